Background: an optimization exercise with open tools, aiming at small area and a short achievable clock period. Do not read the settings as production practice.
At most, simulation tests tie the RTL to the original design; equivalence was not proved.
Runs are listed by start time; runs that overlapped did not see each other's results, and the first one shown may already differ from the original design.
The series may have gaps, and a smaller design here may also do less where the tests do not look.
Function not checked in runs 3 to 8, 10 to 13 and 20: the RTL went through the layout flow alone.
Power figures rest on the tool's default switching activity, not on a simulated workload.

==> design/flow/design.v <==
module alu(input [31:0] aluIn1, input [31:0] aluIn2, input [4:0] func, input aluOp, input iCarry, output reg [31:0] aluOut, output reg carry, output reg overflow, output reg zero, output reg neg);
always@(*)
	begin
		aluOut = 32'b0;
		zero = 1'b0;
		overflow=1'b0;
		carry=1'b0;
		case(aluOp) 
			1'b0:
			begin 
			aluOut = aluIn1 + aluIn2;
			if(aluIn1[31]==0 && aluIn2[31]==0 && aluOut[31]==1)
				overflow=1'b1;
			else if(aluIn1[31]==1 && aluIn2[31]==1 && aluOut[31]==0)
				overflow=1'b1;
			end
			1'b1:
			begin
				case(func)
				5'b00101: begin
			          aluOut = aluIn2 - aluIn1 - iCarry;
			          if(aluIn1[31]==0 && aluIn2[31]==1 && aluOut[31]==1)
				          overflow=1'b1;
			          else if(aluIn1[31]==1 && aluIn2[31]==0 && aluOut[31]==0)
			           	overflow=1'b1;
			           end
				5'b01001: begin
			          aluOut = aluIn2 >> aluIn1;
			          end
				5'b00110: begin
			          aluOut = ~aluIn2; 
			          end
				endcase 			
			end		 
		endcase
		if(aluIn1[31]==0 && aluIn2[31]==1 && aluOut[31]==0)
			carry=1'b1;
		else if(aluIn1[31]==1 && aluIn2[31]==0 && aluOut[31]==0)
			carry=1'b1;
		else if(aluIn1[31]==1 && aluIn2[31]==1)
			carry=1'b1;
		if (aluOut == 0)
			zero = 1'b1;
		neg = aluOut[31];
	end
endmodule
module adder(input [31:0] in1, input [31:0] in2, output reg [31:0] adder_out, output reg overflow);
	always@(*)
	begin
		overflow = 1'b0;
		adder_out = in1 +in2;
		if(in1[31]==0 && in2[31]==0 && adder_out[31]==1)
			overflow=1'b1;
		else if(in1[31]==1 && in2[31]==1 && adder_out[31]==0)
			overflow=1'b1;
		end
endmodule
module simple_adder(input [31:0] in1, input [31:0] in2, output reg [31:0] adder_out);
	always@(*)
	begin
		adder_out = in1 + in2;
	end
endmodule
module control_S (input [4:0] R_opcode, input [4:0] S_opcode,  output reg  ALU_Op,
output reg R_RegWrite, output reg S_RegWrite, output reg Mem_Write, output reg Mem_Read, output reg Branch,
output reg Jump, output reg PC_Write, output reg exception, output reg aluSrcA, output reg aluSrcB);
reg Exception1, Exception2;
always@(*)
begin
aluSrcA = 0;
aluSrcB = 0;
PC_Write = 1;
  case(S_opcode)
    5'b01010: begin  
              Exception1 = 0;
              Branch = 0;
              Jump = 0;
              S_RegWrite = 1;
              Mem_Read = 1;
              Mem_Write = 0;
              end
     5'b01011: begin  
              Exception1 = 0;
              Branch = 0;
              Jump = 0;
              S_RegWrite = 0;
              Mem_Read = 0;
              Mem_Write = 1;
              end
      5'b11100: begin  
              Exception1 = 0;
              Branch = 0;
              Jump = 1;
              S_RegWrite = 0;
              Mem_Read = 0;
              Mem_Write = 0;
              end
      5'b11010: begin  
              Exception1 = 0;
              Branch = 1;
              Jump = 0;
              S_RegWrite = 0;
              Mem_Read = 0;
              Mem_Write = 0;
              end
      default: begin
              Exception1 = 1;
              Branch = 0;
              Jump = 0;
              S_RegWrite = 0;
              Mem_Read = 0;
              Mem_Write = 0;
            end
    endcase
    case(R_opcode)
    5'b00011: begin  
              ALU_Op = 1'b0;
              Exception2= 0;
              aluSrcA = 0 ; 
              aluSrcB = 0 ; 
              R_RegWrite = 1;
              end
      5'b01000: begin  
              Exception2= 0;
              aluSrcA = 1 ; 
              aluSrcB = 1 ; 
              ALU_Op = 1'b1;
              R_RegWrite = 1;
            end
      default: begin
              Exception2= 1;
              ALU_Op = 1'b0;
              R_RegWrite = 0;
              end
   endcase
   exception = Exception1 | Exception2;
  end
endmodule
module ForwardingUnit(input [2:0] ID_EXRm,input [2:0] ID_EXRn, input [2:0] ID_EXSm, input [2:0] ID_EXSn, input [2:0] ID_EXSd, input [2:0]  EX_MEMRd, input [2:0]  EX_MEMSd, input [2:0] MEM_WBRd, input [2:0] MEM_WBSd, input ID_EXMW, input EX_MEMMW, input MEM_WBMR, input EX_MEMRRegWrite,input MEM_WBRRegWrite,input MEM_WBSRegWrite,output reg [1:0]  ForwardA, output reg [1:0] ForwardB , output reg [1:0] ForwardC,output reg [1:0] ForwardD, output reg ForwardAS, output reg ForwardLS);
 always@(*)
 begin
 if((EX_MEMRRegWrite)&&(EX_MEMRd != 0)&&(EX_MEMRd == ID_EXRm)) 
	ForwardA = 2'b01;
 else if((MEM_WBRRegWrite)&&(MEM_WBRd != 0)&&(MEM_WBRd == ID_EXRm) && !((EX_MEMRRegWrite)&&(EX_MEMRd != 0)&&(EX_MEMRd == ID_EXRm))) 
	ForwardA = 2'b10;
 else if ((MEM_WBSRegWrite) && (MEM_WBSd !=0) && (MEM_WBSd == ID_EXRm)) 
	ForwardA = 2'b11;
 else
	ForwardA=2'b00;
 end
 always@(*)
 begin
 if((EX_MEMRRegWrite)&&(EX_MEMRd != 0)&&(EX_MEMRd == ID_EXRn)) 
	ForwardB = 2'b01;
 else if((MEM_WBRRegWrite)&&(MEM_WBRd != 0)&&(MEM_WBRd == ID_EXRn) && !((EX_MEMRRegWrite)&&(EX_MEMRd != 0)&&(EX_MEMRd == ID_EXRn))) 
	ForwardB = 2'b10;
 else if ((MEM_WBSRegWrite) && (MEM_WBSd !=0) && (MEM_WBSd == ID_EXRn)) 
	ForwardB = 2'b11;
 else
	ForwardB=2'b00;
 end
 always@(*)
 begin
 if((EX_MEMRRegWrite)&&(EX_MEMRd != 0)&&(EX_MEMRd == ID_EXSm)) 
	ForwardC = 2'b01;
 else if((MEM_WBRRegWrite)&&(MEM_WBRd != 0)&&(MEM_WBRd == ID_EXSm) && !((EX_MEMRRegWrite)&&(EX_MEMRd != 0)&&(EX_MEMRd == ID_EXSm))) 
	ForwardC = 2'b10;
 else if ((MEM_WBSRegWrite) && (MEM_WBSd !=0) && (MEM_WBSd == ID_EXSm)) 
	ForwardC = 2'b11;
 else
	ForwardC=2'b00;
 end
 always@(*)
 begin
 if((EX_MEMRRegWrite)&&(EX_MEMRd != 0)&&(EX_MEMRd == ID_EXSn)) 
	ForwardD = 2'b01;
 else if((MEM_WBRRegWrite)&&(MEM_WBRd != 0)&&(MEM_WBRd == ID_EXSn) && !((EX_MEMRRegWrite)&&(EX_MEMRd != 0)&&(EX_MEMRd == ID_EXSn))) 
	ForwardD = 2'b10;
 else if ((MEM_WBSRegWrite) && (MEM_WBSd !=0) && (MEM_WBSd == ID_EXSn)) 
	ForwardD = 2'b11;
 else
	ForwardD=2'b00;
end
always@(*)
begin
	if(ID_EXMW && EX_MEMRRegWrite && (EX_MEMRd == ID_EXSd) && (EX_MEMRd != 0))
		ForwardAS = 1;
	else
		ForwardAS = 0;
end
always@(*)
	begin
  if((MEM_WBMR == EX_MEMMW) && (MEM_WBSd == EX_MEMSd) && (MEM_WBSd != 0))
		ForwardLS = 1;
	else
		ForwardLS = 0;
 end
 endmodule
module HazardDetection(input ID_EXMemRead,input [2:0] IF_IDRm, input [2:0] IF_IDRd,input [2:0] IF_IDSm,input [2:0] IF_IDSn,input [2:0] IF_IDSd, input [2:0] ID_EXSd, input Branch, output reg ControlMux,output reg PCWrite, output reg IF_IDWrite);
 always@(*)
 begin
    ControlMux=1'b1;
    PCWrite=1'b1;
    IF_IDWrite = 1'b1;
 if(Branch || ((ID_EXMemRead) && ((ID_EXSd == IF_IDRm) || (ID_EXSd == IF_IDRd) ||(ID_EXSd == IF_IDSm) || (ID_EXSd == IF_IDSn))))
  begin
    ControlMux=1'b0;
    PCWrite=1'b0;
    IF_IDWrite = 1'b0;
  end
	end
 endmodule
module D_ff_Mem (input clk, input reset, input regWrite, input decOut1b,input init, input d, output reg q);
	always @ (posedge clk)
	begin
	if(reset==1)
		q<=init;
	else
		if(regWrite == 1 && decOut1b==1) begin q<=d; end
	end
endmodule
module register1bit(input clk,input reset,input regWrite,input decOut1b,input init, input d_in, output q_out);
	D_ff_Mem dMem0 (clk,reset,regWrite,decOut1b,init,d_in,q_out);
endmodule
module register2bit(input clk,input reset,input regWrite,input decOut1b,input [1:0]init, input [1:0] d_in, output [1:0] q_out);
	D_ff_Mem dMem0 (clk,reset,regWrite,decOut1b,init[0],d_in[0],q_out[0]);
	D_ff_Mem dMem1 (clk,reset,regWrite,decOut1b,init[1],d_in[1],q_out[1]);
endmodule
module register_Mem(input clk,input reset,input regWrite,input decOut1b,input [7:0]init, input [7:0] d_in, output [7:0] q_out);
	D_ff_Mem dMem0 (clk,reset,regWrite,decOut1b,init[0],d_in[0],q_out[0]);
	D_ff_Mem dMem1 (clk,reset,regWrite,decOut1b,init[1],d_in[1],q_out[1]);
	D_ff_Mem dMem2 (clk,reset,regWrite,decOut1b,init[2],d_in[2],q_out[2]);
	D_ff_Mem dMem3 (clk,reset,regWrite,decOut1b,init[3],d_in[3],q_out[3]);
	D_ff_Mem dMem4 (clk,reset,regWrite,decOut1b,init[4],d_in[4],q_out[4]);
	D_ff_Mem dMem5 (clk,reset,regWrite,decOut1b,init[5],d_in[5],q_out[5]);
	D_ff_Mem dMem6 (clk,reset,regWrite,decOut1b,init[6],d_in[6],q_out[6]);
	D_ff_Mem dMem7 (clk,reset,regWrite,decOut1b,init[7],d_in[7],q_out[7]);
endmodule
module mux16to1( input [7:0] outR0,outR1,outR2,outR3,outR4,outR5,outR6,outR7,outR8,outR9,outR10,outR11,outR12,outR13,outR14,outR15, input [3:0] Sel, output reg [7:0] outBus );
	always@(outR0 or outR1 or outR2 or outR3 or outR4 or outR5 or outR6 or outR7 or outR8 or outR9 or outR10 or outR11 or outR12 or outR13 or outR14 or outR15 or Sel)
	case (Sel)
				4'b0000: outBus=outR0;
				4'b0001: outBus=outR1;
				4'b0010: outBus=outR2;
				4'b0011: outBus=outR3;
				4'b0100: outBus=outR4;
				4'b0101: outBus=outR5;
				4'b0110: outBus=outR6;
				4'b0111: outBus=outR7;
				4'b1000: outBus=outR8;
				4'b1001: outBus=outR9;
				4'b1010: outBus=outR10;
				4'b1011: outBus=outR11;
				4'b1100: outBus=outR12;
				4'b1101: outBus=outR13;
				4'b1110: outBus=outR14;
				4'b1111: outBus=outR15;
	endcase
endmodule
module Mem(input clk, input reset,input memWrite,input memRead, input [31:0] pc, input [7:0] dataIn,output [7:0] IR );
	wire [7:0] Qout0, Qout1, Qout2, Qout3, Qout4, Qout5, Qout6, Qout7,
					Qout8, Qout9, Qout10, Qout11, Qout12, Qout13, Qout14, Qout15;
	wire [15:0] decOut;
	decoder4to16 dec0( pc[4:1], decOut);
	register_Mem r0(clk,reset,memWrite,decOut[0],8'b0000_1111,dataIn,Qout0);  
	register_Mem r1(clk,reset,memWrite,decOut[1],8'b1010_0101,dataIn,Qout1);  
	register_Mem r2(clk,reset,memWrite,decOut[2],8'b0100_0010,dataIn,Qout2);  
	register_Mem r3(clk,reset,memWrite,decOut[3],8'b0000_0000,dataIn,Qout3);  
	register_Mem r4(clk,reset,memWrite,decOut[4],8'b0000_0000,dataIn,Qout4);  
	register_Mem r5(clk,reset,memWrite,decOut[5],8'b0000_1001,dataIn,Qout5);  
	register_Mem r6(clk,reset,memWrite,decOut[6],8'b1010_1010,dataIn,Qout6);  
	register_Mem r7(clk,reset,memWrite,decOut[7],8'b1000_0100,dataIn,Qout7);   
	register_Mem r8(clk,reset,memWrite,decOut[8],8'b1010_0000,dataIn,Qout8);  
	register_Mem r9(clk,reset,memWrite,decOut[9],8'b0100_0000,dataIn,Qout9);  
	register_Mem r10(clk,reset,memWrite,decOut[10],8'b0000_0001,dataIn,Qout10);  
	register_Mem r11(clk,reset,memWrite,decOut[11],8'b0000_0111,dataIn,Qout11);  
	register_Mem r12(clk,reset,memWrite,decOut[12],8'b0000_0000,dataIn,Qout12);	 
	register_Mem r13(clk,reset,memWrite,decOut[13],8'b1100_0000,dataIn,Qout13);  
	register_Mem r14(clk,reset,memWrite,decOut[14],8'b0010_0101,dataIn,Qout14);  
	register_Mem r15(clk,reset,memWrite,decOut[15],8'b0010_0011,dataIn,Qout15);  
	mux16to1 mMem (Qout0,Qout1,Qout2,Qout3,Qout4,Qout5,Qout6,Qout7,Qout8,Qout9,Qout10,Qout11,Qout12,Qout13,Qout14,Qout15,pc[4:1],IR);
endmodule
module D_ff (input clk, input reset, input regWrite1,input regWrite2, input decOut1b,input decOut2b, input d1,input d2, output reg q);
	always @(posedge clk)
	begin
	if(reset==1'b1)
		q<=1'b0;
	else
		if(regWrite1 == 1'b1 && decOut1b==1'b1) begin q<=d1; end
		else
		  if(regWrite2 == 1'b1 && decOut2b==1'b1) begin q<=d2; end
	end
endmodule
module register32bit( input clk, input reset, input regWrite1,input regWrite2, input decOut1b,input decOut2b, input [31:0] writeData1,input [31:0] writeData2, output  [31:0] outR );
	D_ff d0(clk, reset, regWrite1,regWrite2, decOut1b,decOut2b, writeData1[0], writeData2[0], outR[0]);
	D_ff d1(clk, reset, regWrite1,regWrite2, decOut1b,decOut2b, writeData1[1], writeData2[1], outR[1]);
	D_ff d2(clk, reset, regWrite1,regWrite2, decOut1b,decOut2b, writeData1[2], writeData2[2], outR[2]);
	D_ff d3(clk, reset, regWrite1,regWrite2, decOut1b,decOut2b, writeData1[3], writeData2[3], outR[3]);
	D_ff d4(clk, reset, regWrite1,regWrite2, decOut1b,decOut2b, writeData1[4], writeData2[4], outR[4]);
	D_ff d5(clk, reset, regWrite1,regWrite2, decOut1b,decOut2b, writeData1[5], writeData2[5], outR[5]);
	D_ff d6(clk, reset, regWrite1,regWrite2, decOut1b,decOut2b, writeData1[6], writeData2[6], outR[6]);
	D_ff d7(clk, reset, regWrite1,regWrite2, decOut1b,decOut2b, writeData1[7], writeData2[7], outR[7]);
	D_ff d8(clk, reset, regWrite1,regWrite2, decOut1b,decOut2b, writeData1[8], writeData2[8], outR[8]);
	D_ff d9(clk, reset, regWrite1,regWrite2, decOut1b,decOut2b, writeData1[9], writeData2[9], outR[9]);
	D_ff d10(clk, reset,regWrite1,regWrite2, decOut1b,decOut2b, writeData1[10],writeData2[10], outR[10]);
	D_ff d11(clk, reset,regWrite1,regWrite2, decOut1b,decOut2b, writeData1[11],writeData2[11], outR[11]);
	D_ff d12(clk, reset,regWrite1,regWrite2, decOut1b,decOut2b, writeData1[12],writeData2[12], outR[12]);
	D_ff d13(clk, reset,regWrite1,regWrite2, decOut1b,decOut2b, writeData1[13],writeData2[13], outR[13]);
	D_ff d14(clk, reset,regWrite1,regWrite2, decOut1b,decOut2b, writeData1[14],writeData2[14], outR[14]);
	D_ff d15(clk, reset,regWrite1,regWrite2, decOut1b,decOut2b, writeData1[15],writeData2[15], outR[15]);
  D_ff d16(clk, reset, regWrite1,regWrite2, decOut1b,decOut2b, writeData1[16], writeData2[16], outR[16]);
	D_ff d17(clk, reset, regWrite1,regWrite2, decOut1b,decOut2b, writeData1[17], writeData2[17], outR[17]);
	D_ff d18(clk, reset, regWrite1,regWrite2, decOut1b,decOut2b, writeData1[18], writeData2[18], outR[18]);
	D_ff d19(clk, reset, regWrite1,regWrite2, decOut1b,decOut2b, writeData1[19], writeData2[19], outR[19]);
	D_ff d20(clk, reset, regWrite1,regWrite2, decOut1b,decOut2b, writeData1[20], writeData2[20], outR[20]);
	D_ff d21(clk, reset, regWrite1,regWrite2, decOut1b,decOut2b, writeData1[21], writeData2[21], outR[21]);
	D_ff d22(clk, reset, regWrite1,regWrite2, decOut1b,decOut2b, writeData1[22], writeData2[22], outR[22]);
	D_ff d23(clk, reset, regWrite1,regWrite2, decOut1b,decOut2b, writeData1[23], writeData2[23], outR[23]);
	D_ff d24(clk, reset, regWrite1,regWrite2, decOut1b,decOut2b, writeData1[24], writeData2[24], outR[24]);
	D_ff d25(clk, reset, regWrite1,regWrite2, decOut1b,decOut2b, writeData1[25],writeData2[25], outR[25]);
	D_ff d26(clk, reset, regWrite1,regWrite2, decOut1b,decOut2b, writeData1[26],writeData2[26], outR[26]);
	D_ff d27(clk, reset, regWrite1,regWrite2, decOut1b,decOut2b, writeData1[27],writeData2[27], outR[27]);
	D_ff d28(clk, reset, regWrite1,regWrite2, decOut1b,decOut2b, writeData1[28],writeData2[28], outR[28]);
	D_ff d29(clk, reset, regWrite1,regWrite2, decOut1b,decOut2b, writeData1[29],writeData2[29], outR[29]);
	D_ff d30(clk, reset, regWrite1,regWrite2, decOut1b,decOut2b, writeData1[30],writeData2[30], outR[30]);
	D_ff d31(clk, reset, regWrite1,regWrite2, decOut1b,decOut2b, writeData1[31],writeData2[31], outR[31]);
endmodule
module registerSet( input clk, input reset, input regWrite1,input regWrite2 ,input [7:0] decOut1,
  input [7:0] decOut2, input [31:0] writeData1, input [31:0] writeData2, output [31:0] outR0,
  output [31:0] outR1,output [31:0] outR2,output [31:0] outR3,output [31:0] outR4,output [31:0] outR5,
  output [31:0] outR6,output [31:0] outR7 );
		register32bit r0 (clk, reset, 1'b0     ,1'b0     , decOut1[0] , decOut2[0] , writeData1 ,writeData2, outR0 );
		register32bit r1 (clk, reset, regWrite1,regWrite2, decOut1[1] , decOut2[1] , writeData1 ,writeData2, outR1 );
		register32bit r2 (clk, reset, regWrite1,regWrite2, decOut1[2] , decOut2[2] , writeData1 ,writeData2, outR2 );
		register32bit r3 (clk, reset, regWrite1,regWrite2, decOut1[3] , decOut2[3] , writeData1 ,writeData2, outR3 );
		register32bit r4 (clk, reset, regWrite1,regWrite2, decOut1[4] , decOut2[4] , writeData1 ,writeData2, outR4 );
		register32bit r5 (clk, reset, regWrite1,regWrite2, decOut1[5] , decOut2[5] , writeData1 ,writeData2, outR5 );
		register32bit r6 (clk, reset, regWrite1,regWrite2, decOut1[6] , decOut2[6] , writeData1 ,writeData2, outR6 );
		register32bit r7 (clk, reset, regWrite1,regWrite2, decOut1[7] , decOut2[7] , writeData1 ,writeData2, outR7 );
	endmodule
module decoder4to16(input [3:0] sel, output [15:0] decOut);
	assign decOut = 16'b1 << sel;
endmodule
module decoder3to8(input [2:0] destReg, output reg [7:0] decOut);
	always@(*)
	case(destReg)
			3'b000: decOut=8'b00000001;
			3'b001: decOut=8'b00000010;
			3'b010: decOut=8'b00000100;
			3'b011: decOut=8'b00001000;
			3'b100: decOut=8'b00010000;
			3'b101: decOut=8'b00100000;
			3'b110: decOut=8'b01000000;
			3'b111: decOut=8'b10000000;
	endcase
endmodule
module mux8to1( input [31:0] outR0,outR1,outR2,outR3,outR4,outR5,outR6,outR7, input [2:0] Sel, output reg [31:0] outBus );
	always@(outR0 or outR1 or outR2 or outR3 or outR4 or outR5 or outR6 or outR7 or Sel)
	case (Sel)
				3'b000: outBus=outR0;
				3'b001: outBus=outR1;
				3'b010: outBus=outR2;
				3'b011: outBus=outR3;
				3'b100: outBus=outR4;
				3'b101: outBus=outR5;
				3'b110: outBus=outR6;
				3'b111: outBus=outR7;
	endcase
endmodule
module registerFile(input clk, input reset, input RregWrite,input SregWrite,input [2:0] Rm, input [2:0] Rn,
		input [2:0] Rd, input [2:0] RwAddr, input [31:0] RwriteData,input [2:0] Sm, input [2:0] Sn, input [2:0] Sd, input [2:0] SwAddr,
		input [31:0] SwriteData, output [31:0] RmoutBus, output [31:0] RnoutBus, output [31:0] RdoutBus, output [31:0] SmoutBus,
		output [31:0] SnoutBus,output [31:0] SdoutBus );
	wire [7:0] RdecOut;
	wire [7:0] SdecOut;
	wire [31:0] outR0,outR1,outR2,outR3,outR4,outR5,outR6,outR7;
	decoder3to8 dec0 (RwAddr,RdecOut);
	decoder3to8 dec1 (SwAddr,SdecOut);
	registerSet RegSet(clk,reset,RregWrite,SregWrite, RdecOut,SdecOut,RwriteData,SwriteData,outR0,outR1,outR2,outR3,outR4,outR5,outR6,outR7 );
	mux8to1 m1(outR0,outR1,outR2,outR3,outR4,outR5,outR6,outR7,Rm,RmoutBus);
	mux8to1 m2(outR0,outR1,outR2,outR3,outR4,outR5,outR6,outR7,Rd,RdoutBus);
	mux8to1 m6(outR0,outR1,outR2,outR3,outR4,outR5,outR6,outR7,Rn,RnoutBus);
	mux8to1 m3(outR0,outR1,outR2,outR3,outR4,outR5,outR6,outR7,Sm,SmoutBus);
	mux8to1 m4(outR0,outR1,outR2,outR3,outR4,outR5,outR6,outR7,Sn,SnoutBus);
	mux8to1 m5(outR0,outR1,outR2,outR3,outR4,outR5,outR6,outR7,Sd,SdoutBus);
endmodule
module mux4to1_32bits(input [31:0] in1, input [31:0] in2, input [31:0] in3,input [31:0] in4, input [1:0] sel, output reg [31:0] muxout);
always @ (*)
  begin
    case(sel)
      2'b00: muxout = in1;
      2'b01: muxout = in2;
      2'b10: muxout = in3;
      2'b11: muxout = in4;
    endcase
end
endmodule
module mux2to1_32bits(input [31:0] in1, input [31:0] in2, input sel, output reg [31:0] muxout);
always@(*)
  begin
    case(sel)
      0: muxout = in1;
      1: muxout = in2;
  endcase
end
endmodule
module mux2to1_2bits(input selector, output reg [1:0] muxout);
always @(*)
begin
  case (selector)
    0: muxout = 2'b10;
    1: muxout = 2'b01;
  endcase
end
endmodule
module D_ff_reg (input clk, input reset, input regWrite , input decOut1b, input d, output reg q);
	always @ (posedge clk)
	begin
	if(reset==1'b1)
		q<=1'b0;
	else
		if(regWrite == 1'b1 && decOut1b==1'b1) begin q<=d; end
		end
endmodule
module register1bit_pipe( input clk, input reset, input regWrite, input decOut1b, input writeData, output outBus);
  D_ff_reg d0(clk, reset, regWrite, decOut1b, writeData, outBus);
endmodule
module register2bit_pipe( input clk, input reset, input regWrite, input decOut1b, input [1:0] writeData, output  [1:0] outBus);
  D_ff_reg d0(clk, reset, regWrite, decOut1b, writeData[0], outBus[0]);
	D_ff_reg d1(clk, reset, regWrite, decOut1b, writeData[1], outBus[1]);
endmodule
module register3bit_pipe( input clk, input reset, input regWrite, input decOut1b, input [2:0] writeData, output  [2:0] outBus);
  D_ff_reg d0(clk, reset, regWrite, decOut1b, writeData[0], outBus[0]);
	D_ff_reg d1(clk, reset, regWrite, decOut1b, writeData[1], outBus[1]);
  D_ff_reg d2(clk, reset, regWrite, decOut1b, writeData[2], outBus[2]);
endmodule
module register7bit_pipe( input clk, input reset, input regWrite, input decOut1b, input [6:0] writeData, output  [6:0] outBus);
  D_ff_reg d0(clk, reset, regWrite, decOut1b, writeData[0], outBus[0]);
	D_ff_reg d1(clk, reset, regWrite, decOut1b, writeData[1], outBus[1]);
  D_ff_reg d2(clk, reset, regWrite, decOut1b, writeData[2], outBus[2]);
  D_ff_reg d3(clk, reset, regWrite, decOut1b, writeData[3], outBus[3]);
	D_ff_reg d4(clk, reset, regWrite, decOut1b, writeData[4], outBus[4]);
  D_ff_reg d5(clk, reset, regWrite, decOut1b, writeData[5], outBus[5]);
  D_ff_reg d6(clk, reset, regWrite, decOut1b, writeData[6], outBus[6]);
endmodule
module register5bit_pipe( input clk, input reset, input regWrite, input decOut1b, input [4:0] writeData, output  [4:0] outBus);
  D_ff_reg d0(clk, reset, regWrite, decOut1b, writeData[0], outBus[0]);
	D_ff_reg d1(clk, reset, regWrite, decOut1b, writeData[1], outBus[1]);
  D_ff_reg d2(clk, reset, regWrite, decOut1b, writeData[2], outBus[2]);
  D_ff_reg d3(clk, reset, regWrite, decOut1b, writeData[3], outBus[3]);
	D_ff_reg d4(clk, reset, regWrite, decOut1b, writeData[4], outBus[4]);
endmodule
module register8bit_pipe( input clk, input reset, input regWrite, input decOut1b, input [7:0] writeData, output  [7:0] outBus);
  D_ff_reg d0(clk, reset, regWrite, decOut1b, writeData[0], outBus[0]);
	D_ff_reg d1(clk, reset, regWrite, decOut1b, writeData[1], outBus[1]);
  D_ff_reg d2(clk, reset, regWrite, decOut1b, writeData[2], outBus[2]);
	D_ff_reg d3(clk, reset, regWrite, decOut1b, writeData[3], outBus[3]);
  D_ff_reg d4(clk, reset, regWrite, decOut1b, writeData[4], outBus[4]);
	D_ff_reg d5(clk, reset, regWrite, decOut1b, writeData[5], outBus[5]);
  D_ff_reg d6(clk, reset, regWrite, decOut1b, writeData[6], outBus[6]);
	D_ff_reg d7(clk, reset, regWrite, decOut1b, writeData[7], outBus[7]);
endmodule
module register32bit_pipe(input clk, input reset, input regWrite, input decOut1b, input [31:0] writeData, output  [31:0] outBus);
  D_ff_reg d0(clk, reset, regWrite, decOut1b, writeData[0], outBus[0]);
	D_ff_reg d1(clk, reset, regWrite, decOut1b, writeData[1], outBus[1]);
  D_ff_reg d2(clk, reset, regWrite, decOut1b, writeData[2], outBus[2]);
	D_ff_reg d3(clk, reset, regWrite, decOut1b, writeData[3], outBus[3]);
  D_ff_reg d4(clk, reset, regWrite, decOut1b, writeData[4], outBus[4]);
	D_ff_reg d5(clk, reset, regWrite, decOut1b, writeData[5], outBus[5]);
  D_ff_reg d6(clk, reset, regWrite, decOut1b, writeData[6], outBus[6]);
	D_ff_reg d7(clk, reset, regWrite, decOut1b, writeData[7], outBus[7]);
  D_ff_reg d8(clk, reset, regWrite, decOut1b, writeData[8], outBus[8]);
	D_ff_reg d9(clk, reset, regWrite, decOut1b, writeData[9], outBus[9]);
  D_ff_reg d10(clk, reset, regWrite, decOut1b, writeData[10], outBus[10]);
	D_ff_reg d11(clk, reset, regWrite, decOut1b, writeData[11], outBus[11]);
  D_ff_reg d12(clk, reset, regWrite, decOut1b, writeData[12], outBus[12]);
	D_ff_reg d13(clk, reset, regWrite, decOut1b, writeData[13], outBus[13]);
  D_ff_reg d14(clk, reset, regWrite, decOut1b, writeData[14], outBus[14]);
	D_ff_reg d15(clk, reset, regWrite, decOut1b, writeData[15], outBus[15]);
  D_ff_reg d16(clk, reset, regWrite, decOut1b, writeData[16], outBus[16]);
	D_ff_reg d17(clk, reset, regWrite, decOut1b, writeData[17], outBus[17]);
  D_ff_reg d18(clk, reset, regWrite, decOut1b, writeData[18], outBus[18]);
	D_ff_reg d19(clk, reset, regWrite, decOut1b, writeData[19], outBus[19]);
  D_ff_reg d20(clk, reset, regWrite, decOut1b, writeData[20], outBus[20]);
	D_ff_reg d21(clk, reset, regWrite, decOut1b, writeData[21], outBus[21]);
  D_ff_reg d22(clk, reset, regWrite, decOut1b, writeData[22], outBus[22]);
	D_ff_reg d23(clk, reset, regWrite, decOut1b, writeData[23], outBus[23]);
  D_ff_reg d24(clk, reset, regWrite, decOut1b, writeData[24], outBus[24]);
	D_ff_reg d25(clk, reset, regWrite, decOut1b, writeData[25], outBus[25]);
  D_ff_reg d26(clk, reset, regWrite, decOut1b, writeData[26], outBus[26]);
	D_ff_reg d27(clk, reset, regWrite, decOut1b, writeData[27], outBus[27]);
  D_ff_reg d28(clk, reset, regWrite, decOut1b, writeData[28], outBus[28]);
	D_ff_reg d29(clk, reset, regWrite, decOut1b, writeData[29], outBus[29]);
  D_ff_reg d30(clk, reset, regWrite, decOut1b, writeData[30], outBus[30]);
	D_ff_reg d31(clk, reset, regWrite, decOut1b, writeData[31], outBus[31]);
endmodule
module pipeline0(input clk, input reset,input regWrite, input decOut1b, input pipelineFlush, input [31:0] pcOut, instr, output [31:0] p0_pcOut, p0_instr);
  register32bit_pipe PCValue(clk, reset || pipelineFlush, regWrite, decOut1b, instr, p0_instr);
  register32bit_pipe pc(clk, reset || pipelineFlush, regWrite, decOut1b, pcOut, p0_pcOut);
endmodule
module pipeline1(input clk, input reset, input regWritePipe, input memRead, input decOut1b, memWrite, R_regWrite, S_regWrite,
 aluSrcA, aluSrcB, branch,  PCWrite, input [31:0] p0_pcOut, RmoutBus, RnoutBus, RdoutBus, SmoutBus, SnoutBus, SdoutBus, input aluOp,
 input [2:0] Rm, Rn, Rd, Sm, Sn, Sd, Imm, input [4:0] func, output [31:0] p1_pcOut, p1_RmoutBus, p1_RnoutBus, p1_RdoutBus, p1_SmoutBus, p1_SnoutBus, p1_SdoutBus,
 output p1_aluOp, output [2:0] p1_Rm,  p1_Rn, p1_Rd, p1_Sm, p1_Sn, p1_Sd, p1_Imm, output p1_memWrite, p1_memRead,
  p1_S_regWrite, p1_R_regWrite, p1_branch, p1_jump, p1_aluSrcA, p1_aluSrcB, output [4:0] p1_func, output p1_PCWrite );
  register32bit_pipe pc(clk, reset, regWritePipe, decOut1b, p0_pcOut, p1_pcOut);
  register32bit_pipe regRm(clk, reset, regWritePipe, decOut1b, RmoutBus, p1_RmoutBus);
  register32bit_pipe regRd(clk, reset, regWritePipe, decOut1b, RdoutBus, p1_RdoutBus);
  register32bit_pipe regSm(clk, reset, regWritePipe, decOut1b, SmoutBus, p1_SmoutBus);
  register32bit_pipe regSn(clk, reset, regWritePipe, decOut1b, SnoutBus, p1_SnoutBus);
  register32bit_pipe regSd(clk, reset, regWritePipe, decOut1b, SdoutBus, p1_SdoutBus);
  register32bit_pipe regRn(clk, reset, regWritePipe, decOut1b, RnoutBus, p1_RnoutBus);
  register5bit_pipe funcfield (clk, reset, regWritePipe, decOut1b, func, p1_func);
  register3bit_pipe decode_Rm(clk, reset, regWritePipe, decOut1b, Rm, p1_Rm);
  register3bit_pipe decode_Rn(clk, reset, regWritePipe, decOut1b, Rn, p1_Rn);
  register3bit_pipe decode_Rd(clk, reset, regWritePipe, decOut1b, Rd, p1_Rd);
  register3bit_pipe decode_Sm(clk, reset, regWritePipe, decOut1b, Sm, p1_Sm);
  register3bit_pipe decode_Sn(clk, reset, regWritePipe, decOut1b, Sn, p1_Sn);
  register3bit_pipe decode_Sd(clk, reset, regWritePipe, decOut1b, Sd, p1_Sd);
  register3bit_pipe decode_Imm(clk, reset, regWritePipe, decOut1b, Imm, p1_Imm);
  register1bit_pipe sig_ALUOP(clk, reset, regWritePipe, decOut1b, aluOp, p1_aluOp);
  register1bit_pipe sig_memWrite(clk, reset, regWritePipe, decOut1b, memWrite, p1_memWrite);
  register1bit_pipe sig_memRead(clk, reset, regWritePipe, decOut1b, memRead, p1_memRead);
  register1bit_pipe sig_RregWrite(clk, reset, regWritePipe, decOut1b, R_regWrite, p1_R_regWrite);
  register1bit_pipe sig_SregWrite(clk, reset, regWritePipe, decOut1b, S_regWrite, p1_S_regWrite);
  register1bit_pipe sig_PCWrite(clk, reset, regWritePipe, decOut1b, PCWrite, p1_PCWrite);
  register1bit_pipe sig_ALUSRCA(clk, reset, regWritePipe, decOut1b, aluSrcA, p1_aluSrcA);
  register1bit_pipe sig_ALUSRCb(clk, reset, regWritePipe, decOut1b, aluSrcB, p1_aluSrcB);
  register1bit_pipe sig_branch(clk, reset, regWritePipe, decOut1b, branch, p1_branch);
  assign p1_jump = 1'b0;
endmodule
module pipeline2(input clk, input reset,input regWritePipe, input decOut1b, input [31:0] aluOut, p1_SdoutBus, input [7:0] flag , input carry,
input p1_memRead, p1_PCWrite, p1_branch,  input p1_memWrite,input p1_S_regWrite, p1_R_regWrite , input [2:0] p1_Rd, p1_Sd,
input [31:0] adderOut, output p2_memRead, output p2_memWrite,
	output p2_S_regWrite, p2_R_regWrite, output [31:0] p2_aluOut, output [7:0] p2_flag, output p2_carry, output [2:0] p2_Rd, p2_Sd, output p2_PCWrite, p2_branch, output [31:0] p2_adderOut, p2_SdoutBus);
  register3bit_pipe decode2_Rd(clk, reset, regWritePipe, decOut1b, p1_Rd, p2_Rd);
  register3bit_pipe decode2_Sd(clk, reset, regWritePipe, decOut1b, p1_Sd, p2_Sd);
  register8bit_pipe flagRegister(clk, reset, regWritePipe, decOut1b, flag, p2_flag);
  register32bit_pipe regOfSd(clk, reset, regWritePipe, decOut1b, p1_SdoutBus, p2_SdoutBus);
  register32bit_pipe aluoutreg(clk, reset, regWritePipe, decOut1b, aluOut, p2_aluOut);
  register32bit_pipe adderoutreg(clk, reset, regWritePipe, decOut1b, adderOut, p2_adderOut);
  register1bit_pipe sig2_R_regWrite(clk, reset, regWritePipe, decOut1b, p1_R_regWrite, p2_R_regWrite);
  register1bit_pipe sig2_S_regWrite(clk, reset, regWritePipe, decOut1b, p1_S_regWrite, p2_S_regWrite);
  register1bit_pipe sig2_readMem(clk, reset, regWritePipe, decOut1b, p1_memRead, p2_memRead);
  register1bit_pipe sig2_writeMem(clk, reset, regWritePipe, decOut1b, p1_memWrite, p2_memWrite);
  register1bit_pipe sig2_PCWrite(clk, reset, regWritePipe, decOut1b, p1_PCWrite, p2_PCWrite);
  register1bit_pipe sig2_branch(clk, reset, regWritePipe, decOut1b, p1_branch, p2_branch);
  register1bit_pipe sig2_carry(clk, reset, regWritePipe, decOut1b, carry, p2_carry);
endmodule
module pipeline3(input clk, input reset,input regWritePipe, input decOut1b, p2_MR, input [2:0] p2_Rd, p2_Sd, input [31:0] p2_aluOut, input [31:0] memOut,input p2_S_regWrite,p2_R_regWrite, output p3_MR, p3_R_regWrite, p3_S_regWrite, output [2:0] p3_Sd, p3_Rd,output [31:0] p3_aluOut, p3_memOut);
	register32bit_pipe ALUOUT(clk, reset, regWritePipe, decOut1b, p2_aluOut, p3_aluOut );
	register32bit_pipe MEMORY(clk, reset, regWritePipe, decOut1b, memOut, p3_memOut);
	register3bit_pipe decode_Rd(clk, reset, regWritePipe, decOut1b, p2_Rd, p3_Rd);
	register3bit_pipe decode_Sd(clk, reset, regWritePipe, decOut1b, p2_Sd, p3_Sd);
	  register1bit_pipe MR(clk, reset, regWritePipe, decOut1b, p2_MR, p3_MR);
	register1bit_pipe sig3_R_regWrite( clk, reset, regWritePipe, decOut1b, p2_R_regWrite, p3_R_regWrite );
  register1bit_pipe sig3_S_regWrite( clk, reset, regWritePipe, decOut1b, p2_S_regWrite, p3_S_regWrite );
endmodule
module signExt8to32( input [7:0] offset, output reg [31:0] signExtOffset);
	always@(*)
	begin
			signExtOffset={{24{offset[7]}},offset[7:0]};
	end
endmodule
module signExt11to32( input [10:0] offset, output reg [31:0] signExtOffset);
	always@(*)
	begin
			signExtOffset={{21{offset[7]}},offset[7:0]};
	end
endmodule
module zeroExt8to32( input [7:0] offset, output reg [31:0] zeroExtOffset);
	always@(*)
	begin
			zeroExtOffset = {24'b0, offset};
	end
endmodule
module topmodule (input clk, input reset,
	output [31:0] imem_addr, input [31:0] imem_data,
	output rf_r_we, output [2:0] rf_r_addr, output [31:0] rf_r_data,
	output rf_s_we, output [2:0] rf_s_addr, output [31:0] rf_s_data,
	output dm_we, output [3:0] dm_addr, output [7:0] dm_wdata,
	output [31:0] epc, output [1:0] cause);
	wire [31:0] muxout8, muxout9, PCadder_out, PC_out,  Jump_add, Branch_add, Exception_add, muxout1, muxout2, muxout3, muxout4, muxout5, muxout6, muxout7, instr, p0_instr, p0_pcOut, p1_pcOut;
	wire [31:0] RwriteData, SwriteData,RmoutBus, RdoutBus, SmoutBus, RnoutBus,SnoutBus,SdoutBus, p1_RmoutBus, p1_RnoutBus,
 p1_RdoutBus, p1_SmoutBus, p1_SnoutBus, p1_SdoutBus, p2_SdoutBus;
	wire [31:0] p3_memOut;
	wire [31:0] branch_signExtOffset,jump_signExtOffset, S_type_out, aluOut, p2_aluOut, p2_S_type_out, p3_aluOut, zero_Memout;
	wire p1_PCWrite, ALU_Op, R_RegWrite, S_RegWrite, Mem_Write, Mem_Read, branch, jump, PC_Write, exception, aluSrcA, aluSrcB, p1_aluOp, p1_memWrite, p1_memRead, p1_S_regWrite, p1_R_regWrite, p1_branch, p1_jump, p1_aluSrcA, p1_aluSrcB, p2_memRead,  p2_memWrite, p2_S_regWrite, p2_R_regWrite, p2_PCWrite, p2_branch, p3_memRead, p3_R_regWrite, p3_S_regWrite;
	wire [2:0] p1_Rm,  p1_Rn, p1_Rd, p1_Sm, p1_Sn, p1_Sd, p1_Imm, p2_Rd, p2_Sd, p3_Rd, p3_Sd;
	wire S_carry,S_overflow, carry, overflow, zero, neg, p2_carry;
	wire carryOut = 1'b0;
	wire [1:0] ForwardA, ForwardB , ForwardC,ForwardD;
	wire [7:0] flag, p2_flag, Memout;
	assign flag = 8'b0;
	wire [4:0] p1_func;
	wire ControlMux, hduPCWrite, IF_IDWrite, ForwardAS, ForwardLS;
	wire [1:0] causeWrite;
	wire [1:0] cause_out;
	wire [31:0] EPC_out;
	register32bit_pipe PC(clk, reset, PC_Write && hduPCWrite, 1'b1, muxout3, PC_out);
	simple_adder A_PC(PC_out, 32'b00000000000000000000000000000100, PCadder_out);
	simple_adder A_jump(jump_signExtOffset<<1, PC_out, Jump_add);
	simple_adder A_branch(branch_signExtOffset<<1, PC_out, Branch_add);
	mux2to1_32bits M1(PCadder_out, Jump_add, jump, muxout1);
	mux2to1_32bits M2(muxout1, Branch_add, branch && p2_carry, muxout2);
	mux2to1_32bits M3(muxout2, 32'b1111_1111_1111_1100, exception || overflow, muxout3);
	assign imem_addr = PC_out;
	assign instr = imem_data;
	pipeline0 p0 (clk,  reset,1'b1,1'b1, branch && p2_carry,PC_out, instr, p0_pcOut, p0_instr);
	registerFile R1(clk, reset,  p3_R_regWrite, p3_S_regWrite,p0_instr[8:6], p0_instr[5:3], p0_instr[2:0], p3_Rd, p3_aluOut , p0_instr[24:22], p0_instr[21:19], p0_instr[18:16], p3_Sd, p3_memOut, RmoutBus, RdoutBus, RnoutBus, SmoutBus, SnoutBus,SdoutBus);
	signExt8to32 sExt_branch(p0_instr[23:16], branch_signExtOffset);
	signExt11to32 sExt_jump (p0_instr[26:16] , jump_signExtOffset);
	control_S control (p0_instr[15:11], p0_instr[31:27],  ALU_Op, R_RegWrite, S_RegWrite, Mem_Write, Mem_Read, branch, jump, PC_Write, exception, aluSrcA, aluSrcB);
	pipeline1 p1(clk, reset,1'b1, Mem_Read, 1'b1, Mem_Write, R_RegWrite, S_RegWrite, aluSrcA, aluSrcB, branch,	 PC_Write && hduPCWrite, p0_pcOut, RmoutBus, RnoutBus, RdoutBus, SmoutBus, SnoutBus, SdoutBus, ALU_Op, p0_instr[8:6], p0_instr[5:3], p0_instr[2:0], p0_instr[24:22], p0_instr[21:19], p0_instr[18:16], p0_instr[8:6], p0_instr[10:6], p1_pcOut, p1_RmoutBus, p1_RnoutBus, p1_RdoutBus, p1_SmoutBus, p1_SnoutBus, p1_SdoutBus, p1_aluOp, p1_Rm,  p1_Rn, p1_Rd, p1_Sm, p1_Sn, p1_Sd, p1_Imm, p1_memWrite, p1_memRead,
  p1_S_regWrite, p1_R_regWrite, p1_branch, p1_jump, p1_aluSrcA, p1_aluSrcB, p1_func, p1_PCWrite);
	ForwardingUnit FU(p1_Rm, p1_Rn, p1_Sm, p1_Sn, p1_Sd, p2_Rd, p2_Sd, p3_Rd, p3_Sd, p1_memWrite, p2_memWrite, p3_memRead, p2_R_regWrite, p3_R_regWrite, p3_S_regWrite, ForwardA, ForwardB , ForwardC, ForwardD, ForwardAS, ForwardLS);
	HazardDetection hdu(p1_memRead, p0_instr[5:3], p0_instr[2:0], p0_instr[24:22], p0_instr[21:19], p0_instr[18:16], p1_Sd, branch || jump, ControlMux, hduPCWrite, IF_IDWrite);
	mux4to1_32bits M4 (p1_RmoutBus, p2_aluOut, p3_aluOut, p3_memOut, ForwardA, muxout4);
	mux4to1_32bits M5 (p1_RnoutBus, p2_aluOut, p3_aluOut, p3_memOut, ForwardB, muxout5);
	mux4to1_32bits M6 (p1_SmoutBus, p2_aluOut, p3_aluOut, p3_memOut, ForwardC, muxout6);
	mux4to1_32bits M7 (p1_SnoutBus, p2_aluOut, p3_aluOut, p3_memOut, ForwardD, muxout7);
	adder S_type(muxout6, muxout7, S_type_out, S_overflow);
	mux2to1_32bits M8(muxout4, p1_Imm, p1_aluSrcA, muxout8);
	mux2to1_32bits M9(muxout5, p1_RdoutBus, p1_aluSrcB, muxout9);
	alu A1(muxout8, muxout9, p1_func, p1_aluOp, carryOut, aluOut, carry, overflow, zero, neg);
	mux2to1_2bits causemux(exception, causeWrite);
	register32bit_pipe EPC(clk, reset, exception || overflow, 1'b1, p1_pcOut, EPC_out);
	register2bit CauseReg(clk,reset,exception || overflow,1'b1,2'b00, causeWrite, cause_out);  
	pipeline2 p2(clk, reset,1'b1, 1'b1, aluOut, p1_SdoutBus, flag , carry, p1_memRead, p1_PCWrite, p1_branch,  p1_memWrite, p1_S_regWrite, p1_R_regWrite, p1_Rd, p1_Sd, S_type_out,	 p2_memRead, p2_memWrite, p2_S_regWrite, p2_R_regWrite,  p2_aluOut, p2_flag, p2_carry, p2_Rd, p2_Sd, p2_PCWrite, p2_branch, p2_S_type_out, p2_SdoutBus);
	Mem DM(clk, reset,p2_memWrite,p2_memRead, p2_S_type_out, p2_SdoutBus [7:0],Memout);
	zeroExt8to32 zExt(Memout, zero_Memout);
	pipeline3 p3(clk, reset,1'b1,1'b1, p2_memRead, p2_Rd, p2_Sd, p2_aluOut, zero_Memout,p2_S_regWrite,p2_R_regWrite, p3_memRead, p3_R_regWrite, p3_S_regWrite, p3_Sd, p3_Rd,p3_aluOut, p3_memOut);
	assign rf_r_we = p3_R_regWrite;
	assign rf_r_addr = p3_Rd;
	assign rf_r_data = p3_aluOut;
	assign rf_s_we = p3_S_regWrite;
	assign rf_s_addr = p3_Sd;
	assign rf_s_data = p3_memOut;
	assign dm_we = p2_memWrite;
	assign dm_addr = p2_S_type_out[4:1];
	assign dm_wdata = p2_SdoutBus[7:0];
	assign epc = EPC_out;
	assign cause = cause_out;
endmodule
==> design/flow/run.sh <==
#!/bin/bash
# synth_recipe.tcl (not shown) runs the flow's synth.tcl, then flattens the netlist and writes it again
# the make line also repeats each setting of config.mk as NAME=value (left out here)
make -C /OpenROAD-flow-scripts/flow DESIGN_CONFIG=/design/flow/config.mk WORK_HOME=/design/flow/orfs CLKGATE_MAP_FILE= SYNTH_SCRIPT=/design/flow/synth_recipe.tcl finish
==> design/flow/config.mk <==
export PLATFORM = sky130hd
export DESIGN_NAME = topmodule
export DESIGN_NICKNAME = topmodule
export VERILOG_FILES = /design/flow/design.v
export SDC_FILE = /design/flow/constraint.sdc
export NUM_CORES = 4
export LEC_CHECK = 0
export CAP_MARGIN = 20
export CORE_MARGIN = 2
export CORE_UTILIZATION = 40
export SLEW_MARGIN = 20
==> design/flow/constraint.sdc <==
create_clock -name core_clock -period 6.5 [get_ports {clk}]
set_input_delay 1.3000 -clock core_clock [delete_from_list [all_inputs] [get_ports {clk}]]
set_output_delay 1.3000 -clock core_clock [all_outputs]
set_load 0.01 [all_outputs]
==> impl_metrics.ini, run 1 <==
[sta]
min_period_over_period = 0.952
setup_viol = 0
max_slew_margin = 0.218
finalCriticalPeriod_ns = 6.19
finalClockSkew_ns = 0.0429
rsz0062_at_grt = false
hold_slack_ns = 0.421
fmax_mhz = 162
maxSlewViolCount = 0
finalHoldViolCount = 0
worst_slew_pin_slew_ns = 1.17

[setup_path]
slowest_delay_ns = 0.78
end_kind = register
path_max_fanout = 16
arrival_ns = 6.74
cp.required_ns = 7.05
critical_path.cell_chain = o31ai_2, or4_1, and3_2, nand2_1, a2bb2oi_1, ha_1, buf_4, nand4b_1, a211oi_1, a21o_1, o221ai_1, mux2_2, or4_4, a21boi_1, buf_4, nor2_1, buf_4, o311ai_0
reg2reg_slack_ns = 0.31
path_delay_family = compound AO/OA/AOI/OAI gates
worst-path-buf-inv = 3
critPathKind = register to register
slowest_stage = a2bb2oi_1
crit_path_start_kind = register
critPathMostFrequentCell = buf_4

[synthesis]
yosys_most_used_dff = dfxtp_1
synthArstFlopShare = 0
synth_seq_cells = 762
yosysWarningCount = 19
ys_seq_area_frac = 0.351
synthAdderAreaFrac = 0.0304
synthMuxAreaShare = 0.106
synth_top_cells_by_area = dfxtp_1 (35%), nor2_1 (5.8%), a22oi_1 (4.7%)
syn_inst = 5282
synthTopCellsByCount = dfxtp_1 (762), nor2_1 (670), nand2_1 (440), a21oi_1 (372), clkbuf_1 (343)
synth-compound-area-share = 0.217
synth_top_family_by_area = compound AO/OA/AOI/OAI gates
synth_most_common_cell = dfxtp_1
synth_area_leader_cell = dfxtp_1
synthXorXnorAreaFrac = 0.0262
synth_top_area_share = 0.351
syn_area_sq_mm = 0.0434
synthSimpleGateAreaFrac = 0.193
synth.avg_cell_area_sq_um = 8.22
synth_cell_types = 101
synth_edf_count = 0

[clock_tree]
clk_latency_ns = 0.68
h-tree-depth = 3
numCtsBuffers = 83
cts_sinks = 762
cts_tree = done
clk_pin_slew_ns = 0.06
cts_setup_buffers = 0
root_buffer = clkbuf_16
clock_path_buffers = 3

[worst_hold_path]
min_path_type = register to register

[run]
cap_violations = 0

[placement]
port_buffers = 156
dp_hpwl_microns = 113000
placed_cell_area_sq_mm = 0.0454
gp_congestion = 0.958
dp_cells = 6434

[global_routing]
grt_pass1_vias = 38129
grt_start_max_net_pins = 79
overflow = 0
grt_pass1_wl_microns = 247000
track_usage = 0.286
antenna_found_initial = 4

[power_and_ir_drop]
powerDensity_mw_per_mm2 = 221
irDropWorstVdd_uv = 212
power.leakage_nw = 18.0

[run_status]
status = finished clean

[routing]
drcViolationCount = 0
ant_nets = 0
vias = 40767
drt_first_iter_violations = 5164
viasPerCell = 6.19
drtPass1Iterations = 6
routed_wirelength_microns = 166000
wl_per_cell_microns = 25.2

[die]
start_util = 0.405
io_pins = 185
die_h_microns = 334
dieArea_sq_mm = 0.111
coreArea_sq_mm = 0.107
die_w_microns = 334
rows = 120

[finish]
synthToLayoutAreaGrowth_pct = 11.3
stdcell_count = 6586
fin_nets = 5253
drive_gt1_frac = 0.112
stdcell_area_sq_mm = 0.0483
-- per-layer routing --
metal	track usage	part of all wire
met1	0.403	0.43
met2	0.426	0.43
met5	0	0.00017
met3	0.0594	0.11
met4	0.114	0.038
-- worst reg2reg max path, cell delays in order, from the launching register on --
cell and delay, ns:
dfxtp_1 0.32, o31ai_2 0.53, or4_1 0.35, and3_2 0.45, nand2_1 0.11, a2bb2oi_1 0.78, ha_1 0.39, buf_4 0.18
nand4b_1 0.22, a211oi_1 0.33, a21o_1 0.25, o221ai_1 0.28, mux2_2 0.39, or4_4 0.57, a21boi_1 0.16, buf_4 0.16
nor2_1 0.05, buf_4 0.20, o311ai_0 0.35
-- cell type report --
cell class	count	area [sq um]
Fill cell	10481	59000
Multi-Input combinational cell	3842	25100
Sequential cell	762	15300
Timing Repair Buffer	317	2860
Clock buffer	111	2320
Tap cell	1403	1760
Clock inverter	39	554
Inverter	110	415
Antenna cell	2	5.00
-- stage by stage --
stage	power [mW]	utilization	TNS, ns	setup WS (ns)
after global routing	11.0	0.450	0	0.0248
after global placement	5.85	0.423	0	0.0811
final	10.7	0.450	0	0.310
after floorplan	5.52	-	0	0.873
after detailed placement	5.85	0.423	-0.620	-0.0792
after CTS	10.7	0.450	0	0.0193
-- cells by family after synthesis --
group	count (synthesis)
other	1
adder cells (fa/ha/maj)	103
XOR/XNOR	127
AND/OR/NAND/NOR	1824
multiplexers	374
AO/OA/AOI/OAI	1388
buffers and inverters	703
flip-flops	762
-- cell usage in the layout, fill, tap and decap left out, types with 43 or more instances in the layout --
cell type	count
a21oi_1	363
a221oi_1	65
a22oi_1	271
a311oi_1	65
and2_1	77
buf_4	154
clkbuf_16	83
clkdlybuf4s50_1	155
dfxtp_1	746
ha_1	99
inv_1	105
mux2_2	133
mux2i_1	184
mux4_2	57
nand2_1	440
nand3_1	207
nor2_1	666
nor2b_1	152
nor3_1	76
o21ai_0	174
o22ai_1	50
xnor2_1	82
xor2_1	43
-- final timing paths --
check                               start                    endpoint  cells past startpoint
min              p1.regSd.d3.q$_SDFF_PP0_  p2.regOfSd.d3.q$_SDFF_PP0_                      1
max          p3.decode_Sd.d0.q$_SDFF_PP0_       PC.d16.q$_SDFFE_PP0N_                     18
min reg2reg      p1.regSd.d3.q$_SDFF_PP0_  p2.regOfSd.d3.q$_SDFF_PP0_                      1
max reg2reg  p3.decode_Sd.d0.q$_SDFF_PP0_       PC.d16.q$_SDFFE_PP0N_                     18
-- power by group --
part	switching [mW]	internal (mW)
Sequential	0.111	4.72
Clock	2.09	2.83
Combinational	0.606	0.340
-- timing repair --
action / 4_1_cts / 5_1_grt
endpoints found under the setup margin: 17 / 62
hold buffers: 0 / 0
gates resized for setup: 1 / 11
==> run 2, diff against run 1 <==
==> design/flow/design.v (replaced) <==
module topmodule (input clk, input reset,
	output [31:0] imem_addr, input [31:0] imem_data,
	output rf_r_we, output [2:0] rf_r_addr, output [31:0] rf_r_data,
	output rf_s_we, output [2:0] rf_s_addr, output [31:0] rf_s_data,
	output dm_we, output [3:0] dm_addr, output [7:0] dm_wdata,
	output [31:0] epc, output [1:0] cause);
	reg  [31:2] pc;                  
	reg  [31:0] ir;                  
	reg  [31:2] id_pc;               
	reg  [31:2] ex_pc;
	reg  [31:0] ex_a, ex_b;          
	reg         ex_fa, ex_fb;        
	reg  [4:0]  ex_sm, ex_sn;        
	reg         ex_fc, ex_fd;
	reg  [7:0]  ex_sdat;             
	reg         ex_op1, ex_ovf1, ex_c1;
	reg  [2:0]  ex_rd, ex_sd;
	reg         ex_rwe, ex_ld, ex_st;
	reg  [31:0] mem_alu;
	reg         mem_carry;
	reg  [2:0]  mem_rd, mem_sd;
	reg         mem_rwe, mem_ld, mem_st;
	reg  [3:0]  mem_addr;
	reg  [7:0]  mem_sdat;
	reg  [31:0] wb_alu;
	reg  [7:0]  wb_mem;
	reg  [2:0]  wb_rd, wb_sd;
	reg         wb_rwe, wb_swe;
	reg  [31:2] epc_q;
	reg  [1:0]  cause_q;
	reg  [31:0] rf1, rf2, rf3, rf4, rf5, rf6, rf7;
	reg  [7:0]  dm0, dm1, dm2, dm3, dm4, dm5, dm6, dm7, dm8, dm9, dm10, dm11, dm12, dm13, dm14, dm15;
	wire [4:0] sop  = ir[31:27];
	wire [4:0] rop  = ir[15:11];
	wire [4:0] func = ir[10:6];
	wire [2:0] f_rm = ir[8:6];
	wire [2:0] f_rn = ir[5:3];
	wire [2:0] f_rd = ir[2:0];
	wire [2:0] f_sm = ir[24:22];
	wire [2:0] f_sn = ir[21:19];
	wire [2:0] f_sd = ir[18:16];
	wire is_ld  = sop == 5'b01010;
	wire is_st  = sop == 5'b01011;
	wire is_br  = sop == 5'b11010;
	wire is_jp  = sop == 5'b11100;
	wire is_add = rop == 5'b00011;
	wire is_op1 = rop == 5'b01000;
	wire exc    = ~(is_ld | is_st | is_br | is_jp) | ~(is_add | is_op1);
	wire stall = is_br | is_jp |
		(ex_ld & ((ex_sd == f_rn) | (ex_sd == f_rd) | (ex_sd == f_sm) | (ex_sd == f_sn)));
	wire flush = is_br & mem_carry;
	reg [31:0] rd_a, rd_b;
	reg [4:0]  rd_sm, rd_sn;
	reg [7:0]  rd_sd;
	wire [2:0] a_b = is_op1 ? f_rn : f_rd;
	always @(*) begin
		case (f_rm)
			3'd1: rd_a = rf1; 3'd2: rd_a = rf2; 3'd3: rd_a = rf3; 3'd4: rd_a = rf4;
			3'd5: rd_a = rf5; 3'd6: rd_a = rf6; 3'd7: rd_a = rf7; default: rd_a = 32'd0;
		endcase
		case (a_b)
			3'd1: rd_b = rf1; 3'd2: rd_b = rf2; 3'd3: rd_b = rf3; 3'd4: rd_b = rf4;
			3'd5: rd_b = rf5; 3'd6: rd_b = rf6; 3'd7: rd_b = rf7; default: rd_b = 32'd0;
		endcase
		case (f_sm)
			3'd1: rd_sm = rf1[4:0]; 3'd2: rd_sm = rf2[4:0]; 3'd3: rd_sm = rf3[4:0]; 3'd4: rd_sm = rf4[4:0];
			3'd5: rd_sm = rf5[4:0]; 3'd6: rd_sm = rf6[4:0]; 3'd7: rd_sm = rf7[4:0]; default: rd_sm = 5'd0;
		endcase
		case (f_sn)
			3'd1: rd_sn = rf1[4:0]; 3'd2: rd_sn = rf2[4:0]; 3'd3: rd_sn = rf3[4:0]; 3'd4: rd_sn = rf4[4:0];
			3'd5: rd_sn = rf5[4:0]; 3'd6: rd_sn = rf6[4:0]; 3'd7: rd_sn = rf7[4:0]; default: rd_sn = 5'd0;
		endcase
		case (f_sd)
			3'd1: rd_sd = rf1[7:0]; 3'd2: rd_sd = rf2[7:0]; 3'd3: rd_sd = rf3[7:0]; 3'd4: rd_sd = rf4[7:0];
			3'd5: rd_sd = rf5[7:0]; 3'd6: rd_sd = rf6[7:0]; 3'd7: rd_sd = rf7[7:0]; default: rd_sd = 8'd0;
		endcase
	end
	reg [7:0] memout;
	always @(*) begin
		case (mem_addr)
			4'd0: memout = dm0;   4'd1: memout = dm1;   4'd2: memout = dm2;   4'd3: memout = dm3;
			4'd4: memout = dm4;   4'd5: memout = dm5;   4'd6: memout = dm6;   4'd7: memout = dm7;
			4'd8: memout = dm8;   4'd9: memout = dm9;   4'd10: memout = dm10; 4'd11: memout = dm11;
			4'd12: memout = dm12; 4'd13: memout = dm13; 4'd14: memout = dm14; default: memout = dm15;
		endcase
	end
	wire m2_a = ex_rwe & (ex_rd != 3'd0) & (ex_rd == f_rm);
	wire m2_b = ex_rwe & (ex_rd != 3'd0) & (ex_rd == f_rn);
	wire m2_c = ex_rwe & (ex_rd != 3'd0) & (ex_rd == f_sm);
	wire m2_d = ex_rwe & (ex_rd != 3'd0) & (ex_rd == f_sn);
	wire m3r_a = mem_rwe & (mem_rd != 3'd0) & (mem_rd == f_rm);
	wire m3r_b = mem_rwe & (mem_rd != 3'd0) & (mem_rd == f_rn);
	wire m3r_c = mem_rwe & (mem_rd != 3'd0) & (mem_rd == f_sm);
	wire m3r_d = mem_rwe & (mem_rd != 3'd0) & (mem_rd == f_sn);
	wire m3s_a = mem_ld & (mem_sd != 3'd0) & (mem_sd == f_rm);
	wire m3s_b = mem_ld & (mem_sd != 3'd0) & (mem_sd == f_rn);
	wire m3s_c = mem_ld & (mem_sd != 3'd0) & (mem_sd == f_sm);
	wire m3s_d = mem_ld & (mem_sd != 3'd0) & (mem_sd == f_sn);
	wire [31:0] pre_a = m3r_a ? mem_alu : m3s_a ? {24'd0, memout} : rd_a;
	wire [31:0] pre_b = m3r_b ? mem_alu : m3s_b ? {24'd0, memout} : rd_b;
	wire [4:0]  pre_c = m3r_c ? mem_alu[4:0] : m3s_c ? memout[4:0] : rd_sm;
	wire [4:0]  pre_d = m3r_d ? mem_alu[4:0] : m3s_d ? memout[4:0] : rd_sn;
	wire [31:0] sub_r = rd_b - {29'd0, f_rm};
	wire [31:0] lsr_r = rd_b >> f_rm;
	wire f_sub = func == 5'b00101;
	wire f_lsr = func == 5'b01001;
	wire f_neg = func == 5'b00110;
	wire [31:0] op1_r = f_sub ? sub_r : f_lsr ? lsr_r : f_neg ? ~rd_b : 32'd0;
	wire op1_ovf = f_sub & rd_b[31] & sub_r[31];
	wire op1_c   = rd_b[31] & ~op1_r[31];
	wire [31:0] in1 = ex_fa ? mem_alu : ex_a;
	wire [31:0] in2 = ex_fb ? mem_alu : ex_b;
	wire [32:0] sum = {1'b0, in1} + {1'b0, in2};
	wire ovf_add = (in1[31] == in2[31]) & (sum[31] != in1[31]);
	wire ovf   = ex_op1 ? ex_ovf1 : ovf_add;
	wire carry = ex_op1 ? ex_c1 : sum[32];
	wire [4:0] s1 = ex_fc ? mem_alu[4:0] : ex_sm;
	wire [4:0] s2 = ex_fd ? mem_alu[4:0] : ex_sn;
	wire [4:0] s_sum = s1 + s2;
	wire trap = exc | ovf;
	always @(posedge clk) begin
		if (reset) pc <= 30'd0;
		else if (!stall) pc <= trap ? 30'h3fff : pc + 30'd1;
		if (reset | flush) begin
			ir <= 32'd0;
			id_pc <= 30'd0;
		end else begin
			ir <= imem_data;
			id_pc <= pc;
		end
		if (reset) begin
			ex_pc <= 30'd0; ex_a <= 32'd0; ex_b <= 32'd0; ex_fa <= 1'b0; ex_fb <= 1'b0;
			ex_sm <= 5'd0; ex_sn <= 5'd0; ex_fc <= 1'b0; ex_fd <= 1'b0; ex_sdat <= 8'd0;
			ex_op1 <= 1'b0; ex_ovf1 <= 1'b0; ex_c1 <= 1'b0; ex_rd <= 3'd0; ex_sd <= 3'd0;
			ex_rwe <= 1'b0; ex_ld <= 1'b0; ex_st <= 1'b0;
		end else begin
			ex_pc <= id_pc;
			ex_a <= is_op1 ? op1_r : pre_a;
			ex_b <= is_op1 ? 32'd0 : pre_b;
			ex_fa <= ~is_op1 & m2_a;
			ex_fb <= ~is_op1 & m2_b;
			ex_sm <= pre_c; ex_sn <= pre_d; ex_fc <= m2_c; ex_fd <= m2_d;
			ex_sdat <= rd_sd;
			ex_op1 <= is_op1; ex_ovf1 <= op1_ovf; ex_c1 <= op1_c;
			ex_rd <= f_rd; ex_sd <= f_sd;
			ex_rwe <= is_add | is_op1; ex_ld <= is_ld; ex_st <= is_st;
		end
		if (reset) begin
			mem_alu <= 32'd0; mem_carry <= 1'b0; mem_rd <= 3'd0; mem_sd <= 3'd0;
			mem_rwe <= 1'b0; mem_ld <= 1'b0; mem_st <= 1'b0; mem_addr <= 4'd0; mem_sdat <= 8'd0;
		end else begin
			mem_alu <= sum[31:0]; mem_carry <= carry; mem_rd <= ex_rd; mem_sd <= ex_sd;
			mem_rwe <= ex_rwe; mem_ld <= ex_ld; mem_st <= ex_st; mem_addr <= s_sum[4:1]; mem_sdat <= ex_sdat;
		end
		if (reset) begin
			wb_alu <= 32'd0; wb_mem <= 8'd0; wb_rd <= 3'd0; wb_sd <= 3'd0; wb_rwe <= 1'b0; wb_swe <= 1'b0;
		end else begin
			wb_alu <= mem_alu; wb_mem <= memout; wb_rd <= mem_rd; wb_sd <= mem_sd;
			wb_rwe <= mem_rwe; wb_swe <= mem_ld;
		end
		if (reset) begin
			epc_q <= 30'd0; cause_q <= 2'b00;
		end else if (trap) begin
			epc_q <= ex_pc; cause_q <= exc ? 2'b01 : 2'b10;
		end
	end
	wire [7:0] wr_r = {8{wb_rwe}} & {wb_rd == 3'd7, wb_rd == 3'd6, wb_rd == 3'd5, wb_rd == 3'd4,
		wb_rd == 3'd3, wb_rd == 3'd2, wb_rd == 3'd1, 1'b0};
	wire [7:0] wr_s = {8{wb_swe}} & {wb_sd == 3'd7, wb_sd == 3'd6, wb_sd == 3'd5, wb_sd == 3'd4,
		wb_sd == 3'd3, wb_sd == 3'd2, wb_sd == 3'd1, 1'b0};
	wire [31:0] wb_mem32 = {24'd0, wb_mem};
	always @(posedge clk) begin
		if (reset) rf1 <= 32'd0; else if (wr_r[1]) rf1 <= wb_alu; else if (wr_s[1]) rf1 <= wb_mem32;
		if (reset) rf2 <= 32'd0; else if (wr_r[2]) rf2 <= wb_alu; else if (wr_s[2]) rf2 <= wb_mem32;
		if (reset) rf3 <= 32'd0; else if (wr_r[3]) rf3 <= wb_alu; else if (wr_s[3]) rf3 <= wb_mem32;
		if (reset) rf4 <= 32'd0; else if (wr_r[4]) rf4 <= wb_alu; else if (wr_s[4]) rf4 <= wb_mem32;
		if (reset) rf5 <= 32'd0; else if (wr_r[5]) rf5 <= wb_alu; else if (wr_s[5]) rf5 <= wb_mem32;
		if (reset) rf6 <= 32'd0; else if (wr_r[6]) rf6 <= wb_alu; else if (wr_s[6]) rf6 <= wb_mem32;
		if (reset) rf7 <= 32'd0; else if (wr_r[7]) rf7 <= wb_alu; else if (wr_s[7]) rf7 <= wb_mem32;
	end
	wire [15:0] dm_sel = {15'd0, mem_st} << mem_addr;
	always @(posedge clk) begin
		if (reset) dm0  <= 8'h0f; else if (dm_sel[0])  dm0  <= mem_sdat;
		if (reset) dm1  <= 8'ha5; else if (dm_sel[1])  dm1  <= mem_sdat;
		if (reset) dm2  <= 8'h42; else if (dm_sel[2])  dm2  <= mem_sdat;
		if (reset) dm3  <= 8'h00; else if (dm_sel[3])  dm3  <= mem_sdat;
		if (reset) dm4  <= 8'h00; else if (dm_sel[4])  dm4  <= mem_sdat;
		if (reset) dm5  <= 8'h09; else if (dm_sel[5])  dm5  <= mem_sdat;
		if (reset) dm6  <= 8'haa; else if (dm_sel[6])  dm6  <= mem_sdat;
		if (reset) dm7  <= 8'h84; else if (dm_sel[7])  dm7  <= mem_sdat;
		if (reset) dm8  <= 8'ha0; else if (dm_sel[8])  dm8  <= mem_sdat;
		if (reset) dm9  <= 8'h40; else if (dm_sel[9])  dm9  <= mem_sdat;
		if (reset) dm10 <= 8'h01; else if (dm_sel[10]) dm10 <= mem_sdat;
		if (reset) dm11 <= 8'h07; else if (dm_sel[11]) dm11 <= mem_sdat;
		if (reset) dm12 <= 8'h00; else if (dm_sel[12]) dm12 <= mem_sdat;
		if (reset) dm13 <= 8'hc0; else if (dm_sel[13]) dm13 <= mem_sdat;
		if (reset) dm14 <= 8'h25; else if (dm_sel[14]) dm14 <= mem_sdat;
		if (reset) dm15 <= 8'h23; else if (dm_sel[15]) dm15 <= mem_sdat;
	end
	assign imem_addr = {pc, 2'b00};
	assign rf_r_we   = wb_rwe;
	assign rf_r_addr = wb_rd;
	assign rf_r_data = wb_alu;
	assign rf_s_we   = wb_swe;
	assign rf_s_addr = wb_sd;
	assign rf_s_data = {24'd0, wb_mem};
	assign dm_we     = mem_st;
	assign dm_addr   = mem_addr;
	assign dm_wdata  = mem_sdat;
	assign epc       = {epc_q, 2'b00};
	assign cause     = cause_q;
endmodule
==> impl_metrics.ini, run 2 <==
[finish]
multi_input_area_sq_mm = 0.0191
layout_common_cells = dfxtp_1 (698), nor2_1 (558), mux2i_1 (269)
fin_util = 0.466
regArea_sq_mm = 0.0141
fill_cells = 8279
drive_gt1_frac = 0.102
final_common_cell = dfxtp_1
fin_nets = 3976
synthToLayoutAreaGrowth_pct = 15.2
stdcell_area_sq_mm = 0.0397

[setup_path]
arrival_ns = 5.55
rr_endpoint = pc[25]$_SDFFE_PP0N_
path_max_fanout = 16
critPathKind = register to register
reg2reg_slack_ns = 1.42
crit_path_start_kind = register
r2r-start = ex_fb$_SDFF_PP0_
cp.required_ns = 6.97
end_kind = register
reg2reg_depth = 14

[global_routing]
track_usage = 0.263
antenna_found_initial = 2
grt_start_max_net_pins = 186
overflow = 0
grt_pass1_wl_microns = 182000
grt_pass1_vias = 28675

[die]
start_util = 0.404
rows = 107
io_pins = 185
dieArea_sq_mm = 0.0885
die_h_microns = 298
die_w_microns = 298
coreArea_sq_mm = 0.0853

[sta]
setup_viol = 0
fmax_mhz = 197
finalSetupTns_ns = 0
maxSlewViolCount = 0
max_slew_margin = 0.173
finalClockSkew_ns = 0.0412
min_period_over_period = 0.782
hold_slack_ns = 0.421
rsz0062_at_grt = false
finalCriticalPeriod_ns = 5.08
finalHoldViolCount = 0
worst_slew_pin_slew_ns = 1.23

[power_and_ir_drop]
irDropWorstVdd_uv = 195
power.leakage_nw = 14.7
p_clk_frac = 0.485
p_switching_mw = 2.38
powerDensity_mw_per_mm2 = 246
power_switching_share = 0.244
p_comb_frac = 0.058
p_int_mw = 7.38
share_seq_of_total_power = 0.457
power_mw = 9.75

[clock_tree]
clk_latency_ns = 0.65
clock_path_buffers = 3
clk_pin_slew_ns = 0.06
cts_tree = done
cts_setup_buffers = 0
cts_resized = 0
postCtsHoldBufs = 0
root_buffer = clkbuf_16
h-tree-depth = 3
cts_sinks = 704
numCtsBuffers = 80

[run]
cap_violations = 0

[run_status]
status = finished clean

[routing]
vias = 30626
routed_wirelength_microns = 121000
drtPass1Iterations = 11
drt_first_iter_violations = 3925
ant_nets = 0
wl_per_cell_microns = 23.7
drcViolationCount = 0
viasPerCell = 6.00

[synthesis]
synthTopCellsByCount = dfxtp_1 (704), nor2_1 (575), mux2i_1 (269), clkbuf_1 (251), nand2_1 (224)
synth_top_area_share = 0.409
ys_seq_area_frac = 0.409
syn_inst = 3886
synth_seq_cells = 704
syn_area_sq_mm = 0.0345
synth.avg_cell_area_sq_um = 8.87
yosysWarningCount = 1
synthArstFlopShare = 0
synth_most_common_cell = dfxtp_1
synth_cell_types = 93
yosys_most_used_dff = dfxtp_1
synth_edf_count = 0
synth_top_cells_by_area = dfxtp_1 (41%), mux2i_1 (7.8%), nor2_1 (6.3%)
synth_area_leader_cell = dfxtp_1

[worst_hold_path]
holdPathEnd = ex_pc[13]$_SDFF_PP0_
holdPathStages = 1
min_path_type = register to register
hold_start = id_pc[13]$_SDFF_PP0_

[placement]
dp_hpwl_microns = 79800
placed_cell_area_sq_mm = 0.0369
port_buffers = 154
gp_congestion = 0.931
## run 2: logic make-up after synthesis
kind of cell               Yosys count  share of synthesized area
and+or+nand+nor                   1284                      0.175
other                                1                   0.000109
xor gates and xnor gates           109                     0.0277
DFF                                704                      0.409
buffers and inverters              375                     0.0453
AOI/OAI and AO/OA                  966                      0.196
adders and majority gates           42                     0.0159
muxes                              405                      0.131
## run 2: how the worst max path moves through the flow
stage,slack (ns),depth (start not counted),from,endpoint
6_report,1.42,14,ex_fb$_SDFF_PP0_,pc[25]$_SDFFE_PP0N_
5_1_grt,0.90,14,ex_fb$_SDFF_PP0_,pc[25]$_SDFFE_PP0N_
4_1_cts,1.32,14,ex_fb$_SDFF_PP0_,pc[25]$_SDFFE_PP0N_
3_5_place_dp,1.39,14,ex_fb$_SDFF_PP0_,pc[17]$_SDFFE_PP0N_
3_3_place_gp,1.40,14,ex_fb$_SDFF_PP0_,pc[25]$_SDFFE_PP0N_
2_1_floorplan,2.03,16,ex_fb$_SDFF_PP0_,epc_q[26]$_SDFFE_PP0N_
## run 2: stage by stage
step	instances	setup WS, ns
floorplan	3913	2.03
global placement	4960	1.40
detailed placement	4960	1.39
CTS	5103	1.32
global route	5106	0.901
finish	5107	1.42
## run 2: per-layer routing
metal  up-vias  part of all wire  track usage  wire length (microns)
met5         -          0.000091            0                     11
li1      14051                 -            -                      -
met2      1528              0.44        0.405                  53400
met3       323             0.090       0.0532                  10900
met1     14722              0.42        0.350                  50400
met4         2             0.051        0.126                   6130
## run 2: area by class of cell
type / count / area share
clock buffer: 112 / 0.0573
clock inverter: 31 / 0.0115
timing repair buffer: 236 / 0.0551
inverter: 44 / 0.00416
sequential: 704 / 0.355
tap: 1144 / 0.0360
antenna: 2 / 0.000126
multi-input combinational: 2834 / 0.481
## run 2: worst max-delay path, stage by stage (launching register included)
cell	delay (ns)
dfxtp_1	0.56
mux2i_1	0.34
inv_1	0.08
ha_1	0.31
a211o_1	0.31
a2111oi_0	0.70
o221ai_1	0.50
and3b_1	0.32
o211ai_1	0.30
nor3_1	0.14
mux2i_1	0.43
o21ai_0	0.17
buf_4	0.21
nand2_1	0.43
nor2_1	0.12
## run 2: power groups by stage
stage	clock network, mW	registers, mW	logic (mW)
2_1_floorplan	0	4.49	0.379
3_3_place_gp	0	4.54	0.549
3_5_place_dp	0	4.54	0.551
4_1_cts	4.81	4.45	0.553
5_1_grt	4.97	4.46	0.600
6_report	4.73	4.45	0.568
==> run 3, diff against run 2 <==
==> design/flow/design.v (replaced) <==
module topmodule (input clk, input reset,
	output [31:0] imem_addr, input [31:0] imem_data,
	output rf_r_we, output [2:0] rf_r_addr, output [31:0] rf_r_data,
	output rf_s_we, output [2:0] rf_s_addr, output [31:0] rf_s_data,
	output dm_we, output [3:0] dm_addr, output [7:0] dm_wdata,
	output [31:0] epc, output [1:0] cause);
	reg  [31:2] pc;                  
	reg  [31:0] ir;                  
	reg  [31:2] id_pc;               
	reg  [31:2] ex_pc;
	reg  [31:0] ex_a, ex_b;          
	reg         ex_fa, ex_fb;        
	reg  [4:0]  ex_sm, ex_sn;        
	reg         ex_fc, ex_fd;
	reg  [7:0]  ex_sdat;             
	reg         ex_op1, ex_sub, ex_rb31;
	reg  [2:0]  ex_rd, ex_sd;
	reg         ex_rwe, ex_ld, ex_st;
	reg  [31:0] mem_alu;
	reg         mem_carry;
	reg  [2:0]  mem_rd, mem_sd;
	reg         mem_rwe, mem_ld, mem_st;
	reg  [3:0]  mem_addr;
	reg  [7:0]  mem_sdat;
	reg  [31:0] wb_alu;
	reg  [7:0]  wb_mem;
	reg  [2:0]  wb_rd, wb_sd;
	reg         wb_rwe, wb_swe;
	reg  [31:2] epc_q;
	reg  [1:0]  cause_q;
	reg  [31:0] rf1, rf2, rf3, rf4, rf5, rf6, rf7;
	reg  [7:0]  dm0, dm1, dm2, dm3, dm4, dm5, dm6, dm7, dm8, dm9, dm10, dm11, dm12, dm13, dm14, dm15;
	wire [4:0] sop  = ir[31:27];
	wire [4:0] rop  = ir[15:11];
	wire [4:0] func = ir[10:6];
	wire [2:0] f_rm = ir[8:6];
	wire [2:0] f_rn = ir[5:3];
	wire [2:0] f_rd = ir[2:0];
	wire [2:0] f_sm = ir[24:22];
	wire [2:0] f_sn = ir[21:19];
	wire [2:0] f_sd = ir[18:16];
	wire is_ld  = sop == 5'b01010;
	wire is_st  = sop == 5'b01011;
	wire is_br  = sop == 5'b11010;
	wire is_jp  = sop == 5'b11100;
	wire is_add = rop == 5'b00011;
	wire is_op1 = rop == 5'b01000;
	wire exc    = ~(is_ld | is_st | is_br | is_jp) | ~(is_add | is_op1);
	wire stall = is_br | is_jp |
		(ex_ld & ((ex_sd == f_rn) | (ex_sd == f_rd) | (ex_sd == f_sm) | (ex_sd == f_sn)));
	wire flush = is_br & mem_carry;
	wire [2:0] a_b = is_op1 ? f_rn : f_rd;
	wire [7:1] s_a, s_b, s_sm, s_sn, s_sd;
	genvar gi;
	generate for (gi = 1; gi < 8; gi = gi + 1) begin : dec
		assign s_a[gi]  = f_rm == gi;
		assign s_b[gi]  = a_b  == gi;
		assign s_sm[gi] = f_sm == gi;
		assign s_sn[gi] = f_sn == gi;
		assign s_sd[gi] = f_sd == gi;
	end endgenerate
	wire [31:0] rd_a = ({32{s_a[1]}} & rf1) | ({32{s_a[2]}} & rf2) | ({32{s_a[3]}} & rf3) |
		({32{s_a[4]}} & rf4) | ({32{s_a[5]}} & rf5) | ({32{s_a[6]}} & rf6) | ({32{s_a[7]}} & rf7);
	wire [31:0] rd_b = ({32{s_b[1]}} & rf1) | ({32{s_b[2]}} & rf2) | ({32{s_b[3]}} & rf3) |
		({32{s_b[4]}} & rf4) | ({32{s_b[5]}} & rf5) | ({32{s_b[6]}} & rf6) | ({32{s_b[7]}} & rf7);
	wire [4:0] rd_sm = ({5{s_sm[1]}} & rf1[4:0]) | ({5{s_sm[2]}} & rf2[4:0]) | ({5{s_sm[3]}} & rf3[4:0]) |
		({5{s_sm[4]}} & rf4[4:0]) | ({5{s_sm[5]}} & rf5[4:0]) | ({5{s_sm[6]}} & rf6[4:0]) | ({5{s_sm[7]}} & rf7[4:0]);
	wire [4:0] rd_sn = ({5{s_sn[1]}} & rf1[4:0]) | ({5{s_sn[2]}} & rf2[4:0]) | ({5{s_sn[3]}} & rf3[4:0]) |
		({5{s_sn[4]}} & rf4[4:0]) | ({5{s_sn[5]}} & rf5[4:0]) | ({5{s_sn[6]}} & rf6[4:0]) | ({5{s_sn[7]}} & rf7[4:0]);
	wire [7:0] rd_sd = ({8{s_sd[1]}} & rf1[7:0]) | ({8{s_sd[2]}} & rf2[7:0]) | ({8{s_sd[3]}} & rf3[7:0]) |
		({8{s_sd[4]}} & rf4[7:0]) | ({8{s_sd[5]}} & rf5[7:0]) | ({8{s_sd[6]}} & rf6[7:0]) | ({8{s_sd[7]}} & rf7[7:0]);
	wire [15:0] s_m;
	generate for (gi = 0; gi < 16; gi = gi + 1) begin : mdec
		assign s_m[gi] = mem_addr == gi;
	end endgenerate
	wire [7:0] memout =
		({8{s_m[0]}}  & dm0)  | ({8{s_m[1]}}  & dm1)  | ({8{s_m[2]}}  & dm2)  | ({8{s_m[3]}}  & dm3)  |
		({8{s_m[4]}}  & dm4)  | ({8{s_m[5]}}  & dm5)  | ({8{s_m[6]}}  & dm6)  | ({8{s_m[7]}}  & dm7)  |
		({8{s_m[8]}}  & dm8)  | ({8{s_m[9]}}  & dm9)  | ({8{s_m[10]}} & dm10) | ({8{s_m[11]}} & dm11) |
		({8{s_m[12]}} & dm12) | ({8{s_m[13]}} & dm13) | ({8{s_m[14]}} & dm14) | ({8{s_m[15]}} & dm15);
	wire m2_a = ex_rwe & (ex_rd != 3'd0) & (ex_rd == f_rm);
	wire m2_b = ex_rwe & (ex_rd != 3'd0) & (ex_rd == f_rn);
	wire m2_c = ex_rwe & (ex_rd != 3'd0) & (ex_rd == f_sm);
	wire m2_d = ex_rwe & (ex_rd != 3'd0) & (ex_rd == f_sn);
	wire m3r_a = mem_rwe & (mem_rd != 3'd0) & (mem_rd == f_rm);
	wire m3r_b = mem_rwe & (mem_rd != 3'd0) & (mem_rd == f_rn);
	wire m3r_c = mem_rwe & (mem_rd != 3'd0) & (mem_rd == f_sm);
	wire m3r_d = mem_rwe & (mem_rd != 3'd0) & (mem_rd == f_sn);
	wire m3s_a = mem_ld & (mem_sd != 3'd0) & (mem_sd == f_rm);
	wire m3s_b = mem_ld & (mem_sd != 3'd0) & (mem_sd == f_rn);
	wire m3s_c = mem_ld & (mem_sd != 3'd0) & (mem_sd == f_sm);
	wire m3s_d = mem_ld & (mem_sd != 3'd0) & (mem_sd == f_sn);
	wire [31:0] pre_a = m3r_a ? mem_alu : m3s_a ? {24'd0, memout} : rd_a;
	wire [31:0] pre_b = m3r_b ? mem_alu : m3s_b ? {24'd0, memout} : rd_b;
	wire [4:0]  pre_c = m3r_c ? mem_alu[4:0] : m3s_c ? memout[4:0] : rd_sm;
	wire [4:0]  pre_d = m3r_d ? mem_alu[4:0] : m3s_d ? memout[4:0] : rd_sn;
	wire f_sub = func == 5'b00101;
	wire f_lsr = func == 5'b01001;
	wire f_neg = func == 5'b00110;
	wire [31:0] neg_imm = {{29{f_rm != 3'd0}}, 3'd0 - f_rm};
	wire [31:0] lsr_r = rd_b >> f_rm;
	wire [31:0] op1_a = f_sub ? neg_imm : f_lsr ? lsr_r : f_neg ? ~rd_b : 32'd0;
	wire [31:0] in1 = ex_fa ? mem_alu : ex_a;
	wire [31:0] in2 = ex_fb ? mem_alu : ex_b;
	wire [32:0] sum = {1'b0, in1} + {1'b0, in2};
	wire ovf_add = (in1[31] == in2[31]) & (sum[31] != in1[31]);
	wire ovf   = ex_op1 ? (ex_sub & ex_rb31 & sum[31]) : ovf_add;
	wire carry = ex_op1 ? (ex_rb31 & ~sum[31]) : sum[32];
	wire [4:0] s1 = ex_fc ? mem_alu[4:0] : ex_sm;
	wire [4:0] s2 = ex_fd ? mem_alu[4:0] : ex_sn;
	wire [4:0] s_sum = s1 + s2;
	wire trap = exc | ovf;
	always @(posedge clk) begin
		if (reset) pc <= 30'd0;
		else if (!stall) pc <= trap ? 30'h3fff : pc + 30'd1;
		if (reset | flush) begin
			ir <= 32'd0;
			id_pc <= 30'd0;
		end else begin
			ir <= imem_data;
			id_pc <= pc;
		end
		if (reset) begin
			ex_pc <= 30'd0; ex_a <= 32'd0; ex_b <= 32'd0; ex_fa <= 1'b0; ex_fb <= 1'b0;
			ex_op1 <= 1'b0; ex_rwe <= 1'b0; ex_ld <= 1'b0; ex_st <= 1'b0;
		end else begin
			ex_pc <= id_pc;
			ex_a <= is_op1 ? op1_a : pre_a;
			ex_b <= is_op1 ? (f_sub ? rd_b : 32'd0) : pre_b;
			ex_fa <= ~is_op1 & m2_a;
			ex_fb <= ~is_op1 & m2_b;
			ex_op1 <= is_op1;
			ex_rwe <= is_add | is_op1; ex_ld <= is_ld; ex_st <= is_st;
		end
		ex_sm <= pre_c; ex_sn <= pre_d; ex_fc <= m2_c; ex_fd <= m2_d;
		ex_sdat <= rd_sd;
		ex_sub <= f_sub; ex_rb31 <= rd_b[31];
		ex_rd <= f_rd; ex_sd <= f_sd;
		if (reset) begin
			mem_rwe <= 1'b0; mem_ld <= 1'b0; mem_st <= 1'b0;
		end else begin
			mem_rwe <= ex_rwe; mem_ld <= ex_ld; mem_st <= ex_st;
		end
		mem_alu <= sum[31:0]; mem_carry <= carry; mem_rd <= ex_rd; mem_sd <= ex_sd;
		mem_addr <= s_sum[4:1]; mem_sdat <= ex_sdat;
		if (reset) begin
			wb_rwe <= 1'b0; wb_swe <= 1'b0;
		end else begin
			wb_rwe <= mem_rwe; wb_swe <= mem_ld;
		end
		wb_alu <= mem_alu; wb_mem <= memout; wb_rd <= mem_rd; wb_sd <= mem_sd;
		if (reset) begin
			epc_q <= 30'd0; cause_q <= 2'b00;
		end else if (trap) begin
			epc_q <= ex_pc; cause_q <= exc ? 2'b01 : 2'b10;
		end
	end
	wire [7:1] hit_r, hit_s, w_r, w_s, keep;
	generate for (gi = 1; gi < 8; gi = gi + 1) begin : rfc
		assign hit_r[gi] = wb_rwe & (wb_rd == gi);
		assign hit_s[gi] = wb_swe & (wb_sd == gi);
		assign w_r[gi]   = ~reset & hit_r[gi];
		assign w_s[gi]   = ~reset & ~hit_r[gi] & hit_s[gi];
		assign keep[gi]  = ~reset & ~hit_r[gi] & ~hit_s[gi];
	end endgenerate
	always @(posedge clk) begin
		rf1 <= ({32{w_r[1]}} & wb_alu) | ({32{w_s[1]}} & {24'd0, wb_mem}) | ({32{keep[1]}} & rf1);
		rf2 <= ({32{w_r[2]}} & wb_alu) | ({32{w_s[2]}} & {24'd0, wb_mem}) | ({32{keep[2]}} & rf2);
		rf3 <= ({32{w_r[3]}} & wb_alu) | ({32{w_s[3]}} & {24'd0, wb_mem}) | ({32{keep[3]}} & rf3);
		rf4 <= ({32{w_r[4]}} & wb_alu) | ({32{w_s[4]}} & {24'd0, wb_mem}) | ({32{keep[4]}} & rf4);
		rf5 <= ({32{w_r[5]}} & wb_alu) | ({32{w_s[5]}} & {24'd0, wb_mem}) | ({32{keep[5]}} & rf5);
		rf6 <= ({32{w_r[6]}} & wb_alu) | ({32{w_s[6]}} & {24'd0, wb_mem}) | ({32{keep[6]}} & rf6);
		rf7 <= ({32{w_r[7]}} & wb_alu) | ({32{w_s[7]}} & {24'd0, wb_mem}) | ({32{keep[7]}} & rf7);
	end
	wire [15:0] dw, dk;
	generate for (gi = 0; gi < 16; gi = gi + 1) begin : dmc
		assign dw[gi] = ~reset & mem_st & s_m[gi];
		assign dk[gi] = ~reset & ~(mem_st & s_m[gi]);
	end endgenerate
	always @(posedge clk) begin
		dm0  <= ({8{dw[0]}}  & mem_sdat) | ({8{dk[0]}}  & dm0)  | ({8{reset}} & 8'h0f);
		dm1  <= ({8{dw[1]}}  & mem_sdat) | ({8{dk[1]}}  & dm1)  | ({8{reset}} & 8'ha5);
		dm2  <= ({8{dw[2]}}  & mem_sdat) | ({8{dk[2]}}  & dm2)  | ({8{reset}} & 8'h42);
		dm3  <= ({8{dw[3]}}  & mem_sdat) | ({8{dk[3]}}  & dm3)  | ({8{reset}} & 8'h00);
		dm4  <= ({8{dw[4]}}  & mem_sdat) | ({8{dk[4]}}  & dm4)  | ({8{reset}} & 8'h00);
		dm5  <= ({8{dw[5]}}  & mem_sdat) | ({8{dk[5]}}  & dm5)  | ({8{reset}} & 8'h09);
		dm6  <= ({8{dw[6]}}  & mem_sdat) | ({8{dk[6]}}  & dm6)  | ({8{reset}} & 8'haa);
		dm7  <= ({8{dw[7]}}  & mem_sdat) | ({8{dk[7]}}  & dm7)  | ({8{reset}} & 8'h84);
		dm8  <= ({8{dw[8]}}  & mem_sdat) | ({8{dk[8]}}  & dm8)  | ({8{reset}} & 8'ha0);
		dm9  <= ({8{dw[9]}}  & mem_sdat) | ({8{dk[9]}}  & dm9)  | ({8{reset}} & 8'h40);
		dm10 <= ({8{dw[10]}} & mem_sdat) | ({8{dk[10]}} & dm10) | ({8{reset}} & 8'h01);
		dm11 <= ({8{dw[11]}} & mem_sdat) | ({8{dk[11]}} & dm11) | ({8{reset}} & 8'h07);
		dm12 <= ({8{dw[12]}} & mem_sdat) | ({8{dk[12]}} & dm12) | ({8{reset}} & 8'h00);
		dm13 <= ({8{dw[13]}} & mem_sdat) | ({8{dk[13]}} & dm13) | ({8{reset}} & 8'hc0);
		dm14 <= ({8{dw[14]}} & mem_sdat) | ({8{dk[14]}} & dm14) | ({8{reset}} & 8'h25);
		dm15 <= ({8{dw[15]}} & mem_sdat) | ({8{dk[15]}} & dm15) | ({8{reset}} & 8'h23);
	end
	assign imem_addr = {pc, 2'b00};
	assign rf_r_we   = wb_rwe;
	assign rf_r_addr = wb_rd;
	assign rf_r_data = wb_alu;
	assign rf_s_we   = wb_swe;
	assign rf_s_addr = wb_sd;
	assign rf_s_data = {24'd0, wb_mem};
	assign dm_we     = mem_st;
	assign dm_addr   = mem_addr;
	assign dm_wdata  = mem_sdat;
	assign epc       = {epc_q, 2'b00};
	assign cause     = cause_q;
endmodule
--- a/design/flow/config.mk
+++ b/design/flow/config.mk
@@ -8,4 +8,5 @@
 export CAP_MARGIN = 20
 export CORE_MARGIN = 2
 export CORE_UTILIZATION = 40
+export SETUP_SLACK_MARGIN = 2.5
 export SLEW_MARGIN = 20
==> impl_metrics.ini, run 3 <==
[sta]
max_slew_margin = 0.218
min_period_over_period = 0.617
setup_viol = 0
maxSlewViolCount = 0
worst_slew_pin_slew_ns = 1.17
hold_slack_ns = 0.324
fmax_mhz = 250
finalCriticalPeriod_ns = 4.01
rsz0062_at_grt = true
finalSetupTns_ns = 0
finalHoldViolCount = 0
finalClockSkew_ns = 0.0287

[finish]
fin_util = 0.473
synthToLayoutAreaGrowth_pct = 17.0
fin_nets = 3739
final_common_cell = dfxtp_1
stdcell_area_sq_mm = 0.0388
layout_common_cells = dfxtp_1 (700), nand2_1 (320), a21oi_1 (204)
drive_gt1_frac = 0.133
stdcell_count = 4797

[routing]
vias = 29440
ant_nets = 0
viasPerCell = 6.14
routed_wirelength_microns = 119000
drcViolationCount = 0
wl_per_cell_microns = 24.8
drt_first_iter_violations = 4015
drtPass1Iterations = 10

[synthesis]
synth_top_family_by_area = compound AO/OA/AOI/OAI gates
synthTopCellsByCount = dfxtp_1 (704), nand2_1 (321), clkbuf_1 (221), a21oi_1 (206), nor2_1 (204)
synth_seq_cells = 704
yosys_most_used_dff = dfxtp_1
synthArstFlopShare = 0
synthAdderAreaFrac = 0.0171
synth_area_leader_cell = dfxtp_1
synth_top_area_share = 0.426
synth_cell_types = 94
synth-compound-area-share = 0.230
synth_most_common_cell = dfxtp_1
syn_area_sq_mm = 0.0331
synth_edf_count = 0
synthMuxAreaShare = 0.108
syn_inst = 3593
yosysWarningCount = 1
ys_seq_area_frac = 0.426
synthXorXnorAreaFrac = 0.0257
synth.avg_cell_area_sq_um = 9.21
synth_top_cells_by_area = dfxtp_1 (43%), mux2_2 (5.3%), a22o_1 (4.8%)
synthSimpleGateAreaFrac = 0.140

[global_routing]
overflow = 0
track_usage = 0.269
grt_pass1_wl_microns = 177000
antenna_found_initial = 1
grt_pass1_vias = 27485
grt_start_max_net_pins = 93

[placement]
port_buffers = 154
gp_congestion = 0.923
dp_cells = 4629
placed_cell_area_sq_mm = 0.0357
dp_hpwl_microns = 79000

[setup_path]
crit_cells = 8
critPathKind = register to register
slowest_delay_ns = 0.70
end_kind = register
rr_endpoint = ex_a[7]$_SDFF_PP0_
critical_path.cell_chain = inv_1, a211oi_1, or2_1, a21oi_1, a21oi_1, nor2_1, a221o_1, a221o_1
crit_path_start_kind = register
r2r-start = ir[1]$_SDFF_PP0_
reg2reg_slack_ns = 2.49
path_max_fanout = 8
reg2reg_depth = 8
path_delay_family = compound AO/OA/AOI/OAI gates
arrival_ns = 4.53
slowest_stage = dfxtp_1
cp.required_ns = 7.02
worst-path-buf-inv = 1

[die]
io_pins = 185
die_h_microns = 292
rows = 105
dieArea_sq_mm = 0.0851
die_w_microns = 292
start_util = 0.404
coreArea_sq_mm = 0.0820

[clock_tree]
h-tree-depth = 3
clock_path_buffers = 3
cts_sinks = 704
clk_latency_ns = 0.66
clk_pin_slew_ns = 0.06
postCtsHoldBufs = 0
cts_tree = done
root_buffer = clkbuf_16
numCtsBuffers = 80

[worst_hold_path]
hold_start = ex_sdat[3]$_DFF_P_
holdPathEnd = mem_sdat[3]$_DFF_P_
holdPathStages = 0
min_path_type = register to register

[run_status]
status = finished clean

[power_and_ir_drop]
power.leakage_nw = 14.7
irDropWorstVdd_uv = 188
powerDensity_mw_per_mm2 = 258

[run]
cap_violations = 0
[run 3: cell types whose count changed in the layout (fill, tap and decap cells not counted), sizes merged, moves of 24 or more]
| cell | delta |
|---|---|
| nand2 | +96 |
| xor2 | -28 |
| inv | +76 |
| nand3 | +40 |
| nor2 | -369 |
| a22o | +165 |
| o21ai | +24 |
| a222oi | +47 |
| mux2 | +46 |
| a211oi | -42 |
| nor2b | -58 |
| buf | +32 |
| a22oi | -153 |
| mux2i | -126 |
[run 3: metal layers]
metal / GRT usage / routed length (microns)
met1: 0.351 / 48400
met2: 0.424 / 53500
met3: 0.0508 / 10800
met4: 0.137 / 6100
met5: 0 / 0
[run 3: how the worst max path moves through the flow]
| stage | end | slack, ns | start |
|---|---|---|---|
| floorplan | pc[22]$_SDFFE_PP0N_ | 2.87 | ex_fa$_SDFF_PP0_ |
| global placement | pc[7]$_SDFFE_PP0N_ | 1.68 | ex_fb$_SDFF_PP0_ |
| detailed placement | pc[11]$_SDFFE_PP0N_ | 1.63 | ex_fb$_SDFF_PP0_ |
| CTS | epc_q[5]$_SDFFE_PP0N_ | 2.52 | ex_fb$_SDFF_PP0_ |
| global route | ex_a[7]$_SDFF_PP0_ | 2.48 | ir[1]$_SDFF_PP0_ |
| finish | ex_a[7]$_SDFF_PP0_ | 2.49 | ir[1]$_SDFF_PP0_ |
[run 3: stage by stage]
| stage | worst slack (ns) | power (mW) |
|---|---|---|
| detailed placement | 1.63 | 5.38 |
| CTS | 2.52 | 10.0 |
| finish | 2.49 | 10.0 |
| floorplan | 2.87 | 5.02 |
| global route | 2.48 | 10.3 |
| global placement | 1.68 | 5.37 |
[run 3: kinds of logic after synthesis]
logic type / count (synthesis)
AO/OA/AOI/OAI: 1033
XOR/XNOR: 97
adder cells (fa/ha/maj): 44
buffers and inverters: 430
flip-flops: 704
multiplexers: 317
other: 1
AND/OR/NAND/NOR: 967
[run 3: repair_timing]
item / 4_1_cts / 5_1_grt
buffers inserted: 2 / 16
resized for setup: 8 / 8
setup endpoints to repair: 71 / 82
gates cloned: 0 / 0
pin swaps: 2 / 2
[run 3: layout make-up]
type | instances | area (sq um)
diodes | 1 | 2.50
repair buffers | 268 | 2520
flip-flops and latches | 704 | 14100
inverters | 121 | 454
clock buffers | 107 | 2290
multi-input cells | 2486 | 17600
well taps | 1070 | 1340
fillers | 7838 | 43200
clock inverters | 40 | 478
[run 3: worst reg2reg max path: cells and delay by family (launching register included)]
kind                   cells  cell delay (ns)
AO/OA/AOI/OAI              5             1.96
AND/OR/NAND/NOR            2             0.89
flip-flops                 1             0.70
buffers and inverters      1             0.32
[run 3: where the power goes]
part / internal (mW) / total, mW / leakage [nW] / switching (mW)
combinational: 0.264 / 0.780 / 7.66 / 0.515
sequential: 4.39 / 4.53 / 5.72 / 0.140
clock: 2.72 / 4.69 / 1.35 / 1.97
total: 7.38 / 10.0 / 14.7 / 2.62
==> run 4, diff against run 3 <==
--- a/design/flow/config.mk
+++ b/design/flow/config.mk
@@ -7,6 +7,6 @@
 export LEC_CHECK = 0
 export CAP_MARGIN = 20
 export CORE_MARGIN = 2
-export CORE_UTILIZATION = 40
+export CORE_UTILIZATION = 65
 export SETUP_SLACK_MARGIN = 2.5
 export SLEW_MARGIN = 20
==> impl_metrics.ini, run 4 <==
[sta]
fmax_mhz = 245
max_slew_margin = 0.188
finalHoldViolCount = 0
worst_slew_pin_slew_ns = 1.22
setup_viol = 0
finalClockSkew_ns = 0.0248
finalSetupTns_ns = 0
maxSlewViolCount = 0
rsz0062_at_grt = true
min_period_over_period = 0.627
finalCriticalPeriod_ns = 4.08

[clock_tree]
cts_tree = done
postCtsHoldBufs = 0
clock_path_buffers = 3
clk_pin_slew_ns = 0.06
cts_sinks = 704
clk_latency_ns = 0.65
root_buffer = clkbuf_16
numCtsBuffers = 73
h-tree-depth = 3

[worst_hold_path]
min_path_type = register to register
holdPathEnd = mem_sdat[7]$_DFF_P_
holdPathStages = 0
hold_start = ex_sdat[7]$_DFF_P_

[setup_path]
critical_path.cell_chain = or2_1, o21ai_4, o22ai_2, a221o_1, o22ai_1, mux2i_1, a221oi_1, a211oi_1
path_max_fanout = 17
crit_start = ir[15]$_SDFF_PP0_
reg2reg_slack_ns = 2.42
slowest_delay_ns = 0.62
end_kind = register
arrival_ns = 4.55
rr_endpoint = ex_a[26]$_SDFF_PP0_
slowest_stage = o22ai_1
critPathKind = register to register
crit_path_start_kind = register
cp.required_ns = 6.98
reg2reg_depth = 8
r2r-start = ir[15]$_SDFF_PP0_

[die]
start_util = 0.660
coreArea_sq_mm = 0.0502
dieArea_sq_mm = 0.0528
die_w_microns = 230
rows = 82
io_pins = 185
die_h_microns = 230

[synthesis]
synth_cell_types = 94
synth_most_common_cell = dfxtp_1
synth_top_area_share = 0.426
syn_area_sq_mm = 0.0331
synthTopCellsByCount = dfxtp_1 (704), nand2_1 (321), clkbuf_1 (221), a21oi_1 (206), nor2_1 (204)
yosysWarningCount = 1
synth.avg_cell_area_sq_um = 9.21
synth_area_leader_cell = dfxtp_1
yosys_most_used_dff = dfxtp_1
synthArstFlopShare = 0
ys_seq_area_frac = 0.426
synth_seq_cells = 704
synth_top_cells_by_area = dfxtp_1 (43%), mux2_2 (5.3%), a22o_1 (4.8%)
syn_inst = 3593
synth_edf_count = 0

[power_and_ir_drop]
p_switching_mw = 2.49
power.leakage_nw = 14.6
power_switching_share = 0.250
share_seq_of_total_power = 0.455
p_comb_frac = 0.077
p_clk_frac = 0.468
irDropWorstVdd_uv = 231
powerDensity_mw_per_mm2 = 263
power_mw = 9.99
p_int_mw = 7.50

[placement]
port_buffers = 154
placed_cell_area_sq_mm = 0.0350
dp_hpwl_microns = 77200
gp_congestion = 0.984

[finish]
fin_util = 0.758
fin_nets = 3713
layout_common_cells = dfxtp_1 (698), nand2_1 (319), a21oi_1 (204)
drive_gt1_frac = 0.127
fill_cells = 3525
final_common_cell = dfxtp_1
stdcell_area_sq_mm = 0.0380
synthToLayoutAreaGrowth_pct = 14.9

[routing]
vias = 30983
drcViolationCount = 0
wl_per_cell_microns = 27.6
ant_nets = 0
routed_wirelength_microns = 121000
drt_first_iter_violations = 4702
drtPass1Iterations = 11
viasPerCell = 7.10

[global_routing]
grt_pass1_vias = 29939
grt_start_max_net_pins = 105
track_usage = 0.439
antenna_found_initial = 1
grt_pass1_wl_microns = 179000
overflow = 0

[run]
cap_violations = 0

[run_status]
status = finished clean
[run 4: cell count changes in the layout (fill, tap and decap cells not counted), sizes merged]
cell,before,now
clkinv,29,17
inv,122,123
buf,115,95
clkinvlp,5,1
clkbuf,107,100
bufinv,5,14
[run 4: critical path, delay by kind of cell (launching register included)]
kind	cells	cell delay [ns]
AOI/OAI and AO/OA	6	2.83
and+or+nand+nor	1	0.49
DFF	1	0.31
muxes	1	0.27
[run 4: through the flow]
step	hold slack, ns	worst slack (ns)	std cells
after floorplan	0.310	2.87	3620
after global placement	0.311	1.65	4219
after detailed placement	0.312	1.87	4219
after CTS	0.327	2.47	4354
after global routing	0.328	2.47	4365
final	0.326	2.42	4366
[run 4: metal layers]
metal | share of wire | vias to the layer above | GRT usage
met2 | 0.45 | 2323 | 0.688
met5 | 0 | - | 0
met1 | 0.35 | 14722 | 0.516
li1 | - | 13251 | -
met4 | 0.093 | 0 | 0.358
met3 | 0.11 | 687 | 0.100
[run 4: worst max-delay path by stage]
stage / end / slack, ns / cells past startpoint
finish: ex_a[26]$_SDFF_PP0_ / 2.42 / 8
global route: ex_a[7]$_SDFF_PP0_ / 2.47 / 9
CTS: ex_a[25]$_SDFF_PP0_ / 2.47 / 9
detailed placement: pc[21]$_SDFFE_PP0N_ / 1.87 / 11
global placement: pc[15]$_SDFFE_PP0N_ / 1.65 / 12
floorplan: pc[22]$_SDFFE_PP0N_ / 2.87 / 15
[run 4: cell families (layout without fill, tap and decap cells)]
group | Yosys count | count (layout) | share of synthesized area
AO/OA/AOI/OAI | 1033 | 1033 | 0.230
AND/OR/NAND/NOR | 967 | 967 | 0.140
flip-flops | 704 | 704 | 0.426
buffers and inverters | 430 | 503 | 0.0535
multiplexers | 317 | 317 | 0.108
XOR/XNOR | 97 | 97 | 0.0257
adder cells (fa/ha/maj) | 44 | 44 | 0.0171
other | 1 | 29 | 0.000113
[run 4: area by class of cell]
type	instances	area (sq um)	share of cell area
timing repair buffer	249	2320	0.0611
tap	672	841	0.0221
inverter	121	454	0.0119
antenna	1	2.50	0.0000658
sequential	704	14100	0.371
multi-input combinational	2486	17600	0.463
clock inverter	34	583	0.0153
clock buffer	99	2110	0.0554
[run 4: power groups by stage]
stage	clock [mW]	combinational, mW	sequential [mW]
floorplan	0	0.453	4.56
global placement	0	0.701	4.63
detailed placement	0	0.713	4.63
CTS	4.67	0.721	4.54
global route	4.84	0.785	4.55
finish	4.68	0.765	4.55
[run 4: what timing repair did]
item	4_1_cts	5_1_grt
gates cloned	0	2
pin swaps	1	5
gates resized for setup	16	12
setup endpoints to repair	88	105
buffers inserted	2	8
==> run 5, diff against run 4 <==
--- a/design/flow/config.mk
+++ b/design/flow/config.mk
@@ -7,6 +7,6 @@
 export LEC_CHECK = 0
 export CAP_MARGIN = 20
 export CORE_MARGIN = 2
-export CORE_UTILIZATION = 65
-export SETUP_SLACK_MARGIN = 2.5
+export CORE_UTILIZATION = 40
+export SETUP_SLACK_MARGIN = 3.5
 export SLEW_MARGIN = 20
==> impl_metrics.ini, run 5 <==
[run_status]
status = finished clean

[setup_path]
path_max_fanout = 7
crit_start = ex_fa$_SDFF_PP0_
rr_endpoint = epc_q[18]$_SDFFE_PP0N_
path_delay_family = buffers and inverters
crit_cells = 16
end_kind = register
reg2reg_slack_ns = 2.99
critPathMostFrequentCell = buf_12
r2r-start = ex_fa$_SDFF_PP0_
critical_path.cell_chain = buf_12, buf_16, buf_6, mux2_4, ha_4, nand2_4, o221ai_4, a21oi_4, a211oi_4, nor4b_4, nor4bb_4, buf_12, buf_12, buf_16, mux2i_1, nor2_1
slowest_delay_ns = 0.42
slowest_stage = dfxtp_4
cp.required_ns = 7.01
reg2reg_depth = 16
crit_path_start_kind = register
arrival_ns = 4.02
critPathKind = register to register
worst-path-buf-inv = 6
crit_end = epc_q[18]$_SDFFE_PP0N_

[synthesis]
syn_inst = 3593
synthMuxAreaShare = 0.108
synth_top_family_by_area = compound AO/OA/AOI/OAI gates
synth_edf_count = 0
synthXorXnorAreaFrac = 0.0257
synth_seq_cells = 704
syn_area_sq_mm = 0.0331
synth_top_area_share = 0.426
synth-compound-area-share = 0.230
synth_cell_types = 94
synth_top_cells_by_area = dfxtp_1 (43%), mux2_2 (5.3%), a22o_1 (4.8%)
yosysWarningCount = 1
synth_area_leader_cell = dfxtp_1
synth_most_common_cell = dfxtp_1
synth.avg_cell_area_sq_um = 9.21
synthSimpleGateAreaFrac = 0.140
synthTopCellsByCount = dfxtp_1 (704), nand2_1 (321), clkbuf_1 (221), a21oi_1 (206), nor2_1 (204)
synthAdderAreaFrac = 0.0171
ys_seq_area_frac = 0.426
yosys_most_used_dff = dfxtp_1
synthArstFlopShare = 0

[clock_tree]
clk_latency_ns = 0.65
root_buffer = clkbuf_16
clock_path_buffers = 3
postCtsHoldBufs = 0
clk_pin_slew_ns = 0.06
numCtsBuffers = 78
h-tree-depth = 3
cts_tree = done
cts_sinks = 704

[placement]
port_buffers = 154
dp_hpwl_microns = 78000
dp_cells = 4614
post-place-ws_ns = 1.95
gp_congestion = 0.938

[sta]
maxSlewViolCount = 0
finalSetupTns_ns = 0
fmax_mhz = 285
worst_slew_pin_slew_ns = 1.09
rsz0062_at_grt = true
finalClockSkew_ns = 0.0413
fin_ws_ns = 2.99
finalCriticalPeriod_ns = 3.51
min_period_over_period = 0.539
finalHoldViolCount = 0
max_slew_margin = 0.258
setup_viol = 0

[routing]
routed_wirelength_microns = 129000
drcViolationCount = 0
vias = 31114
wl_per_cell_microns = 26.0
ant_nets = 0
drtPass1Iterations = 10
viasPerCell = 6.28
drt_first_iter_violations = 4309

[die]
io_pins = 185
dieArea_sq_mm = 0.0851
coreArea_sq_mm = 0.0820
rows = 105
start_util = 0.404
die_h_microns = 292
die_w_microns = 292

[finish]
stdcell_count = 4953
fin_nets = 3899
layout_common_cells = dfxtp_1 (636), nand2_1 (313), buf_4 (203)
fill_cells = 7428
regArea_sq_mm = 0.0143
multi_input_area_sq_mm = 0.0191
synthToLayoutAreaGrowth_pct = 28.0
drive_gt1_frac = 0.228
fin_util = 0.517
antenna_cells = 0
final_common_cell = dfxtp_1

[power_and_ir_drop]
powerDensity_mw_per_mm2 = 244
power_mw = 10.3
irDropWorstVdd_uv = 186
power.leakage_nw = 16.1

[global_routing]
track_usage = 0.289
overflow = 0
grt_pass1_vias = 29591
grt_start_max_net_pins = 100
antenna_found_initial = 2
grt_pass1_wl_microns = 189000

[worst_hold_path]
min_path_type = register to register
hold_start = ex_sdat[6]$_DFF_P_

[run]
cap_violations = 0
[run 5: cell counts after synthesis]
Identical to the previous run, type by type.
[run 5: layer usage]
metal	global-route usage	vias up	part of all wire
li1	-	13663	-
met1	0.369	14980	0.39
met2	0.445	1984	0.44
met3	0.0600	483	0.10
met4	0.180	4	0.066
met5	0	-	0.00021
[run 5: cells by family (layout without fill, tap and decap cells)]
group	count (synthesis)	after routing
AOI/OAI and AO/OA	1033	1033
xor gates and xnor gates	97	97
adders and majority gates	44	44
buffers and inverters	430	690
DFF	704	704
muxes	317	317
other	1	28
and+or+nand+nor	967	970
[run 5: where the power goes]
group	total [mW]	switching (mW)	internal [mW]
Combinational	0.959	0.581	0.378
Clock	4.82	1.92	2.91
Sequential	4.54	0.154	4.39
Total	10.3	2.65	7.67
[run 5: through the flow]
stage	hold slack [ns]	area, sq um
final	0.323	42400
after global routing	0.333	42400
after CTS	0.325	41200
after detailed placement	0.312	35900
after global placement	0.312	35900
after floorplan	0.310	33700
[run 5: worst min-delay path by stage]
| stage | slack [ns] | cells past startpoint | endpoint |
|---|---|---|---|
| after global routing | 0.33 | 0 | mem_sdat[4]$_DFF_P_ |
| after floorplan | 0.31 | 0 | mem_sdat[0]$_DFF_P_ |
| after CTS | 0.32 | 0 | mem_sdat[0]$_DFF_P_ |
| final | 0.32 | 0 | mem_sdat[6]$_DFF_P_ |
| after global placement | 0.31 | 0 | mem_sdat[3]$_DFF_P_ |
| after detailed placement | 0.31 | 0 | mem_sdat[0]$_DFF_P_ |
[run 5: final cells by class]
cell class	count	share of cell area
Clock inverter	38	0.0141
Multi-Input combinational cell	2489	0.451
Timing Repair Buffer	427	0.105
Tap cell	1070	0.0316
Inverter	121	0.0111
Clock buffer	104	0.0517
Sequential cell	704	0.336
[run 5: timing repair]
| action | CTS | global route |
|---|---|---|
| setup endpoints to repair | 216 | 181 |
| pin swaps | 58 | 60 |
| cloned | 17 | 2 |
| buffers inserted | 123 | 54 |
| resized for setup | 296 | 141 |
[run 5: worst reg2reg max path: stages, from the launching register on]
cell,delay [ns]
dfxtp_4,0.42
buf_12,0.14
buf_16,0.14
buf_6,0.11
mux2_4,0.31
ha_4,0.33
nand2_4,0.07
o221ai_4,0.24
a21oi_4,0.11
a211oi_4,0.36
nor4b_4,0.10
nor4bb_4,0.33
buf_12,0.20
buf_12,0.15
buf_16,0.13
mux2i_1,0.18
nor2_1,0.05
==> run 6, diff against run 5 <==
--- a/design/flow/config.mk
+++ b/design/flow/config.mk
@@ -8,5 +8,7 @@
 export CAP_MARGIN = 20
 export CORE_MARGIN = 2
 export CORE_UTILIZATION = 40
-export SETUP_SLACK_MARGIN = 3.5
+export CTS_CLUSTER_DIAMETER = 60
+export CTS_CLUSTER_SIZE = 30
+export SETUP_SLACK_MARGIN = 2.5
 export SLEW_MARGIN = 20
==> impl_metrics.ini, run 6 <==
[setup_path]
slowest_delay_ns = 0.77
cp.required_ns = 6.98
arrival_ns = 4.44
crit_end = ex_a[26]$_SDFF_PP0_
crit_path_start_kind = register
r2r-start = ir[12]$_SDFF_PP0_
path_max_fanout = 34
slowest_stage = nor2_4
rr_endpoint = ex_a[26]$_SDFF_PP0_
critPathKind = register to register
critical_path.cell_chain = or3b_4, nor2_4, o31ai_2, buf_4, a221o_1, o22ai_1, mux2i_1, a221oi_1, a211oi_1
crit_start = ir[12]$_SDFF_PP0_
reg2reg_slack_ns = 2.55
reg2reg_depth = 9
end_kind = register

[synthesis]
synth_edf_count = 0
synth.avg_cell_area_sq_um = 9.21
synthTopCellsByCount = dfxtp_1 (704), nand2_1 (321), clkbuf_1 (221), a21oi_1 (206), nor2_1 (204)
syn_inst = 3593
synth_top_cells_by_area = dfxtp_1 (43%), mux2_2 (5.3%), a22o_1 (4.8%)
synth_top_area_share = 0.426
ys_seq_area_frac = 0.426
synth_most_common_cell = dfxtp_1
yosys_most_used_dff = dfxtp_1
synthArstFlopShare = 0
synth_seq_cells = 704
synth_area_leader_cell = dfxtp_1
yosysWarningCount = 1
synth_cell_types = 94
syn_area_sq_mm = 0.0331

[placement]
dp_hpwl_microns = 79000
gp_congestion = 0.923
port_buffers = 154

[power_and_ir_drop]
irDropWorstVdd_uv = 208
power.leakage_nw = 14.5
power_mw = 9.66
powerDensity_mw_per_mm2 = 252

[routing]
wl_per_cell_microns = 24.9
viasPerCell = 6.14
vias = 29307
routed_wirelength_microns = 119000
drt_first_iter_violations = 3771
drcViolationCount = 0
ant_nets = 0
drtPass1Iterations = 9

[sta]
max_slew_margin = 0.244
maxSlewViolCount = 0
finalCriticalPeriod_ns = 3.95
worst_slew_pin_slew_ns = 1.13
finalHoldViolCount = 0
rsz0062_at_grt = true
setup_viol = 0
min_period_over_period = 0.608
finalSetupTns_ns = 0
finalClockSkew_ns = 0.0410
fmax_mhz = 253

[clock_tree]
clk_latency_ns = 0.66
cts_tree = done
root_buffer = clkbuf_16
clock_path_buffers = 3
cts_sinks = 704
clk_pin_slew_ns = 0.07
h-tree-depth = 3
numCtsBuffers = 68
postCtsHoldBufs = 0

[finish]
layout_common_cells = dfxtp_1 (700), nand2_1 (320), a21oi_1 (204)
synthToLayoutAreaGrowth_pct = 15.9
final_common_cell = dfxtp_1
fin_nets = 3721
drive_gt1_frac = 0.129

[global_routing]
grt_start_max_net_pins = 93
overflow = 0
antenna_found_initial = 0
grt_pass1_vias = 27318
grt_pass1_wl_microns = 177000
track_usage = 0.269

[die]
dieArea_sq_mm = 0.0851
die_h_microns = 292
start_util = 0.404
rows = 105
io_pins = 185
die_w_microns = 292
coreArea_sq_mm = 0.0820

[worst_hold_path]
min_path_type = register to register

[run]
cap_violations = 0

[run_status]
status = finished clean
==> run 6: logic make-up (layout without fill, tap and decap cells) <==
group / after synthesis / after routing / share of synthesized area
AO/OA/AOI/OAI: 1033 / 1033 / 0.230
AND/OR/NAND/NOR: 967 / 967 / 0.140
multiplexers: 317 / 317 / 0.108
other: 1 / 29 / 0.000113
flip-flops: 704 / 704 / 0.426
XOR/XNOR: 97 / 97 / 0.0257
buffers and inverters: 430 / 509 / 0.0535
adder cells (fa/ha/maj): 44 / 44 / 0.0171
==> run 6: critical path: cells and delay by family (launching register included) <==
| family | cells | cell delay [ns] |
|---|---|---|
| and+or+nand+nor | 2 | 1.30 |
| buffers and inverters | 1 | 0.29 |
| DFF | 1 | 0.34 |
| AOI/OAI and AO/OA | 5 | 1.66 |
| muxes | 1 | 0.21 |
==> run 6: per-layer routing <==
| layer | up-vias | global-route usage | share of wire |
|---|---|---|---|
| met5 | - | 0 | 0 |
| met4 | 0 | 0.139 | 0.053 |
| met1 | 14176 | 0.352 | 0.41 |
| met3 | 290 | 0.0489 | 0.086 |
| li1 | 13276 | - | - |
| met2 | 1565 | 0.422 | 0.45 |
==> run 6: through the flow <==
stage / cells / cell area (sq um) / hold slack [ns] / setup slack [ns] / utilization
after CTS: 4757 / 38200 / 0.305 / 2.52 / 0.466
final: 4770 / 38400 / 0.312 / 2.55 / 0.468
after global placement: 4627 / 35600 / 0.310 / 1.68 / 0.435
after detailed placement: 4629 / 35700 / 0.312 / 1.63 / 0.435
after floorplan: 3620 / 33200 / 0.310 / 2.87 / -
after global routing: 4769 / 38400 / 0.311 / 2.49 / 0.468
==> run 6: worst min path at each step <==
| stage | from | slack, ns | endpoint | depth (start not counted) |
|---|---|---|---|---|
| floorplan | ex_sdat[0]$_DFF_P_ | 0.31 | mem_sdat[0]$_DFF_P_ | 0 |
| global placement | ex_sdat[3]$_DFF_P_ | 0.31 | mem_sdat[3]$_DFF_P_ | 0 |
| detailed placement | ex_sdat[7]$_DFF_P_ | 0.31 | mem_sdat[7]$_DFF_P_ | 0 |
| CTS | ex_sdat[1]$_DFF_P_ | 0.31 | mem_sdat[1]$_DFF_P_ | 0 |
| global route | ex_sdat[1]$_DFF_P_ | 0.31 | mem_sdat[1]$_DFF_P_ | 0 |
| finish | ex_sdat[1]$_DFF_P_ | 0.31 | mem_sdat[1]$_DFF_P_ | 0 |
==> run 6: cell type report <==
| class | instances | area, sq um |
|---|---|---|
| repair buffers | 262 | 2460 |
| flip-flops and latches | 704 | 14100 |
| clock buffers | 74 | 1770 |
| diodes | 1 | 2.50 |
| inverters | 121 | 454 |
| well taps | 1070 | 1340 |
| fillers | 7885 | 43600 |
| clock inverters | 52 | 686 |
| multi-input cells | 2486 | 17500 |
==> run 6: report_power, final <==
group	leakage, nW	internal (mW)	switching (mW)
clock network	1.19	2.25	2.10
registers	5.72	4.39	0.139
logic	7.62	0.264	0.515
total	14.5	6.90	2.76
==> run 6: timing repair <==
item	CTS	global route
buffers inserted	2	10
hold endpoints to repair	0	0
resized for setup	8	7
pin swaps	2	2
gates cloned	0	0
endpoints found under the setup margin	72	87
==> run 7, diff against run 6 <==
--- a/design/flow/design.v
+++ b/design/flow/design.v
@@ -4,12 +4,14 @@
 	output rf_s_we, output [2:0] rf_s_addr, output [31:0] rf_s_data,
 	output dm_we, output [3:0] dm_addr, output [7:0] dm_wdata,
 	output [31:0] epc, output [1:0] cause);
-	reg  [31:2] pc;                  
+	reg  [31:2] pcb;                 
+	reg         pct;                 
 	reg  [31:0] ir;                  
+	reg  [7:1]  ir_sa, ir_sb;        
 	reg  [31:2] id_pc;               
 	reg  [31:2] ex_pc;
 	reg  [31:0] ex_a, ex_b;          
-	reg         ex_fa, ex_fb;        
+	reg  [3:0]  ex_fa, ex_fb;        
 	reg  [4:0]  ex_sm, ex_sn;        
 	reg         ex_fc, ex_fd;
 	reg  [7:0]  ex_sdat;             
@@ -17,7 +19,7 @@
 	reg  [2:0]  ex_rd, ex_sd;
 	reg         ex_rwe, ex_ld, ex_st;
 	reg  [31:0] mem_alu;
-	reg         mem_carry;
+	reg         mem_g, mem_p;        
 	reg  [2:0]  mem_rd, mem_sd;
 	reg         mem_rwe, mem_ld, mem_st;
 	reg  [3:0]  mem_addr;
@@ -26,10 +28,12 @@
 	reg  [7:0]  wb_mem;
 	reg  [2:0]  wb_rd, wb_sd;
 	reg         wb_rwe, wb_swe;
-	reg  [31:2] epc_q;
+	reg  [31:2] epc_a, epc_b;        
+	reg         epc_s;
 	reg  [1:0]  cause_q;
 	reg  [31:0] rf1, rf2, rf3, rf4, rf5, rf6, rf7;
 	reg  [7:0]  dm0, dm1, dm2, dm3, dm4, dm5, dm6, dm7, dm8, dm9, dm10, dm11, dm12, dm13, dm14, dm15;
+	wire [31:2] pc = pct ? 30'h3fff : pcb;
 	wire [4:0] sop  = ir[31:27];
 	wire [4:0] rop  = ir[15:11];
 	wire [4:0] func = ir[10:6];
@@ -48,13 +52,15 @@
 	wire exc    = ~(is_ld | is_st | is_br | is_jp) | ~(is_add | is_op1);
 	wire stall = is_br | is_jp |
 		(ex_ld & ((ex_sd == f_rn) | (ex_sd == f_rd) | (ex_sd == f_sm) | (ex_sd == f_sn)));
+	wire mem_carry = mem_g | (mem_p & ~mem_alu[31]);
 	wire flush = is_br & mem_carry;
-	wire [2:0] a_b = is_op1 ? f_rn : f_rd;
-	wire [7:1] s_a, s_b, s_sm, s_sn, s_sd;
+	wire [7:1] s_a, s_b, s_sm, s_sn, s_sd, nx_sa, nx_sb;
 	genvar gi;
 	generate for (gi = 1; gi < 8; gi = gi + 1) begin : dec
-		assign s_a[gi]  = f_rm == gi;
-		assign s_b[gi]  = a_b  == gi;
+		assign s_a[gi]  = ir_sa[gi];
+		assign s_b[gi]  = ir_sb[gi];
+		assign nx_sa[gi] = imem_data[8:6] == gi;
+		assign nx_sb[gi] = (imem_data[15:11] == 5'b01000 ? imem_data[5:3] : imem_data[2:0]) == gi;
 		assign s_sm[gi] = f_sm == gi;
 		assign s_sn[gi] = f_sn == gi;
 		assign s_sd[gi] = f_sd == gi;
@@ -78,8 +84,8 @@
 		({8{s_m[4]}}  & dm4)  | ({8{s_m[5]}}  & dm5)  | ({8{s_m[6]}}  & dm6)  | ({8{s_m[7]}}  & dm7)  |
 		({8{s_m[8]}}  & dm8)  | ({8{s_m[9]}}  & dm9)  | ({8{s_m[10]}} & dm10) | ({8{s_m[11]}} & dm11) |
 		({8{s_m[12]}} & dm12) | ({8{s_m[13]}} & dm13) | ({8{s_m[14]}} & dm14) | ({8{s_m[15]}} & dm15);
-	wire m2_a = ex_rwe & (ex_rd != 3'd0) & (ex_rd == f_rm);
-	wire m2_b = ex_rwe & (ex_rd != 3'd0) & (ex_rd == f_rn);
+	wire eq_a = ex_rd == f_rm;
+	wire eq_b = ex_rd == f_rn;
 	wire m2_c = ex_rwe & (ex_rd != 3'd0) & (ex_rd == f_sm);
 	wire m2_d = ex_rwe & (ex_rd != 3'd0) & (ex_rd == f_sn);
 	wire m3r_a = mem_rwe & (mem_rd != 3'd0) & (mem_rd == f_rm);
@@ -100,35 +106,46 @@
 	wire [31:0] neg_imm = {{29{f_rm != 3'd0}}, 3'd0 - f_rm};
 	wire [31:0] lsr_r = rd_b >> f_rm;
 	wire [31:0] op1_a = f_sub ? neg_imm : f_lsr ? lsr_r : f_neg ? ~rd_b : 32'd0;
-	wire [31:0] in1 = ex_fa ? mem_alu : ex_a;
-	wire [31:0] in2 = ex_fb ? mem_alu : ex_b;
+	wire [31:0] in1, in2;
+	generate for (gi = 0; gi < 4; gi = gi + 1) begin : fwd
+		assign in1[8*gi+7:8*gi] = ex_fa[gi] ? mem_alu[8*gi+7:8*gi] : ex_a[8*gi+7:8*gi];
+		assign in2[8*gi+7:8*gi] = ex_fb[gi] ? mem_alu[8*gi+7:8*gi] : ex_b[8*gi+7:8*gi];
+	end endgenerate
 	wire [32:0] sum = {1'b0, in1} + {1'b0, in2};
 	wire ovf_add = (in1[31] == in2[31]) & (sum[31] != in1[31]);
 	wire ovf   = ex_op1 ? (ex_sub & ex_rb31 & sum[31]) : ovf_add;
-	wire carry = ex_op1 ? (ex_rb31 & ~sum[31]) : sum[32];
+	wire cy_g = ~ex_op1 & in1[31] & in2[31];
+	wire cy_p = ex_op1 ? ex_rb31 : (in1[31] ^ in2[31]);
 	wire [4:0] s1 = ex_fc ? mem_alu[4:0] : ex_sm;
 	wire [4:0] s2 = ex_fd ? mem_alu[4:0] : ex_sn;
 	wire [4:0] s_sum = s1 + s2;
 	wire trap = exc | ovf;
 	always @(posedge clk) begin
-		if (reset) pc <= 30'd0;
-		else if (!stall) pc <= trap ? 30'h3fff : pc + 30'd1;
+		if (reset) begin
+			pcb <= 30'd0; pct <= 1'b0;
+		end else if (!stall) begin
+			pcb <= pc + 30'd1; pct <= trap;
+		end
 		if (reset | flush) begin
 			ir <= 32'd0;
+			ir_sa <= 7'd0; ir_sb <= 7'd0;
 			id_pc <= 30'd0;
 		end else begin
 			ir <= imem_data;
+			ir_sa <= nx_sa; ir_sb <= nx_sb;
 			id_pc <= pc;
 		end
 		if (reset) begin
-			ex_pc <= 30'd0; ex_a <= 32'd0; ex_b <= 32'd0; ex_fa <= 1'b0; ex_fb <= 1'b0;
+			ex_pc <= 30'd0; ex_a <= 32'd0; ex_b <= 32'd0; ex_fa <= 4'd0; ex_fb <= 4'd0;
 			ex_op1 <= 1'b0; ex_rwe <= 1'b0; ex_ld <= 1'b0; ex_st <= 1'b0;
 		end else begin
 			ex_pc <= id_pc;
 			ex_a <= is_op1 ? op1_a : pre_a;
 			ex_b <= is_op1 ? (f_sub ? rd_b : 32'd0) : pre_b;
-			ex_fa <= ~is_op1 & m2_a;
-			ex_fb <= ~is_op1 & m2_b;
+			ex_fa <= {4{~is_op1 & ex_rwe}} & {eq_a & (ex_rd != 3'd0) & (f_rm != 3'd0), eq_a & (|(ex_rd | f_rm)),
+				eq_a & (f_rm != 3'd0), eq_a & (ex_rd != 3'd0)};
+			ex_fb <= {4{~is_op1 & ex_rwe}} & {eq_b & (ex_rd != 3'd0) & (f_rn != 3'd0), eq_b & (|(ex_rd | f_rn)),
+				eq_b & (f_rn != 3'd0), eq_b & (ex_rd != 3'd0)};
 			ex_op1 <= is_op1;
 			ex_rwe <= is_add | is_op1; ex_ld <= is_ld; ex_st <= is_st;
 		end
@@ -141,7 +158,7 @@
 		end else begin
 			mem_rwe <= ex_rwe; mem_ld <= ex_ld; mem_st <= ex_st;
 		end
-		mem_alu <= sum[31:0]; mem_carry <= carry; mem_rd <= ex_rd; mem_sd <= ex_sd;
+		mem_alu <= sum[31:0]; mem_g <= cy_g; mem_p <= cy_p; mem_rd <= ex_rd; mem_sd <= ex_sd;
 		mem_addr <= s_sum[4:1]; mem_sdat <= ex_sdat;
 		if (reset) begin
 			wb_rwe <= 1'b0; wb_swe <= 1'b0;
@@ -150,10 +167,13 @@
 		end
 		wb_alu <= mem_alu; wb_mem <= memout; wb_rd <= mem_rd; wb_sd <= mem_sd;
 		if (reset) begin
-			epc_q <= 30'd0; cause_q <= 2'b00;
-		end else if (trap) begin
-			epc_q <= ex_pc; cause_q <= exc ? 2'b01 : 2'b10;
-		end
+			epc_a <= 30'd0; epc_b <= 30'd0; epc_s <= 1'b0;
+		end else begin
+			if (epc_s) epc_a <= ex_pc; else epc_b <= ex_pc;
+			epc_s <= epc_s ^ trap;
+		end
+		if (reset) cause_q <= 2'b00;
+		else if (trap) cause_q <= exc ? 2'b01 : 2'b10;
 	end
 	wire [7:1] hit_r, hit_s, w_r, w_s, keep;
 	generate for (gi = 1; gi < 8; gi = gi + 1) begin : rfc
@@ -205,6 +225,6 @@
 	assign dm_we     = mem_st;
 	assign dm_addr   = mem_addr;
 	assign dm_wdata  = mem_sdat;
-	assign epc       = {epc_q, 2'b00};
+	assign epc       = {epc_s ? epc_b : epc_a, 2'b00};
 	assign cause     = cause_q;
 endmodule
==> design/flow/config.mk (replaced) <==
export PLATFORM = sky130hd
export DESIGN_NAME = topmodule
export DESIGN_NICKNAME = topmodule
export VERILOG_FILES = /design/flow/design.v
export SDC_FILE = /design/flow/constraint.sdc
export NUM_CORES = 4
export LEC_CHECK = 0
export ABC_AREA = 1
export CAP_MARGIN = 20
export CORE_MARGIN = 2
export CORE_UTILIZATION = 40
export SETUP_SLACK_MARGIN = 3.0
export SLEW_MARGIN = 20
==> impl_metrics.ini, run 7 <==
[run_status]
status = finished clean

[setup_path]
end_kind = output pin
arrival_ns = 2.22
cp.required_ns = 5.20
critPathKind = register to output pin
path_max_fanout = 24
crit_path_start_kind = register

[synthesis]
synth-compound-area-share = 0.187
synth.avg_cell_area_sq_um = 7.30
synthTopCellsByCount = nand2_1 (1121), dfxtp_1 (757), inv_1 (564), nor2_1 (366), o21ai_0 (282)
synthMuxAreaShare = 0.00332
synth_top_family_by_area = simple AND/OR/NAND/NOR gates
syn_area_sq_mm = 0.0339
yosys_most_used_dff = dfxtp_1
synthSimpleGateAreaFrac = 0.228
yosysWarningCount = 1
syn_inst = 4645
synth_edf_count = 0
synthArstFlopShare = 0
synth_cell_types = 58
ys_seq_area_frac = 0.447
synth_top_area_share = 0.447
synthAdderAreaFrac = 0.0178
synth_seq_cells = 757
synth_area_leader_cell = dfxtp_1
synthXorXnorAreaFrac = 0.0212
synth_top_cells_by_area = dfxtp_1 (45%), nand2_1 (12%), inv_1 (6.2%)
synth_most_common_cell = nand2_1

[finish]
final_common_cell = nand2_1
fin_nets = 4808
fin_util = 0.468
layout_common_cells = nand2_1 (1111), dfxtp_1 (754), inv_1 (560)
synthToLayoutAreaGrowth_pct = 15.7
drive_gt1_frac = 0.0583
stdcell_area_sq_mm = 0.0392

[clock_tree]
cts_tree = done
clk_pin_slew_ns = 0.06
clk_latency_ns = 0.65
cts_sinks = 757
h-tree-depth = 3
root_buffer = clkbuf_16
clock_path_buffers = 3
numCtsBuffers = 84
postCtsHoldBufs = 0

[sta]
worst_slew_pin_slew_ns = 1.21
maxSlewViolCount = 0
setup_viol = 0
max_slew_margin = 0.185
hold_slack_ns = 0.325
finalCriticalPeriod_ns = 3.52
fmax_mhz = 284
finalHoldViolCount = 0
finalSetupTns_ns = 0
min_period_over_period = 0.542
finalClockSkew_ns = 0.0281
rsz0062_at_grt = true

[die]
coreArea_sq_mm = 0.0838
io_pins = 185
die_h_microns = 295
die_w_microns = 295
rows = 106
start_util = 0.405
dieArea_sq_mm = 0.0871

[global_routing]
grt_pass1_vias = 30393
overflow = 0
grt_start_max_net_pins = 94
track_usage = 0.283
grt_pass1_wl_microns = 188000
antenna_found_initial = 6

[routing]
drtPass1Iterations = 8
viasPerCell = 5.58
routed_wirelength_microns = 127000
drcViolationCount = 0
wl_per_cell_microns = 21.4
vias = 33050
ant_nets = 0
drt_first_iter_violations = 3308

[power_and_ir_drop]
power.leakage_nw = 15.3
powerDensity_mw_per_mm2 = 256
power_mw = 10.0
irDropWorstVdd_uv = 229

[placement]
port_buffers = 154
placed_cell_area_sq_mm = 0.0364
gp_congestion = 0.963
dp_hpwl_microns = 86400

[run]
cap_violations = 0

[worst_hold_path]
min_path_type = register to register
## run 7: logic make-up after synthesis
kind of cell	after synthesis
AND/OR/NAND/NOR	1871
multiplexers	10
other	1
XOR/XNOR	82
flip-flops	757
AO/OA/AOI/OAI	1060
adder cells (fa/ha/maj)	47
buffers and inverters	817
## run 7: critical path, cell delays in order (launching register included)
cell and delay (ns):
dfxtp_1 0.36, buf_12 0.19, clkinvlp_4 0.11, buf_4 0.18
nand2_1 0.18, inv_1 0.07, clkdlybuf4s50_1 0.47
## run 7: power breakdown
part | internal, mW | switching, mW | total, mW
Clock | 2.68 | 1.98 | 4.66
Sequential | 4.71 | 0.0784 | 4.79
Combinational | 0.173 | 0.402 | 0.575
## run 7: what timing repair did
item,CTS,global route
endpoints found under the setup margin,65,56
cloned,0,3
hold endpoints to repair,0,0
resized for setup,17,7
buffers inserted,2,0
pin swaps,0,0
## run 7: cell type report
cell class	count	area (sq um)
Inverter	581	2200
Sequential cell	757	15200
Timing Repair Buffer	204	1990
Antenna cell	5	12.5
Clock inverter	30	218
Clock buffer	118	2460
Multi-Input combinational cell	3098	15700
Fill cell	8508	44600
Timing Repair inverter	1	8.76
Tap cell	1134	1420
## run 7: per-layer routing
layer  global-route usage  vias to the layer above  wire [microns]
met3               0.0397                      339           10600
li1                     -                    15572               -
met5                    0                        -               0
met1                0.382                    15532           54000
met4                0.152                        0            7190
met2                0.437                     1607           55300
## run 7: final timing paths
check / start / endpoint / slack, ns / depth (start not counted)
max: pct$_SDFFE_PP0N_ / imem_addr[30] / 2.98 / 6
min: ex_sdat[1]$_DFF_P_ / mem_sdat[1]$_DFF_P_ / 0.33 / 0
max reg2reg: wb_sd[1]$_DFF_P_ / rf1[1]$_DFF_P_ / 3.12 / 6
min reg2reg: ex_sdat[1]$_DFF_P_ / mem_sdat[1]$_DFF_P_ / 0.33 / 0
## run 7: per-stage QoR
step	std cells	setup WS, ns
final	5928	2.98
after global routing	5926	2.89
after CTS	5920	2.95
after detailed placement	5770	2.75
after global placement	5769	2.76
after floorplan	4672	3.86
==> run 8, diff against run 7 <==
==> design/flow/flow/run.sh (new file) <==
#!/bin/bash
# Own layout flow: the standard flow (standard.sh), unchanged except that the port
# buffers are sky130_fd_sc_hd__buf_2 cells instead of the delay cells buffer_ports picks by
# default. The synthesis is the standard one. Each step's output goes to a log file in this
# folder, and ORFS keeps its own per-step logs under orfs/logs.
set -euo pipefail
W=$(pwd)
export BUFFER_PORTS_ARGS="-buffer_cell sky130_fd_sc_hd__buf_2"
bash standard.sh synth > $W/flow_synth.log 2>&1
bash standard.sh > $W/flow_layout.log 2>&1
==> design/flow/standard.sh (new file) <==
#!/bin/bash
# synth_recipe.tcl (not shown) runs the flow's synth.tcl, then flattens the netlist and writes it again
# the make line also repeats each setting of config.mk as NAME=value (left out here)
make -C /OpenROAD-flow-scripts/flow DESIGN_CONFIG=/design/flow/config.mk WORK_HOME=/design/flow/orfs CLKGATE_MAP_FILE= SYNTH_SCRIPT=/design/flow/synth_recipe.tcl "${@:-finish}"
removed: design/flow/run.sh
==> impl_metrics.ini, run 8 <==
[synthesis]
synth_edf_count = 0
synth_most_common_cell = nand2_1
synth_top_area_share = 0.447
ys_seq_area_frac = 0.447
synth_cell_types = 58
syn_inst = 4645
yosys_most_used_dff = dfxtp_1
synth_top_cells_by_area = dfxtp_1 (45%), nand2_1 (12%), inv_1 (6.2%)
synth_seq_cells = 757
synth.avg_cell_area_sq_um = 7.30
yosysWarningCount = 1
syn_area_sq_mm = 0.0339
synthArstFlopShare = 0
synthTopCellsByCount = nand2_1 (1121), dfxtp_1 (757), inv_1 (564), nor2_1 (366), o21ai_0 (282)
synth_area_leader_cell = dfxtp_1

[die]
die_h_microns = 295
die_w_microns = 295
io_pins = 185
rows = 106
start_util = 0.405
coreArea_sq_mm = 0.0838
dieArea_sq_mm = 0.0871

[run_status]
status = finished clean

[sta]
finalClockSkew_ns = 0.0374
finalCriticalPeriod_ns = 3.49
finalSetupTns_ns = 0
finalHoldViolCount = 0
setup_viol = 0
max_slew_margin = 0.215
maxSlewViolCount = 0
rsz0062_at_grt = true
fmax_mhz = 287
min_period_over_period = 0.536
worst_slew_pin_slew_ns = 1.17

[placement]
gp_congestion = 0.947
port_buffers = 154
dp_hpwl_microns = 86200

[routing]
ant_nets = 0
viasPerCell = 5.56
vias = 32926
drtPass1Iterations = 7
routed_wirelength_microns = 127000
wl_per_cell_microns = 21.5
drt_first_iter_violations = 3649
drcViolationCount = 0

[worst_hold_path]
min_path_type = register to register

[setup_path]
critPathKind = input pin to register
path_delay_family = buffers and inverters
slowest_delay_ns = 1.01
path_max_fanout = 68
arrival_ns = 4.02
end_kind = register
crit_path_start_kind = input pin
slowest_stage = nor3_2
worst-path-buf-inv = 2
critical_path.cell_chain = buf_6, nor3_2, clkinvlp_4, o221ai_1
cp.required_ns = 7.04

[global_routing]
antenna_found_initial = 5
track_usage = 0.284
grt_pass1_wl_microns = 190000
overflow = 0
grt_pass1_vias = 30427
grt_start_max_net_pins = 99

[run]
cap_violations = 0

[finish]
final_common_cell = nand2_1
layout_common_cells = nand2_1 (1115), dfxtp_1 (749), inv_1 (560)
drive_gt1_frac = 0.0891
fin_nets = 4799
multi_input_area_sq_mm = 0.0157
fin_util = 0.458
fill_cells = 8553
regArea_sq_mm = 0.0152
synthToLayoutAreaGrowth_pct = 13.2

[clock_tree]
cts_sinks = 757
clk_latency_ns = 0.66
clock_path_buffers = 3
h-tree-depth = 3
numCtsBuffers = 83
root_buffer = clkbuf_16
clk_pin_slew_ns = 0.06
cts_tree = done

[power_and_ir_drop]
irDropWorstVdd_uv = 209
power.leakage_nw = 15.4
powerDensity_mw_per_mm2 = 263
power_mw = 10.1
run 8: worst paths after layout:
kind                                         start                   to  slack [ns]  cells after the start
worst max-delay path                         reset       rf1[3]$_DFF_P_        3.01                      4
worst min-delay path            ex_sdat[2]$_DFF_P_  mem_sdat[2]$_DFF_P_        0.32                      0
worst max register to register    ir[6]$_SDFF_PP0_  ex_a[19]$_SDFF_PP0_        3.13                     10
worst min register to register  ex_sdat[2]$_DFF_P_  mem_sdat[2]$_DFF_P_        0.32                      0
run 8: per-stage QoR:
stage	instances	instance area, sq um	hold WS [ns]	setup slack, ns
3_3_place_gp	5763	35600	0.310	2.60
4_1_cts	5914	38300	0.325	3.05
5_1_grt	5918	38400	0.333	3.00
3_5_place_dp	5763	35600	0.312	2.60
2_1_floorplan	4672	34000	0.310	3.86
6_report	5920	38400	0.323	3.01
run 8: layer usage:
| metal | up-vias | track usage | part of all wire | wire [microns] |
|---|---|---|---|---|
| li1 | 15552 | - | - | - |
| met1 | 15404 | 0.371 | 0.41 | 52600 |
| met2 | 1589 | 0.447 | 0.44 | 56400 |
| met3 | 379 | 0.0472 | 0.083 | 10600 |
| met4 | 2 | 0.159 | 0.059 | 7450 |
| met5 | - | 0 | 0.00010 | 13 |
run 8: cells by family (layout without fill, tap and decap cells):
group	count (synthesis)	after routing	synth area share
AND/OR/NAND/NOR	1871	1871	0.228
AO/OA/AOI/OAI	1060	1060	0.187
buffers and inverters	817	926	0.0952
flip-flops	757	757	0.447
XOR/XNOR	82	82	0.0212
adder cells (fa/ha/maj)	47	47	0.0178
multiplexers	10	10	0.00332
other	1	33	0.000111
run 8: cell type report:
type | count | share of cell area
well taps | 1134 | 0.0370
diodes | 5 | 0.000326
inverters | 581 | 0.0571
clock buffers | 112 | 0.0609
multi-input cells | 3098 | 0.410
clock inverters | 36 | 0.0103
repair buffers | 197 | 0.0288
flip-flops and latches | 757 | 0.395
run 8: what timing repair did:
action / 4_1_cts / 5_1_grt
setup endpoints to repair: 39 / 32
hold buffers: 0 / 0
setup buffers: 3 / 0
resized for setup: 4 / 6
cloned: 0 / 0
run 8: power breakdown:
group	switching [mW]	leakage [nW]	internal, mW
Sequential	0.0843	6.14	4.71
Combinational	0.394	7.95	0.133
Clock	2.02	1.35	2.74
Total	2.50	15.4	7.58
==> run 9, diff against run 8 <==
--- a/design/flow/design.v
+++ b/design/flow/design.v
@@ -7,11 +7,10 @@
 	reg  [31:2] pcb;                 
 	reg         pct;                 
 	reg  [31:0] ir;                  
-	reg  [7:1]  ir_sa, ir_sb;        
 	reg  [31:2] id_pc;               
 	reg  [31:2] ex_pc;
 	reg  [31:0] ex_a, ex_b;          
-	reg  [3:0]  ex_fa, ex_fb;        
+	reg         ex_fa, ex_fb;        
 	reg  [4:0]  ex_sm, ex_sn;        
 	reg         ex_fc, ex_fd;
 	reg  [7:0]  ex_sdat;             
@@ -19,7 +18,7 @@
 	reg  [2:0]  ex_rd, ex_sd;
 	reg         ex_rwe, ex_ld, ex_st;
 	reg  [31:0] mem_alu;
-	reg         mem_g, mem_p;        
+	reg         mem_carry;
 	reg  [2:0]  mem_rd, mem_sd;
 	reg         mem_rwe, mem_ld, mem_st;
 	reg  [3:0]  mem_addr;
@@ -28,8 +27,7 @@
 	reg  [7:0]  wb_mem;
 	reg  [2:0]  wb_rd, wb_sd;
 	reg         wb_rwe, wb_swe;
-	reg  [31:2] epc_a, epc_b;        
-	reg         epc_s;
+	reg  [31:2] epc_q;
 	reg  [1:0]  cause_q;
 	reg  [31:0] rf1, rf2, rf3, rf4, rf5, rf6, rf7;
 	reg  [7:0]  dm0, dm1, dm2, dm3, dm4, dm5, dm6, dm7, dm8, dm9, dm10, dm11, dm12, dm13, dm14, dm15;
@@ -52,15 +50,13 @@
 	wire exc    = ~(is_ld | is_st | is_br | is_jp) | ~(is_add | is_op1);
 	wire stall = is_br | is_jp |
 		(ex_ld & ((ex_sd == f_rn) | (ex_sd == f_rd) | (ex_sd == f_sm) | (ex_sd == f_sn)));
-	wire mem_carry = mem_g | (mem_p & ~mem_alu[31]);
 	wire flush = is_br & mem_carry;
-	wire [7:1] s_a, s_b, s_sm, s_sn, s_sd, nx_sa, nx_sb;
+	wire [2:0] a_b = is_op1 ? f_rn : f_rd;
+	wire [7:1] s_a, s_b, s_sm, s_sn, s_sd;
 	genvar gi;
 	generate for (gi = 1; gi < 8; gi = gi + 1) begin : dec
-		assign s_a[gi]  = ir_sa[gi];
-		assign s_b[gi]  = ir_sb[gi];
-		assign nx_sa[gi] = imem_data[8:6] == gi;
-		assign nx_sb[gi] = (imem_data[15:11] == 5'b01000 ? imem_data[5:3] : imem_data[2:0]) == gi;
+		assign s_a[gi]  = f_rm == gi;
+		assign s_b[gi]  = a_b  == gi;
 		assign s_sm[gi] = f_sm == gi;
 		assign s_sn[gi] = f_sn == gi;
 		assign s_sd[gi] = f_sd == gi;
@@ -84,8 +80,8 @@
 		({8{s_m[4]}}  & dm4)  | ({8{s_m[5]}}  & dm5)  | ({8{s_m[6]}}  & dm6)  | ({8{s_m[7]}}  & dm7)  |
 		({8{s_m[8]}}  & dm8)  | ({8{s_m[9]}}  & dm9)  | ({8{s_m[10]}} & dm10) | ({8{s_m[11]}} & dm11) |
 		({8{s_m[12]}} & dm12) | ({8{s_m[13]}} & dm13) | ({8{s_m[14]}} & dm14) | ({8{s_m[15]}} & dm15);
-	wire eq_a = ex_rd == f_rm;
-	wire eq_b = ex_rd == f_rn;
+	wire m2_a = ex_rwe & (ex_rd != 3'd0) & (ex_rd == f_rm);
+	wire m2_b = ex_rwe & (ex_rd != 3'd0) & (ex_rd == f_rn);
 	wire m2_c = ex_rwe & (ex_rd != 3'd0) & (ex_rd == f_sm);
 	wire m2_d = ex_rwe & (ex_rd != 3'd0) & (ex_rd == f_sn);
 	wire m3r_a = mem_rwe & (mem_rd != 3'd0) & (mem_rd == f_rm);
@@ -106,16 +102,12 @@
 	wire [31:0] neg_imm = {{29{f_rm != 3'd0}}, 3'd0 - f_rm};
 	wire [31:0] lsr_r = rd_b >> f_rm;
 	wire [31:0] op1_a = f_sub ? neg_imm : f_lsr ? lsr_r : f_neg ? ~rd_b : 32'd0;
-	wire [31:0] in1, in2;
-	generate for (gi = 0; gi < 4; gi = gi + 1) begin : fwd
-		assign in1[8*gi+7:8*gi] = ex_fa[gi] ? mem_alu[8*gi+7:8*gi] : ex_a[8*gi+7:8*gi];
-		assign in2[8*gi+7:8*gi] = ex_fb[gi] ? mem_alu[8*gi+7:8*gi] : ex_b[8*gi+7:8*gi];
-	end endgenerate
+	wire [31:0] in1 = ex_fa ? mem_alu : ex_a;
+	wire [31:0] in2 = ex_fb ? mem_alu : ex_b;
 	wire [32:0] sum = {1'b0, in1} + {1'b0, in2};
 	wire ovf_add = (in1[31] == in2[31]) & (sum[31] != in1[31]);
 	wire ovf   = ex_op1 ? (ex_sub & ex_rb31 & sum[31]) : ovf_add;
-	wire cy_g = ~ex_op1 & in1[31] & in2[31];
-	wire cy_p = ex_op1 ? ex_rb31 : (in1[31] ^ in2[31]);
+	wire carry = ex_op1 ? (ex_rb31 & ~sum[31]) : sum[32];
 	wire [4:0] s1 = ex_fc ? mem_alu[4:0] : ex_sm;
 	wire [4:0] s2 = ex_fd ? mem_alu[4:0] : ex_sn;
 	wire [4:0] s_sum = s1 + s2;
@@ -128,24 +120,20 @@
 		end
 		if (reset | flush) begin
 			ir <= 32'd0;
-			ir_sa <= 7'd0; ir_sb <= 7'd0;
 			id_pc <= 30'd0;
 		end else begin
 			ir <= imem_data;
-			ir_sa <= nx_sa; ir_sb <= nx_sb;
 			id_pc <= pc;
 		end
 		if (reset) begin
-			ex_pc <= 30'd0; ex_a <= 32'd0; ex_b <= 32'd0; ex_fa <= 4'd0; ex_fb <= 4'd0;
+			ex_pc <= 30'd0; ex_a <= 32'd0; ex_b <= 32'd0; ex_fa <= 1'b0; ex_fb <= 1'b0;
 			ex_op1 <= 1'b0; ex_rwe <= 1'b0; ex_ld <= 1'b0; ex_st <= 1'b0;
 		end else begin
 			ex_pc <= id_pc;
 			ex_a <= is_op1 ? op1_a : pre_a;
 			ex_b <= is_op1 ? (f_sub ? rd_b : 32'd0) : pre_b;
-			ex_fa <= {4{~is_op1 & ex_rwe}} & {eq_a & (ex_rd != 3'd0) & (f_rm != 3'd0), eq_a & (|(ex_rd | f_rm)),
-				eq_a & (f_rm != 3'd0), eq_a & (ex_rd != 3'd0)};
-			ex_fb <= {4{~is_op1 & ex_rwe}} & {eq_b & (ex_rd != 3'd0) & (f_rn != 3'd0), eq_b & (|(ex_rd | f_rn)),
-				eq_b & (f_rn != 3'd0), eq_b & (ex_rd != 3'd0)};
+			ex_fa <= ~is_op1 & m2_a;
+			ex_fb <= ~is_op1 & m2_b;
 			ex_op1 <= is_op1;
 			ex_rwe <= is_add | is_op1; ex_ld <= is_ld; ex_st <= is_st;
 		end
@@ -158,7 +146,7 @@
 		end else begin
 			mem_rwe <= ex_rwe; mem_ld <= ex_ld; mem_st <= ex_st;
 		end
-		mem_alu <= sum[31:0]; mem_g <= cy_g; mem_p <= cy_p; mem_rd <= ex_rd; mem_sd <= ex_sd;
+		mem_alu <= sum[31:0]; mem_carry <= carry; mem_rd <= ex_rd; mem_sd <= ex_sd;
 		mem_addr <= s_sum[4:1]; mem_sdat <= ex_sdat;
 		if (reset) begin
 			wb_rwe <= 1'b0; wb_swe <= 1'b0;
@@ -167,13 +155,10 @@
 		end
 		wb_alu <= mem_alu; wb_mem <= memout; wb_rd <= mem_rd; wb_sd <= mem_sd;
 		if (reset) begin
-			epc_a <= 30'd0; epc_b <= 30'd0; epc_s <= 1'b0;
-		end else begin
-			if (epc_s) epc_a <= ex_pc; else epc_b <= ex_pc;
-			epc_s <= epc_s ^ trap;
-		end
-		if (reset) cause_q <= 2'b00;
-		else if (trap) cause_q <= exc ? 2'b01 : 2'b10;
+			epc_q <= 30'd0; cause_q <= 2'b00;
+		end else if (trap) begin
+			epc_q <= ex_pc; cause_q <= exc ? 2'b01 : 2'b10;
+		end
 	end
 	wire [7:1] hit_r, hit_s, w_r, w_s, keep;
 	generate for (gi = 1; gi < 8; gi = gi + 1) begin : rfc
@@ -225,6 +210,6 @@
 	assign dm_we     = mem_st;
 	assign dm_addr   = mem_addr;
 	assign dm_wdata  = mem_sdat;
-	assign epc       = {epc_s ? epc_b : epc_a, 2'b00};
+	assign epc       = {epc_q, 2'b00};
 	assign cause     = cause_q;
 endmodule
==> design/flow/run.sh (new file) <==
#!/bin/bash
# synth_recipe.tcl (not shown) runs the flow's synth.tcl, then flattens the netlist and writes it again
# the make line also repeats each setting of config.mk as NAME=value (left out here)
make -C /OpenROAD-flow-scripts/flow DESIGN_CONFIG=/design/flow/config.mk WORK_HOME=/design/flow/orfs CLKGATE_MAP_FILE= SYNTH_SCRIPT=/design/flow/synth_recipe.tcl finish
removed: design/flow/flow/run.sh
removed: design/flow/standard.sh
==> impl_metrics.ini, run 9 <==
[routing]
drtPass1Iterations = 8
wl_per_cell_microns = 24.1
ant_nets = 0
vias = 32530
drcViolationCount = 0
drt_first_iter_violations = 3798
viasPerCell = 5.83
routed_wirelength_microns = 134000

[global_routing]
gr-usage-met2 = 0.486
met3_usage = 0.0621
antenna_found_initial = 4
use_met1 = 0.390
grt_pass1_vias = 30263
track_usage = 0.311
overflow = 0
grt_start_max_net_pins = 65
busiest_layer = met2
grt_pass1_wl_microns = 194000

[setup_path]
path_max_fanout = 40
cp.required_ns = 7.03
reg2reg_slack_ns = 3.03
crit_path_start_kind = register
end_kind = register
critPathKind = register to register
slowest_delay_ns = 0.50
critPathMostFrequentCell = o21ai_0
critical_path.cell_chain = clkbuf_8, clkinvlp_4, ha_1, nand2_2, buf_4, o22ai_1, a2111oi_0, nand2_1, nand3_1, o21ai_0, o21ai_0, a21oi_1
slowest_stage = a2111oi_0
arrival_ns = 4.00
worst-path-buf-inv = 3
path_delay_family = buffers and inverters

[worst_hold_path]
min_path_type = register to register

[power_and_ir_drop]
power_mw = 9.64
p_clk_frac = 0.471
irDropWorstVdd_uv = 206
p_switching_mw = 2.44
power_switching_share = 0.253
power.leakage_nw = 14.2
p_comb_frac = 0.068
powerDensity_mw_per_mm2 = 255
share_seq_of_total_power = 0.461
p_int_mw = 7.20

[synthesis]
synth_most_common_cell = dfxtp_1
synthArstFlopShare = 0
syn_inst = 4350
ys_seq_area_frac = 0.438
yosysWarningCount = 1
synthTopCellsByCount = dfxtp_1 (705), inv_1 (694), nand2_1 (657), nor2_1 (497), o22ai_1 (382)
synth_top_cells_by_area = dfxtp_1 (44%), inv_1 (8.1%), nand2_1 (7.7%)
yosys_most_used_dff = dfxtp_1
synth_cell_types = 59
synth_edf_count = 0
synth.avg_cell_area_sq_um = 7.41
syn_area_sq_mm = 0.0322
synth_top_area_share = 0.438
synth_seq_cells = 705
synth_area_leader_cell = dfxtp_1

[clock_tree]
h-tree-depth = 3
postCtsHoldBufs = 0
cts_sinks = 705
clk_pin_slew_ns = 0.06
clk_latency_ns = 0.66
numCtsBuffers = 78
cts_tree = done
root_buffer = clkbuf_16
clock_path_buffers = 3

[sta]
finalCriticalPeriod_ns = 3.47
max_slew_margin = 0.191
worst_slew_pin_slew_ns = 1.21
maxSlewViolCount = 0
finalClockSkew_ns = 0.0419
fmax_mhz = 288
finalHoldViolCount = 0
min_period_over_period = 0.535
finalSetupTns_ns = 0
rsz0062_at_grt = true
setup_viol = 0

[finish]
final_common_cell = dfxtp_1
multi_input_area_sq_mm = 0.0147
synthToLayoutAreaGrowth_pct = 17.1
fill_cells = 8101
layout_common_cells = dfxtp_1 (701), inv_1 (684), nand2_1 (644)
drive_gt1_frac = 0.0684
fin_nets = 4539
regArea_sq_mm = 0.0141

[die]
start_util = 0.402
io_pins = 185
die_h_microns = 288
dieArea_sq_mm = 0.0829
die_w_microns = 288
rows = 104
coreArea_sq_mm = 0.0802

[placement]
dp_hpwl_microns = 86500
gp_congestion = 0.977
port_buffers = 154

[run]
cap_violations = 0

[run_status]
status = finished clean
==> run 9: cell count changes after synthesis, moves of 54 or more <==
| cell | before | now |
|---|---|---|
| nor2_1 | 366 | 497 |
| nand4_1 | 35 | 108 |
| nand2_1 | 1121 | 657 |
| nand3_1 | 220 | 149 |
| o22ai_1 | 270 | 382 |
| o21ai_0 | 282 | 228 |
| inv_1 | 564 | 694 |
| a21oi_1 | 257 | 165 |
==> run 9: layout make-up <==
class,count,share of cell area
repair buffers,234,0.0612
multi-input cells,2736,0.390
well taps,1060,0.0351
inverters,706,0.0708
flip-flops and latches,705,0.374
clock inverters,28,0.00985
clock buffers,107,0.0586
diodes,2,0.000133
==> run 9: layer usage <==
metal,vias up,routed length [microns]
met1,15075,51900
li1,14868,-
met2,2013,58500
met5,-,13
met4,2,10300
met3,572,13500
==> run 9: worst register-to-register path: stages, from the launching register on <==
cell	delay [ns]
dfxtp_2	0.33
clkbuf_8	0.39
clkinvlp_4	0.29
ha_1	0.28
nand2_2	0.43
buf_4	0.45
o22ai_1	0.13
a2111oi_0	0.50
nand2_1	0.12
nand3_1	0.11
o21ai_0	0.10
o21ai_0	0.17
a21oi_1	0.06
==> run 9: timing repair <==
item                                    in CTS  in global routing
buffers inserted                             8                  8
endpoints found under the setup margin     120                133
resized for setup                           30                 38
gates cloned                                 3                  3
pin swaps                                    5                  4
==> run 9: logic make-up (layout without fill, tap and decap cells) <==
| family | after synthesis | count (layout) | synth area share |
|---|---|---|---|
| DFF | 705 | 705 | 0.438 |
| and+or+nand+nor | 1539 | 1541 | 0.204 |
| other | 1 | 30 | 0.000116 |
| AOI/OAI and AO/OA | 1054 | 1055 | 0.204 |
| xor gates and xnor gates | 68 | 68 | 0.0185 |
| buffers and inverters | 939 | 1075 | 0.118 |
| adders and majority gates | 44 | 44 | 0.0175 |
==> run 9: final timing paths <==
path                           start             endpoint  cells after the start
setup / recovery    ir[6]$_SDFF_PP0_   ex_a[7]$_SDFF_PP0_                     12
hold / removal    ex_sdat[6]$_DFF_P_  mem_sdat[6]$_DFF_P_                      0
setup reg to reg    ir[6]$_SDFF_PP0_   ex_a[7]$_SDFF_PP0_                     12
hold reg to reg   ex_sdat[6]$_DFF_P_  mem_sdat[6]$_DFF_P_                      0
==> run 9: power by group through the flow <==
stage          logic (mW)  clock network [mW]  registers, mW
2_1_floorplan       0.371                   0           4.51
3_3_place_gp        0.604                   0           4.54
3_5_place_dp        0.605                   0           4.54
4_1_cts             0.620                4.57           4.45
5_1_grt             0.681                4.75           4.45
6_report            0.655                4.54           4.45
==> run 9: metrics by stage <==
stage               setup WS [ns]  instance area, sq um  std cells  utilization  hold WS [ns]
finish                       3.03                 37700       5578        0.471         0.325
global route                 2.98                 37700       5577        0.471         0.329
CTS                          3.00                 37400       5564        0.467         0.326
detailed placement           1.91                 34600       5418        0.432         0.312
global placement             1.96                 34600       5418        0.432         0.310
floorplan                    3.23                 32300       4377            -         0.310
==> run 10, diff against run 9 <==
==> design/flow/design.v: back to that of run 7 <==
==> design/flow/flow/run.sh (new file) <==
#!/bin/bash
# Own layout flow: the standard flow (standard.sh), unchanged except that the port
# buffers are sky130_fd_sc_hd__buf_2 cells instead of the delay cells buffer_ports picks by
# default. The synthesis is the standard one. Each step's output goes to a log file in this
# folder, and ORFS keeps its own per-step logs under orfs/logs.
set -euo pipefail
W=$(pwd)
export BUFFER_PORTS_ARGS="-buffer_cell sky130_fd_sc_hd__buf_2"
bash standard.sh synth > $W/flow_synth.log 2>&1
bash standard.sh > $W/flow_layout.log 2>&1
==> design/flow/standard.sh (new file) <==
#!/bin/bash
# synth_recipe.tcl (not shown) runs the flow's synth.tcl, then flattens the netlist and writes it again
# the make line also repeats each setting of config.mk as NAME=value (left out here)
make -C /OpenROAD-flow-scripts/flow DESIGN_CONFIG=/design/flow/config.mk WORK_HOME=/design/flow/orfs CLKGATE_MAP_FILE= SYNTH_SCRIPT=/design/flow/synth_recipe.tcl "${@:-finish}"
--- a/design/flow/config.mk
+++ b/design/flow/config.mk
@@ -9,5 +9,5 @@
 export CAP_MARGIN = 20
 export CORE_MARGIN = 2
 export CORE_UTILIZATION = 40
-export SETUP_SLACK_MARGIN = 3.0
+export SETUP_SLACK_MARGIN = 3.5
 export SLEW_MARGIN = 20
removed: design/flow/run.sh
==> impl_metrics.ini, run 10 <==
[synthesis]
synth_most_common_cell = nand2_1
synth_top_area_share = 0.447
synth_area_leader_cell = dfxtp_1
synth_edf_count = 0
synth_seq_cells = 757
synth_cell_types = 58
syn_area_sq_mm = 0.0339
ys_seq_area_frac = 0.447
syn_inst = 4645
yosysWarningCount = 1
synth.avg_cell_area_sq_um = 7.30
yosys_most_used_dff = dfxtp_1
synth_top_cells_by_area = dfxtp_1 (45%), nand2_1 (12%), inv_1 (6.2%)
synthArstFlopShare = 0
synthTopCellsByCount = nand2_1 (1121), dfxtp_1 (757), inv_1 (564), nor2_1 (366), o21ai_0 (282)

[die]
die_w_microns = 295
start_util = 0.405
dieArea_sq_mm = 0.0871
io_pins = 185
coreArea_sq_mm = 0.0838
rows = 106
die_h_microns = 295

[global_routing]
grt_pass1_vias = 30626
track_usage = 0.287
grt_start_max_net_pins = 99
grt_pass1_wl_microns = 191000
overflow = 0
antenna_found_initial = 5

[run_status]
status = finished clean

[placement]
gp_congestion = 0.947
post-place-ws_ns = 2.60
placed_cell_area_sq_mm = 0.0356
port_buffers = 154
dp_hpwl_microns = 86200

[setup_path]
path_max_fanout = 6
crit_start = pct$_SDFFE_PP0N_
cp.required_ns = 5.20
end_kind = output pin
critPathKind = register to output pin
reg2reg_depth = 6
slowest_stage = dfxtp_4
r2r-start = ir_sa[1]$_SDFF_PP0_
slowest_delay_ns = 0.35
arrival_ns = 1.81
critical_path.cell_chain = buf_4, bufbuf_16, nor2_4, buf_2
crit_path_start_kind = register
reg2reg_slack_ns = 3.55
rr_endpoint = ex_a[10]$_SDFF_PP0_

[routing]
ant_nets = 0
drcViolationCount = 0
viasPerCell = 5.58
drt_first_iter_violations = 3748
vias = 33353
drtPass1Iterations = 6
routed_wirelength_microns = 129000
wl_per_cell_microns = 21.7

[sta]
finalSetupTns_ns = 0
min_period_over_period = 0.479
worst_slew_pin_slew_ns = 1.17
maxSlewViolCount = 0
max_slew_margin = 0.212
setup_viol = 0
fin_ws_ns = 3.39
finalClockSkew_ns = 0.0326
rsz0062_at_grt = true
finalCriticalPeriod_ns = 3.11
fmax_mhz = 321
finalHoldViolCount = 0

[power_and_ir_drop]
p_comb_frac = 0.059
share_seq_of_total_power = 0.473
p_int_mw = 7.62
p_clk_frac = 0.468
irDropWorstVdd_uv = 209
power_switching_share = 0.249
p_switching_mw = 2.53
power_mw = 10.2
powerDensity_mw_per_mm2 = 258
power.leakage_nw = 15.8

[finish]
fin_nets = 4853
layout_common_cells = nand2_1 (1103), dfxtp_1 (740), inv_1 (548)
stdcell_area_sq_mm = 0.0394
synthToLayoutAreaGrowth_pct = 16.2
drive_gt1_frac = 0.109
final_common_cell = nand2_1
fill_cells = 8426
fin_util = 0.470
regArea_sq_mm = 0.0152
multi_input_area_sq_mm = 0.0160

[clock_tree]
clock_path_buffers = 3
clk_latency_ns = 0.65
root_buffer = clkbuf_16
h-tree-depth = 3
cts_sinks = 757
numCtsBuffers = 83
postCtsHoldBufs = 0
cts_tree = done
clk_pin_slew_ns = 0.06

[worst_hold_path]
holdPathStages = 0
min_path_type = register to register
holdPathEnd = mem_sdat[2]$_DFF_P_
hold_start = ex_sdat[2]$_DFF_P_

[run]
cap_violations = 0
==> run 10: cell types whose count changed after synthesis, moves of 73 or more <==
cell | before | now
inv_1 | 694 | 564
nand4_1 | 108 | 35
nor2_1 | 497 | 366
o22ai_1 | 382 | 270
a21oi_1 | 165 | 257
nand2_1 | 657 | 1121
==> run 10: power groups by stage <==
stage               Sequential [mW]  Combinational [mW]  Clock, mW
floorplan                      4.85               0.347          0
global placement               4.90               0.508          0
detailed placement             4.90               0.511          0
CTS                            4.80               0.546       4.80
global route                   4.80               0.641       4.99
finish                         4.80               0.600       4.76
==> run 10: cell families (layout without fill, tap and decap cells) <==
family	Yosys count	in the layout	synth area share
flip-flops	757	757	0.447
AO/OA/AOI/OAI	1060	1060	0.187
other	1	33	0.000111
buffers and inverters	817	980	0.0952
multiplexers	10	10	0.00332
adder cells (fa/ha/maj)	47	47	0.0178
XOR/XNOR	82	82	0.0212
AND/OR/NAND/NOR	1871	1871	0.228
==> run 10: metal layers <==
layer / GRT usage / vias up / part of all wire
met4: 0.167 / 0 / 0.063
met3: 0.0462 / 415 / 0.089
li1: - / 15665 / -
met5: 0 / - / 0
met1: 0.376 / 15573 / 0.41
met2: 0.448 / 1700 / 0.44
==> run 10: worst max-delay path by stage <==
stage | endpoint | slack (ns) | cells past startpoint
finish | imem_addr[27] | 3.39 | 4
global route | imem_addr[27] | 3.36 | 4
CTS | imem_addr[28] | 3.37 | 7
detailed placement | ex_a[19]$_SDFF_PP0_ | 2.60 | 10
global placement | rf2[0]$_DFF_P_ | 2.60 | 4
floorplan | mem_alu[20]$_DFF_P_ | 3.86 | 12
==> run 10: area by class of cell <==
class | count | area share
sequential | 757 | 0.385
tap | 1134 | 0.0360
clock inverter | 36 | 0.0101
timing repair buffer | 247 | 0.0439
antenna | 5 | 0.000317
clock buffer | 112 | 0.0593
inverter | 581 | 0.0571
multi-input combinational | 3098 | 0.407
timing repair inverter | 4 | 0.000952
==> run 10: critical path, delay by kind of cell (launching register included) <==
| kind | cells | cell delay (ns) |
|---|---|---|
| buffers and inverters | 3 | 0.62 |
| flip-flops | 1 | 0.35 |
| AND/OR/NAND/NOR | 1 | 0.21 |
==> run 10: stage by stage <==
stage	hold slack [ns]	std cells
after floorplan	0.310	4672
after global placement	0.310	5763
after detailed placement	0.312	5763
after CTS	0.325	5927
after global routing	0.333	5973
final	0.321	5974
==> run 10: what timing repair did <==
action / in CTS / in global routing
resized for setup: 64 / 80
gates cloned: 5 / 5
endpoints found under the setup margin: 118 / 100
pin swaps: 6 / 3
setup buffers: 11 / 36
==> run 11, diff against run 10 <==
==> design/flow/flow/run.sh (replaced) <==
#!/bin/bash
# Own layout flow: the standard flow (standard.sh) with two layout changes: the port
# buffers are sky130_fd_sc_hd__buf_2 cells instead of the delay cells buffer_ports picks by
# default, and the clock tree uses larger sink clusters and no dummy loads. The synthesis is
# the standard one. Each step's output goes to a log file in this folder, and ORFS keeps its
# own per-step logs under orfs/logs.
set -euo pipefail
W=$(pwd)
export BUFFER_PORTS_ARGS="-buffer_cell sky130_fd_sc_hd__buf_2"
export CTS_ARGS="-sink_clustering_enable -repair_clock_nets -dont_use_dummy_load -sink_clustering_size 24 -sink_clustering_max_diameter 100"
bash standard.sh synth > $W/flow_synth.log 2>&1
bash standard.sh > $W/flow_layout.log 2>&1
==> impl_metrics.ini, run 11 <==
[run_status]
status = finished clean

[routing]
routed_wirelength_microns = 127000
vias = 32699
wl_per_cell_microns = 21.8
drtPass1Iterations = 6
ant_nets = 0
drcViolationCount = 0
viasPerCell = 5.61
drt_first_iter_violations = 3645

[die]
start_util = 0.405
die_w_microns = 295
die_h_microns = 295
io_pins = 185
dieArea_sq_mm = 0.0871
coreArea_sq_mm = 0.0838
rows = 106

[global_routing]
overflow = 0
grt_pass1_vias = 30001
track_usage = 0.283
antenna_found_initial = 5
grt_start_max_net_pins = 99
grt_pass1_wl_microns = 189000

[clock_tree]
cts_tree = done
clk_latency_ns = 0.61
numCtsBuffers = 39
clock_path_buffers = 3
h-tree-depth = 2
cts_sinks = 757
postCtsHoldBufs = 0
root_buffer = clkbuf_16
clk_pin_slew_ns = 0.09

[sta]
setup_viol = 0
min_period_over_period = 0.478
finalCriticalPeriod_ns = 3.11
finalSetupTns_ns = 0
finalHoldViolCount = 0
max_slew_margin = 0.173
finalClockSkew_ns = 0.0779
worst_slew_pin_slew_ns = 1.23
fmax_mhz = 322
maxSlewViolCount = 0
rsz0062_at_grt = true

[setup_path]
end_kind = output pin
crit_start = pct$_SDFFE_PP0N_
rr_endpoint = ex_a[5]$_SDFF_PP0_
critPathKind = register to output pin
arrival_ns = 1.81
path_max_fanout = 9
reg2reg_depth = 10
cp.required_ns = 5.20
crit_path_start_kind = register
reg2reg_slack_ns = 3.57
r2r-start = mem_sd[0]$_DFF_P_

[worst_hold_path]
holdPathEnd = mem_sdat[4]$_DFF_P_
holdPathStages = 0
hold_start = ex_sdat[4]$_DFF_P_
min_path_type = register to register

[placement]
port_buffers = 154
gp_congestion = 0.947
placed_cell_area_sq_mm = 0.0356
dp_hpwl_microns = 86200

[finish]
stdcell_area_sq_mm = 0.0372
layout_common_cells = nand2_1 (1104), dfxtp_1 (740), inv_1 (551)
drive_gt1_frac = 0.0848
synthToLayoutAreaGrowth_pct = 9.73
final_common_cell = nand2_1
fin_nets = 4776

[power_and_ir_drop]
p_switching_mw = 2.03
p_clk_frac = 0.328
p_int_mw = 5.94
share_seq_of_total_power = 0.601
power.leakage_nw = 14.8
p_comb_frac = 0.071
powerDensity_mw_per_mm2 = 214
power_switching_share = 0.255
irDropWorstVdd_uv = 158

[synthesis]
synthTopCellsByCount = nand2_1 (1121), dfxtp_1 (757), inv_1 (564), nor2_1 (366), o21ai_0 (282)
synth_most_common_cell = nand2_1
yosys_most_used_dff = dfxtp_1
synth_top_cells_by_area = dfxtp_1 (45%), nand2_1 (12%), inv_1 (6.2%)
syn_inst = 4645
synth.avg_cell_area_sq_um = 7.30
ys_seq_area_frac = 0.447
syn_area_sq_mm = 0.0339
synth_edf_count = 0
synth_seq_cells = 757
synth_area_leader_cell = dfxtp_1
synth_cell_types = 58
synth_top_area_share = 0.447
synthArstFlopShare = 0
yosysWarningCount = 1

[run]
cap_violations = 0
==> run 11: cell counts after synthesis <==
No cell type changed its count.
==> run 11: timing repair <==
item / CTS / global route
buffers inserted: 7 / 11
endpoints found under the setup margin: 117 / 130
gates cloned: 4 / 2
pin swaps: 2 / 2
resized for setup: 55 / 54
==> run 11: kinds of logic (layout without fill, tap and decap cells) <==
logic type	Yosys count	in the layout	share of synthesized area
DFF	757	757	0.447
buffers and inverters	817	838	0.0952
and+or+nand+nor	1871	1871	0.228
other	1	32	0.000111
AOI/OAI and AO/OA	1060	1060	0.187
adders and majority gates	47	47	0.0178
muxes	10	10	0.00332
xor gates and xnor gates	82	82	0.0212
==> run 11: metrics by stage <==
stage / hold slack [ns] / cells / power (mW) / worst slack [ns] / utilization
finish: 0.334 / 5831 / 7.97 / 3.39 / 0.444
global route: 0.339 / 5830 / 8.22 / 3.34 / 0.444
CTS: 0.335 / 5813 / 7.99 / 3.35 / 0.440
detailed placement: 0.312 / 5763 / 5.41 / 2.60 / 0.424
global placement: 0.310 / 5763 / 5.40 / 2.60 / 0.424
floorplan: 0.310 / 4672 / 5.20 / 3.86 / -
==> run 11: final cells by class <==
type / count / area (sq um)
repair inverters: 2 / 12.5
repair buffers: 216 / 1400
clock buffers: 39 / 976
inverters: 581 / 2230
multi-input cells: 3098 / 16000
diodes: 4 / 10.0
well taps: 1134 / 1420
fillers: 8641 / 46600
flip-flops and latches: 757 / 15200
==> run 11: worst max path at each step <==
stage,endpoint,slack (ns)
2_1_floorplan,mem_alu[20]$_DFF_P_,3.86
3_3_place_gp,rf2[0]$_DFF_P_,2.60
3_5_place_dp,ex_a[19]$_SDFF_PP0_,2.60
4_1_cts,imem_addr[5],3.35
5_1_grt,imem_addr[28],3.34
6_report,imem_addr[23],3.39
==> run 11: power groups by stage <==
stage          clock network [mW]  logic, mW  registers (mW)
2_1_floorplan                   0      0.347            4.85
3_3_place_gp                    0      0.508            4.90
3_5_place_dp                    0      0.511            4.90
4_1_cts                      2.66      0.536            4.79
5_1_grt                      2.82      0.606            4.80
6_report                     2.61      0.564            4.80
==> run 11: per-layer routing <==
layer	up-vias	share of wire	GRT usage
met5	-	0.00010	0
met4	2	0.063	0.159
met3	357	0.088	0.0447
met2	1633	0.44	0.441
met1	15288	0.41	0.374
li1	15419	-	-
==> run 11: critical path: stages, from the launching register on <==
cell and delay, ns:
dfxtp_4 0.40, buf_12 0.13, clkinvlp_4 0.09, buf_12 0.16
buf_12 0.13, nand2_8 0.07, inv_1 0.07, buf_2 0.14
==> run 12, diff against run 11 <==
--- a/design/flow/design.v
+++ b/design/flow/design.v
@@ -7,7 +7,6 @@
 	reg  [31:2] pcb;                 
 	reg         pct;                 
 	reg  [31:0] ir;                  
-	reg  [7:1]  ir_sa, ir_sb;        
 	reg  [31:2] id_pc;               
 	reg  [31:2] ex_pc;
 	reg  [31:0] ex_a, ex_b;          
@@ -28,8 +27,7 @@
 	reg  [7:0]  wb_mem;
 	reg  [2:0]  wb_rd, wb_sd;
 	reg         wb_rwe, wb_swe;
-	reg  [31:2] epc_a, epc_b;        
-	reg         epc_s;
+	reg  [31:2] epc_q;
 	reg  [1:0]  cause_q;
 	reg  [31:0] rf1, rf2, rf3, rf4, rf5, rf6, rf7;
 	reg  [7:0]  dm0, dm1, dm2, dm3, dm4, dm5, dm6, dm7, dm8, dm9, dm10, dm11, dm12, dm13, dm14, dm15;
@@ -54,13 +52,12 @@
 		(ex_ld & ((ex_sd == f_rn) | (ex_sd == f_rd) | (ex_sd == f_sm) | (ex_sd == f_sn)));
 	wire mem_carry = mem_g | (mem_p & ~mem_alu[31]);
 	wire flush = is_br & mem_carry;
-	wire [7:1] s_a, s_b, s_sm, s_sn, s_sd, nx_sa, nx_sb;
+	wire [2:0] a_b = is_op1 ? f_rn : f_rd;
+	wire [7:1] s_a, s_b, s_sm, s_sn, s_sd;
 	genvar gi;
 	generate for (gi = 1; gi < 8; gi = gi + 1) begin : dec
-		assign s_a[gi]  = ir_sa[gi];
-		assign s_b[gi]  = ir_sb[gi];
-		assign nx_sa[gi] = imem_data[8:6] == gi;
-		assign nx_sb[gi] = (imem_data[15:11] == 5'b01000 ? imem_data[5:3] : imem_data[2:0]) == gi;
+		assign s_a[gi]  = f_rm == gi;
+		assign s_b[gi]  = a_b  == gi;
 		assign s_sm[gi] = f_sm == gi;
 		assign s_sn[gi] = f_sn == gi;
 		assign s_sd[gi] = f_sd == gi;
@@ -128,11 +125,9 @@
 		end
 		if (reset | flush) begin
 			ir <= 32'd0;
-			ir_sa <= 7'd0; ir_sb <= 7'd0;
 			id_pc <= 30'd0;
 		end else begin
 			ir <= imem_data;
-			ir_sa <= nx_sa; ir_sb <= nx_sb;
 			id_pc <= pc;
 		end
 		if (reset) begin
@@ -167,13 +162,10 @@
 		end
 		wb_alu <= mem_alu; wb_mem <= memout; wb_rd <= mem_rd; wb_sd <= mem_sd;
 		if (reset) begin
-			epc_a <= 30'd0; epc_b <= 30'd0; epc_s <= 1'b0;
-		end else begin
-			if (epc_s) epc_a <= ex_pc; else epc_b <= ex_pc;
-			epc_s <= epc_s ^ trap;
-		end
-		if (reset) cause_q <= 2'b00;
-		else if (trap) cause_q <= exc ? 2'b01 : 2'b10;
+			epc_q <= 30'd0; cause_q <= 2'b00;
+		end else if (trap) begin
+			epc_q <= ex_pc; cause_q <= exc ? 2'b01 : 2'b10;
+		end
 	end
 	wire [7:1] hit_r, hit_s, w_r, w_s, keep;
 	generate for (gi = 1; gi < 8; gi = gi + 1) begin : rfc
@@ -225,6 +217,6 @@
 	assign dm_we     = mem_st;
 	assign dm_addr   = mem_addr;
 	assign dm_wdata  = mem_sdat;
-	assign epc       = {epc_s ? epc_b : epc_a, 2'b00};
+	assign epc       = {epc_q, 2'b00};
 	assign cause     = cause_q;
 endmodule
==> design/flow/flow/run.sh (replaced) <==
#!/bin/bash
# Own layout flow: the standard flow (standard.sh), unchanged except that the port
# buffers are sky130_fd_sc_hd__buf_2 cells instead of the delay cells buffer_ports picks by
# default. The synthesis is the standard one. Each step's output goes to a log file in this
# folder, and ORFS keeps its own per-step logs under orfs/logs.
set -euo pipefail
W=$(pwd)
export BUFFER_PORTS_ARGS="-buffer_cell sky130_fd_sc_hd__buf_2"
bash standard.sh synth > $W/flow_synth.log 2>&1
bash standard.sh > $W/flow_layout.log 2>&1
==> impl_metrics.ini, run 12 <==
[finish]
final_common_cell = dfxtp_1
synthToLayoutAreaGrowth_pct = 18.8
layout_common_cells = dfxtp_1 (694), inv_1 (674), nand2_1 (620)
regArea_sq_mm = 0.0143
antenna_cells = 0
multi_input_area_sq_mm = 0.0153
drive_gt1_frac = 0.130
fin_nets = 4630
fill_cells = 8103
stdcell_count = 5663

[clock_tree]
numCtsBuffers = 79
clk_pin_slew_ns = 0.06
postCtsHoldBufs = 0
h-tree-depth = 3
cts_tree = done
root_buffer = clkbuf_16
cts_sinks = 712
clk_latency_ns = 0.64
clock_path_buffers = 3

[routing]
drt_first_iter_violations = 4167
ant_nets = 0
routed_wirelength_microns = 135000
viasPerCell = 5.90
drcViolationCount = 0
drtPass1Iterations = 8
wl_per_cell_microns = 23.9
vias = 33403

[die]
die_w_microns = 289
io_pins = 185
start_util = 0.403
rows = 104
coreArea_sq_mm = 0.0804
dieArea_sq_mm = 0.0833
die_h_microns = 289

[sta]
setup_viol = 0
hold_slack_ns = 0.324
finalSetupTns_ns = 0
finalCriticalPeriod_ns = 2.99
fin_ws_ns = 3.51
finalHoldViolCount = 0
maxSlewViolCount = 0
max_slew_margin = 0.168
min_period_over_period = 0.459
fmax_mhz = 335
worst_slew_pin_slew_ns = 1.24
finalClockSkew_ns = 0.0198
rsz0062_at_grt = true

[synthesis]
synth_cell_types = 58
synth_top_cells_by_area = dfxtp_1 (44%), inv_1 (8.0%), nand2_1 (7.5%)
syn_area_sq_mm = 0.0324
synth_edf_count = 0
synth_seq_cells = 712
synthTopCellsByCount = dfxtp_1 (712), inv_1 (691), nand2_1 (645), nor2_1 (484), o22ai_1 (378)
synth_top_family_by_area = compound AO/OA/AOI/OAI gates
synthXorXnorAreaFrac = 0.0181
synthAdderAreaFrac = 0.0194
synthArstFlopShare = 0
synthMuxAreaShare = 0
synth_area_leader_cell = dfxtp_1
syn_inst = 4382
synth.avg_cell_area_sq_um = 7.39
ys_seq_area_frac = 0.440
synth_most_common_cell = dfxtp_1
synthSimpleGateAreaFrac = 0.203
yosysWarningCount = 1
synth_top_area_share = 0.440
yosys_most_used_dff = dfxtp_1
synth-compound-area-share = 0.204

[power_and_ir_drop]
irDropWorstVdd_uv = 204
powerDensity_mw_per_mm2 = 255
power_mw = 9.84
power.leakage_nw = 15.0

[setup_path]
critical_path.cell_chain = buf_2, clkinv_4, nand3_1, buf_4, o221ai_1
slowest_delay_ns = 0.55
cp.required_ns = 6.96
crit_path_start_kind = input pin
end_kind = register
arrival_ns = 3.45
critPathKind = input pin to register
slowest_stage = buf_4
path_max_fanout = 33

[placement]
dp_hpwl_microns = 86400
gp_congestion = 0.990
dp_cells = 5433
port_buffers = 154
post-place-ws_ns = 2.10

[global_routing]
antenna_found_initial = 1
grt_pass1_vias = 30739
overflow = 0
grt_pass1_wl_microns = 194000
track_usage = 0.309
grt_start_max_net_pins = 72

[run]
cap_violations = 0

[worst_hold_path]
min_path_type = register to register

[run_status]
status = finished clean
run 12: changes by cell type after synthesis, sizes merged, moves of 85 or more:
cell,delta
a21oi,-85
nand2,-475
nand4,+99
inv,+118
nor2,+107
o22ai,+108
run 12: report_power, final:
| group | total (mW) | switching [mW] | internal [mW] |
|---|---|---|---|
| registers | 4.49 | 0.0681 | 4.42 |
| logic | 0.686 | 0.502 | 0.183 |
| clock network | 4.66 | 1.90 | 2.76 |
run 12: final timing paths:
path	from	to	slack, ns	cells after the start
setup / recovery	reset	rf2[7]$_DFF_P_	3.51	5
hold / removal	ex_sdat[7]$_DFF_P_	mem_sdat[7]$_DFF_P_	0.32	0
setup reg to reg	ex_fa[1]$_SDFF_PP0_	mem_alu[29]$_DFF_P_	3.52	10
hold reg to reg	ex_sdat[7]$_DFF_P_	mem_sdat[7]$_DFF_P_	0.32	0
run 12: final cells by class:
| cell class | instances | share of cell area |
|---|---|---|
| Tap cell | 1060 | 0.0344 |
| Inverter | 699 | 0.0692 |
| Clock buffer | 109 | 0.0580 |
| Multi-Input combinational cell | 2761 | 0.398 |
| Clock inverter | 28 | 0.0107 |
| Sequential cell | 712 | 0.371 |
| Timing Repair Buffer | 294 | 0.0583 |
run 12: through the flow:
step / utilization / instance area, sq um
after detailed placement: 0.422 / 33900
after floorplan: - / 32500
after global routing: 0.479 / 38500
after CTS: 0.468 / 37600
final: 0.479 / 38500
after global placement: 0.422 / 33900
run 12: repair_timing:
item | in CTS | in global routing
endpoints found under the setup margin | 245 | 171
buffers inserted | 39 | 39
pin swaps | 17 | 40
cloned | 9 | 6
gates resized for setup | 135 | 127
endpoints found under the hold margin | 0 | 0
run 12: routing by layer:
metal	up-vias	track usage	wire length (microns)
met5	-	0	11
met4	2	0.206	10500
met3	502	0.0778	15200
met2	2076	0.465	56600
met1	15651	0.392	52800
li1	15172	-	-
run 12: kinds of logic (layout without fill, tap and decap cells):
kind of cell,Yosys count,in the layout
flops,712,712
buf+inv,943,1130
simple gates,1536,1542
fa+ha+maj,49,49
compound gates,1074,1075
xor+xnor,67,67
other cells,1,28
run 12: critical path: cells and delay by family:
kind                   cells  cell delay [ns]
AOI/OAI and AO/OA          1             0.19
buffers and inverters      3             1.42
and+or+nand+nor            1             0.50
==> run 13, diff against run 12 <==
--- a/design/flow/design.v
+++ b/design/flow/design.v
@@ -6,6 +6,7 @@
 	output [31:0] epc, output [1:0] cause);
 	reg  [31:2] pcb;                 
 	reg         pct;                 
+	reg  [2:0]  pct_o;               
 	reg  [31:0] ir;                  
 	reg  [31:2] id_pc;               
 	reg  [31:2] ex_pc;
@@ -117,11 +118,16 @@
 	wire [4:0] s2 = ex_fd ? mem_alu[4:0] : ex_sn;
 	wire [4:0] s_sum = s1 + s2;
 	wire trap = exc | ovf;
+	wire ovf_s = ex_op1 & ex_sub & ex_rb31 & sum[31];
+	wire ovf_a = ~ex_op1 & ovf_add;
+	wire trap_b = (exc | ovf_s) | ovf_a;
+	wire trap_c = exc | (ovf_s | ovf_a);
+	wire trap_d = (exc | ovf_a) | ovf_s;
 	always @(posedge clk) begin
 		if (reset) begin
-			pcb <= 30'd0; pct <= 1'b0;
+			pcb <= 30'd0; pct <= 1'b0; pct_o <= 3'd0;
 		end else if (!stall) begin
-			pcb <= pc + 30'd1; pct <= trap;
+			pcb <= pc + 30'd1; pct <= trap; pct_o <= {trap_d, trap_c, trap_b};
 		end
 		if (reset | flush) begin
 			ir <= 32'd0;
@@ -207,7 +213,8 @@
 		dm14 <= ({8{dw[14]}} & mem_sdat) | ({8{dk[14]}} & dm14) | ({8{reset}} & 8'h25);
 		dm15 <= ({8{dw[15]}} & mem_sdat) | ({8{dk[15]}} & dm15) | ({8{reset}} & 8'h23);
 	end
-	assign imem_addr = {pc, 2'b00};
+	assign imem_addr = {pct_o[2] ? 8'h00 : pcb[31:24], pct_o[1] ? 8'h00 : pcb[23:16],
+		pct_o[0] ? 14'h3fff : pcb[15:2], 2'b00};
 	assign rf_r_we   = wb_rwe;
 	assign rf_r_addr = wb_rd;
 	assign rf_r_data = wb_alu;
==> design/flow/flow/run.sh (replaced) <==
#!/bin/bash
# Own layout flow: the standard flow (standard.sh) with two layout changes: the port
# buffers are sky130_fd_sc_hd__buf_2 cells instead of the delay cells buffer_ports picks by
# default, and the clock tree uses larger sink clusters and no dummy loads. The synthesis is
# the standard one. Each step's output goes to a log file in this folder, and ORFS keeps its
# own per-step logs under orfs/logs.
set -euo pipefail
W=$(pwd)
export BUFFER_PORTS_ARGS="-buffer_cell sky130_fd_sc_hd__buf_2"
export CTS_ARGS="-sink_clustering_enable -repair_clock_nets -dont_use_dummy_load -sink_clustering_size 24 -sink_clustering_max_diameter 100"
bash standard.sh synth > $W/flow_synth.log 2>&1
bash standard.sh > $W/flow_layout.log 2>&1
==> impl_metrics.ini, run 13 <==
[setup_path]
rr_endpoint = mem_alu[29]$_DFF_P_
end_kind = register
reg2reg_slack_ns = 3.50
reg2reg_depth = 14
cp.required_ns = 6.93
path_max_fanout = 11
arrival_ns = 3.43
r2r-start = ex_fb[0]$_SDFF_PP0_
critPathKind = register to register
crit_path_start_kind = register
crit_start = ex_fb[0]$_SDFF_PP0_

[sta]
hold_slack_ns = 0.325
setup_viol = 0
max_slew_margin = 0.180
maxSlewViolCount = 0
finalSetupTns_ns = 0
finalHoldViolCount = 0
min_period_over_period = 0.461
finalCriticalPeriod_ns = 3.00
fmax_mhz = 334
rsz0062_at_grt = true
worst_slew_pin_slew_ns = 1.23
finalClockSkew_ns = 0.0829

[routing]
drcViolationCount = 0
vias = 33075
wl_per_cell_microns = 23.9
drt_first_iter_violations = 4477
drtPass1Iterations = 8
routed_wirelength_microns = 135000
ant_nets = 0
viasPerCell = 5.85

[synthesis]
syn_area_sq_mm = 0.0329
synth_top_cells_by_area = dfxtp_1 (44%), nand2_1 (8.5%), inv_1 (7.4%)
synth_area_leader_cell = dfxtp_1
synthArstFlopShare = 0
yosysWarningCount = 1
syn_inst = 4484
synth.avg_cell_area_sq_um = 7.33
synthTopCellsByCount = nand2_1 (748), dfxtp_1 (715), inv_1 (645), nor2_1 (447), o22ai_1 (363)
synth_edf_count = 0
synth_seq_cells = 715
ys_seq_area_frac = 0.436
synth_cell_types = 60
synth_top_area_share = 0.436
synth_most_common_cell = nand2_1
yosys_most_used_dff = dfxtp_1

[power_and_ir_drop]
power_mw = 7.72
powerDensity_mw_per_mm2 = 209
power.leakage_nw = 14.2
irDropWorstVdd_uv = 189

[finish]
fill_cells = 8422
final_common_cell = nand2_1
fin_nets = 4664
synthToLayoutAreaGrowth_pct = 12.2
drive_gt1_frac = 0.105
layout_common_cells = nand2_1 (726), dfxtp_1 (696), inv_1 (632)

[worst_hold_path]
holdPathEnd = wb_alu[27]$_DFF_P_
min_path_type = register to register
holdPathStages = 0
hold_start = mem_alu[27]$_DFF_P_

[die]
io_pins = 185
die_w_microns = 291
die_h_microns = 291
coreArea_sq_mm = 0.0817
rows = 105
dieArea_sq_mm = 0.0844
start_util = 0.402

[global_routing]
antenna_found_initial = 4
overflow = 0
grt_pass1_vias = 29939
grt_start_max_net_pins = 81
grt_pass1_wl_microns = 193000
track_usage = 0.300

[clock_tree]
clk_latency_ns = 0.61
numCtsBuffers = 38
clock_path_buffers = 3
clk_pin_slew_ns = 0.10
cts_sinks = 715
root_buffer = clkbuf_16
h-tree-depth = 2
cts_tree = done

[placement]
port_buffers = 154
gp_congestion = 0.991
dp_hpwl_microns = 88700

[run]
cap_violations = 0

[run_status]
status = finished clean
run 13: cell count changes in the layout (fill, tap and decap cells not counted), sizes merged, moves of 10 or more:
cell,delta
o21ai,-29
clkbuf,-71
a21oi,+59
o221ai,-13
buf,-15
nor3,+22
o31ai,+15
nor2,-36
o22ai,-15
or2,+10
nand2,+101
inv,-36
run 13: metrics by stage:
step | area, sq um | std cells | setup WS [ns] | utilization
after floorplan | 33000 | 4511 | 3.65 | -
after CTS | 36200 | 5615 | 3.51 | 0.443
after global routing | 36900 | 5650 | 3.47 | 0.451
after detailed placement | 34500 | 5547 | 2.52 | 0.422
after global placement | 34500 | 5547 | 2.53 | 0.422
final | 36900 | 5650 | 3.50 | 0.451
run 13: how the worst max path moves through the flow:
stage	slack [ns]	endpoint	depth (start not counted)
global route	3.47	mem_alu[29]$_DFF_P_	14
floorplan	3.65	rf7[5]$_DFF_P_	6
detailed placement	2.52	ex_a[10]$_SDFF_PP0_	11
CTS	3.51	ex_a[12]$_SDFF_PP0_	18
finish	3.50	mem_alu[29]$_DFF_P_	14
global placement	2.53	ex_a[10]$_SDFF_PP0_	11
run 13: routing by layer:
| metal | global-route usage | wire length, microns |
|---|---|---|
| met5 | 0 | 13 |
| met4 | 0.135 | 6900 |
| met3 | 0.0652 | 15200 |
| met2 | 0.463 | 58400 |
| met1 | 0.401 | 54200 |
run 13: worst max-delay path, cell delays in order (launching register included):
cell	delay, ns
dfxtp_4	0.40
nor2_1	0.11
a21oi_1	0.05
ha_1	0.37
nand3_1	0.11
nand2_2	0.11
a21oi_2	0.07
o21ai_2	0.18
buf_4	0.14
buf_4	0.12
a21boi_0	0.14
o21bai_1	0.42
nand4_1	0.23
nand2_1	0.15
xor2_1	0.23
run 13: cell families (layout without fill, tap and decap cells):
kind of cell | count (synthesis) | after routing | share of synthesized area
AND/OR/NAND/NOR | 1637 | 1638 | 0.212
flip-flops | 715 | 715 | 0.436
XOR/XNOR | 69 | 69 | 0.0184
buffers and inverters | 915 | 982 | 0.110
other | 1 | 29 | 0.000114
AO/OA/AOI/OAI | 1098 | 1098 | 0.204
adder cells (fa/ha/maj) | 49 | 49 | 0.0191
run 13: power by group:
part	internal [mW]	switching, mW	total (mW)	leakage (nW)
Clock	1.05	1.48	2.53	0.468
Sequential	4.44	0.0762	4.52	5.80
Combinational	0.178	0.490	0.668	7.92
Total	5.67	2.05	7.72	14.2
run 13: layout make-up:
| class | count | area [sq um] | share of cell area |
|---|---|---|---|
| Inverter | 663 | 2530 | 0.0688 |
| Tap cell | 1070 | 1340 | 0.0363 |
| Timing Repair Buffer | 279 | 2090 | 0.0567 |
| Antenna cell | 1 | 2.50 | 0.0000679 |
| Sequential cell | 715 | 14400 | 0.390 |
| Clock buffer | 38 | 951 | 0.0258 |
| Multi-Input combinational cell | 2882 | 15600 | 0.422 |
| Timing Repair inverter | 2 | 15.0 | 0.000407 |
run 13: what timing repair did:
action,in CTS,in global routing
gates cloned,5,5
endpoints found under the setup margin,135,105
hold buffers,0,0
pin swaps,11,23
setup buffers,25,28
resized for setup,121,83
==> run 14, diff against run 13 <==
--- a/design/flow/design.v
+++ b/design/flow/design.v
@@ -8,6 +8,7 @@
 	reg         pct;                 
 	reg  [2:0]  pct_o;               
 	reg  [31:0] ir;                  
+	reg  [7:1]  ir_sa, ir_sb;        
 	reg  [31:2] id_pc;               
 	reg  [31:2] ex_pc;
 	reg  [31:0] ex_a, ex_b;          
@@ -28,7 +29,8 @@
 	reg  [7:0]  wb_mem;
 	reg  [2:0]  wb_rd, wb_sd;
 	reg         wb_rwe, wb_swe;
-	reg  [31:2] epc_q;
+	reg  [31:2] epc_a, epc_b;        
+	reg         epc_s;
 	reg  [1:0]  cause_q;
 	reg  [31:0] rf1, rf2, rf3, rf4, rf5, rf6, rf7;
 	reg  [7:0]  dm0, dm1, dm2, dm3, dm4, dm5, dm6, dm7, dm8, dm9, dm10, dm11, dm12, dm13, dm14, dm15;
@@ -53,12 +55,13 @@
 		(ex_ld & ((ex_sd == f_rn) | (ex_sd == f_rd) | (ex_sd == f_sm) | (ex_sd == f_sn)));
 	wire mem_carry = mem_g | (mem_p & ~mem_alu[31]);
 	wire flush = is_br & mem_carry;
-	wire [2:0] a_b = is_op1 ? f_rn : f_rd;
-	wire [7:1] s_a, s_b, s_sm, s_sn, s_sd;
+	wire [7:1] s_a, s_b, s_sm, s_sn, s_sd, nx_sa, nx_sb;
 	genvar gi;
 	generate for (gi = 1; gi < 8; gi = gi + 1) begin : dec
-		assign s_a[gi]  = f_rm == gi;
-		assign s_b[gi]  = a_b  == gi;
+		assign s_a[gi]  = ir_sa[gi];
+		assign s_b[gi]  = ir_sb[gi];
+		assign nx_sa[gi] = imem_data[8:6] == gi;
+		assign nx_sb[gi] = (imem_data[15:11] == 5'b01000 ? imem_data[5:3] : imem_data[2:0]) == gi;
 		assign s_sm[gi] = f_sm == gi;
 		assign s_sn[gi] = f_sn == gi;
 		assign s_sd[gi] = f_sd == gi;
@@ -131,9 +134,11 @@
 		end
 		if (reset | flush) begin
 			ir <= 32'd0;
+			ir_sa <= 7'd0; ir_sb <= 7'd0;
 			id_pc <= 30'd0;
 		end else begin
 			ir <= imem_data;
+			ir_sa <= nx_sa; ir_sb <= nx_sb;
 			id_pc <= pc;
 		end
 		if (reset) begin
@@ -168,10 +173,13 @@
 		end
 		wb_alu <= mem_alu; wb_mem <= memout; wb_rd <= mem_rd; wb_sd <= mem_sd;
 		if (reset) begin
-			epc_q <= 30'd0; cause_q <= 2'b00;
-		end else if (trap) begin
-			epc_q <= ex_pc; cause_q <= exc ? 2'b01 : 2'b10;
-		end
+			epc_a <= 30'd0; epc_b <= 30'd0; epc_s <= 1'b0;
+		end else begin
+			if (epc_s) epc_a <= ex_pc; else epc_b <= ex_pc;
+			epc_s <= epc_s ^ trap;
+		end
+		if (reset) cause_q <= 2'b00;
+		else if (trap) cause_q <= exc ? 2'b01 : 2'b10;
 	end
 	wire [7:1] hit_r, hit_s, w_r, w_s, keep;
 	generate for (gi = 1; gi < 8; gi = gi + 1) begin : rfc
@@ -224,6 +232,6 @@
 	assign dm_we     = mem_st;
 	assign dm_addr   = mem_addr;
 	assign dm_wdata  = mem_sdat;
-	assign epc       = {epc_q, 2'b00};
+	assign epc       = {epc_s ? epc_b : epc_a, 2'b00};
 	assign cause     = cause_q;
 endmodule
==> impl_metrics.ini, run 14 <==
[global_routing]
grt_pass1_vias = 30057
grt_pass1_wl_microns = 186000
track_usage = 0.280
antenna_found_initial = 7
grt_start_max_net_pins = 77
overflow = 0

[sta]
maxSlewViolCount = 0
hold_slack_ns = 0.300
min_period_over_period = 0.451
setup_viol = 0
fmax_mhz = 341
finalCriticalPeriod_ns = 2.93
finalClockSkew_ns = 0.113
worst_slew_pin_slew_ns = 1.11
finalHoldViolCount = 0
max_slew_margin = 0.254
rsz0062_at_grt = true
finalSetupTns_ns = 0
fin_ws_ns = 3.57

[finish]
final_common_cell = nand2_1
synthToLayoutAreaGrowth_pct = 8.62
stdcell_area_sq_mm = 0.0368
fill_cells = 8695
regArea_sq_mm = 0.0152
stdcell_count = 5785
drive_gt1_frac = 0.0837
fin_nets = 4731
layout_common_cells = nand2_1 (1064), dfxtp_1 (745), inv_1 (537)
fin_util = 0.439
multi_input_area_sq_mm = 0.0157

[synthesis]
syn_area_sq_mm = 0.0339
synth_area_leader_cell = dfxtp_1
synthTopCellsByCount = nand2_1 (1073), dfxtp_1 (760), inv_1 (544), nor2_1 (386), o22ai_1 (279)
yosysWarningCount = 1
synth_cell_types = 67
synthSimpleGateAreaFrac = 0.230
synth_edf_count = 0
syn_inst = 4610
synth_top_cells_by_area = dfxtp_1 (45%), nand2_1 (12%), inv_1 (6.0%)
synth-compound-area-share = 0.186
synthMuxAreaShare = 0
synthArstFlopShare = 0
synth_most_common_cell = nand2_1
yosys_most_used_dff = dfxtp_1
synthXorXnorAreaFrac = 0.0214
synth_seq_cells = 760
synth.avg_cell_area_sq_um = 7.36
synthAdderAreaFrac = 0.0178
ys_seq_area_frac = 0.449
synth_top_family_by_area = simple AND/OR/NAND/NOR gates
synth_top_area_share = 0.449

[routing]
wl_per_cell_microns = 21.7
drtPass1Iterations = 6
drcViolationCount = 0
routed_wirelength_microns = 126000
viasPerCell = 5.59
ant_nets = 0
vias = 32342
drt_first_iter_violations = 3216

[setup_path]
critPathKind = register to output pin
rr_endpoint = pct_o[0]$_SDFFE_PP0N_
crit_path_start_kind = register
crit_start = mem_sdat[0]$_DFF_P_
slowest_stage = dfxtp_1
path_max_fanout = 9
reg2reg_depth = 16
crit_end = dm_wdata[0]
arrival_ns = 1.63
critical_path.cell_chain = buf_2
r2r-start = mem_alu[3]$_DFF_P_
path_delay_family = flip-flops
slowest_delay_ns = 0.78
reg2reg_slack_ns = 3.66
crit_cells = 1
cp.required_ns = 5.20
end_kind = output pin
worst-path-buf-inv = 1

[run]
cap_violations = 0

[power_and_ir_drop]
p_comb_frac = 0.069
p_clk_frac = 0.330
power_switching_share = 0.253
p_int_mw = 5.98
powerDensity_mw_per_mm2 = 217
power.leakage_nw = 14.5
share_seq_of_total_power = 0.601
irDropWorstVdd_uv = 181
p_switching_mw = 2.03
power_mw = 8.01

[clock_tree]
h-tree-depth = 2
numCtsBuffers = 40
clk_pin_slew_ns = 0.09
postCtsHoldBufs = 0
cts_tree = done
clock_path_buffers = 3
root_buffer = clkbuf_16
cts_sinks = 760
clk_latency_ns = 0.64

[die]
rows = 106
start_util = 0.405
die_h_microns = 295
die_w_microns = 295
io_pins = 185
dieArea_sq_mm = 0.0871
coreArea_sq_mm = 0.0838

[placement]
port_buffers = 154
gp_congestion = 1.00
dp_hpwl_microns = 86100
post-place-ws_ns = 2.51
placed_cell_area_sq_mm = 0.0355
dp_cells = 5729

[worst_hold_path]
min_path_type = register to register
hold_start = mem_alu[17]$_DFF_P_

[run_status]
status = finished clean
[run 14: worst min-delay path by stage]
stage                               end  slack, ns  cells past startpoint
finish               wb_alu[17]$_DFF_P_       0.30                      0
floorplan           mem_sdat[0]$_DFF_P_       0.31                      0
global route         wb_alu[20]$_DFF_P_       0.30                      0
detailed placement  mem_sdat[0]$_DFF_P_       0.31                      0
global placement    mem_sdat[3]$_DFF_P_       0.31                      0
CTS                  wb_alu[20]$_DFF_P_       0.31                      0
[run 14: routing by layer]
metal	global-route usage	part of all wire	vias up
met5	0	0.000088	-
li1	-	-	15296
met4	0.165	0.064	2
met3	0.0322	0.074	331
met1	0.362	0.41	15201
met2	0.450	0.45	1512
[run 14: what timing repair did]
item                       CTS  global route
setup endpoints to repair  271            90
pin swaps                    0             1
resized for setup           29            33
setup buffers                0             9
cloned                       3             1
[run 14: cells by family (layout without fill, tap and decap cells)]
kind of cell | after synthesis | count (layout)
xor+xnor | 83 | 83
flops | 760 | 760
fa+ha+maj | 47 | 47
other cells | 1 | 31
buf+inv | 810 | 821
simple gates | 1861 | 1861
compound gates | 1048 | 1048
[run 14: area by class of cell]
class | count | area share
timing repair buffer | 208 | 0.0347
tap | 1134 | 0.0385
timing repair inverter | 2 | 0.000442
multi-input combinational | 3067 | 0.426
antenna | 3 | 0.000204
clock buffer | 40 | 0.0272
sequential | 760 | 0.414
inverter | 571 | 0.0595
[run 14: power groups by stage]
stage | Combinational [mW] | Clock (mW) | Sequential, mW
CTS | 0.531 | 2.69 | 4.81
global placement | 0.511 | 0 | 4.92
global route | 0.592 | 2.86 | 4.82
detailed placement | 0.514 | 0 | 4.92
finish | 0.549 | 2.65 | 4.81
floorplan | 0.363 | 0 | 4.87
==> run 15, diff against run 14 <==
--- a/design/flow/config.mk
+++ b/design/flow/config.mk
@@ -9,5 +9,5 @@
 export CAP_MARGIN = 20
 export CORE_MARGIN = 2
 export CORE_UTILIZATION = 40
-export SETUP_SLACK_MARGIN = 3.5
+export SETUP_SLACK_MARGIN = 4.0
 export SLEW_MARGIN = 20
==> impl_metrics.ini, run 15 <==
[clock_tree]
cts_tree = done
postCtsHoldBufs = 0
clock_path_buffers = 3
clk_latency_ns = 0.63
numCtsBuffers = 39
cts_sinks = 760
h-tree-depth = 2
root_buffer = clkbuf_16
clk_pin_slew_ns = 0.10

[routing]
drtPass1Iterations = 8
wl_per_cell_microns = 22.2
ant_nets = 0
drcViolationCount = 0
routed_wirelength_microns = 131000
drt_first_iter_violations = 3713
viasPerCell = 5.59
vias = 33049

[power_and_ir_drop]
power.leakage_nw = 15.6
p_int_mw = 6.00
p_clk_frac = 0.323
power_switching_share = 0.256
p_switching_mw = 2.06
share_seq_of_total_power = 0.597
p_comb_frac = 0.080
powerDensity_mw_per_mm2 = 203
irDropWorstVdd_uv = 205

[global_routing]
track_usage = 0.287
grt_pass1_vias = 30545
overflow = 0
grt_pass1_wl_microns = 190000
antenna_found_initial = 9
grt_start_max_net_pins = 96

[placement]
dp_hpwl_microns = 87000
dp_cells = 5727
placed_cell_area_sq_mm = 0.0355
gp_congestion = 0.986
post-place-ws_ns = 2.66
port_buffers = 154

[synthesis]
ys_seq_area_frac = 0.449
yosysWarningCount = 1
synth_area_leader_cell = dfxtp_1
synth_most_common_cell = nand2_1
synth_edf_count = 0
synthArstFlopShare = 0
synth_cell_types = 67
synth_seq_cells = 760
synth_top_cells_by_area = dfxtp_1 (45%), nand2_1 (12%), inv_1 (6.0%)
synth.avg_cell_area_sq_um = 7.36
synthTopCellsByCount = nand2_1 (1073), dfxtp_1 (760), inv_1 (544), nor2_1 (386), o22ai_1 (279)
synth_top_area_share = 0.449
syn_area_sq_mm = 0.0339
yosys_most_used_dff = dfxtp_1
syn_inst = 4610

[sta]
fmax_mhz = 347
finalCriticalPeriod_ns = 2.88
fin_ws_ns = 3.62
max_slew_margin = 0.229
worst_slew_pin_slew_ns = 1.15
min_period_over_period = 0.443
finalClockSkew_ns = 0.113
rsz0062_at_grt = true
setup_viol = 0
finalSetupTns_ns = 0
hold_slack_ns = 0.287
maxSlewViolCount = 0
finalHoldViolCount = 0

[die]
io_pins = 185
rows = 106
die_h_microns = 295
die_w_microns = 295
dieArea_sq_mm = 0.0871
coreArea_sq_mm = 0.0838
start_util = 0.405

[setup_path]
slowest_stage = dfxtp_4
critical_path.cell_chain = buf_12, inv_16, nand2_2, nand2_1, buf_2
worst-path-buf-inv = 3
r2r-start = ex_fa[0]$_SDFF_PP0_
crit_end = epc[24]
rr_endpoint = mem_alu[25]$_DFF_P_
crit_path_start_kind = register
cp.required_ns = 5.20
arrival_ns = 1.58
path_delay_family = flip-flops
path_max_fanout = 16
end_kind = output pin
reg2reg_slack_ns = 3.91
reg2reg_depth = 19
critPathKind = register to output pin
crit_start = epc_s$_SDFF_PP0_
slowest_delay_ns = 0.45
crit_cells = 5

[finish]
drive_gt1_frac = 0.173
final_common_cell = nand2_1
synthToLayoutAreaGrowth_pct = 16.9
stdcell_count = 5910
stdcell_area_sq_mm = 0.0396
layout_common_cells = nand2_1 (982), dfxtp_1 (664), inv_1 (510)
fin_nets = 4856

[worst_hold_path]
hold_start = mem_alu[21]$_DFF_P_
min_path_type = register to register

[run]
cap_violations = 0

[run_status]
status = finished clean
## run 15: cell count changes in the layout (fill, tap and decap cells not counted), sizes merged
cell / before / now
clkbuf: 40 / 43
buf: 206 / 326
inv: 561 / 564
clkinvlp: 5 / 8
bufbuf: 2 / 1
clkinv: 7 / 4
## run 15: cell type report
type,instances,area (sq um)
sequential,760,15500
timing repair buffer,331,2650
fill,8414,44200
tap,1134,1420
inverter,571,2220
clock buffer,39,976
antenna,3,7.51
multi-input combinational,3067,16900
timing repair inverter,5,48.8
## run 15: worst min-delay path by stage
stage	end	slack, ns	cells after the start
2_1_floorplan	mem_sdat[0]$_DFF_P_	0.31	0
3_3_place_gp	mem_sdat[3]$_DFF_P_	0.31	0
3_5_place_dp	mem_sdat[0]$_DFF_P_	0.31	0
4_1_cts	wb_alu[20]$_DFF_P_	0.30	0
5_1_grt	wb_alu[21]$_DFF_P_	0.29	0
6_report	wb_alu[21]$_DFF_P_	0.29	0
## run 15: cell families (layout without fill, tap and decap cells)
logic type | count (synthesis) | count (layout) | synth area share
simple gates | 1861 | 1861 | 0.230
compound gates | 1048 | 1048 | 0.186
buf+inv | 810 | 946 | 0.0964
flops | 760 | 760 | 0.449
xor+xnor | 83 | 83 | 0.0214
fa+ha+maj | 47 | 47 | 0.0178
other cells | 1 | 31 | 0.000111
## run 15: routing by layer
metal / part of all wire / track usage / routed length [microns] / vias up
met5: 0.000061 / 0 / 8 / -
met4: 0.055 / 0.146 / 7160 / 2
met3: 0.078 / 0.0421 / 10200 / 339
met2: 0.46 / 0.472 / 60500 / 1503
met1: 0.41 / 0.366 / 53400 / 15628
li1: - / - / - / 15577
## run 15: what timing repair did
item                       in CTS  in global routing
pin swaps                      45                 84
setup endpoints to repair     587                248
gates cloned                   10                  2
setup buffers                  57                 72
gates resized for setup       317                298
## run 15: through the flow
| step | total power, mW | utilization |
|---|---|---|
| 6_report | 8.06 | 0.473 |
| 5_1_grt | 8.32 | 0.473 |
| 4_1_cts | 8.06 | 0.452 |
| 3_3_place_gp | 5.43 | 0.423 |
| 3_5_place_dp | 5.43 | 0.423 |
| 2_1_floorplan | 5.24 | - |
## run 15: power groups by stage
stage,combinational [mW],sequential (mW),clock [mW]
after CTS,0.579,4.81,2.67
after floorplan,0.363,4.87,0
after global placement,0.509,4.92,0
final,0.643,4.81,2.61
after detailed placement,0.511,4.92,0
after global routing,0.688,4.82,2.82
==> run 16, diff against run 15 <==
--- a/design/flow/config.mk
+++ b/design/flow/config.mk
@@ -9,5 +9,7 @@
 export CAP_MARGIN = 20
 export CORE_MARGIN = 2
 export CORE_UTILIZATION = 40
-export SETUP_SLACK_MARGIN = 4.0
+export GPL_ROUTABILITY_DRIVEN = 0
+export PLACE_DENSITY = 0.7
+export SETUP_SLACK_MARGIN = 3.5
 export SLEW_MARGIN = 20
==> impl_metrics.ini, run 16 <==
[synthesis]
synth_cell_types = 67
synth_area_leader_cell = dfxtp_1
syn_area_sq_mm = 0.0339
synth_most_common_cell = nand2_1
yosysWarningCount = 1
synth_seq_cells = 760
syn_inst = 4610
ys_seq_area_frac = 0.449
synthTopCellsByCount = nand2_1 (1073), dfxtp_1 (760), inv_1 (544), nor2_1 (386), o22ai_1 (279)
yosys_most_used_dff = dfxtp_1
synth_top_area_share = 0.449
synth.avg_cell_area_sq_um = 7.36
synth_top_cells_by_area = dfxtp_1 (45%), nand2_1 (12%), inv_1 (6.0%)
synth_edf_count = 0
synthArstFlopShare = 0

[clock_tree]
cts_tree = done
h-tree-depth = 2
cts_sinks = 760
clock_path_buffers = 3
clk_pin_slew_ns = 0.10
numCtsBuffers = 37
clk_latency_ns = 0.63
root_buffer = clkbuf_16
postCtsHoldBufs = 0

[setup_path]
critical_path.cell_chain = buf_4, nor3_4, clkinvlp_4, o221ai_1
critPathKind = input pin to register
path_delay_family = buffers and inverters
slowest_delay_ns = 0.88
end_kind = register
cp.required_ns = 7.01
crit_path_start_kind = input pin
arrival_ns = 3.49
slowest_stage = nor3_4
path_max_fanout = 12
worst-path-buf-inv = 2

[global_routing]
grt_start_max_net_pins = 97
grt_pass1_wl_microns = 179000
grt_pass1_vias = 30083
track_usage = 0.265
overflow = 0
antenna_found_initial = 9

[placement]
dp_hpwl_microns = 82100
port_buffers = 154
post-place-ws_ns = 2.69
dp_cells = 5723

[sta]
max_slew_margin = 0.228
min_period_over_period = 0.459
finalCriticalPeriod_ns = 2.98
finalClockSkew_ns = 0.0859
fmax_mhz = 335
setup_viol = 0
finalHoldViolCount = 0
worst_slew_pin_slew_ns = 1.15
fin_ws_ns = 3.52
maxSlewViolCount = 0
finalSetupTns_ns = 0
rsz0062_at_grt = true

[routing]
drtPass1Iterations = 6
routed_wirelength_microns = 120000
vias = 32886
drt_first_iter_violations = 4462
drcViolationCount = 0
wl_per_cell_microns = 20.8
viasPerCell = 5.69
ant_nets = 0

[power_and_ir_drop]
power.leakage_nw = 14.4
irDropWorstVdd_uv = 181
powerDensity_mw_per_mm2 = 215

[finish]
synthToLayoutAreaGrowth_pct = 8.27
final_common_cell = nand2_1
stdcell_count = 5780
fill_cells = 8596
fin_nets = 4720
regArea_sq_mm = 0.0153
layout_common_cells = nand2_1 (1063), dfxtp_1 (744), inv_1 (536)
drive_gt1_frac = 0.0832
multi_input_area_sq_mm = 0.0157

[die]
rows = 106
coreArea_sq_mm = 0.0838
die_w_microns = 295
io_pins = 185
dieArea_sq_mm = 0.0871
start_util = 0.405
die_h_microns = 295

[run_status]
status = finished clean

[run]
cap_violations = 0

[worst_hold_path]
min_path_type = register to register
## run 16: layer usage
metal	share of wire	vias up	global-route usage
met5	0	-	0
met4	0.069	0	0.166
met2	0.43	1935	0.404
met1	0.39	15286	0.351
met3	0.11	398	0.0435
li1	-	15267	-
## run 16: path summary, 6_finish.rpt
kind	startpoint	end	slack, ns	depth (start not counted)
max	reset	rf2[2]$_DFF_P_	3.52	4
min	mem_alu[27]$_DFF_P_	wb_alu[27]$_DFF_P_	0.32	0
max reg2reg	wb_sd[2]$_DFF_P_	rf2[2]$_DFF_P_	3.52	6
min reg2reg	mem_alu[27]$_DFF_P_	wb_alu[27]$_DFF_P_	0.32	0
## run 16: repair_timing
action / 4_1_cts / 5_1_grt
resized for setup: 29 / 36
buffers inserted: 0 / 6
endpoints found under the setup margin: 122 / 100
pin swaps: 0 / 1
gates cloned: 3 / 2
## run 16: worst register-to-register path, cell delays in order (launching register included)
cell,delay [ns]
dfxtp_1,0.43
nor2_1,0.08
inv_1,0.26
nor2_1,0.13
nor3_4,0.86
clkinvlp_4,0.77
o221ai_1,0.36
## run 16: cell type report
type	count	share of cell area
Antenna cell	9	0.000613
Clock buffer	37	0.0252
Inverter	571	0.0595
Multi-Input combinational cell	3067	0.428
Sequential cell	760	0.415
Tap cell	1134	0.0386
Timing Repair Buffer	199	0.0322
Timing Repair inverter	3	0.000647
## run 16: cells by family (layout without fill, tap and decap cells)
kind of cell,count (synthesis),count (layout),synth area share
other,1,37,0.000111
buffers and inverters,810,810,0.0964
AO/OA/AOI/OAI,1048,1048,0.186
AND/OR/NAND/NOR,1861,1861,0.230
flip-flops,760,760,0.449
XOR/XNOR,83,83,0.0214
adder cells (fa/ha/maj),47,47,0.0178
## run 16: power by group
group	switching [mW]	internal [mW]	leakage, nW
sequential	0.0931	4.72	6.17
clock	1.50	1.03	0.456
combinational	0.390	0.148	7.77
total	1.99	5.90	14.4
## run 16: stage by stage
stage / hold WS [ns] / util / power (mW) / area, sq um
2_1_floorplan: 0.310 / - / 5.24 / 34000
3_3_place_gp: 0.310 / 0.423 / 5.42 / 35400
3_5_place_dp: 0.312 / 0.423 / 5.42 / 35500
4_1_cts: 0.326 / 0.435 / 7.89 / 36500
5_1_grt: 0.315 / 0.438 / 8.11 / 36700
6_report: 0.317 / 0.438 / 7.88 / 36700
==> run 17, diff against run 16 <==
--- a/design/flow/config.mk
+++ b/design/flow/config.mk
@@ -9,7 +9,5 @@
 export CAP_MARGIN = 20
 export CORE_MARGIN = 2
 export CORE_UTILIZATION = 40
-export GPL_ROUTABILITY_DRIVEN = 0
-export PLACE_DENSITY = 0.7
-export SETUP_SLACK_MARGIN = 3.5
+export SETUP_SLACK_MARGIN = 3.25
 export SLEW_MARGIN = 20
==> impl_metrics.ini, run 17 <==
[run_status]
status = finished clean

[sta]
worst_slew_pin_slew_ns = 1.20
finalCriticalPeriod_ns = 3.20
setup_viol = 0
fmax_mhz = 312
finalHoldViolCount = 0
min_period_over_period = 0.492
finalSetupTns_ns = 0
maxSlewViolCount = 0
hold_slack_ns = 0.294
finalClockSkew_ns = 0.117
max_slew_margin = 0.194
rsz0062_at_grt = true

[clock_tree]
clock_path_buffers = 3
clk_pin_slew_ns = 0.10
root_buffer = clkbuf_16
clk_latency_ns = 0.64
cts_tree = done
h-tree-depth = 2
numCtsBuffers = 40
cts_sinks = 760

[synthesis]
synth_cell_types = 67
synth_seq_cells = 760
synthArstFlopShare = 0
synth_area_leader_cell = dfxtp_1
yosysWarningCount = 1
synth_top_cells_by_area = dfxtp_1 (45%), nand2_1 (12%), inv_1 (6.0%)
synth_most_common_cell = nand2_1
yosys_most_used_dff = dfxtp_1
synth_top_area_share = 0.449
syn_area_sq_mm = 0.0339
synthTopCellsByCount = nand2_1 (1073), dfxtp_1 (760), inv_1 (544), nor2_1 (386), o22ai_1 (279)
synth.avg_cell_area_sq_um = 7.36
syn_inst = 4610
ys_seq_area_frac = 0.449
synth_edf_count = 0

[power_and_ir_drop]
irDropWorstVdd_uv = 183
powerDensity_mw_per_mm2 = 218
p_comb_frac = 0.066
share_seq_of_total_power = 0.603
power_switching_share = 0.253
p_int_mw = 5.97
p_clk_frac = 0.331
power.leakage_nw = 14.4
p_switching_mw = 2.02

[placement]
port_buffers = 154
gp_congestion = 1.00
dp_hpwl_microns = 86100
placed_cell_area_sq_mm = 0.0355

[routing]
drcViolationCount = 0
routed_wirelength_microns = 125000
vias = 32300
drtPass1Iterations = 6
ant_nets = 0
viasPerCell = 5.59
drt_first_iter_violations = 3389
wl_per_cell_microns = 21.6

[die]
die_w_microns = 295
dieArea_sq_mm = 0.0871
coreArea_sq_mm = 0.0838
die_h_microns = 295
start_util = 0.405
io_pins = 185
rows = 106

[setup_path]
end_kind = register
crit_path_start_kind = register
cp.required_ns = 6.84
critPathKind = register to register
arrival_ns = 3.54
path_max_fanout = 40
reg2reg_slack_ns = 3.30

[global_routing]
antenna_found_initial = 6
track_usage = 0.278
grt_pass1_wl_microns = 185000
grt_pass1_vias = 29979
overflow = 0
grt_start_max_net_pins = 77

[finish]
drive_gt1_frac = 0.0783
stdcell_area_sq_mm = 0.0366
layout_common_cells = nand2_1 (1066), dfxtp_1 (749), inv_1 (541)
fin_nets = 4721
final_common_cell = nand2_1
fill_cells = 8716
synthToLayoutAreaGrowth_pct = 7.96
fin_util = 0.437

[worst_hold_path]
min_path_type = register to register

[run]
cap_violations = 0
-- run 17: cell types whose count changed in the layout (fill, tap and decap cells not counted), moves of 4 or more --
cell     previous run  this run
diode_2             9         4
buf_6               4         0
inv_1             536       541
dfxtp_4             8         2
dfxtp_1           744       749
buf_4              39        44
-- run 17: cell families (layout without fill, tap and decap cells) --
group,count (synthesis),in the layout,synth area share
xor+xnor,83,83,0.0214
fa+ha+maj,47,47,0.0178
flops,760,760,0.449
simple gates,1861,1861,0.230
buf+inv,810,811,0.0964
compound gates,1048,1048,0.186
other cells,1,32,0.000111
-- run 17: metal layers --
metal  vias to the layer above  share of wire  global-route usage  routed length (microns)
met5                         -       0.000088                   0                       11
met2                      1441           0.45               0.447                    56100
met1                     15261           0.41               0.360                    51500
met4                         2          0.065               0.165                     8090
met3                       333          0.073              0.0322                     9100
li1                      15263              -                   -                        -
-- run 17: worst paths after layout --
check / from / endpoint / cells past startpoint
worst max-delay path: ir[6]$_SDFF_PP0_ / ex_fa[2]$_SDFF_PP0_ / 6
worst min-delay path: mem_alu[20]$_DFF_P_ / wb_alu[20]$_DFF_P_ / 0
worst max register to register: ir[6]$_SDFF_PP0_ / ex_fa[2]$_SDFF_PP0_ / 6
worst min register to register: mem_alu[20]$_DFF_P_ / wb_alu[20]$_DFF_P_ / 0
-- run 17: cell type report --
type,instances,area [sq um],area share
multi-input cells,3067,15600,0.427
flip-flops and latches,760,15200,0.416
inverters,571,2180,0.0595
well taps,1134,1420,0.0388
repair buffers,199,1130,0.0309
clock buffers,40,1000,0.0273
diodes,4,10.0,0.000273
repair inverters,1,5.00,0.000137
-- run 17: power by group through the flow --
stage,Sequential [mW],Combinational (mW),Clock (mW)
finish,4.81,0.530,2.64
global route,4.82,0.574,2.86
CTS,4.81,0.517,2.69
detailed placement,4.92,0.514,0
global placement,4.92,0.511,0
floorplan,4.87,0.363,0
-- run 17: worst max-delay path: stages, from the launching register on --
cell and delay [ns]:
dfxtp_1 0.33, buf_4 0.38, inv_1 0.11, buf_4 0.30, ha_1 0.32, or3_1 0.41, nor4_1 1.02
-- run 17: stage by stage --
step	power [mW]	setup slack, ns	instances
after global routing	8.25	3.22	5774
after global placement	5.43	2.55	5729
final	7.99	3.30	5776
after floorplan	5.24	3.82	4637
after detailed placement	5.43	2.51	5729
after CTS	8.02	3.25	5769
-- run 17: what timing repair did --
action / in CTS / in global routing
gates resized for setup: 7 / 28
endpoints found under the setup margin: 77 / 167
hold buffers: 0 / 0
cloned: 0 / 1
setup buffers: 0 / 2
==> run 18, diff against run 17 <==
--- a/design/flow/config.mk
+++ b/design/flow/config.mk
@@ -8,6 +8,6 @@
 export ABC_AREA = 1
 export CAP_MARGIN = 20
 export CORE_MARGIN = 2
-export CORE_UTILIZATION = 40
-export SETUP_SLACK_MARGIN = 3.25
+export CORE_UTILIZATION = 30
+export SETUP_SLACK_MARGIN = 3.5
 export SLEW_MARGIN = 20
==> impl_metrics.ini, run 18 <==
[run_status]
status = finished clean

[synthesis]
synth_top_area_share = 0.449
yosys_most_used_dff = dfxtp_1
synth_area_leader_cell = dfxtp_1
synth_most_common_cell = nand2_1
synthArstFlopShare = 0
yosysWarningCount = 1
synth_cell_types = 67
synth.avg_cell_area_sq_um = 7.36
synth_edf_count = 0
synth_seq_cells = 760
syn_area_sq_mm = 0.0339
synth_top_cells_by_area = dfxtp_1 (45%), nand2_1 (12%), inv_1 (6.0%)
syn_inst = 4610
ys_seq_area_frac = 0.449
synthTopCellsByCount = nand2_1 (1073), dfxtp_1 (760), inv_1 (544), nor2_1 (386), o22ai_1 (279)

[routing]
ant_nets = 0
vias = 32505
wl_per_cell_microns = 21.0
drtPass1Iterations = 5
drt_first_iter_violations = 3690
routed_wirelength_microns = 129000
viasPerCell = 5.28
drcViolationCount = 0

[global_routing]
antenna_found_initial = 13
grt_pass1_vias = 30219
overflow = 0
busiest_layer = met2
met3_usage = 0.0280
grt_pass1_wl_microns = 191000
gr-usage-met2 = 0.334
grt_start_max_net_pins = 66
use_met1 = 0.290
track_usage = 0.214

[placement]
dp_hpwl_microns = 88500
placed_cell_area_sq_mm = 0.0359
port_buffers = 154
post-place-ws_ns = 2.59
gp_congestion = 0.964

[worst_hold_path]
min_path_type = register to register
hold_start = mem_alu[18]$_DFF_P_

[clock_tree]
cts_tree = done
h-tree-depth = 2
numCtsBuffers = 38
clk_latency_ns = 0.63
postCtsHoldBufs = 0
clock_path_buffers = 3
cts_sinks = 760
root_buffer = clkbuf_16
clk_pin_slew_ns = 0.10

[setup_path]
reg2reg_slack_ns = 3.53
crit_end = dm_wdata[0]
slowest_stage = dfxtp_1
crit_start = mem_sdat[0]$_DFF_P_
end_kind = output pin
crit_cells = 1
rr_endpoint = ex_fa[2]$_SDFF_PP0_
critPathKind = register to output pin
critical_path.cell_chain = buf_2
cp.required_ns = 5.20
r2r-start = ir[6]$_SDFF_PP0_
crit_path_start_kind = register
path_delay_family = flip-flops
arrival_ns = 1.69
worst-path-buf-inv = 1
slowest_delay_ns = 0.82
reg2reg_depth = 6
path_max_fanout = 9

[die]
dieArea_sq_mm = 0.116
rows = 123
coreArea_sq_mm = 0.112
die_h_microns = 340
io_pins = 185
die_w_microns = 340
start_util = 0.302

[power_and_ir_drop]
share_seq_of_total_power = 0.604
power_mw = 7.98
p_int_mw = 5.93
p_clk_frac = 0.327
p_switching_mw = 2.05
power.leakage_nw = 14.5
power_switching_share = 0.256
powerDensity_mw_per_mm2 = 214
p_comb_frac = 0.069
irDropWorstVdd_uv = 155

[finish]
fin_nets = 4735
multi_input_area_sq_mm = 0.0157
regArea_sq_mm = 0.0153
layout_common_cells = nand2_1 (1057), dfxtp_1 (742), inv_1 (536)
final_common_cell = nand2_1
fill_cells = 12156
synthToLayoutAreaGrowth_pct = 10.2
drive_gt1_frac = 0.0879
stdcell_area_sq_mm = 0.0374

[sta]
fin_ws_ns = 3.51
max_slew_margin = 0.235
finalSetupTns_ns = 0
worst_slew_pin_slew_ns = 1.14
finalHoldViolCount = 0
maxSlewViolCount = 0
setup_viol = 0
fmax_mhz = 334
min_period_over_period = 0.460
finalClockSkew_ns = 0.0771
finalCriticalPeriod_ns = 2.99
rsz0062_at_grt = true

[run]
cap_violations = 0
[run 18: final cells by class]
class	count	area share
clock buffer	38	0.0254
timing repair buffer	214	0.0362
inverter	571	0.0587
tap	1500	0.0502
timing repair inverter	2	0.000536
multi-input combinational	3067	0.420
antenna	6	0.000402
sequential	760	0.408
[run 18: power by group through the flow]
stage	clock (mW)	combinational (mW)	sequential (mW)
2_1_floorplan	0	0.363	4.87
3_3_place_gp	0	0.507	4.93
3_5_place_dp	0	0.510	4.93
4_1_cts	2.65	0.535	4.82
5_1_grt	2.81	0.597	4.83
6_report	2.61	0.552	4.82
[run 18: logic make-up (layout without fill, tap and decap cells)]
kind of cell    after synthesis  in the layout  synth area share
flops                       760            760             0.449
other cells                   1             34          0.000111
simple gates               1861           1861             0.230
buf+inv                     810            825            0.0964
compound gates             1048           1048             0.186
xor+xnor                     83             83            0.0214
fa+ha+maj                    47             47            0.0178
[run 18: metal layers]
metal | part of all wire | vias to the layer above
li1 | - | 15321
met1 | 0.42 | 15306
met2 | 0.44 | 1566
met3 | 0.082 | 312
met4 | 0.053 | 0
met5 | 0 | -
[run 18: what timing repair did]
item,4_1_cts,5_1_grt
pin swaps,0,1
endpoints found under the setup margin,160,109
buffers inserted,5,10
gates cloned,3,2
gates resized for setup,29,45
[run 18: worst min-delay path by stage]
stage                     slack (ns)  cells after the start                   to
after floorplan                 0.31                      0  mem_sdat[0]$_DFF_P_
after global placement          0.31                      0  mem_sdat[1]$_DFF_P_
after detailed placement        0.31                      0  mem_sdat[1]$_DFF_P_
after CTS                       0.32                      0   wb_alu[17]$_DFF_P_
after global routing            0.31                      0   wb_alu[18]$_DFF_P_
final                           0.31                      0   wb_alu[18]$_DFF_P_
[run 18: metrics by stage]
step	cells	util	hold slack, ns
3_3_place_gp	6094	0.320	0.310
2_1_floorplan	4637	-	0.310
6_report	6158	0.333	0.310
5_1_grt	6156	0.333	0.313
3_5_place_dp	6094	0.320	0.312
4_1_cts	6140	0.330	0.319
==> run 19, diff against run 18 <==
--- a/design/flow/config.mk
+++ b/design/flow/config.mk
@@ -8,6 +8,6 @@
 export ABC_AREA = 1
 export CAP_MARGIN = 20
 export CORE_MARGIN = 2
-export CORE_UTILIZATION = 30
+export CORE_UTILIZATION = 55
 export SETUP_SLACK_MARGIN = 3.5
 export SLEW_MARGIN = 20
==> impl_metrics.ini, run 19 <==
[run_status]
status = finished clean

[power_and_ir_drop]
p_switching_mw = 2.00
share_seq_of_total_power = 0.608
p_comb_frac = 0.068
power.leakage_nw = 14.5
p_int_mw = 5.92
p_clk_frac = 0.324
powerDensity_mw_per_mm2 = 218
irDropWorstVdd_uv = 213
power_switching_share = 0.252

[sta]
maxSlewViolCount = 0
finalHoldViolCount = 0
finalSetupTns_ns = 0
finalClockSkew_ns = 0.0342
finalCriticalPeriod_ns = 3.01
rsz0062_at_grt = true
max_slew_margin = 0.199
hold_slack_ns = 0.333
min_period_over_period = 0.463
worst_slew_pin_slew_ns = 1.19
fmax_mhz = 332
setup_viol = 0

[clock_tree]
root_buffer = clkbuf_16
clk_pin_slew_ns = 0.10
clk_latency_ns = 0.61
h-tree-depth = 2
cts_sinks = 760
clock_path_buffers = 3
cts_tree = done
numCtsBuffers = 38

[global_routing]
antenna_found_initial = 5
grt_pass1_vias = 29256
overflow = 0
track_usage = 0.376
grt_pass1_wl_microns = 182000
grt_start_max_net_pins = 80

[routing]
ant_nets = 0
drcViolationCount = 0
drt_first_iter_violations = 4112
highest_layer = met5
routed_wirelength_microns = 123000
viasPerCell = 5.95
met1_length_microns = 52100
wl_per_cell_microns = 22.6
met3_length_microns = 15600
met2_length_microns = 51600
drtPass1Iterations = 6
vias = 32423

[setup_path]
cp.required_ns = 5.20
r2r-start = ir_sb[1]$_SDFF_PP0_
reg2reg_slack_ns = 3.50
critPathKind = register to output pin
rr_endpoint = ex_a[22]$_SDFF_PP0_
arrival_ns = 1.71
path_max_fanout = 16
reg2reg_depth = 8
crit_path_start_kind = register
end_kind = output pin

[synthesis]
synthArstFlopShare = 0
yosysWarningCount = 1
synth_top_area_share = 0.449
syn_area_sq_mm = 0.0339
synth_edf_count = 0
synth_seq_cells = 760
synth_cell_types = 67
synth_area_leader_cell = dfxtp_1
synthTopCellsByCount = nand2_1 (1073), dfxtp_1 (760), inv_1 (544), nor2_1 (386), o22ai_1 (279)
synth.avg_cell_area_sq_um = 7.36
synth_most_common_cell = nand2_1
ys_seq_area_frac = 0.449
yosys_most_used_dff = dfxtp_1
synth_top_cells_by_area = dfxtp_1 (45%), nand2_1 (12%), inv_1 (6.0%)
syn_inst = 4610

[worst_hold_path]
holdPathEnd = mem_sdat[5]$_DFF_P_
hold_start = ex_sdat[5]$_DFF_P_
holdPathStages = 0
min_path_type = register to register

[finish]
synthToLayoutAreaGrowth_pct = 7.31
stdcell_count = 5449
fin_util = 0.593
fin_nets = 4740
fill_cells = 5902
drive_gt1_frac = 0.0848
final_common_cell = nand2_1
layout_common_cells = nand2_1 (1067), dfxtp_1 (744), inv_1 (537)

[die]
start_util = 0.553
dieArea_sq_mm = 0.0637
die_h_microns = 252
coreArea_sq_mm = 0.0614
rows = 91
die_w_microns = 252
io_pins = 185

[placement]
dp_hpwl_microns = 83800
port_buffers = 154
dp_cells = 5395
gp_congestion = 0.973

[run]
cap_violations = 0
[run 19: repair_timing]
action                     in CTS  in global routing
setup endpoints to repair     182                130
hold buffers                    0                  0
setup buffers                   3                  7
resized for setup              33                 30
pin swaps                       0                  1
gates cloned                    3                  0
[run 19: area by class of cell]
| class | instances | area [sq um] | area share |
|---|---|---|---|
| multi-input cells | 3067 | 15700 | 0.430 |
| diodes | 2 | 5.00 | 0.000138 |
| well taps | 790 | 988 | 0.0272 |
| clock buffers | 38 | 951 | 0.0261 |
| repair buffers | 220 | 1340 | 0.0368 |
| flip-flops and latches | 760 | 15300 | 0.419 |
| repair inverters | 1 | 7.51 | 0.000206 |
| inverters | 571 | 2180 | 0.0600 |
[run 19: worst max-delay path by stage]
| stage | startpoint | cells past startpoint | slack [ns] | end |
|---|---|---|---|---|
| after floorplan | ex_fb[0]$_SDFF_PP0_ | 12 | 3.82 | mem_alu[20]$_DFF_P_ |
| after global placement | reset | 5 | 2.61 | rf2[7]$_DFF_P_ |
| after detailed placement | reset | 6 | 2.59 | ex_b[12]$_SDFF_PP0_ |
| after CTS | epc_s$_SDFF_PP0_ | 4 | 3.45 | epc[21] |
| after global routing | epc_s$_SDFF_PP0_ | 4 | 3.45 | epc[21] |
| final | epc_s$_SDFF_PP0_ | 4 | 3.49 | epc[21] |
[run 19: power by group through the flow]
stage	sequential, mW	combinational [mW]	clock, mW
2_1_floorplan	4.87	0.363	0
3_3_place_gp	4.92	0.510	0
3_5_place_dp	4.92	0.513	0
4_1_cts	4.81	0.527	2.60
5_1_grt	4.82	0.585	2.75
6_report	4.81	0.542	2.57
[run 19: logic make-up after synthesis]
| group | synth area share |
|---|---|
| other | 0.000111 |
| DFF | 0.449 |
| AOI/OAI and AO/OA | 0.186 |
| adders and majority gates | 0.0178 |
| and+or+nand+nor | 0.230 |
| buffers and inverters | 0.0964 |
| xor gates and xnor gates | 0.0214 |
[run 19: layer usage]
metal,track usage,vias up
li1,-,15315
met1,0.532,15062
met2,0.555,1818
met3,0.106,226
met4,0.112,2
met5,0,-
[run 19: worst max-delay path, cell delays in order (launching register included)]
cell and delay [ns]:
dfxtp_4 0.48, buf_12 0.20, nand2_1 0.09, nand2_1 0.17, buf_2 0.16
[run 19: metrics by stage]
stage                     power (mW)  setup slack [ns]  cell area [sq um]
after detailed placement        5.43              2.59              35100
after global placement          5.43              2.61              35100
after floorplan                 5.24              3.82              34000
after global routing            8.15              3.45              36400
final                           7.92              3.49              36400
after CTS                       7.94              3.45              36200
==> run 20, diff against run 19 <==
--- a/design/flow/design.v
+++ b/design/flow/design.v
@@ -29,8 +29,7 @@
 	reg  [7:0]  wb_mem;
 	reg  [2:0]  wb_rd, wb_sd;
 	reg         wb_rwe, wb_swe;
-	reg  [31:2] epc_a, epc_b;        
-	reg         epc_s;
+	reg  [31:2] epc_q;
 	reg  [1:0]  cause_q;
 	reg  [31:0] rf1, rf2, rf3, rf4, rf5, rf6, rf7;
 	reg  [7:0]  dm0, dm1, dm2, dm3, dm4, dm5, dm6, dm7, dm8, dm9, dm10, dm11, dm12, dm13, dm14, dm15;
@@ -173,13 +172,10 @@
 		end
 		wb_alu <= mem_alu; wb_mem <= memout; wb_rd <= mem_rd; wb_sd <= mem_sd;
 		if (reset) begin
-			epc_a <= 30'd0; epc_b <= 30'd0; epc_s <= 1'b0;
-		end else begin
-			if (epc_s) epc_a <= ex_pc; else epc_b <= ex_pc;
-			epc_s <= epc_s ^ trap;
-		end
-		if (reset) cause_q <= 2'b00;
-		else if (trap) cause_q <= exc ? 2'b01 : 2'b10;
+			epc_q <= 30'd0; cause_q <= 2'b00;
+		end else if (trap) begin
+			epc_q <= ex_pc; cause_q <= exc ? 2'b01 : 2'b10;
+		end
 	end
 	wire [7:1] hit_r, hit_s, w_r, w_s, keep;
 	generate for (gi = 1; gi < 8; gi = gi + 1) begin : rfc
@@ -232,6 +228,6 @@
 	assign dm_we     = mem_st;
 	assign dm_addr   = mem_addr;
 	assign dm_wdata  = mem_sdat;
-	assign epc       = {epc_s ? epc_b : epc_a, 2'b00};
+	assign epc       = {epc_q, 2'b00};
 	assign cause     = cause_q;
 endmodule
--- a/design/flow/config.mk
+++ b/design/flow/config.mk
@@ -8,6 +8,6 @@
 export ABC_AREA = 1
 export CAP_MARGIN = 20
 export CORE_MARGIN = 2
-export CORE_UTILIZATION = 55
+export CORE_UTILIZATION = 40
 export SETUP_SLACK_MARGIN = 3.5
 export SLEW_MARGIN = 20
==> impl_metrics.ini, run 20 <==
[finish]
final_common_cell = nand2_1
synthToLayoutAreaGrowth_pct = 9.24
drive_gt1_frac = 0.0812
layout_common_cells = nand2_1 (1002), dfxtp_1 (717), inv_1 (571)
fill_cells = 8521
fin_nets = 4674

[routing]
drt_first_iter_violations = 3785
wl_per_cell_microns = 21.5
drtPass1Iterations = 7
viasPerCell = 5.60
routed_wirelength_microns = 122000
ant_nets = 0
vias = 31756
drcViolationCount = 0

[run]
cap_violations = 0

[setup_path]
path_max_fanout = 32
worst-path-buf-inv = 3
arrival_ns = 3.50
critical_path.cell_chain = buf_4, clkinv_2, buf_4, nand2_2, o21ai_0
path_delay_family = buffers and inverters
critPathKind = input pin to register
critPathMostFrequentCell = buf_4
slowest_delay_ns = 0.78
slowest_stage = nand2_2
crit_path_start_kind = input pin
end_kind = register
cp.required_ns = 6.92

[power_and_ir_drop]
irDropWorstVdd_uv = 208
power_mw = 7.65
powerDensity_mw_per_mm2 = 213
power.leakage_nw = 14.3

[synthesis]
synthTopCellsByCount = nand2_1 (1011), dfxtp_1 (729), inv_1 (578), nor2_1 (433), o22ai_1 (288)
synth_cell_types = 63
synth_edf_count = 0
yosysWarningCount = 1
syn_area_sq_mm = 0.0329
synth_seq_cells = 729
synth_area_leader_cell = dfxtp_1
syn_inst = 4525
synth.avg_cell_area_sq_um = 7.26
synthArstFlopShare = 0
ys_seq_area_frac = 0.444
synth_most_common_cell = nand2_1
yosys_most_used_dff = dfxtp_1
synth_top_cells_by_area = dfxtp_1 (44%), nand2_1 (12%), inv_1 (6.6%)
synth_top_area_share = 0.444

[global_routing]
grt_pass1_wl_microns = 181000
track_usage = 0.276
grt_pass1_vias = 29228
grt_start_max_net_pins = 79
antenna_found_initial = 3
overflow = 0

[clock_tree]
h-tree-depth = 2
numCtsBuffers = 38
cts_sinks = 729
clock_path_buffers = 3
root_buffer = clkbuf_16
clk_latency_ns = 0.64
cts_tree = done
postCtsHoldBufs = 0
clk_pin_slew_ns = 0.10

[die]
coreArea_sq_mm = 0.0817
io_pins = 185
dieArea_sq_mm = 0.0844
die_w_microns = 291
rows = 105
start_util = 0.402
die_h_microns = 291

[sta]
finalSetupTns_ns = 0
finalCriticalPeriod_ns = 3.08
max_slew_margin = 0.233
fmax_mhz = 325
finalHoldViolCount = 0
setup_viol = 0
min_period_over_period = 0.474
worst_slew_pin_slew_ns = 1.14
finalClockSkew_ns = 0.108
maxSlewViolCount = 0
rsz0062_at_grt = true

[placement]
port_buffers = 154
gp_congestion = 0.983
dp_hpwl_microns = 81900

[worst_hold_path]
min_path_type = register to register

[run_status]
status = finished clean
-- run 20: cell types whose count changed after synthesis, moves of 20 or more --
cell	delta
nand2_1	-62
nor2_1	+47
a21oi_1	-38
inv_1	+34
dfxtp_1	-31
a221oi_1	+20
-- run 20: area by class of cell --
class                      count  area (sq um)  share of cell area
antenna                        6          15.0            0.000418
clock buffer                  38           951              0.0265
inverter                     591          2250              0.0627
multi-input combinational   3010         15400               0.428
sequential                   729         14600               0.408
tap                         1070          1340              0.0373
timing repair buffer         222          1330              0.0371
timing repair inverter         1          7.51            0.000209
-- run 20: report_power, final --
group	internal, mW	switching (mW)
sequential	4.53	0.0776
combinational	0.135	0.373
clock	1.05	1.49
-- run 20: cell families (layout without fill, tap and decap cells) --
kind of cell / Yosys count / in the layout / synth area share
DFF: 729 / 729 / 0.444
other: 1 / 34 / 0.000114
xor gates and xnor gates: 67 / 67 / 0.0179
buffers and inverters: 816 / 852 / 0.0992
and+or+nand+nor: 1854 / 1857 / 0.235
adders and majority gates: 47 / 47 / 0.0184
AOI/OAI and AO/OA: 1011 / 1011 / 0.185
-- run 20: worst register-to-register path: stages, from the launching register on --
cell      delay [ns]
dfxtp_1         0.36
clkinv_1        0.61
nor2_2          1.11
nand2_1         0.46
o22ai_1         0.28
inv_1           0.05
-- run 20: final timing paths --
path                                         start           endpoint  slack, ns  depth (start not counted)
worst min-delay path            mem_alu[9]$_DFF_P_  wb_alu[9]$_DFF_P_       0.31                          0
worst max-delay path                         reset    rf6[17]$_DFF_P_       3.42                          5
worst min register to register  mem_alu[9]$_DFF_P_  wb_alu[9]$_DFF_P_       0.31                          0
worst max register to register   mem_st$_SDFF_PP0_    dm11[0]$_DFF_P_       3.56                          5
-- run 20: layer usage --
metal,vias to the layer above,global-route usage,wire (microns)
li1,15070,-,-
met5,-,0,13
met3,283,0.0578,10900
met4,2,0.103,4790
met2,1470,0.447,55300
met1,14931,0.362,51100
-- run 20: repair_timing --
item                                    CTS  global route
endpoints found under the setup margin  170           287
gates resized for setup                  35            32
hold endpoints to repair                  0             0
pin swaps                                 1            10
cloned                                    4             0
buffers inserted                          6            16
-- run 20: through the flow --
stage / instances / cell area (sq um) / hold slack (ns) / utilization / setup slack [ns]
final: 5667 / 35900 / 0.307 / 0.439 / 3.42
after global placement: 5596 / 34400 / 0.310 / 0.422 / 2.56
after CTS: 5645 / 35600 / 0.306 / 0.436 / 3.48
after global routing: 5661 / 35900 / 0.316 / 0.439 / 3.34
after floorplan: 4552 / 33000 / 0.310 / - / 3.86
after detailed placement: 5597 / 34500 / 0.312 / 0.422 / 2.56
==> run 21, diff against run 20 <==
--- a/design/flow/design.v
+++ b/design/flow/design.v
@@ -29,7 +29,8 @@
 	reg  [7:0]  wb_mem;
 	reg  [2:0]  wb_rd, wb_sd;
 	reg         wb_rwe, wb_swe;
-	reg  [31:2] epc_q;
+	reg  [31:2] epc_a, epc_b;        
+	reg         epc_s;
 	reg  [1:0]  cause_q;
 	reg  [31:0] rf1, rf2, rf3, rf4, rf5, rf6, rf7;
 	reg  [7:0]  dm0, dm1, dm2, dm3, dm4, dm5, dm6, dm7, dm8, dm9, dm10, dm11, dm12, dm13, dm14, dm15;
@@ -172,10 +173,13 @@
 		end
 		wb_alu <= mem_alu; wb_mem <= memout; wb_rd <= mem_rd; wb_sd <= mem_sd;
 		if (reset) begin
-			epc_q <= 30'd0; cause_q <= 2'b00;
-		end else if (trap) begin
-			epc_q <= ex_pc; cause_q <= exc ? 2'b01 : 2'b10;
-		end
+			epc_a <= 30'd0; epc_b <= 30'd0; epc_s <= 1'b0;
+		end else begin
+			if (epc_s) epc_a <= ex_pc; else epc_b <= ex_pc;
+			epc_s <= epc_s ^ trap;
+		end
+		if (reset) cause_q <= 2'b00;
+		else if (trap) cause_q <= exc ? 2'b01 : 2'b10;
 	end
 	wire [7:1] hit_r, hit_s, w_r, w_s, keep;
 	generate for (gi = 1; gi < 8; gi = gi + 1) begin : rfc
@@ -228,6 +232,6 @@
 	assign dm_we     = mem_st;
 	assign dm_addr   = mem_addr;
 	assign dm_wdata  = mem_sdat;
-	assign epc       = {epc_q, 2'b00};
+	assign epc       = {epc_s ? epc_b : epc_a, 2'b00};
 	assign cause     = cause_q;
 endmodule
--- a/design/flow/config.mk
+++ b/design/flow/config.mk
@@ -6,8 +6,8 @@
 export NUM_CORES = 4
 export LEC_CHECK = 0
 export ABC_AREA = 1
-export CAP_MARGIN = 20
+export CAP_MARGIN = 0
 export CORE_MARGIN = 2
 export CORE_UTILIZATION = 40
 export SETUP_SLACK_MARGIN = 3.5
-export SLEW_MARGIN = 20
+export SLEW_MARGIN = 0
==> impl_metrics.ini, run 21 <==
[run_status]
status = finished clean

[global_routing]
grt_pass1_vias = 30057
antenna_found_initial = 7
grt_pass1_wl_microns = 186000
overflow = 0
track_usage = 0.280
grt_start_max_net_pins = 77

[synthesis]
synth_top_family_by_area = simple AND/OR/NAND/NOR gates
synth-compound-area-share = 0.186
synth_seq_cells = 760
synth_top_cells_by_area = dfxtp_1 (45%), nand2_1 (12%), inv_1 (6.0%)
yosysWarningCount = 1
yosys_most_used_dff = dfxtp_1
synthArstFlopShare = 0
synthTopCellsByCount = nand2_1 (1073), dfxtp_1 (760), inv_1 (544), nor2_1 (386), o22ai_1 (279)
synth.avg_cell_area_sq_um = 7.36
synth_cell_types = 67
synthMuxAreaShare = 0
syn_inst = 4610
ys_seq_area_frac = 0.449
syn_area_sq_mm = 0.0339
synth_edf_count = 0
synth_most_common_cell = nand2_1
synthXorXnorAreaFrac = 0.0214
synthAdderAreaFrac = 0.0178
synth_area_leader_cell = dfxtp_1
synthSimpleGateAreaFrac = 0.230
synth_top_area_share = 0.449

[die]
dieArea_sq_mm = 0.0871
coreArea_sq_mm = 0.0838
die_w_microns = 295
start_util = 0.405
die_h_microns = 295
rows = 106
io_pins = 185

[sta]
fmax_mhz = 343
maxSlewViolCount = 0
worst_slew_pin_slew_ns = 1.16
rsz0062_at_grt = true
min_period_over_period = 0.449
finalSetupTns_ns = 0
finalHoldViolCount = 0
fin_ws_ns = 3.58
max_slew_margin = 0.222
finalCriticalPeriod_ns = 2.92
setup_viol = 0
finalClockSkew_ns = 0.113

[routing]
routed_wirelength_microns = 126000
drcViolationCount = 0
viasPerCell = 5.59
vias = 32349
drtPass1Iterations = 6
ant_nets = 0
wl_per_cell_microns = 21.7
drt_first_iter_violations = 3225

[placement]
dp_hpwl_microns = 86100
dp_cells = 5729
gp_congestion = 1.00
port_buffers = 154
placed_cell_area_sq_mm = 0.0355
post-place-ws_ns = 2.51

[clock_tree]
cts_sinks = 760
clk_pin_slew_ns = 0.09
numCtsBuffers = 40
clock_path_buffers = 3
cts_tree = done
clk_latency_ns = 0.64
root_buffer = clkbuf_16
h-tree-depth = 2

[finish]
stdcell_count = 5785
final_common_cell = nand2_1
synthToLayoutAreaGrowth_pct = 8.60
fin_nets = 4731
drive_gt1_frac = 0.0837
layout_common_cells = nand2_1 (1064), dfxtp_1 (745), inv_1 (537)
fill_cells = 8695
stdcell_area_sq_mm = 0.0368

[worst_hold_path]
min_path_type = register to register

[setup_path]
path_delay_family = buffers and inverters
end_kind = output pin
critPathKind = register to output pin
crit_path_start_kind = register
slowest_delay_ns = 0.40
slowest_stage = dfxtp_4
arrival_ns = 1.62
cp.required_ns = 5.20
critPathMostFrequentCell = nand2_1
path_max_fanout = 31
critical_path.cell_chain = buf_12, clkinv_16, nand2_1, nand2_1, buf_2
worst-path-buf-inv = 3

[power_and_ir_drop]
powerDensity_mw_per_mm2 = 217
power_mw = 8.01
irDropWorstVdd_uv = 181
power.leakage_nw = 14.5

[run]
cap_violations = 0
==> run 21: cell families after synthesis <==
group / after synthesis
AO/OA/AOI/OAI: 1048
buffers and inverters: 810
flip-flops: 760
adder cells (fa/ha/maj): 47
other: 1
XOR/XNOR: 83
AND/OR/NAND/NOR: 1861
==> run 21: final cells by class <==
| cell class | count | area, sq um | share of cell area |
|---|---|---|---|
| timing repair buffer | 208 | 1280 | 0.0347 |
| multi-input combinational | 3067 | 15700 | 0.425 |
| timing repair inverter | 2 | 16.3 | 0.000442 |
| clock buffer | 40 | 1000 | 0.0272 |
| tap | 1134 | 1420 | 0.0385 |
| sequential | 760 | 15200 | 0.414 |
| antenna | 3 | 7.51 | 0.000204 |
| inverter | 571 | 2190 | 0.0595 |
==> run 21: layer usage <==
metal	global-route usage	wire length, microns
met1	0.362	51700
met2	0.450	56500
met3	0.0322	9350
met4	0.165	8130
met5	0	11
==> run 21: stage by stage <==
step                      hold WS [ns]   util
after global placement           0.310  0.423
final                            0.300  0.439
after floorplan                  0.310      -
after global routing             0.303  0.439
after CTS                        0.307  0.437
after detailed placement         0.312  0.423
==> run 21: power by group <==
group / switching [mW] / internal, mW / total [mW]
Clock: 1.54 / 1.10 / 2.64
Sequential: 0.0890 / 4.73 / 4.81
Combinational: 0.397 / 0.152 / 0.549
==> run 21: repair_timing <==
item,in CTS,in global routing
hold buffers,0,0
pin swaps,0,1
endpoints found under the setup margin,271,88
resized for setup,29,33
gates cloned,3,1
buffers inserted,0,9
==> run 21: final timing paths <==
check / cells after the start / from / to / slack, ns
hold reg to reg: 0 / mem_alu[17]$_DFF_P_ / wb_alu[17]$_DFF_P_ / 0.30
setup / recovery: 5 / epc_s$_SDFF_PP0_ / epc[19] / 3.58
setup reg to reg: 16 / mem_alu[3]$_DFF_P_ / pct_o[0]$_SDFFE_PP0N_ / 3.65
hold / removal: 0 / mem_alu[17]$_DFF_P_ / wb_alu[17]$_DFF_P_ / 0.30

port drivers added, routing unchanged:
How much do the figures lean on ideal ports? The routed layouts below were timed once more, with nothing changed but the port constraints. Step 1 sets driving cells, clkbuf_16 on the clock port and buf_2 on the other inputs (assumed; they add their load-dependent delay and slew). Step 2 also shifts input and output timing later by t, the mid clock arrival at the registers, as if the neighbouring blocks saw the same clock. Three values: no drivers, after step 1, after step 2; two values: the first two.
run | t (ns) | slack for setup (ns) | hold WS [ns] | worst setup path after step 2 | latest minus earliest clock arrival (ns)
run 1 | 0.732 | 0.310 / 0.310 / 0.310 | 0.421 / 0.421 / 0.421 | register to register | 0.045 / 0.046
run 2 | 0.688 | 1.418 / 1.418 / 1.418 | 0.421 / 0.421 / 0.421 | register to register | 0.043 / 0.043
run 3 | 0.707 | 2.492 / 2.492 / 2.492 | 0.324 / 0.324 / 0.324 | register to register | 0.034 / 0.034
run 4 | 0.699 | 2.423 / 2.423 / 2.423 | 0.326 / 0.326 / 0.326 | register to register | 0.028 / 0.028
run 5 | 0.691 | 2.995 / 2.995 / 2.919 | 0.323 / 0.323 / 0.323 | input to register | 0.042 / 0.043
run 6 | 0.705 | 2.546 / 2.546 / 2.546 | 0.312 / 0.312 / 0.312 | register to register | 0.042 / 0.042
run 7 | 0.693 | 2.976 / 2.915 / 2.424 | 0.325 / 0.325 / 0.325 | input to register | 0.032 / 0.032
run 8 | 0.701 | 3.014 / 3.046 / 2.345 | 0.323 / 0.323 / 0.323 | input to register | 0.039 / 0.039
run 9 | 0.710 | 3.026 / 3.026 / 2.534 | 0.325 / 0.325 / 0.325 | input to register | 0.043 / 0.043
run 10 | 0.702 | 3.388 / 3.326 / 2.759 | 0.321 / 0.321 / 0.321 | input to register | 0.041 / 0.041
run 11 | 0.639 | 3.393 / 3.331 / 2.832 | 0.334 / 0.334 / 0.334 | input to register | 0.095 / 0.095
run 12 | 0.700 | 3.514 / 3.467 / 2.844 | 0.324 / 0.324 / 0.324 | input to register | 0.021 / 0.021
run 13 | 0.628 | 3.504 / 3.504 / 2.978 | 0.325 / 0.325 / 0.325 | input to register | 0.084 / 0.084
run 14 | 0.650 | 3.570 / 3.504 / 2.957 | 0.300 / 0.300 / 0.300 | input to register | 0.117 / 0.117
run 15 | 0.643 | 3.621 / 3.553 / 3.424 | 0.287 / 0.287 / 0.287 | input to register | 0.115 / 0.114
run 16 | 0.659 | 3.516 / 3.524 / 2.901 | 0.317 / 0.317 / 0.317 | input to register | 0.087 / 0.087
run 17 | 0.649 | 3.300 / 3.300 / 2.725 | 0.294 / 0.294 / 0.294 | input to register | 0.120 / 0.120
run 18 | 0.655 | 3.510 / 3.443 / 3.008 | 0.310 / 0.310 / 0.310 | input to register | 0.078 / 0.078
run 19 | 0.657 | 3.489 / 3.422 / 2.930 | 0.333 / 0.333 / 0.333 | input to register | 0.036 / 0.035
run 20 | 0.666 | 3.422 / 3.468 / 2.802 | 0.307 / 0.307 / 0.307 | input to register | 0.109 / 0.108
run 21 | 0.650 | 3.582 / 3.516 / 2.974 | 0.300 / 0.300 / 0.300 | input to register | 0.117 / 0.117
After both steps every run listed still meets setup and hold. For run 12, which loses most, drivers alone change the setup slack by -0.047 ns; drivers and shift together by -0.670 ns.
